This design comes from an exercise in tuning for small area on the open sky130 flow, not from production work.
At most, simulation tests tie the RTL to the original design; equivalence was not proved.
The runs stand in the order in which they began. Some may have run side by side, so a run need not build on the results above it, and the first need not be the original design.
The series may have gaps, and a smaller design here may also do less where the tests do not look.
The RTL of runs 3 to 5 and 14 was laid out without a check of its function.
Power is estimated from default activity; no workload was simulated.

$ cat design.v
`timescale 1ns / 1ps
module mainClock(
    output reg Vsync,  
    output reg Hsync,  
    output reg [2:0] Rcolor,  
    output reg [2:0] Gcolor,  
    output reg [1:0] Bcolor,  
    output reg [3:0] lScore,  
    output reg [3:0] rScore,  
    output reg [1:0] winner,  
    output reg speakerOut,  
    input FPGAclk,  
    input reset,  
    input startGame,  
    input setColor,  
    input setSpeed,  
    input [2:0] Rinput,  
    input [2:0] Ginput,  
    input [1:0] Binput,  
    input encoderLA,  
    input encoderLB,  
    input encoderRA,  
    input encoderRB  
    );
    reg display;
    reg clockCount;
    reg [10:0] Hcount;
    reg [18:0] Vcount;
    reg [9:0] VpixelCount;
    reg [9:0] HpixelCount;
    reg [10:0] LpaddleTLH;
    reg [10:0] LpaddleHeight;
    reg [18:0] LpaddleTLV;
    reg [18:0] LpaddleWidth;
    reg [10:0] RpaddleTLH;
    reg [10:0] RpaddleHeight;
    reg [18:0] RpaddleTLV;
    reg [18:0] RpaddleWidth;
    reg [10:0] ballTLH;
    reg [10:0] ballHeight;
    reg [18:0] ballTLV;
    reg [18:0] ballWidth;
    reg [3:0] ballVspeed;
    reg [3:0] ballHspeed;
    reg ballMovingRight;
    reg ballMovingDown;
    reg [4:0] ballOffset;  
    reg [7:0] gameSpeed;
    reg [7:0] gameCount;
    reg [2:0] Rmem;
    reg [2:0] Gmem;
    reg [1:0] Bmem;
    reg [11:0] screenWidth;
    reg [11:0] screenHeight;
    reg [1:0] gameState;
    reg [26:0] pauseCount;
    reg prevRA;
    reg prevLA;
    reg playTone;
    reg [16:0] toneFrq;
    parameter toneFrqMax=31;  
    parameter toneLength=6200;  
    always@(posedge FPGAclk or posedge reset)
    begin
        if(reset) begin
            Vcount = 0;
            Hcount = 0;
            Vsync = 1;
            Hsync = 1;
            display = 0;
            VpixelCount = 0;
            HpixelCount = 0;
            clockCount = 0;
            ballOffset = 25;
            Rcolor = 0;
            Rmem = 0;
            Gcolor = 0;
            Gmem = 0;
            Bcolor = 0;
            Bmem = 0;
            LpaddleWidth = 20;
            LpaddleHeight = 100;
            LpaddleTLH = 20;
            LpaddleTLV = 190;
            RpaddleWidth = 20;
            RpaddleHeight = 100;
            RpaddleTLH = 600;
            RpaddleTLV = 190;
            ballTLH = 310;
            ballHeight = 20;
            ballTLV = 230;
            ballWidth = 20;
            playTone = 1;
            ballVspeed = 50;
            ballHspeed = 50;
            ballMovingRight = 0;
            ballMovingDown = 0;
            gameState = 0;
            gameSpeed = 128;
            gameCount = 0;
            screenWidth = 639;
            screenHeight = 479;
            lScore = 0;
            rScore = 0;
            pauseCount = 0;
            prevRA = 0;
            prevLA = 0;
            speakerOut = 0;
            toneFrq = 0;
            winner = 0;
        end else begin
            if(playTone == 1) begin
                if(pauseCount < toneLength) begin
                    if(toneFrq == toneFrqMax) begin
                        speakerOut = ~speakerOut;
                        toneFrq = 0;
                    end else begin
                        toneFrq = toneFrq + 1;
                    end
                    pauseCount = pauseCount + 1;   
                end else begin
                    pauseCount = 0;
                    playTone = 0;
                end
            end
            if(prevRA != encoderRA) begin
                if(gameState != 0 && prevRA == 0) begin
                    if(encoderRB == 1) begin
                        if(RpaddleTLV > (16 - gameSpeed/16)) begin
                            RpaddleTLV = RpaddleTLV - (16 - gameSpeed/16) - 1;
                        end
                    end else begin
                        if(RpaddleTLV + RpaddleHeight < screenHeight - ballOffset - (16 - gameSpeed/16)) begin
                            RpaddleTLV = RpaddleTLV + (16 - gameSpeed/16) + 1;
                        end
                    end
                end
                prevRA = encoderRA;
            end
            if(prevLA != encoderLA) begin
                if(gameState != 0 && prevLA == 0) begin
                    if(encoderLB == 1) begin
                        if(LpaddleTLV > (16 - gameSpeed/16)) begin
                            LpaddleTLV = LpaddleTLV - (16-gameSpeed/16) - 1;
                        end
                    end else begin
                        if(LpaddleTLV + LpaddleHeight < screenHeight - ballOffset - (16-gameSpeed/16)) begin
                            LpaddleTLV = LpaddleTLV + (16 - gameSpeed/16) + 1;
                        end
                    end
                end
                prevLA = encoderLA;
            end
            if(clockCount == 0) begin
                if(display == 1) begin
                if(setColor == 1) begin
                    Rmem=Rinput;
                    Gmem=Ginput;
                    Bmem=Binput;
                end
                if(setSpeed == 1) begin
                    gameSpeed[7:5] = Rinput;
                    gameSpeed[4:2] = Ginput;
                    gameSpeed[1:0] = Binput;
                end
                if (((HpixelCount > RpaddleTLH
                        && HpixelCount < (RpaddleTLH+RpaddleWidth)
                        && (((VpixelCount-15) > RpaddleTLV))
                        && (VpixelCount-15) < (RpaddleTLV+RpaddleHeight)))
                        || (((HpixelCount > LpaddleTLH)
                        && (HpixelCount < (LpaddleTLH+LpaddleWidth))))
                        && (((VpixelCount-15) > LpaddleTLV)
                        && ((VpixelCount-15) < (LpaddleTLV+LpaddleHeight)))
                        || (((HpixelCount > ballTLH)
                        && (HpixelCount < (ballTLH+ballWidth))))
                        && (((VpixelCount-15) > ballTLV)
                        && ((VpixelCount-15) < (ballTLV+ballHeight)))) begin
                    Rcolor = ~Rmem;
                    Gcolor = ~Gmem;
                    Bcolor = ~Bmem;
                end else begin
                    Rcolor = Rmem;
                    Gcolor = Gmem;
                    Bcolor = Bmem;
                end
                case(gameState)
                    0:  
                    begin  
                        if(startGame == 1) begin
                            gameState = 1;
                        end
                    end
                    1:  
                    begin
                        begin
                            if(gameCount == gameSpeed || gameCount > gameSpeed) begin
                                gameCount=0;
                                if(ballMovingRight==1) begin
                                    if((ballTLH + ballWidth) > screenWidth) begin
                                        if(lScore == 9) begin
                                            gameState = 3;
                                            winner = 1;
                                            pauseCount = 0;
                                        end else begin
                                            lScore = lScore + 1;
                                            gameState = 2;
                                            winner = 0;
                                        end
                                        ballMovingRight = 0;
                                        ballTLH = (screenWidth - ballWidth);
                                        ballTLH = 310;
                                        ballTLV = 230;
                                    end
                                    else if((ballTLH+ballWidth)>RpaddleTLH
                                            && (ballTLH+ballWidth)<(RpaddleTLH+RpaddleWidth)
                                            && ballTLV<(RpaddleTLV+RpaddleHeight)
                                            && (ballTLV+ballHeight)>RpaddleTLV) begin
                                        ballMovingRight = 0;
                                        playTone = 1;
                                    end else begin
                                        ballTLH = (ballTLH + ballHspeed);
                                    end
                                end else begin
                                    if(ballTLH < ballHspeed) begin
                                        if(rScore == 9)  begin
                                            gameState = 3;
                                            pauseCount = 0;
                                            winner = 2;
                                        end else begin
                                            rScore = rScore + 1;
                                            gameState = 2;
                                            winner = 0;
                                        end
                                        ballMovingRight = 1;
                                        ballTLH = 310;
                                        ballTLV = 230;
                                    end else if(ballTLH < (LpaddleTLH + LpaddleWidth)
                                                && ballTLH>LpaddleTLH
                                                && ballTLV<(LpaddleTLV+LpaddleHeight)
                                                && (ballTLV+ballHeight)>LpaddleTLV) begin
                                        ballMovingRight = 1;
                                        playTone = 1;
                                    end else begin
                                        ballTLH = (ballTLH - ballHspeed);
                                    end
                                end
                                if(ballMovingDown == 1) begin
                                    if((ballTLV + ballHeight + ballOffset) > screenHeight) begin
                                        ballMovingDown=0;
                                        ballTLV = (screenHeight - ballHeight - ballOffset);
                                    end else begin
                                        ballTLV = (ballTLV + ballVspeed);
                                    end
                                end else begin
                                    if(ballTLV < ballVspeed) begin
                                        ballMovingDown = 1;
                                        ballTLV = 0;
                                    end else begin
                                        ballTLV = (ballTLV - ballVspeed);
                                    end
                                end
                            end else begin
                                gameCount = gameCount + 1;
                            end
                        end
                    end
                    2:  
                    begin
                        if(pauseCount == 16383) begin
                            pauseCount = 0;
                            gameState = 1;
                        end else begin
                            pauseCount = pauseCount + 1;
                        end
                    end
                    3:  
                    begin
                        if(startGame == 1) begin
                            rScore = 0;
                            lScore = 0;
                            gameState = 1;
                            winner = 0;
                        end else begin
                            case(winner)
                                0:
                                begin
                                    winner=3;
                                end
                                1:
                                begin
                                    if(pauseCount < 625) begin
                                        lScore = 9;
                                    end else begin
                                        lScore = 15;
                                    end
                                end
                                2:
                                begin
                                    if(pauseCount < 625) begin
                                        rScore = 9;
                                    end else begin
                                        rScore = 15;
                                    end
                                end
                                3:
                                begin
                                end
                            endcase
                            if(pauseCount > 1250) begin
                                pauseCount = 0;
                            end else begin
                                pauseCount = pauseCount + 1;
                            end
                        end
                    end
                endcase
                if(HpixelCount == 639) begin
                    HpixelCount = 0;
                    if(VpixelCount == 479) begin
                        VpixelCount = 0;
                    end else begin
                        VpixelCount = VpixelCount + 1;
                    end
                end else begin
                    HpixelCount = HpixelCount + 1;
                end
            end else begin
                Rcolor = 0;
                Gcolor = 0;
                Bcolor = 0;
            end
                if(Hcount==0) begin
                    Hsync = 0;
                end else if(Hcount==95) begin
                    Hsync=1;
                end
                else if(Hcount==143) begin
                    display = 1;
                    HpixelCount = 0;
                end else if(Hcount == 783) begin
                    display = 0;
                end
                Hcount = Hcount + 1;
                if(Hcount == 800) begin
                    Hcount = 0;
                end
                if(Vcount == 0) begin
                    Vsync = 0;
                end else if(Vcount==1600) begin
                    Vsync = 1;
                    VpixelCount = 0;
                end
                Vcount = Vcount + 1;
                if(Vcount == 416800) begin
                    Vcount = 0;
                end
                clockCount = ~clockCount;
            end else begin
                clockCount = ~clockCount;
            end
        end
    end
endmodule
$ cat run.sh
#!/bin/bash
# synth_recipe.tcl (not shown) runs the flow's synth.tcl, then flattens the netlist and writes it again
# the make line also repeats each setting of config.mk as NAME=value (left out here)
make -C /OpenROAD-flow-scripts/flow DESIGN_CONFIG=/design/flow/config.mk WORK_HOME=/design/flow/orfs CLKGATE_MAP_FILE= SYNTH_SCRIPT=/design/flow/synth_recipe.tcl finish
$ cat config.mk
export PLATFORM = sky130hd
export DESIGN_NAME = mainClock
export DESIGN_NICKNAME = mainClock
export VERILOG_FILES = /design/flow/design.v
export SDC_FILE = /design/flow/constraint.sdc
export NUM_CORES = 4
export LEC_CHECK = 0
export CAP_MARGIN = 20
export CORE_MARGIN = 2
export CORE_UTILIZATION = 40
export SLEW_MARGIN = 20
$ cat constraint.sdc
create_clock -name core_clock -period 20.0 [get_ports {FPGAclk}]
set_input_delay 4.0000 -clock core_clock [delete_from_list [all_inputs] [get_ports {FPGAclk}]]
set_output_delay 4.0000 -clock core_clock [all_outputs]
set_load 0.01 [all_outputs]
==> summary.txt, run 1 <==
Run status
  • Outcome: timing/DRC/antenna clean

GRT
  • GRT Total Usage: 22.3%
  • Pin count of the biggest net entering global routing: 110
  • Gr ovfl total: 0
  • Vias in the first global route: 19349
  • Initial antenna violation count: 0
  • First-pass GRT wire length: 103000 um

Worst setup path
  • Crit. End Element: flop
  • Register-to-Register Path Depth: 32
  • CP required: 20.45 ns
  • Worst R2R Start: gameSpeed[4]$_DFFE_PP0P_
  • RR Endpoint: ballTLH[3]$_DFFE_PP0P_
  • Flop2flop setup slack: 11.32 ns
  • Crit path max fanout: 8
  • Critical path startpoint category: input port
  • Arr. time, crit path: 10.24 ns
  • Crit Path Class: input port to flop

Synthesis
  • Async SR Flop Fraction: 100%
  • Yosys cell types: 112
  • Register bit total from synthesis: 215
  • Register area share after synthesis: 25.0%
  • Cell with the most instances after synthesis: ha_1
  • Synthesized cell area: 0.0217 mm2
  • Most common library cells after synthesis: ha_1, nand2_1, nor2_1, dfrtp_1, o21ai_0
  • Yosys top cell by area: dfrtp_1
  • Yosys top cell area share: 21.8%
  • Ys flop type: dfrtp_1
  • Yosys warning total: 1
  • Mapped Cells: 2681
  • Mean post-synth cell area: 8.08 um2
  • Post-synth EDFFs: 0
  • Top post-synthesis cells by area: dfrtp_1, ha_1, xnor2_1, nand2_1, o21ai_0

Routing
  • DR DRC count: 0
  • Initial DRT Pass Iterations: 5
  • Routed WL: 63300 um
  • Antenna-violating nets left: 0
  • DR WL/cell: 18.8 um
  • Via/cell ratio: 5.95
  • Initial DRC count: 1470
  • Via Count: 19980

Final layout
  • Final Non-Filler Cells: 3360
  • Diode count: 0
  • Layout Area Growth over Synthesis: 8.52%
  • Final-stage net count: 2931
  • Design area: 0.0235 mm2
  • Layout cells sized above 1: 6.34%

Placement
  • Placed Cells: 3307
  • Post-DP Area: 0.0225 mm2
  • Placer Congestion: 0.915
  • Detailed Place HPWL: 48100 um
  • Port bufs: 37
  • Place WS: 9.77 ns

Clocking
  • Clock buffer count from CTS: 28
  • Max Root-Sink Buffers: 3
  • CTS Root Cell: clkbuf_16
  • Hold_buf cts: 0
  • # Post-CTS Setup Buffers: 0
  • Post-CTS sizing: 0
  • CTS tree: yes
  • CTS Sinks: 215
  • Clock transition at path regs: 0.06 ns
  • H-tree depth: 1
  • Clock Latency Late Sink: 0.57 ns

Floorplan
  • Die Height: 237 um
  • Num ports: 38
  • Num rows: 85
  • Core Footprint: 0.0537 mm2
  • Die area: 0.0560 mm2
  • Die W: 237 um
  • Starting Density: 40.3%

STA
  • Final Hold Vio Count: 0
  • Tcrit/Tclk final: 48.9%
  • Worst Tran Pin Value: 1.03 ns
  • Final worst slack: 10.21 ns
  • Final setup skew: 0.0118 ns
  • Max-slew headroom: 30.8%
  • Max Fclk: 102 MHz
  • Final setup vio count: 0
  • Setup TNS: 0 ns
  • Max-slew violation count: 0
  • Unrepaired setup endpoints after global routing: false
  • Minimum clock period: 9.79 ns

Worst hold path
  • Worst Hold Path EP: speakerOut$_DFFE_PP0P_
  • Hold/Removal Path Class: flop to flop
  • Min-delay src: speakerOut$_DFFE_PP0P_
  • Cells on Worst Hold Path: 1

Power and ir drop
  • Combinational share of power: 34.0%
  • Peak VDD IR: 0.0728 mV
  • Pwr Density: 67.9 mW/mm2
  • Int Pwr: 1000 uW
  • P_sw: 593 uW
  • Seq pwr share: 32.8%
  • Clock Power Share: 33.2%
  • Sw frac: 37.2%
  • Leakage: 0.00974 uW

Flow run
  • Max-Cap Viols: 0
per-stage QoR:
step | hold slack [ns] | utilization [%] | power [uW]
floorplan | 0.442 | - | 923
global placement | 0.456 | 41.9 | 1050
finish | 0.468 | 43.8 | 1600
detailed placement | 0.460 | 41.9 | 1060
CTS | 0.473 | 43.8 | 1610
global route | 0.506 | 43.8 | 1700
registers in the layout, indices dropped and copies added (netlist names), 2 cells and up:
register and flops:
Bcolor 2, Bmem 2, Gcolor 3, Gmem 3
Hcount 11, HpixelCount 10, LpaddleTLV 19, Rcolor 3
Rmem 3, RpaddleTLV 19, Vcount 19, VpixelCount 10
ballTLH 10, ballTLV 19, gameCount 8, gameSpeed 8
gameState 2, lScore 4, pauseCount 27, rScore 4
toneFrq 17, winner 2
worst max-delay path, cell delays in order:
cell	delay, ns
clkdlybuf4s50_1	0.49
nor3b_2	0.46
nand2_1	0.21
nor4b_1	0.27
o21ai_1	0.17
nor3_1	0.34
xor2_1	0.41
inv_2	0.16
nor2_1	0.21
and3_1	0.25
nand3_1	0.12
nor3_1	0.22
xnor2_1	0.19
ha_1	0.28
and4_1	0.22
a2111oi_0	0.41
nand4_1	0.14
a311oi_1	0.38
and2_1	0.20
o311ai_0	0.12
o211ai_1	0.25
a21o_1	0.29
a21o_2	0.21
o21ai_0	0.11
o31a_1	0.11
how the worst max path moves through the flow:
stage / from / endpoint / slack, ns / cells past startpoint
3_5_place_dp: encoderRA / ballTLH[3]$_DFFE_PP0P_ / 9.77 / 25
4_1_cts: encoderRA / ballTLH[3]$_DFFE_PP0P_ / 10.33 / 25
2_1_floorplan: reset / Bcolor[0]$_DFFE_PP0N_ / 10.16 / 1
6_report: encoderRA / ballTLH[3]$_DFFE_PP0P_ / 10.21 / 25
3_3_place_gp: encoderRA / ballTLH[3]$_DFFE_PP0P_ / 9.99 / 25
5_1_grt: encoderRA / ballTLH[3]$_DFFE_PP0P_ / 9.50 / 25
power groups by stage:
stage / sequential (uW) / clock [uW] / combinational, uW
2_1_floorplan: 486 / 0 / 437
3_3_place_gp: 531 / 0 / 519
3_5_place_dp: 532 / 0 / 532
4_1_cts: 524 / 545 / 537
5_1_grt: 530 / 565 / 607
6_report: 524 / 531 / 542
cell usage in the layout (no fill, tap or decap), drive strengths merged, types with 15 or more instances in the layout:
cell type      count
clkdlybuf4s50     37
mux2i             29
a21o              35
nor3              92
a211oi            19
a31oi             25
o21a              32
a21oi            170
o31ai             32
xor2              49
inv              137
o21ai            195
nor2b             51
and3              44
o211ai            16
and2              17
or3               19
nand2            245
ha               268
buf               18
xnor2            118
nand2b            44
nand4             63
nand3            115
o22ai             15
dfstp             26
dfrtp            189
clkbuf            42
nor2             222
nor4              46
logic make-up (layout without fill, tap and decap cells):
logic type,after synthesis,in the layout,synth area share [%]
AO/OA/AOI/OAI,688,688,21.1
multiplexers,38,38,1.81
adder cells (fa/ha/maj),274,274,15.9
AND/OR/NAND/NOR,1036,1036,24.5
buffers and inverters,263,246,4.81
XOR/XNOR,167,167,6.86
flip-flops,215,215,25.0
final cells by class:
class	instances	area (um2)
multi-input combinational	2203	15200
inverter	138	526
fill	5259	30200
sequential	215	5410
timing repair buffer	56	510
clock inverter	11	139
clock buffer	41	831
tap	696	871
per-layer routing:
metal  GRT usage, %  part of all wire [%]
met3           2.10                   4.7
met1           30.6                    46
met2           37.1                    46
met5              0                     0
met4           6.79                   2.6
==> run 2: changes to the inputs <==
==> design.v (replaced) <==
module mainClock(
    output reg Vsync,
    output reg Hsync,
    output [2:0] Rcolor,
    output [2:0] Gcolor,
    output [1:0] Bcolor,
    output reg [3:0] lScore,
    output reg [3:0] rScore,
    output reg [1:0] winner,
    output reg speakerOut,
    input FPGAclk,
    input reset,
    input startGame,
    input setColor,
    input setSpeed,
    input [2:0] Rinput,
    input [2:0] Ginput,
    input [1:0] Binput,
    input encoderLA,
    input encoderLB,
    input encoderRA,
    input encoderRB
    );
    function [15:0] add;
        input [15:0] a;
        input [15:0] b;
        input ci;
        integer i;
        reg c;
        begin
            c = ci;
            for (i = 0; i < 16; i = i + 1) begin
                add[i] = a[i] ^ b[i] ^ c;
                c = (a[i] & b[i]) | (c & (a[i] ^ b[i]));
            end
        end
    endfunction
    function [10:0] sub;
        input [10:0] a;
        input [10:0] b;
        reg [15:0] t;
        begin
            t = add({5'b0, a}, {5'b0, ~b}, 1'b1);
            sub = t[10:0];
        end
    endfunction
    function ltu;
        input [15:0] a;
        input [15:0] b;
        integer i;
        reg c;
        begin
            c = 0;
            for (i = 0; i < 16; i = i + 1)
                c = (~a[i] & b[i]) | (~a[i] & c) | (b[i] & c);
            ltu = c;
        end
    endfunction
    reg ph;              
    reg [9:0] X;         
    reg [9:0] Y;         
    reg cv;              
    reg inv;             
    reg [2:0] Rmem;
    reg [2:0] Gmem;
    reg [1:0] Bmem;
    reg [7:0] gameSpeed;
    reg [7:0] gameCount;
    reg [13:0] pauseCount;
    reg [4:0] toneFrq;
    reg playTone;
    reg [8:0] lp;        
    reg [8:0] rp;        
    reg [8:0] bh;        
    reg [7:0] bv;        
    reg mr, md;
    reg prevRA, prevLA;
    reg [1:0] gameState;
    assign Rcolor = cv ? (Rmem ^ {3{inv}}) : 3'd0;
    assign Gcolor = cv ? (Gmem ^ {3{inv}}) : 3'd0;
    assign Bcolor = cv ? (Bmem ^ {2{inv}}) : 2'd0;
    wire [4:0] step = 5'd17 - {1'b0, gameSpeed[7:4]};
    wire ge480 = Y[9] | (&Y[8:5]);
    wire [9:0] V = ge480 ? {4'b0, Y[9], Y[4:0]} : Y;
    wire ff = Y[9] & Y[8];   
    wire mvR = (gameState != 0) & encoderRA & ~prevRA;
    wire mvL = (gameState != 0) & encoderLA & ~prevLA;
    wire [10:0] rsum = add({2'b0, rp}, {6'b0, step} ^ {11{encoderRB}}, encoderRB);
    wire [10:0] lsum = add({2'b0, lp}, {6'b0, step} ^ {11{encoderLB}}, encoderLB);
    wire rok = encoderRB ? ~rsum[10] : ltu(rsum, 11'd355);
    wire lok = encoderLB ? ~lsum[10] : ltu(lsum, 11'd355);
    wire [8:0] rp_n = (mvR & rok) ? rsum[8:0] : rp;
    wire [8:0] lp_n = (mvL & lok) ? lsum[8:0] : lp;
    wire [8:0] pd = X[9] ? rp_n : lp_n;
    wire [10:0] dP = sub({1'b0, V}, {2'b0, pd});
    wire vP = ~dP[10] & ~ltu(dP, 11'd16) & ltu(dP, 11'd115);
    wire hP = (~ltu({1'b0, X}, 11'd601) & ltu({1'b0, X}, 11'd620))
            | (~ltu({1'b0, X}, 11'd21) & ltu({1'b0, X}, 11'd40));
    wire [10:0] dBH = sub({2'b0, X[9:1]}, {2'b0, bh});
    wire hB = ~dBH[10] & ltu(dBH, 11'd10) & ((dBH[3:0] != 0) | X[0]);
    wire [10:0] dBV = sub({2'b0, V[9:1]}, {3'b0, bv});
    wire vB = ~dBV[10] & ~ltu(dBV, 11'd8) & (ltu(dBV, 11'd17) | ((dBV[9:0] == 17) & ~V[0]));
    wire hit = ((hP & vP) | (hB & vB)) & ~ff;
    wire [8:0] pc_ = mr ? rp_n : lp_n;
    wire [10:0] dC = sub({2'b0, bv, 1'b0}, {2'b0, pc_});
    wire pHit = dC[10] ? ~ltu(dC[10:0], 11'd2029) : ltu(dC, 11'd100);
    always @(posedge FPGAclk or posedge reset) begin
        if (reset) begin
            ph = 0; X = 656; Y = 1021; Vsync = 1; Hsync = 1; cv = 0; inv = 0;
            Rmem = 0; Gmem = 0; Bmem = 0;
            gameSpeed = 128; gameCount = 0; pauseCount = 0; toneFrq = 0; playTone = 1;
            speakerOut = 0;
            lp = 190; rp = 190; bh = 155; bv = 115; mr = 0; md = 0;
            prevRA = 0; prevLA = 0; gameState = 0; lScore = 0; rScore = 0; winner = 0;
        end else begin
            if (playTone) begin
                if (ltu(pauseCount, 6200)) begin
                    if (&toneFrq) speakerOut = ~speakerOut;
                    toneFrq = add(toneFrq, 0, 1);
                    pauseCount = add(pauseCount, 0, 1);
                end else begin
                    pauseCount = 0;
                    playTone = 0;
                end
            end
            rp = rp_n;
            lp = lp_n;
            prevRA = encoderRA;
            prevLA = encoderLA;
            if (!ph) begin
                if (~X[9] | ~(X[8] | X[7])) begin
                    if (setColor) begin
                        Rmem = Rinput; Gmem = Ginput; Bmem = Binput;
                    end
                    if (setSpeed) gameSpeed = {Rinput, Ginput, Binput};
                    inv = hit;
                    cv = 1;
                    case (gameState)
                        0: if (startGame) gameState = 1;
                        1: begin
                            if (!ltu(gameCount, gameSpeed)) begin
                                gameCount = 0;
                                if (mr) begin
                                    if (bh[8] & bh[5] & bh[4] & bh[2] & bh[1]) begin  
                                        if (lScore == 9) begin
                                            gameState = 3; winner = 1; pauseCount = 0;
                                        end else begin
                                            lScore = add(lScore, 0, 1); gameState = 2; winner = 0;
                                        end
                                        mr = 0; bh = 155; bv = 115;
                                    end else if (~ltu(bh, 291) && ltu(bh, 300) && pHit) begin
                                        mr = 0; playTone = 1;
                                    end else begin
                                        bh = add(bh, 0, 1);
                                    end
                                end else begin
                                    if (bh == 0) begin
                                        if (rScore == 9) begin
                                            gameState = 3; pauseCount = 0; winner = 2;
                                        end else begin
                                            rScore = add(rScore, 0, 1); gameState = 2; winner = 0;
                                        end
                                        mr = 1; bh = 155; bv = 115;
                                    end else if (ltu(bh, 20) && ~ltu(bh, 11) && pHit) begin
                                        mr = 1; playTone = 1;
                                    end else begin
                                        bh = add(bh, 16'hffff, 0);
                                    end
                                end
                                if (md) begin
                                    if (bv[7] & bv[6] & bv[4] & bv[3] & bv[1]) begin  
                                        md = 0; bv = 217;
                                    end else begin
                                        bv = add(bv, 0, 1);
                                    end
                                end else begin
                                    if (bv == 0) begin
                                        md = 1;
                                    end else begin
                                        bv = add(bv, 16'hffff, 0);
                                    end
                                end
                            end else begin
                                gameCount = add(gameCount, 0, 1);
                            end
                        end
                        2: begin
                            if (&pauseCount) gameState = 1;
                            pauseCount = add(pauseCount, 0, 1);
                        end
                        3: begin
                            if (startGame) begin
                                rScore = 0; lScore = 0; gameState = 1; winner = 0;
                            end else begin
                                if (winner[0]) lScore = ltu(pauseCount, 625) ? 9 : 15;
                                if (winner[1]) rScore = ltu(pauseCount, 625) ? 9 : 15;
                                if (ltu(1250, pauseCount)) pauseCount = 0;
                                else pauseCount = add(pauseCount, 0, 1);
                            end
                        end
                    endcase
                end else begin
                    cv = 0;
                end
                if (X == 656) begin
                    Hsync = 0;
                    Y = (Y[9] & ~Y[8] & Y[3]) ? 10'd0 : add(Y, 0, 1);
                    Vsync = ~(Y[9] & ((~Y[8] & (Y[3] | (Y[2] & Y[1] & Y[0]))) | (Y[8] & Y[1])));
                end else if (X == 751) begin
                    Hsync = 1;
                end
                X = (X[9] & X[8] & (&X[4:0])) ? 10'd0 : add(X, 0, 1);
                ph = 1;
            end else begin
                ph = 0;
            end
        end
    end
endmodule
==> run 2 against run 1 <==
  * Flip-flop and latch count decreased by 94
  * Cell count decreased by 59%
  * Clock power shrank 36%
  * Combinational power rose by 1%
  * Critical path depth rose by 16
  * Via count is 63% lower
  * Synthesized area fell by 55%
  * Sequential power is 29% lower
  * Largest power group unchanged
  * Global-route usage down 4.1 points
  * Still clean
  * Non-clock buffer count decreased by 15
  * Final area decreased by 53%
  * Critical endpoint is now bh[0]$_DFFE_PP1P_
==> summary.txt, run 2 <==
Clocking
  • Clock transition at path regs: 0.06 ns
  • # Post-CTS Setup Buffers: 0
  • CTS tree: yes
  • Hold_buf cts: 0
  • CTS Root Cell: clkbuf_16
  • H-tree depth: 4
  • Clock Latency Late Sink: 0.42 ns
  • Post-CTS sizing: 0
  • Max Root-Sink Buffers: 2
  • Clock buffer count from CTS: 17
  • CTS Sinks: 121

Final layout
  • Largest register FFs: 14
  • Util after Layout: 45.9%
  • Final-stage net count: 1216
  • Layout cells sized above 1: 12.9%
  • Commonest non-fill, non-tap cells in the layout: nand2_1, inv_1, ha_1, dfrtp_1, o21ai_0
  • Diode count: 0
  • Layout Area Growth over Synthesis: 13.2%
  • Commonest non-fill, non-tap cell in the layout: nand2_1
  • Design area: 0.0111 mm2

Power and ir drop
  • Combinational share of power: 43.4%
  • P_sw: 489 uW
  • Peak VDD IR: 0.0461 mV
  • Pwr Density: 114 mW/mm2
  • Int Pwr: 774 uW
  • Seq pwr share: 29.6%
  • Leakage: 0.00518 uW
  • Overall power: 1260 uW
  • Sw frac: 38.8%
  • Clock Power Share: 27.0%

Worst setup path
  • Register-to-Register Path Depth: 40
  • Worst R2R Start: gameSpeed[4]$_DFFE_PP0P_
  • Crit path max fanout: 11
  • RR Endpoint: bh[0]$_DFFE_PP1P_
  • Crit Path Class: input port to flop
  • Largest stage delay on the critical path: 0.66 ns
  • CP required: 20.34 ns
  • Cell mode on critical path: fa_1
  • Arr. time, crit path: 14.10 ns
  • Crit. End Element: flop
  • Critical path startpoint category: input port
  • Critical path origin: encoderLB
  • Flop2flop setup slack: 9.89 ns
  • Slowest CP cell: clkdlybuf4s50_1
  • CP endpoint: bh[0]$_DFFE_PP1P_

Placement
  • Port bufs: 37
  • Placer Congestion: 0.873
  • Detailed Place HPWL: 16400 um
  • Post-DP Area: 0.0105 mm2

GRT
  • M1 GR Usage: 25.0%
  • GRT Total Usage: 18.2%
  • Gr ovfl total: 0
  • Initial antenna violation count: 0
  • First-pass GRT wire length: 38000 um
  • Met3 usage: 2.58%
  • Pin count of the biggest net entering global routing: 75
  • Vias in the first global route: 7543
  • Met2 usage: 29.6%
  • GRT Max-Usage Layer: met2

STA
  • Tcrit/Tclk final: 68.8%
  • Final setup vio count: 0
  • Max-slew headroom: 34.4%
  • Final setup skew: 0.0104 ns
  • Setup TNS: 0 ns
  • Max-slew violation count: 0
  • Minimum clock period: 13.76 ns
  • Max Fclk: 72.7 MHz
  • Fin Hold WS: 0.461 ns
  • Worst Tran Pin Value: 0.983 ns
  • Unrepaired setup endpoints after global routing: false
  • Final Hold Vio Count: 0

Worst hold path
  • Cells on Worst Hold Path: 2
  • Hold/Removal Path Class: flop to flop

Floorplan
  • Die Height: 161 um
  • Die area: 0.0258 mm2
  • Num ports: 38
  • Num rows: 57
  • Starting Density: 40.5%
  • Die W: 161 um
  • Core Footprint: 0.0242 mm2

Routing
  • Initial DRT Pass Iterations: 5
  • Via/cell ratio: 5.32
  • DR DRC count: 0
  • Antenna-violating nets left: 0
  • DR WL/cell: 15.8 um
  • Via Count: 7417
  • Routed WL: 22100 um
  • Initial DRC count: 284

Synthesis
  • Yosys warning total: 1
  • Mean post-synth cell area: 9.56 um2
  • Top post-synthesis cells by area: dfrtp_1, ha_1, dfstp_2, fa_1, nand2_1
  • Mapped Cells: 1028
  • Async SR Flop Fraction: 100%
  • Register bit total from synthesis: 121
  • Yosys cell types: 87
  • Yosys top cell by area: dfrtp_1
  • Most common library cells after synthesis: nand2_1, inv_1, ha_1, dfrtp_1, o21ai_0
  • Ys flop type: dfrtp_1
  • Synthesized cell area: 0.00982 mm2
  • Yosys top cell area share: 21.1%
  • Cell with the most instances after synthesis: nand2_1
  • Post-synth EDFFs: 0
  • Register area share after synthesis: 31.3%

Flow run
  • Max-Cap Viols: 0

Run status
  • Outcome: timing/DRC/antenna clean
[run 2: per-stage QoR]
stage | std cells | setup slack, ns
after floorplan | 1029 | 7.24
after global placement | 1362 | 6.01
after detailed placement | 1362 | 5.76
after CTS | 1394 | 6.20
after global routing | 1394 | 5.50
final | 1394 | 6.24
[run 2: power groups by stage]
| stage | clock, uW | sequential [uW] | combinational [uW] |
|---|---|---|---|
| after floorplan | 0 | 357 | 410 |
| after global placement | 0 | 376 | 536 |
| after detailed placement | 0 | 377 | 549 |
| after CTS | 348 | 374 | 553 |
| after global routing | 358 | 383 | 632 |
| final | 341 | 373 | 548 |
[run 2: critical path: cells and delay by family]
family / cells / cell delay [ns]
mux: 3 / 1.18
buf+inv: 11 / 1.28
compound gates: 5 / 1.16
fa+ha+maj: 16 / 4.59
simple gates: 6 / 1.88
[run 2: logic make-up after synthesis]
| logic type | share of synthesized area, % |
|---|---|
| DFF | 31.3 |
| AOI/OAI and AO/OA | 14.9 |
| buffers and inverters | 6.06 |
| muxes | 7.07 |
| other | 0.0382 |
| xor gates and xnor gates | 2.23 |
| and+or+nand+nor | 16.7 |
| adders and majority gates | 21.7 |
[run 2: worst min path at each step]
stage | startpoint | to | slack (ns)
6_report | Vsync$_DFFE_PP1P_ | Vsync$_DFFE_PP1P_ | 0.46
2_1_floorplan | toneFrq[1]$_DFFE_PP0P_ | toneFrq[1]$_DFFE_PP0P_ | 0.44
4_1_cts | Vsync$_DFFE_PP1P_ | Vsync$_DFFE_PP1P_ | 0.47
5_1_grt | Vsync$_DFFE_PP1P_ | Vsync$_DFFE_PP1P_ | 0.49
3_5_place_dp | Vsync$_DFFE_PP1P_ | Vsync$_DFFE_PP1P_ | 0.46
3_3_place_gp | Vsync$_DFFE_PP1P_ | Vsync$_DFFE_PP1P_ | 0.45
[run 2: layout make-up]
class                           count  area [um2]
Clock inverter                     12         185
Fill cell                        2325       13100
Sequential cell                   121        3080
Inverter                          115         434
Timing Repair Buffer               41         400
Tap cell                          324         405
Clock buffer                       20         467
Multi-Input combinational cell    761        6160
[run 2: per-layer routing]
| layer | up-vias | wire length (um) |
|---|---|---|
| met5 | - | 0 |
| met4 | 0 | 396 |
| met3 | 25 | 719 |
| met2 | 127 | 10400 |
| met1 | 3623 | 10600 |
| li1 | 3642 | - |
==> run 3: changes to the inputs <==
==> design.v (replaced) <==
module mainClock(
    output Vsync,
    output Hsync,
    output [2:0] Rcolor,
    output [2:0] Gcolor,
    output [1:0] Bcolor,
    output reg [3:0] lScore,
    output reg [3:0] rScore,
    output [1:0] winner,
    output reg speakerOut,
    input FPGAclk,
    input reset,
    input startGame,
    input setColor,
    input setSpeed,
    input [2:0] Rinput,
    input [2:0] Ginput,
    input [1:0] Binput,
    input encoderLA,
    input encoderLB,
    input encoderRA,
    input encoderRB
    );
    function [15:0] add;
        input [15:0] a;
        input [15:0] b;
        input ci;
        integer i;
        reg c;
        begin
            c = ci;
            for (i = 0; i < 16; i = i + 1) begin
                add[i] = a[i] ^ b[i] ^ c;
                c = (a[i] & b[i]) | (c & (a[i] ^ b[i]));
            end
        end
    endfunction
    function ltu;
        input [15:0] a;
        input [15:0] b;
        integer i;
        reg c;
        begin
            c = 0;
            for (i = 0; i < 16; i = i + 1)
                c = (~a[i] & b[i]) | (~a[i] & c) | (b[i] & c);
            ltu = c;
        end
    endfunction
    reg ph;              
    reg [9:0] X;         
    reg [9:0] Y;         
    reg inv;             
    reg [2:0] Rmem;
    reg [2:0] Gmem;
    reg [1:0] Bmem;
    reg [7:0] gameSpeed;
    reg [7:0] gameCount;
    reg [13:0] pauseCount;
    reg [4:0] toneFrq;
    reg playTone;
    reg [8:0] lp;        
    reg [8:0] rp;        
    reg [8:0] bh;        
    reg [7:0] bv;        
    reg mr, md;
    reg prevRA, prevLA;
    reg [1:0] gameState;
    reg wl;              
    wire disp = ~(X[9] & (X[8] | X[7]));            
    wire dp = ~ph & disp;                           
    wire cv = (X != 0) & ltu(X, 641);   
    assign Hsync = ~(~ltu(X, 657) & ltu(X, 752));
    wire yhigh = Y[9] & ((~Y[8] & (Y[3] | (Y[2] & Y[1] & Y[0]))) | (Y[8] & Y[1]));
    assign Vsync = ~yhigh;
    wire x656 = (X == 656);
    wire x799 = X[9] & X[8] & (&X[4:0]);
    wire y520 = Y[9] & ~Y[8] & Y[3];
    assign Rcolor = cv ? (Rmem ^ {3{inv}}) : 3'd0;
    assign Gcolor = cv ? (Gmem ^ {3{inv}}) : 3'd0;
    assign Bcolor = cv ? (Bmem ^ {2{inv}}) : 2'd0;
    wire g3 = gameState[1] & gameState[0];
    assign winner = {g3 & ~wl, g3 & wl};
    wire ge480 = Y[9] | (&Y[8:5]);
    wire [9:0] V = ge480 ? {4'b0, Y[9], Y[4:0]} : Y;
    wire ff = Y[9] & Y[8];   
    wire [4:0] step = 5'd17 - {1'b0, gameSpeed[7:4]};
    wire run = gameState[1] | gameState[0];
    wire mvR = run & encoderRA & ~prevRA;
    wire mvL = run & encoderLA & ~prevLA;
    wire [15:0] rsum = add({7'b0, rp}, {11'b0, step} ^ {16{encoderRB}}, encoderRB);
    wire [15:0] lsum = add({7'b0, lp}, {11'b0, step} ^ {16{encoderLB}}, encoderLB);
    wire rok = encoderRB ? ~rsum[15] : ltu(rsum, 355);
    wire lok = encoderLB ? ~lsum[15] : ltu(lsum, 355);
    wire [8:0] rp_n = (mvR & rok) ? rsum[8:0] : rp;
    wire [8:0] lp_n = (mvL & lok) ? lsum[8:0] : lp;
    wire [8:0] pd = X[9] ? rp_n : lp_n;
    wire [15:0] dP = add({6'b0, V}, ~{7'b0, pd}, 1'b1);
    wire vP = ~dP[15] & ~ltu(dP, 16) & ltu(dP, 115);
    wire hP = (~ltu(X, 601) & ltu(X, 620)) | (~ltu(X, 21) & ltu(X, 40));
    wire [15:0] dBH = add({7'b0, X[9:1]}, ~{7'b0, bh}, 1'b1);
    wire hB = ~dBH[15] & ltu(dBH, 10) & ((dBH[3:0] != 0) | X[0]);
    wire [15:0] dBV = add({7'b0, V[9:1]}, ~{8'b0, bv}, 1'b1);
    wire vB = ~dBV[15] & ~ltu(dBV, 8) & (ltu(dBV, 17) | ((dBV[9:0] == 17) & ~V[0]));
    wire hit = ((hP & vP) | (hB & vB)) & ~ff;
    wire [7:0] gs_n = setSpeed ? {Rinput, Ginput, Binput} : gameSpeed;
    wire stepNow = ~ltu(gameCount, gs_n);
    wire s1 = gameState == 1;
    wire s2 = gameState == 2;
    wire gstep = dp & s1 & stepNow;
    wire rw = mr & bh[8] & bh[5] & bh[4] & bh[2] & bh[1];    
    wire lw = ~mr & (bh == 0);
    wire wall = rw | lw;
    wire lwin = rw & lScore[3] & lScore[0];                  
    wire rwin = lw & rScore[3] & rScore[0];
    wire win = lwin | rwin;
    wire [8:0] pc_ = mr ? rp_n : lp_n;
    wire [15:0] dC = add({7'b0, bv, 1'b0}, ~{7'b0, pc_}, 1'b1);
    wire pHit = dC[15] ? ~ltu(dC, 16'hffed) : ltu(dC, 100);
    wire inCol = mr ? (~ltu(bh, 291) & ltu(bh, 300)) : (ltu(bh, 20) & ~ltu(bh, 11));
    wire phit = ~wall & inCol & pHit;
    wire lt6200 = ltu(pauseCount, 6200);
    wire tinc = playTone & lt6200;
    wire tz = playTone & ~lt6200;
    wire s3ns = dp & g3 & ~startGame;
    wire s23 = (dp & s2) | s3ns;
    wire [15:0] pcsum = add({2'b0, pauseCount}, {14'b0, tinc & s23, 1'b0}, tinc ^ s23);
    wire gt1250 = ~tz & (tinc ? ~ltu(pauseCount, 1250) : ~ltu(pauseCount, 1251));
    wire ge625 = ~tz & (tinc ? ~ltu(pauseCount, 624) : ~ltu(pauseCount, 625));
    wire pclr = (gstep & win) | (s3ns & gt1250) | tz;
    always @(posedge FPGAclk or posedge reset) begin
        if (reset) begin
            ph <= 0; X <= 656; Y <= 1021; inv <= 0;
            Rmem <= 0; Gmem <= 0; Bmem <= 0;
            gameSpeed <= 128; gameCount <= 0; pauseCount <= 0; toneFrq <= 0; playTone <= 1;
            speakerOut <= 0;
            lp <= 190; rp <= 190; bh <= 155; bv <= 115; mr <= 0; md <= 0;
            prevRA <= 0; prevLA <= 0; gameState <= 0; wl <= 0; lScore <= 0; rScore <= 0;
        end else begin
            ph <= ~ph;
            prevRA <= encoderRA;
            prevLA <= encoderLA;
            rp <= rp_n;
            lp <= lp_n;
            if (tinc) begin
                toneFrq <= add(toneFrq, 0, 1);
                if (&toneFrq) speakerOut <= ~speakerOut;
            end
            playTone <= (playTone & lt6200) | (gstep & phit);
            pauseCount <= pclr ? {13'b0, tz & s23} : pcsum[13:0];
            if (~ph) begin
                X <= x799 ? 10'd0 : add(X, 0, 1);
                if (x656) Y <= y520 ? 10'd0 : add(Y, 0, 1);
            end
            if (dp) begin
                inv <= hit;
                if (setColor) begin
                    Rmem <= Rinput; Gmem <= Ginput; Bmem <= Binput;
                end
                gameSpeed <= gs_n;
                case (gameState)
                    0: if (startGame) gameState <= 1;
                    1: begin
                        gameCount <= stepNow ? 8'd0 : add(gameCount, 0, 1);
                        if (stepNow) begin
                            if (wall) begin
                                mr <= lw;
                                bh <= 155;
                                bv <= md ? 116 : 114;
                                gameState <= win ? 2'd3 : 2'd2;
                                wl <= rw;
                                if (rw & ~win) lScore <= add(lScore, 0, 1);
                                if (lw & ~win) rScore <= add(rScore, 0, 1);
                            end else begin
                                if (phit) mr <= ~mr;
                                else bh <= add(bh, mr ? 0 : 16'hffff, mr);
                                if (md) begin
                                    bv <= add(bv, (bv == 218) ? 16'hffff : 0, bv != 218);
                                    if (bv == 218) md <= 0;
                                end else begin
                                    if (bv == 0) md <= 1;
                                    else bv <= add(bv, 16'hffff, 0);
                                end
                            end
                        end
                    end
                    2: if (~playTone & (&pauseCount)) gameState <= 1;
                    3: begin
                        if (startGame) begin
                            lScore <= 0; rScore <= 0; gameState <= 1;
                        end else if (wl) begin
                            lScore[2:1] <= {2{ge625}};
                        end else begin
                            rScore[2:1] <= {2{ge625}};
                        end
                    end
                endcase
            end
        end
    end
endmodule
==> run 3 against run 2 <==
  * Worst setup slack improved by 0.13 ns
  * Critical path depth decreased by 2
  * Highest routed layer unchanged
  * Clock-buffer cell count decreased by 1
  * Clock power decreased by 15%
  * Combinational power decreased by 7.7%
==> summary.txt, run 3 <==
Routing
  • Antenna-violating nets left: 0
  • Routed WL: 19100 um
  • Top layer in use: met4
  • Via/cell ratio: 5.16
  • Routed wl met3: 452 um
  • DR DRC count: 0
  • Initial DRC count: 327
  • M1 wire length: 9300 um
  • Via Count: 6156
  • DR WL/cell: 16.0 um
  • WL met2: 9040 um
  • Initial DRT Pass Iterations: 4

Synthesis
  • Ys flop type: dfrtp_1
  • Mapped Cells: 869
  • Async SR Flop Fraction: 100%
  • Register area share after synthesis: 34.5%
  • Cell with the most instances after synthesis: nand2_1
  • Yosys warning total: 1
  • Yosys top cell area share: 23.5%
  • Synthesized cell area: 0.00862 mm2
  • Most common library cells after synthesis: nand2_1, inv_1, dfrtp_1, o21ai_0, ha_1
  • Register bit total from synthesis: 117
  • Top post-synthesis cells by area: dfrtp_1, fa_1, dfstp_2, ha_1, nand2_1
  • Yosys top cell by area: dfrtp_1
  • Yosys cell types: 69
  • Post-synth EDFFs: 0
  • Mean post-synth cell area: 9.92 um2

Worst setup path
  • Crit path buf inv count: 8
  • Cell mode on critical path: fa_1
  • CP required: 20.36 ns
  • Crit Path Class: input port to flop
  • Crit path max fanout: 11
  • Crit. End Element: flop
  • Critical path startpoint category: input port
  • CP Depth: 39
  • Largest stage delay on the critical path: 0.71 ns
  • Arr. time, crit path: 13.99 ns
  • Critical path's top delay family: adder cells
  • Slowest CP cell: or4b_2
  • Register-to-Register Path Depth: 38

Clocking
  • Clock buffer count from CTS: 17
  • Clock transition at path regs: 0.05 ns
  • H-tree depth: 4
  • Hold_buf cts: 0
  • CTS tree: yes
  • # Post-CTS Setup Buffers: 0
  • CTS Sinks: 117
  • Post-CTS sizing: 0
  • CTS Root Cell: clkbuf_16
  • Max Root-Sink Buffers: 2
  • Clock Latency Late Sink: 0.43 ns

Power and ir drop
  • Pwr Density: 119 mW/mm2
  • Peak VDD IR: 0.0643 mV
  • Leakage: 0.00456 uW

Final layout
  • Final Non-Filler Cells: 1193
  • Layout Area Growth over Synthesis: 13.9%
  • Final-stage net count: 1046
  • Diode count: 0
  • Commonest non-fill, non-tap cells in the layout: nand2_1, inv_1, dfrtp_1, o21ai_0, ha_1
  • Commonest non-fill, non-tap cell in the layout: nand2_1
  • Layout cells sized above 1: 13.0%
  • Largest register FFs: 14

Placement
  • Placed Cells: 1161
  • Detailed Place HPWL: 14200 um
  • Port bufs: 37
  • Placer Congestion: 0.829

STA
  • Final setup skew: 0.00999 ns
  • Minimum clock period: 13.63 ns
  • Final setup vio count: 0
  • Setup TNS: 0 ns
  • Unrepaired setup endpoints after global routing: false
  • Worst Tran Pin Value: 0.879 ns
  • Max Fclk: 73.4 MHz
  • Max-slew violation count: 0
  • Tcrit/Tclk final: 68.1%
  • Final Hold Vio Count: 0
  • Max-slew headroom: 41.2%

GRT
  • Gr ovfl total: 0
  • GRT Total Usage: 18.3%
  • Initial antenna violation count: 0
  • First-pass GRT wire length: 32500 um
  • Pin count of the biggest net entering global routing: 67
  • Vias in the first global route: 6371

Floorplan
  • Core Footprint: 0.0211 mm2
  • Num ports: 38
  • Die area: 0.0227 mm2
  • Die Height: 151 um
  • Starting Density: 40.9%
  • Die W: 151 um
  • Num rows: 53

Flow run
  • Max-Cap Viols: 0

Run status
  • Outcome: timing/DRC/antenna clean

Worst hold path
  • Cells on Worst Hold Path: 1
  • Hold/Removal Path Class: flop to flop
## run 3: per-layer routing
metal / global-route usage [%] / up-vias
met5: 0 / -
met4: 5.56 / 0
met3: 3.67 / 28
met2: 29.6 / 62
met1: 24.9 / 3001
li1: - / 3065
## run 3: worst paths after layout
kind | start | endpoint | slack, ns
max in group asynchronous | reset | Gmem[1]$_DFFE_PP0P_ | 14.65
worst min-delay path | toneFrq[4]$_DFFE_PP0P_ | toneFrq[4]$_DFFE_PP0P_ | 0.48
min in group asynchronous | reset | gameSpeed[0]$_DFFE_PP0P_ | 4.03
worst max register to register | gameSpeed[4]$_DFFE_PP0P_ | bh[3]$_DFFE_PP1P_ | 10.01
worst min register to register | toneFrq[4]$_DFFE_PP0P_ | toneFrq[4]$_DFFE_PP0P_ | 0.48
worst max-delay path | encoderRB | bh[3]$_DFFE_PP1P_ | 6.37
## run 3: layout make-up
| type | count | area [um2] |
|---|---|---|
| Tap cell | 275 | 344 |
| Fill cell | 2030 | 11300 |
| Multi-Input combinational cell | 631 | 5180 |
| Inverter | 95 | 359 |
| Sequential cell | 117 | 2970 |
| Clock buffer | 19 | 453 |
| Timing Repair Buffer | 43 | 415 |
| Clock inverter | 13 | 101 |
## run 3: kinds of logic after synthesis
logic type,Yosys count,synth area share (%)
AND/OR/NAND/NOR,261,15.1
adder cells (fa/ha/maj),124,23.2
multiplexers,57,7.02
AO/OA/AOI/OAI,162,12.1
XOR/XNOR,25,2.54
buffers and inverters,122,5.53
other,1,0.0435
flip-flops,117,34.5
## run 3: report_power, final
group	leakage [uW]	switching, uW	total, uW	internal [uW]
combinational	0.00291	283	506	222
clock	0.000256	125	290	166
sequential	0.00140	64.1	369	305
## run 3: through the flow
stage               hold WS, ns  instance area (um2)  setup slack, ns  power [uW]  utilization [%]
finish                    0.476                 9820             6.37        1170             46.6
global route              0.484                 9820             5.72        1280             46.6
CTS                       0.474                 9820             6.34        1180             46.6
detailed placement        0.464                 9270             5.90         877             44.0
global placement          0.458                 9270             6.06         868             44.0
floorplan                 0.438                 8630             7.14         730                -
==> run 4: changes to the inputs <==
--- a/design.v
+++ b/design.v
@@ -84,3 +84,3 @@
     wire ge480 = Y[9] | (&Y[8:5]);
-    wire [9:0] V = ge480 ? {4'b0, Y[9], Y[4:0]} : Y;
+    wire [8:0] V = ge480 ? {3'b0, Y[9], Y[4:0]} : Y[8:0];
     wire ff = Y[9] & Y[8];   
@@ -90,6 +90,6 @@
     wire mvL = run & encoderLA & ~prevLA;
-    wire [15:0] rsum = add({7'b0, rp}, {11'b0, step} ^ {16{encoderRB}}, encoderRB);
-    wire [15:0] lsum = add({7'b0, lp}, {11'b0, step} ^ {16{encoderLB}}, encoderLB);
-    wire rok = encoderRB ? ~rsum[15] : ltu(rsum, 355);
-    wire lok = encoderLB ? ~lsum[15] : ltu(lsum, 355);
+    wire [15:0] rsum = add({7'b0, rp}, {6'b0, {5{encoderRB}}, step ^ {5{encoderRB}}}, encoderRB);
+    wire [15:0] lsum = add({7'b0, lp}, {6'b0, {5{encoderLB}}, step ^ {5{encoderLB}}}, encoderLB);
+    wire rok = encoderRB ? ~rsum[9] : ltu(rsum[8:0], 355);
+    wire lok = encoderLB ? ~lsum[9] : ltu(lsum[8:0], 355);
     wire [8:0] rp_n = (mvR & rok) ? rsum[8:0] : rp;
@@ -97,9 +97,9 @@
     wire [8:0] pd = X[9] ? rp_n : lp_n;
-    wire [15:0] dP = add({6'b0, V}, ~{7'b0, pd}, 1'b1);
-    wire vP = ~dP[15] & ~ltu(dP, 16) & ltu(dP, 115);
+    wire [15:0] dP = add({7'b0, V}, {6'b0, 1'b1, ~pd}, 1'b1);
+    wire vP = ~dP[9] & ~ltu(dP[8:0], 16) & ltu(dP[8:0], 115);
     wire hP = (~ltu(X, 601) & ltu(X, 620)) | (~ltu(X, 21) & ltu(X, 40));
-    wire [15:0] dBH = add({7'b0, X[9:1]}, ~{7'b0, bh}, 1'b1);
-    wire hB = ~dBH[15] & ltu(dBH, 10) & ((dBH[3:0] != 0) | X[0]);
-    wire [15:0] dBV = add({7'b0, V[9:1]}, ~{8'b0, bv}, 1'b1);
-    wire vB = ~dBV[15] & ~ltu(dBV, 8) & (ltu(dBV, 17) | ((dBV[9:0] == 17) & ~V[0]));
+    wire [15:0] dBH = add({7'b0, X[9:1]}, {6'b0, 1'b1, ~bh}, 1'b1);
+    wire hB = ~dBH[9] & ltu(dBH[8:0], 10) & ((dBH[3:0] != 0) | X[0]);
+    wire [15:0] dBV = add({8'b0, V[8:1]}, {7'b0, 1'b1, ~bv}, 1'b1);
+    wire vB = ~dBV[8] & ~ltu(dBV[7:0], 8) & (ltu(dBV[7:0], 17) | ((dBV[7:0] == 17) & ~V[0]));
     wire hit = ((hP & vP) | (hB & vB)) & ~ff;
@@ -117,4 +117,4 @@
     wire [8:0] pc_ = mr ? rp_n : lp_n;
-    wire [15:0] dC = add({7'b0, bv, 1'b0}, ~{7'b0, pc_}, 1'b1);
-    wire pHit = dC[15] ? ~ltu(dC, 16'hffed) : ltu(dC, 100);
+    wire [15:0] dC = add({7'b0, bv, 1'b0}, {6'b0, 1'b1, ~pc_}, 1'b1);
+    wire pHit = dC[9] ? ~ltu(dC[8:0], 9'h1ed) : ltu(dC[8:0], 100);
     wire inCol = mr ? (~ltu(bh, 291) & ltu(bh, 300)) : (ltu(bh, 20) & ~ltu(bh, 11));
--- a/config.mk
+++ b/config.mk
@@ -9,3 +9,4 @@
 export CORE_MARGIN = 2
-export CORE_UTILIZATION = 40
+export CORE_UTILIZATION = 65
+export CTS_BUF_LIST = sky130_fd_sc_hd__clkbuf_4
 export SLEW_MARGIN = 20
==> run 4 against run 3 <==
  * Register-to-register slack about the same
  * Maximum frequency increased by 1.5%
  * Synthesized area increased by 2.1%
  * Cell count decreased by 6.0%
  * Total power decreased by 4.0%
  * Clock skew increased by 0.0076 ns
  * Hold slack improved by 0.0071 ns
  * Sequential power increased by 2%
  * Combinational power increased by 6.7%
  * Die area decreased by 36%
  * Worst setup slack improved by 0.20 ns
  * Largest power group unchanged
==> summary.txt, run 4 <==
Run status
  • Outcome: timing/DRC/antenna clean

STA
  • Worst Tran Pin Value: 0.934 ns
  • Unrepaired setup endpoints after global routing: false
  • Final Hold Vio Count: 0
  • Max Fclk: 74.5 MHz
  • Final setup skew: 0.0176 ns
  • Minimum clock period: 13.43 ns
  • Max-slew headroom: 37.5%
  • Tcrit/Tclk final: 67.1%
  • Max-slew violation count: 0
  • Setup TNS: 0 ns
  • Final setup vio count: 0

Floorplan
  • Num ports: 38
  • Num rows: 42
  • Starting Density: 66.5%
  • Die W: 120 um
  • Die area: 0.0145 mm2
  • Core Footprint: 0.0132 mm2
  • Die Height: 120 um

Power and ir drop
  • Clock Power Share: 18.1%
  • Int Pwr: 658 uW
  • Overall power: 1120 uW
  • Pwr Density: 117 mW/mm2
  • Sw frac: 41.2%
  • Peak VDD IR: 0.0878 mV
  • Seq pwr share: 33.6%
  • P_sw: 460 uW
  • Leakage: 0.00434 uW
  • Combinational share of power: 48.3%

Clocking
  • CTS Sinks: 117
  • Clock Latency Late Sink: 0.56 ns
  • CTS Root Cell: clkbuf_4
  • Post-CTS sizing: 0
  • Clock transition at path regs: 0.10 ns
  • H-tree depth: 4
  • Clock buffer count from CTS: 17
  • CTS tree: yes
  • Max Root-Sink Buffers: 2
  • Hold_buf cts: 0
  • # Post-CTS Setup Buffers: 0

Final layout
  • Layout Area Growth over Synthesis: 9.01%
  • Commonest non-fill, non-tap cell in the layout: nand2_1
  • Diode count: 0
  • Design area: 0.00960 mm2
  • Layout cells sized above 1: 12.7%
  • Commonest non-fill, non-tap cells in the layout: nand2_1, dfrtp_1, inv_1, o21ai_0, ha_1
  • Final-stage net count: 1070
  • Largest register FFs: 14

Placement
  • Detailed Place HPWL: 14400 um
  • Placer Congestion: 0.895
  • Post-DP Area: 0.00927 mm2
  • Port bufs: 37

Worst setup path
  • Crit. End Element: flop
  • Crit path max fanout: 11
  • Largest stage delay on the critical path: 0.67 ns
  • Critical path startpoint category: input port
  • CP required: 20.44 ns
  • Crit Path Class: input port to flop
  • Cell mode on critical path: fa_1
  • Slowest CP cell: clkdlybuf4s50_1
  • Arr. time, crit path: 13.87 ns

Synthesis
  • Ys flop type: dfrtp_1
  • Top post-synthesis cells by area: dfrtp_1, fa_1, dfstp_2, ha_1, nand2_1
  • Yosys cell types: 71
  • Mapped Cells: 903
  • Mean post-synth cell area: 9.75 um2
  • Yosys top cell by area: dfrtp_1
  • Yosys warning total: 1
  • Async SR Flop Fraction: 100%
  • Synthesized cell area: 0.00880 mm2
  • Register area share after synthesis: 33.8%
  • Yosys top cell area share: 23.0%
  • Register bit total from synthesis: 117
  • Most common library cells after synthesis: nand2_1, inv_1, dfrtp_1, ha_1, o21ai_0
  • Cell with the most instances after synthesis: nand2_1
  • Post-synth EDFFs: 0

GRT
  • Initial antenna violation count: 0
  • Pin count of the biggest net entering global routing: 72
  • First-pass GRT wire length: 33100 um
  • Gr ovfl total: 0
  • Vias in the first global route: 6865
  • GRT Total Usage: 28.7%

Routing
  • Routed WL: 19100 um
  • DR WL/cell: 17.1 um
  • Initial DRT Pass Iterations: 9
  • Via Count: 6702
  • Via/cell ratio: 5.98
  • DR DRC count: 0
  • Antenna-violating nets left: 0
  • Initial DRC count: 465

Worst hold path
  • Hold/Removal Path Class: flop to flop

Flow run
  • Max-Cap Viols: 0
==> run 4: cell count changes in the layout (fill, tap and decap cells not counted), sizes merged, moves of 7 or more <==
cell   previous run  this run
nor2             40        57
nor3             16        24
o21ai            71        63
nand3            16        25
inv              97        82
nand2           104       116
a31oi             8        15
==> run 4: through the flow <==
stage / hold slack [ns] / util, % / cells / setup WS [ns]
final: 0.483 / 72.5 / 1121 / 6.57
after global routing: 0.498 / 72.5 / 1121 / 6.03
after CTS: 0.482 / 72.5 / 1121 / 6.63
after detailed placement: 0.465 / 70.0 / 1089 / 6.07
after global placement: 0.461 / 70.0 / 1089 / 6.52
after floorplan: 0.445 / - / 903 / 7.54
==> run 4: path summary, 6_finish.rpt <==
kind,start,to,slack (ns),cells after the start
worst max-delay path,encoderRB,bh[2]$_DFFE_PP0P_,6.57,39
worst min-delay path,toneFrq[4]$_DFFE_PP0P_,toneFrq[4]$_DFFE_PP0P_,0.48,1
worst max register to register,gameSpeed[4]$_DFFE_PP0P_,bh[2]$_DFFE_PP0P_,10.00,38
worst min register to register,toneFrq[4]$_DFFE_PP0P_,toneFrq[4]$_DFFE_PP0P_,0.48,1
max in group asynchronous,reset,bh[5]$_DFFE_PP0P_,14.89,3
min in group asynchronous,reset,rp[8]$_DFF_PP0_,3.98,2
==> run 4: logic make-up (layout without fill, tap and decap cells) <==
group / Yosys count / after routing / synth area share [%]
AND/OR/NAND/NOR: 316 / 316 / 17.9
buffers and inverters: 115 / 157 / 5.43
flip-flops: 117 / 117 / 33.8
AO/OA/AOI/OAI: 153 / 153 / 11.4
XOR/XNOR: 25 / 25 / 2.49
adder cells (fa/ha/maj): 121 / 121 / 22.3
multiplexers: 56 / 56 / 6.79
==> run 4: power groups by stage <==
stage               combinational (uW)  clock [uW]  sequential [uW]
finish                             540         202              376
global route                       614         217              387
CTS                                536         205              376
detailed placement                 530           0              380
global placement                   493           0              378
floorplan                          406           0              358
==> run 4: final cells by class <==
cell class / instances / area [um2]
Inverter: 83 / 314
Timing Repair Buffer: 42 / 408
Clock inverter: 13 / 186
Fill cell: 1005 / 3650
Tap cell: 176 / 220
Sequential cell: 117 / 2970
Multi-Input combinational cell: 671 / 5350
Clock buffer: 19 / 143
==> run 4: routing by layer <==
| metal | GRT usage, % | up-vias | share of wire [%] |
|---|---|---|---|
| met5 | 0 | - | 0 |
| met4 | 8.79 | 0 | 1.8 |
| met3 | 6.56 | 40 | 5.0 |
| met2 | 47.5 | 193 | 49 |
| met1 | 38.0 | 3301 | 44 |
| li1 | - | 3168 | - |
==> run 4: worst max-delay path, delay by kind of cell <==
family / cells / cell delay [ns]
mux: 3 / 1.16
simple gates: 9 / 1.81
compound gates: 3 / 0.55
fa+ha+maj: 16 / 5.18
buf+inv: 8 / 1.16
==> run 5: changes to the inputs <==
--- a/config.mk
+++ b/config.mk
@@ -9,4 +9,4 @@
 export CORE_MARGIN = 2
-export CORE_UTILIZATION = 65
-export CTS_BUF_LIST = sky130_fd_sc_hd__clkbuf_4
+export CORE_UTILIZATION = 40
+export CTS_BUF_LIST = sky130_fd_sc_hd__clkbuf_8
 export SLEW_MARGIN = 20
==> run 5 against run 4 <==
  * Still clean on timing, DRC and antenna
  * Sequential power hardly changed
  * Non-clock buffer count did not move
  * Register-to-register slack improved by 0.25 ns
  * Sequential share of layout area is 0.62 points lower
  * Flip-flop and latch count unchanged
  * Global-route usage decreased by 11 points
  * Clock power rose by 9%
  * Cell count up 9.3%
  * Final area up 2.0%
  * Critical path type unchanged
  * Critical endpoint is now bh[6]$_DFFE_PP0P_
  * Highest routed layer unchanged
==> summary.txt, run 5 <==
Run status
  • Outcome: timing/DRC/antenna clean

Floorplan
  • Starting Density: 40.6%
  • Num rows: 54
  • Core Footprint: 0.0217 mm2
  • Die Height: 152 um
  • Num ports: 38
  • Die area: 0.0232 mm2
  • Die W: 152 um

Worst hold path
  • Worst Hold Path EP: toneFrq[4]$_DFFE_PP0P_
  • Hold/Removal Path Class: flop to flop
  • Cells on Worst Hold Path: 1
  • Min-delay src: toneFrq[4]$_DFFE_PP0P_

Clocking
  • Max Root-Sink Buffers: 2
  • CTS Sinks: 117
  • Hold_buf cts: 0
  • H-tree depth: 4
  • # Post-CTS Setup Buffers: 0
  • CTS Root Cell: clkbuf_8
  • CTS tree: yes
  • Clock buffer count from CTS: 17
  • Post-CTS sizing: 0
  • Clock Latency Late Sink: 0.44 ns
  • Clock transition at path regs: 0.08 ns

Flow run
  • Max-Cap Viols: 0

STA
  • Worst Tran Pin Value: 1.04 ns
  • Max-slew violation count: 0
  • Max Fclk: 75.1 MHz
  • Setup TNS: 0 ns
  • Tcrit/Tclk final: 66.6%
  • Unrepaired setup endpoints after global routing: false
  • Final setup skew: 0.0124 ns
  • Minimum clock period: 13.31 ns
  • Max-slew headroom: 30.2%
  • Final Hold Vio Count: 0
  • Final setup vio count: 0

Final layout
  • Layout Area Growth over Synthesis: 11.2%
  • Layout cells sized above 1: 13.2%
  • # fillers: 2079
  • Diode count: 0
  • Largest register FFs: 14
  • Commonest non-fill, non-tap cell in the layout: nand2_1
  • Final-stage net count: 1070
  • Commonest non-fill, non-tap cells in the layout: nand2_1, inv_1, dfrtp_1, o21ai_0, ha_1

Synthesis
  • Mean post-synth cell area: 9.75 um2
  • Yosys cell types: 71
  • Synthesized cell area: 0.00880 mm2
  • Register area share after synthesis: 33.8%
  • Yosys top cell area share: 23.0%
  • Yosys warning total: 1
  • Most common library cells after synthesis: nand2_1, inv_1, dfrtp_1, ha_1, o21ai_0
  • Cell with the most instances after synthesis: nand2_1
  • Yosys top cell by area: dfrtp_1
  • Mapped Cells: 903
  • Async SR Flop Fraction: 100%
  • Ys flop type: dfrtp_1
  • Post-synth EDFFs: 0
  • Register bit total from synthesis: 117
  • Top post-synthesis cells by area: dfrtp_1, fa_1, dfstp_2, ha_1, nand2_1

GRT
  • GRT Total Usage: 17.6%
  • Initial antenna violation count: 0
  • Pin count of the biggest net entering global routing: 77
  • Vias in the first global route: 6480
  • Gr ovfl total: 0
  • First-pass GRT wire length: 33100 um

Routing
  • Via/cell ratio: 5.22
  • DR DRC count: 0
  • Antenna-violating nets left: 0
  • Initial DRC count: 318
  • Routed WL: 19300 um
  • Initial DRT Pass Iterations: 5
  • Via Count: 6396
  • DR WL/cell: 15.8 um

Power and ir drop
  • Leakage: 0.00436 uW
  • Overall power: 1120 uW
  • Pwr Density: 114 mW/mm2
  • Peak VDD IR: 0.0501 mV

Worst setup path
  • Worst R2R Start: gameSpeed[4]$_DFFE_PP0P_
  • Critical path startpoint category: input port
  • RR Endpoint: bh[6]$_DFFE_PP0P_
  • Flop2flop setup slack: 10.25 ns
  • Cell mode on critical path: fa_1
  • Register-to-Register Path Depth: 37
  • Largest stage delay on the critical path: 0.67 ns
  • Crit Path Class: input port to flop
  • Arr. time, crit path: 13.64 ns
  • Crit path max fanout: 11
  • Slowest CP cell: clkdlybuf4s50_1
  • CP required: 20.33 ns
  • Crit. End Element: flop

Placement
  • Port bufs: 37
  • Placer Congestion: 0.861
  • Detailed Place HPWL: 14400 um
run 5: kinds of logic after synthesis:
kind of cell / Yosys count / synth area share (%)
flops: 117 / 33.8
xor+xnor: 25 / 2.49
buf+inv: 115 / 5.43
simple gates: 316 / 17.9
fa+ha+maj: 121 / 22.3
compound gates: 153 / 11.4
mux: 56 / 6.79
run 5: worst max-delay path by stage:
stage | slack [ns] | startpoint | to | cells after the start
final | 6.69 | encoderLB | bh[6]$_DFFE_PP0P_ | 38
after global routing | 6.05 | encoderLB | bh[6]$_DFFE_PP0P_ | 38
after global placement | 6.43 | encoderLB | bh[6]$_DFFE_PP0P_ | 38
after detailed placement | 6.22 | encoderLB | bh[6]$_DFFE_PP0P_ | 38
after floorplan | 7.54 | encoderLB | bh[2]$_DFFE_PP0P_ | 38
after CTS | 6.72 | encoderLB | bh[6]$_DFFE_PP0P_ | 38
run 5: metal layers:
| layer | GRT usage [%] | up-vias | part of all wire (%) | wire [um] |
|---|---|---|---|---|
| met5 | 0 | - | 0 | 0 |
| met2 | 28.8 | 100 | 48 | 9190 |
| met4 | 4.98 | 0 | 1.5 | 295 |
| li1 | - | 3166 | - | - |
| met3 | 3.58 | 17 | 3.0 | 581 |
| met1 | 23.7 | 3113 | 48 | 9260 |
run 5: through the flow:
stage	hold WS (ns)	utilization, %	setup slack [ns]	instances	cell area (um2)
floorplan	0.445	-	7.54	903	8800
global placement	0.461	43.3	6.43	1193	9400
detailed placement	0.463	43.3	6.22	1193	9400
CTS	0.483	45.1	6.72	1225	9790
global route	0.498	45.2	6.05	1225	9790
finish	0.474	45.2	6.69	1225	9790
run 5: cell type report:
class / count / area (um2) / area share (%)
well taps: 280 / 350 / 3.58
clock inverters: 15 / 158 / 1.61
multi-input cells: 671 / 5350 / 54.7
flip-flops and latches: 117 / 2970 / 30.4
clock buffers: 17 / 234 / 2.39
repair buffers: 42 / 412 / 4.20
inverters: 83 / 314 / 3.21
run 5: power breakdown:
group          switching, uW  internal [uW]
Clock                    109            111
Combinational            286            234
Sequential              70.8            307
run 5: worst max-delay path, delay by kind of cell:
family | cells | cell delay [ns]
simple gates | 8 | 1.59
compound gates | 3 | 0.63
mux | 3 | 1.17
fa+ha+maj | 16 | 5.11
buf+inv | 8 | 1.11
==> run 6: changes to the inputs <==
--- a/design.v
+++ b/design.v
@@ -73,3 +73,3 @@
     assign Hsync = ~(~ltu(X, 657) & ltu(X, 752));
-    wire yhigh = Y[9] & ((~Y[8] & (Y[3] | (Y[2] & Y[1] & Y[0]))) | (Y[8] & Y[1]));
+    wire yhigh = Y[9] & ((~Y[8] & Y[5] & (Y[3] | (Y[2] & Y[1] & Y[0]))) | (Y[8] & Y[1]));
     assign Vsync = ~yhigh;
@@ -77,3 +77,4 @@
     wire x799 = X[9] & X[8] & (&X[4:0]);
-    wire y520 = Y[9] & ~Y[8] & Y[3];
+    wire y479 = ~Y[9] & Y[8] & Y[7] & Y[6] & (&Y[4:0]);
+    wire y552 = Y[9] & ~Y[8] & Y[5] & Y[3];
     assign Rcolor = cv ? (Rmem ^ {3{inv}}) : 3'd0;
@@ -83,5 +84,3 @@
     assign winner = {g3 & ~wl, g3 & wl};
-    wire ge480 = Y[9] | (&Y[8:5]);
-    wire [8:0] V = ge480 ? {3'b0, Y[9], Y[4:0]} : Y[8:0];
-    wire ff = Y[9] & Y[8];   
+    wire [8:0] V = Y[8:0];
     wire [4:0] step = 5'd17 - {1'b0, gameSpeed[7:4]};
@@ -104,3 +103,3 @@
     wire vB = ~dBV[8] & ~ltu(dBV[7:0], 8) & (ltu(dBV[7:0], 17) | ((dBV[7:0] == 17) & ~V[0]));
-    wire hit = ((hP & vP) | (hB & vB)) & ~ff;
+    wire hit = (hP & vP) | (hB & vB);
     wire [7:0] gs_n = setSpeed ? {Rinput, Ginput, Binput} : gameSpeed;
@@ -130,5 +129,11 @@
     wire pclr = (gstep & win) | (s3ns & gt1250) | tz;
+    always @(posedge FPGAclk) begin
+        prevRA <= encoderRA;
+        prevLA <= encoderLA;
+        if (dp) inv <= hit;
+        if (gstep & wall) wl <= rw;
+    end
     always @(posedge FPGAclk or posedge reset) begin
         if (reset) begin
-            ph <= 0; X <= 656; Y <= 1021; inv <= 0;
+            ph <= 0; X <= 656; Y <= 1021;
             Rmem <= 0; Gmem <= 0; Bmem <= 0;
@@ -137,7 +142,5 @@
             lp <= 190; rp <= 190; bh <= 155; bv <= 115; mr <= 0; md <= 0;
-            prevRA <= 0; prevLA <= 0; gameState <= 0; wl <= 0; lScore <= 0; rScore <= 0;
+            gameState <= 0; lScore <= 0; rScore <= 0;
         end else begin
             ph <= ~ph;
-            prevRA <= encoderRA;
-            prevLA <= encoderLA;
             rp <= rp_n;
@@ -152,6 +155,5 @@
                 X <= x799 ? 10'd0 : add(X, 0, 1);
-                if (x656) Y <= y520 ? 10'd0 : add(Y, 0, 1);
+                if (x656) Y <= y479 ? 10'd512 : y552 ? 10'd0 : add(Y, 0, 1);
             end
             if (dp) begin
-                inv <= hit;
                 if (setColor) begin
@@ -170,3 +172,2 @@
                                 gameState <= win ? 2'd3 : 2'd2;
-                                wl <= rw;
                                 if (rw & ~win) lScore <= add(lScore, 0, 1);
--- a/config.mk
+++ b/config.mk
@@ -7,2 +7,3 @@
 export LEC_CHECK = 0
+export ABC_AREA = 1
 export CAP_MARGIN = 20
==> run 6 against run 5 <==
  * Register-to-register slack gained 1.0 ns
  * Critical path depth increased by 2
  * Combinational power up 16%
  * Synthesized area down 3.2%
  * Sequential power increased by 3%
  * Clock-buffer cell count increased by 2
  * Via count shrank 0.16%
  * Largest power group unchanged
  * Total power rose by 7.9%
  * Flip-flop and latch count did not move
  * Maximum frequency rose by 5.4%
==> summary.txt, run 6 <==
Run status
  • Outcome: timing/DRC/antenna clean

Clocking
  • CTS tree: yes
  • Post-CTS sizing: 0
  • Clock transition at path regs: 0.07 ns
  • Hold_buf cts: 0
  • Max Root-Sink Buffers: 2
  • CTS Root Cell: clkbuf_8
  • H-tree depth: 4
  • # Post-CTS Setup Buffers: 0
  • Clock Latency Late Sink: 0.46 ns
  • CTS Sinks: 117
  • Clock buffer count from CTS: 17

STA
  • Tcrit/Tclk final: 63.2%
  • Worst Tran Pin Value: 0.938 ns
  • Final Hold Vio Count: 0
  • Final setup skew: 0.0152 ns
  • Final setup vio count: 0
  • Unrepaired setup endpoints after global routing: false
  • Setup TNS: 0 ns
  • Final worst slack: 7.36 ns
  • Max-slew violation count: 0
  • Max Fclk: 79.1 MHz
  • Max-slew headroom: 37.4%
  • Minimum clock period: 12.64 ns

GRT
  • Pin count of the biggest net entering global routing: 74
  • Initial antenna violation count: 0
  • Gr ovfl total: 0
  • GRT Total Usage: 17.8%
  • First-pass GRT wire length: 31500 um
  • Vias in the first global route: 6405

Routing
  • Routed WL: 18200 um
  • Via/cell ratio: 4.89
  • Initial DRT Pass Iterations: 5
  • DR DRC count: 0
  • Initial DRC count: 235
  • Antenna-violating nets left: 0
  • Via Count: 6386
  • DR WL/cell: 13.9 um

Synthesis
  • Yosys top cell by area: dfrtp_1
  • Yosys cell types: 49
  • Cell with the most instances after synthesis: nand2_1
  • Most common library cells after synthesis: nand2_1, inv_1, o21ai_0, dfrtp_1, nor2_1
  • Register area share after synthesis: 34.9%
  • Synthesized cell area: 0.00852 mm2
  • Register bit total from synthesis: 117
  • Post-synth EDFFs: 2
  • Ys flop type: dfrtp_1
  • Top post-synthesis cells by area: dfrtp_1, fa_1, dfstp_2, ha_1, nand2_1
  • Yosys warning total: 1
  • Yosys top cell area share: 22.6%
  • Async SR Flop Fraction: 96.6%
  • Mean post-synth cell area: 8.70 um2
  • Mapped Cells: 979

Placement
  • Place WS: 6.93 ns
  • Port bufs: 37
  • Placed Cells: 1274
  • Detailed Place HPWL: 13800 um
  • Placer Congestion: 0.848

Floorplan
  • Die area: 0.0225 mm2
  • Starting Density: 40.7%
  • Core Footprint: 0.0210 mm2
  • Num ports: 38
  • Die Height: 150 um
  • Die W: 150 um
  • Num rows: 53

Worst setup path
  • Worst R2R Start: gameSpeed[4]$_DFFE_PP0P_
  • Critical path startpoint category: input port
  • Arr. time, crit path: 13.02 ns
  • Crit path max fanout: 14
  • Crit. End Element: flop
  • Flop2flop setup slack: 11.25 ns
  • Critical path origin: encoderLB
  • CP required: 20.38 ns
  • Crit Path Class: input port to flop
  • Slowest CP cell: clkdlybuf4s50_1
  • Register-to-Register Path Depth: 40
  • RR Endpoint: bh[4]$_DFFE_PP1P_
  • Cell mode on critical path: fa_1
  • Largest stage delay on the critical path: 0.63 ns
  • CP endpoint: bh[4]$_DFFE_PP1P_

Final layout
  • Largest register FFs: 14
  • Util after Layout: 45.6%
  • Layout cells sized above 1: 11.6%
  • Commonest non-fill, non-tap cells in the layout: nand2_1, inv_1, o21ai_0, dfrtp_1, nor2_1
  • Footprint of the multi-input gates: 0.00481 mm2
  • Final-stage net count: 1156
  • Diode count: 0
  • Final Non-Filler Cells: 1306
  • Layout Area Growth over Synthesis: 12.1%
  • FF+latch area: 0.00297 mm2
  • # fillers: 2084
  • Commonest non-fill, non-tap cell in the layout: nand2_1

Worst hold path
  • Hold/Removal Path Class: flop to flop

Flow run
  • Max-Cap Viols: 0

Power and ir drop
  • Pwr Density: 126 mW/mm2
  • Peak VDD IR: 0.0583 mV
  • Leakage: 0.00453 uW
==> run 6: changes by cell type after synthesis, sizes merged, moves of 12 or more <==
cell and delta:
o21ai +43, nor2 +18, nand3 +28, and2 -19, mux2i -26, mux2 -19, inv +87, nand2 +80
nor3 -12
==> run 6: how the worst min path moves through the flow <==
stage	from	to	slack (ns)	cells past startpoint
floorplan	toneFrq[0]$_DFFE_PP0P_	toneFrq[0]$_DFFE_PP0P_	0.45	1
global placement	speakerOut$_DFFE_PP0P_	speakerOut$_DFFE_PP0P_	0.47	1
detailed placement	speakerOut$_DFFE_PP0P_	speakerOut$_DFFE_PP0P_	0.47	1
CTS	speakerOut$_DFFE_PP0P_	speakerOut$_DFFE_PP0P_	0.49	1
global route	toneFrq[0]$_DFFE_PP0P_	toneFrq[0]$_DFFE_PP0P_	0.51	1
finish	speakerOut$_DFFE_PP0P_	speakerOut$_DFFE_PP0P_	0.48	1
==> run 6: stage by stage <==
stage | total power [uW] | area, um2 | hold slack, ns
finish | 1210 | 9550 | 0.478
global route | 1350 | 9550 | 0.514
CTS | 1220 | 9540 | 0.486
detailed placement | 990 | 9160 | 0.470
global placement | 984 | 9160 | 0.467
floorplan | 827 | 8520 | 0.453
==> run 6: routing by layer <==
| metal | part of all wire [%] | global-route usage (%) |
|---|---|---|
| met1 | 49 | 24.6 |
| met2 | 46 | 27.9 |
| met3 | 3.2 | 4.33 |
| met4 | 1.8 | 4.81 |
| met5 | 0 | 0 |
==> run 6: power by group <==
group / total [uW] / internal [uW] / switching, uW
combinational: 601 / 250 / 350
sequential: 388 / 313 / 75.0
clock: 218 / 106 / 111
==> run 6: cell type report <==
cell class                      instances  share of cell area, %
Multi-Input combinational cell        672                   50.4
Sequential cell                       117                   31.1
Inverter                              170                   6.73
Timing Repair Buffer                   40                   4.11
Tap cell                              275                   3.60
Clock buffer                           19                   2.74
Clock inverter                         13                   1.28
==> run 6: critical path: cells and delay by family <==
kind | cells | cell delay [ns]
adders and majority gates | 16 | 5.28
and+or+nand+nor | 10 | 1.32
buffers and inverters | 9 | 1.37
AOI/OAI and AO/OA | 4 | 0.66
muxes | 1 | 0.38
==> run 6: logic make-up after synthesis <==
group	Yosys count	synth area share [%]
XOR/XNOR	27	2.78
multiplexers	11	1.45
adder cells (fa/ha/maj)	121	23.1
buffers and inverters	190	8.81
AO/OA/AOI/OAI	150	10.0
flip-flops	117	34.9
AND/OR/NAND/NOR	363	19.0
==> run 7: changes to the inputs <==
==> flow/run.sh (new file) <==
#!/bin/bash
# Own layout flow: the standard ORFS flow, with an area-oriented ABC
# script for the combinational mapping and a clock tree without dummy loads.
# Registers come from the standard synthesis unchanged (ABC does not touch
# flip-flops).  Each tool's output is in the ORFS logs under orfs/logs; the
# make output is in flow_make.log here.
set -euo pipefail
rm -rf scripts_area
cp -r "$FLOW_HOME/scripts" scripts_area
cp flow/abc_area.script scripts_area/abc_area.script
bash standard.sh "SCRIPTS_DIR=$PWD/scripts_area" ABC_AREA=1 \
    "CTS_ARGS=-sink_clustering_enable -repair_clock_nets -dont_use_dummy_load -buf_list sky130_fd_sc_hd__clkbuf_4" \
    finish > flow_make.log 2>&1
==> flow/abc_area.script (new file) <==
strash
dc2
balance
resub -K 8
rewrite -z
resub -K 10 -z
refactor -z
dc2
dch -f
amap
topo
==> standard.sh (new file) <==
#!/bin/bash
# synth_recipe.tcl (not shown) runs the flow's synth.tcl, then flattens the netlist and writes it again
# the make line also repeats each setting of config.mk as NAME=value (left out here)
make -C /OpenROAD-flow-scripts/flow DESIGN_CONFIG=/design/flow/config.mk WORK_HOME=/design/flow/orfs CLKGATE_MAP_FILE= SYNTH_SCRIPT=/design/flow/synth_recipe.tcl "${@:-finish}"
--- a/config.mk
+++ b/config.mk
@@ -7,7 +7,5 @@
 export LEC_CHECK = 0
-export ABC_AREA = 1
 export CAP_MARGIN = 20
 export CORE_MARGIN = 2
-export CORE_UTILIZATION = 40
-export CTS_BUF_LIST = sky130_fd_sc_hd__clkbuf_8
+export CORE_UTILIZATION = 55
 export SLEW_MARGIN = 20
removed: run.sh
==> run 7 against run 6 <==
  * Clock power fell by 49%
  * Combinational power fell by 57%
  * Maximum frequency fell by 10%
  * Largest cell class unchanged
  * Largest power group is now sequential cells
==> summary.txt, run 7 <==
Power and ir drop
  • Overall power: 667 uW
  • Leakage: 0.00347 uW
  • Peak VDD IR: 0.0385 mV
  • Pwr Density: 77.1 mW/mm2

Floorplan
  • Die W: 124 um
  • Die area: 0.0153 mm2
  • Die Height: 124 um
  • Num rows: 43
  • Num ports: 38
  • Starting Density: 56.5%
  • Core Footprint: 0.0139 mm2

Clocking
  • CTS tree: yes
  • Max Root-Sink Buffers: 2
  • Hold_buf cts: 0
  • CTS Sinks: 117
  • Clock transition at path regs: 0.07 ns
  • CTS Root Cell: clkbuf_4
  • Clock buffer count from CTS: 17
  • Post-CTS sizing: 0
  • H-tree depth: 4
  • # Post-CTS Setup Buffers: 0
  • Clock Latency Late Sink: 0.53 ns

STA
  • Setup TNS: 0 ns
  • Max-slew headroom: 38.8%
  • Final Hold Vio Count: 0
  • Max Fclk: 71.1 MHz
  • Worst Tran Pin Value: 0.918 ns
  • Tcrit/Tclk final: 70.3%
  • Minimum clock period: 14.07 ns
  • Final setup vio count: 0
  • Fin Hold WS: 0.470 ns
  • Final setup skew: 0.0473 ns
  • Unrepaired setup endpoints after global routing: false
  • Max-slew violation count: 0

Synthesis
  • Async SR Flop Fraction: 96.6%
  • Yosys warning total: 1
  • Yosys top cell area share: 24.5%
  • Mean post-synth cell area: 9.83 um2
  • Register bit total from synthesis: 117
  • Register area share after synthesis: 37.7%
  • Yosys top cell by area: dfrtp_1
  • Top post-synthesis cells by area: dfrtp_1, fa_1, dfstp_2, ha_1, clkinv_1
  • Synthesized cell area: 0.00788 mm2
  • Ys flop type: dfrtp_1
  • Mapped Cells: 801
  • Post-synth EDFFs: 2
  • Cell with the most instances after synthesis: clkinv_1
  • Yosys cell types: 44
  • Most common library cells after synthesis: clkinv_1, dfrtp_1, nor2_1, ha_1, fa_1

GRT
  • Gr ovfl total: 0
  • Initial antenna violation count: 0
  • GRT Total Usage: 25.9%
  • Vias in the first global route: 6237
  • Pin count of the biggest net entering global routing: 75
  • First-pass GRT wire length: 30500 um

Routing
  • Via Count: 6205
  • Antenna-violating nets left: 0
  • DR WL/cell: 17.3 um
  • Via/cell ratio: 5.97
  • Initial DRC count: 403
  • Routed WL: 18000 um
  • Initial DRT Pass Iterations: 6
  • DR DRC count: 0

Worst setup path
  • Crit path max fanout: 10
  • Largest stage delay on the critical path: 0.70 ns
  • Crit. End Element: flop
  • Critical path startpoint category: input port
  • Arr. time, crit path: 14.45 ns
  • Worst R2R Start: gameSpeed[5]$_DFFE_PP0P_
  • Slowest CP cell: clkdlybuf4s50_1
  • Critical path origin: encoderRB
  • Cell mode on critical path: fa_1
  • Crit Path Class: input port to flop
  • CP required: 20.39 ns

Worst hold path
  • Hold/Removal Path Class: flop to flop
  • Min-delay src: speakerOut$_DFFE_PP0P_

Final layout
  • Util after Layout: 62.1%
  • Layout cells sized above 1: 7.09%
  • Commonest non-fill, non-tap cell in the layout: clkinv_1
  • Commonest non-fill, non-tap cells in the layout: clkinv_1, dfrtp_1, nor2_1, ha_1, fa_1
  • Diode count: 0
  • Largest register FFs: 14
  • Final Non-Filler Cells: 1040
  • Final-stage net count: 1000
  • Layout Area Growth over Synthesis: 9.86%

Placement
  • Detailed Place HPWL: 14300 um
  • Placer Congestion: 0.935
  • Placed Cells: 1023
  • Port bufs: 37

Flow run
  • Max-Cap Viols: 0

Run status
  • Outcome: timing/DRC/antenna clean
run 7: changes by cell type in the layout (fill, tap and decap cells not counted), moves of 19 or more:
cell      previous run  this run
o21ai_0             90        37
inv_1              165         0
clkbuf_8            19         0
a21oi_1             11        39
clkinv_1             1       147
nand2_1            187        48
nand3_1             50        14
o22ai_1              8        53
run 7: path summary, 6_finish.rpt:
path                       depth (start not counted)                  endpoint  slack, ns
max                                               42         bh[8]$_DFFE_PP0P_       5.93
max in group asynchronous                          3  gameSpeed[6]$_DFFE_PP0P_      14.83
min reg2reg                                        1    speakerOut$_DFFE_PP0P_       0.47
min in group asynchronous                          2          X[0]$_DFFE_PP0N_       3.86
min                                                1    speakerOut$_DFFE_PP0P_       0.47
max reg2reg                                       42         bh[8]$_DFFE_PP0P_       9.71
run 7: worst max-delay path, delay by kind of cell:
| family | cells | cell delay (ns) |
|---|---|---|
| buffers and inverters | 11 | 2.26 |
| AOI/OAI and AO/OA | 9 | 2.35 |
| and+or+nand+nor | 6 | 0.99 |
| adders and majority gates | 16 | 4.84 |
run 7: report_power, final:
part           switching, uW  internal (uW)  total, uW  leakage [uW]
combinational            147            112        259       0.00207
sequential              21.9            275        296       0.00132
clock                   73.5           38.6        112     0.0000782
run 7: final cells by class:
| cell class | instances | area (um2) |
|---|---|---|
| clock buffers | 17 | 128 |
| fillers | 1184 | 5280 |
| inverters | 148 | 558 |
| multi-input cells | 536 | 4360 |
| flip-flops and latches | 117 | 2970 |
| well taps | 180 | 225 |
| repair buffers | 42 | 408 |
run 7: metrics by stage:
stage / area [um2] / setup slack, ns
after floorplan: 7880 / 7.49
after CTS: 8650 / 6.00
after global routing: 8650 / 5.21
final: 8650 / 5.93
after global placement: 8520 / 6.06
after detailed placement: 8520 / 5.49
run 7: cell families (layout without fill, tap and decap cells):
group	Yosys count	count (layout)	share of synthesized area (%)
buffers and inverters	148	207	7.05
AO/OA/AOI/OAI	219	219	18.8
flip-flops	117	117	37.7
AND/OR/NAND/NOR	196	196	11.5
adder cells (fa/ha/maj)	121	121	24.9
run 7: per-layer routing:
layer | track usage [%] | wire length (um)
met1 | 36.3 | 8090
met4 | 10.4 | 525
met2 | 39.8 | 8370
met3 | 5.08 | 975
met5 | 0 | 0
==> run 8: changes to the inputs <==
==> flow/run.sh (replaced) <==
#!/bin/bash
# Own layout flow: the standard ORFS flow (standard.sh) with
#  - an area-oriented ABC script (flow/abc_area.script) for the
#    combinational mapping, and no separate full/half-adder extraction,
#    so ABC maps the adders too;
#  - a clock tree built from clkbuf_4 without dummy loads.
# Registers come from the standard synthesis unchanged (dfflibmap runs before
# ABC, which does not touch flip-flops).  Each tool's full output is in the
# ORFS logs under orfs/logs; make's own output is in flow_make.log here.
set -euo pipefail
rm -rf scripts_area
cp -r "$FLOW_HOME/scripts" scripts_area
cp flow/abc_area.script scripts_area/abc_area.script
bash standard.sh "SCRIPTS_DIR=$PWD/scripts_area" ABC_AREA=1 ADDER_MAP_FILE= \
    "CTS_ARGS=-sink_clustering_enable -repair_clock_nets -dont_use_dummy_load -buf_list sky130_fd_sc_hd__clkbuf_4" \
    finish > flow_make.log 2>&1
==> flow/abc_area.script (replaced) <==
strash
&get -n
&deepsyn -T 60
&put
dch -f
amap
topo
==> run 8 against run 7 <==
  * Total power is 29% higher
  * Flip-flop and latch count did not move
  * Via count up 10%
  * Die area fell by 11%
  * Highest routed layer unchanged
==> summary.txt, run 8 <==
Routing
  • Initial DRC count: 492
  • Via Count: 6854
  • Initial DRT Pass Iterations: 5
  • DR DRC count: 0
  • DR WL/cell: 15.4 um
  • Via/cell ratio: 6.03
  • Routed WL: 17500 um
  • Antenna-violating nets left: 0

Final layout
  • Final-stage net count: 984
  • Diode count: 0
  • Final Non-Filler Cells: 1137
  • # fillers: 1211
  • Commonest non-fill, non-tap cells in the layout: nor2_1, clkinv_1, dfrtp_1, o21ai_0, o22ai_1
  • Layout cells sized above 1: 5.80%
  • Commonest non-fill, non-tap cell in the layout: nor2_1
  • Layout Area Growth over Synthesis: 10.5%
  • Largest register FFs: 14

Clocking
  • Clock transition at path regs: 0.08 ns
  • Max Root-Sink Buffers: 2
  • Clock buffer count from CTS: 17
  • Clock Latency Late Sink: 0.53 ns
  • CTS Sinks: 117
  • Post-CTS sizing: 0
  • H-tree depth: 4
  • # Post-CTS Setup Buffers: 0
  • CTS Root Cell: clkbuf_4
  • CTS tree: yes
  • Hold_buf cts: 0

Run status
  • Outcome: timing/DRC/antenna clean

Floorplan
  • Starting Density: 55.8%
  • Num ports: 38
  • Die W: 117 um
  • Num rows: 41
  • Die Height: 117 um
  • Core Footprint: 0.0125 mm2
  • Die area: 0.0136 mm2

Worst setup path
  • Register-to-Register Path Depth: 40
  • Crit path max fanout: 7
  • Flop2flop setup slack: 11.63 ns
  • Critical path's top delay family: compound AO/OA/AOI/OAI gates
  • Crit. End Element: flop
  • Largest stage delay on the critical path: 0.88 ns
  • Crit path buf inv count: 6
  • Slowest CP cell: o41ai_1
  • Cell mode on critical path: nor2_1
  • Worst R2R Start: gameSpeed[5]$_DFFE_PP0P_
  • CP required: 20.43 ns
  • Critical path startpoint category: input port
  • RR Endpoint: bh[2]$_DFFE_PP0P_
  • Arr. time, crit path: 12.36 ns
  • Crit Path Class: input port to flop

Synthesis
  • Mapped Cells: 909
  • Mean post-synth cell area: 7.69 um2
  • Yosys top cell area share: 27.6%
  • Register bit total from synthesis: 117
  • Yosys top cell by area: dfrtp_1
  • Post-synth EDFFs: 2
  • Most common library cells after synthesis: nor2_1, clkinv_1, dfrtp_1, o21ai_0, o22ai_1
  • Register area share after synthesis: 42.5%
  • Synthesized cell area: 0.00699 mm2
  • Async SR Flop Fraction: 96.6%
  • Yosys warning total: 1
  • Cell with the most instances after synthesis: nor2_1
  • Top post-synthesis cells by area: dfrtp_1, dfstp_2, nor2_1, clkinv_1, o22ai_1
  • Yosys cell types: 47
  • Ys flop type: dfrtp_1

STA
  • Unrepaired setup endpoints after global routing: false
  • Worst Tran Pin Value: 0.976 ns
  • Max Fclk: 83.8 MHz
  • Final setup vio count: 0
  • Setup TNS: 0 ns
  • Final setup skew: 0.0317 ns
  • Max-slew violation count: 0
  • Minimum clock period: 11.93 ns
  • Max-slew headroom: 34.1%
  • Tcrit/Tclk final: 59.6%
  • Final worst slack: 8.07 ns
  • Final Hold Vio Count: 0

GRT
  • First-pass GRT wire length: 28800 um
  • GRT Total Usage: 26.8%
  • Initial antenna violation count: 0
  • Gr ovfl total: 0
  • Pin count of the biggest net entering global routing: 70
  • Vias in the first global route: 6184

Placement
  • Port bufs: 37
  • Placed Cells: 1120
  • Placer Congestion: 0.928
  • Detailed Place HPWL: 13300 um
  • Place WS: 7.66 ns

Worst hold path
  • Min-delay src: ph$_DFF_PP0_
  • Hold/Removal Path Class: flop to flop
  • Worst Hold Path EP: X[0]$_DFFE_PP0N_
  • Cells on Worst Hold Path: 1

Power and ir drop
  • Peak VDD IR: 0.0694 mV
  • Leakage: 0.00285 uW
  • Pwr Density: 112 mW/mm2

Flow run
  • Max-Cap Viols: 0
run 8: cell type report:
class	count	area [um2]	share of cell area, %
Multi-Input combinational cell	658	3510	45.5
Inverter	134	505	6.55
Clock buffer	17	128	1.65
Timing Repair Buffer	39	385	4.99
Sequential cell	117	2970	38.5
Tap cell	172	215	2.79
run 8: worst register-to-register path: cells and delay by family, from the launching register on:
family                 cells  cell delay [ns]
AND/OR/NAND/NOR           15             1.86
flip-flops                 1             0.49
buffers and inverters      5             1.08
AO/OA/AOI/OAI             20             4.86
run 8: worst max path at each step:
stage / endpoint / cells past startpoint / slack, ns / start
final: bh[2]$_DFFE_PP0P_ / 41 / 8.07 / encoderLB
after global routing: bh[2]$_DFFE_PP0P_ / 41 / 7.06 / encoderLB
after CTS: bh[2]$_DFFE_PP0P_ / 41 / 8.19 / encoderLB
after detailed placement: bh[8]$_DFFE_PP0P_ / 40 / 7.66 / encoderLB
after global placement: bh[2]$_DFFE_PP0P_ / 41 / 8.06 / encoderLB
after floorplan: bh[7]$_DFFE_PP1P_ / 40 / 9.37 / encoderLB
run 8: per-layer routing:
metal  share of wire [%]  GRT usage [%]
met3                 4.5           5.97
met5                   0              0
met2                  46           42.2
met1                  47           36.5
met4                 2.5           9.96
run 8: report_power, final:
part	total (uW)	switching [uW]	internal, uW	leakage [uW]
Combinational	381	233	148	0.00141
Clock	113	74.3	38.7	0.0000782
Sequential	370	63.9	306	0.00137
Total	864	371	493	0.00285
run 8: per-stage QoR:
step | utilization [%] | hold WS [ns] | power [uW] | cell area, um2
2_1_floorplan | - | 0.451 | 643 | 6990
3_3_place_gp | 60.7 | 0.465 | 731 | 7590
3_5_place_dp | 60.7 | 0.478 | 746 | 7590
4_1_cts | 61.7 | 0.486 | 859 | 7720
5_1_grt | 61.7 | 0.496 | 932 | 7720
6_report | 61.7 | 0.482 | 864 | 7720
run 8: kinds of logic after synthesis:
family | Yosys count | synth area share [%]
buf+inv | 134 | 7.20
simple gates | 352 | 22.0
compound gates | 306 | 28.3
flops | 117 | 42.5
==> run 9: changes to the inputs <==
==> flow/run.sh (replaced) <==
#!/bin/bash
set -euo pipefail
rm -rf scripts_area
cp -r "$FLOW_HOME/scripts" scripts_area
cp flow/abc_area.script scripts_area/abc_area.script
bash standard.sh "SCRIPTS_DIR=$PWD/scripts_area" ABC_AREA=1 ADDER_MAP_FILE= \
    "CTS_ARGS=-sink_clustering_enable -repair_clock_nets -dont_use_dummy_load -buf_list sky130_fd_sc_hd__clkbuf_8 -sink_clustering_size 30 -sink_clustering_max_diameter 100" \
    finish > flow_make.log 2>&1
==> flow/abc_area.script (replaced) <==
strash
dc2
balance
resub -K 8
rewrite -z
resub -K 10 -z
refactor -z
dc2
dch -f
amap
topo
==> run 9 against run 8 <==
  * Global-route usage up 2.5 points
  * Hold slack improved by 0.012 ns
  * Clock-buffer cell count did not move
  * Clock skew shrank 0.014 ns
  * Wire length up 11%
  * Critical endpoint is now bh[4]$_DFFE_PP1P_
  * Still clean
  * Non-clock buffer count rose by 3
  * Die area up 3.9%
  * Sequential share of layout area is 2.0 points lower
==> summary.txt, run 9 <==
Worst setup path
  • Crit Path Class: input port to flop
  • Flop2flop setup slack: 11.86 ns
  • Crit path max fanout: 13
  • CP required: 20.35 ns
  • Crit. End Element: flop
  • Slowest CP cell: o22ai_1
  • Arr. time, crit path: 12.38 ns
  • Cell mode on critical path: nand2_1
  • Critical path startpoint category: input port
  • Largest stage delay on the critical path: 0.63 ns

Worst hold path
  • Hold/Removal Path Class: flop to flop

Floorplan
  • Die Height: 119 um
  • Die area: 0.0142 mm2
  • Core Footprint: 0.0131 mm2
  • Num rows: 42
  • Num ports: 38
  • Starting Density: 55.6%
  • Die W: 119 um

GRT
  • First-pass GRT wire length: 33300 um
  • GRT Total Usage: 29.3%
  • Vias in the first global route: 6745
  • Gr ovfl total: 0
  • Pin count of the biggest net entering global routing: 82
  • Initial antenna violation count: 0

Synthesis
  • Yosys warning total: 1
  • Async SR Flop Fraction: 96.6%
  • Mean post-synth cell area: 7.46 um2
  • Yosys cell types: 42
  • Cell with the most instances after synthesis: nor2_1
  • Mapped Cells: 975
  • Synthesized cell area: 0.00727 mm2
  • Ys flop type: dfrtp_1
  • Post-synth EDFFs: 2
  • Yosys top cell area share: 26.5%
  • Register bit total from synthesis: 117
  • Register area share after synthesis: 40.9%
  • Most common library cells after synthesis: nor2_1, clkinv_1, o21ai_0, nand2_1
  • Top post-synthesis cells by area: dfrtp_1, dfstp_2, nor2_1, o21ai_0, clkinv_1
  • Yosys top cell by area: dfrtp_1

Final layout
  • Util after Layout: 62.3%
  • Commonest non-fill, non-tap cell in the layout: nor2_1
  • Commonest non-fill, non-tap cells in the layout: nor2_1, clkinv_1, o21ai_0, nand2_1
  • Layout cells sized above 1: 5.80%
  • Final Non-Filler Cells: 1210
  • FF+latch area: 0.00297 mm2
  • Footprint of the multi-input gates: 0.00380 mm2
  • Final-stage net count: 1053
  • Layout Area Growth over Synthesis: 12.0%
  • Largest register FFs: 14
  • # fillers: 1180
  • Diode count: 0

Clocking
  • CTS tree: yes
  • Clock Latency Late Sink: 0.44 ns
  • H-tree depth: 4
  • # Post-CTS Setup Buffers: 0
  • Post-CTS sizing: 0
  • Clock buffer count from CTS: 17
  • CTS Root Cell: clkbuf_8
  • Clock transition at path regs: 0.06 ns
  • Hold_buf cts: 0
  • Max Root-Sink Buffers: 2
  • CTS Sinks: 117

Run status
  • Outcome: timing/DRC/antenna clean

STA
  • Final setup vio count: 0
  • Max-slew headroom: 32.5%
  • Setup TNS: 0 ns
  • Minimum clock period: 12.03 ns
  • Fin Hold WS: 0.494 ns
  • Tcrit/Tclk final: 60.2%
  • Final Hold Vio Count: 0
  • Max-slew violation count: 0
  • Final setup skew: 0.0181 ns
  • Worst Tran Pin Value: 1.01 ns
  • Unrepaired setup endpoints after global routing: false
  • Max Fclk: 83.1 MHz

Power and ir drop
  • P_sw: 451 uW
  • Combinational share of power: 50.2%
  • Clock Power Share: 15.2%
  • Seq pwr share: 34.6%
  • Sw frac: 44.1%
  • Peak VDD IR: 0.0603 mV
  • Pwr Density: 125 mW/mm2
  • Leakage: 0.00302 uW
  • Int Pwr: 571 uW

Placement
  • Placer Congestion: 0.901
  • Port bufs: 37
  • Detailed Place HPWL: 14800 um
  • Placed Cells: 1193

Routing
  • Via Count: 7222
  • Antenna-violating nets left: 0
  • DR WL/cell: 16.1 um
  • Initial DRT Pass Iterations: 5
  • Via/cell ratio: 5.97
  • Initial DRC count: 631
  • Routed WL: 19400 um
  • DR DRC count: 0

Flow run
  • Max-Cap Viols: 0
-- run 9: cell types whose count changed in the layout (fill, tap and decap cells not counted), moves of 10 or more --
cell	previous run	this run
o221ai_1	15	5
a22oi_1	9	24
clkbuf_4	17	0
o21ai_0	68	115
a211oi_1	23	10
nor2_1	183	160
nand2_1	65	103
a21oi_1	51	67
clkbuf_8	0	17
o22ai_1	66	77
-- run 9: area by class of cell --
class	count	share of cell area, %
clock buffer	17	2.87
inverter	134	6.23
multi-input combinational	724	46.7
sequential	117	36.5
tap	176	2.70
timing repair buffer	42	5.01
-- run 9: path summary, 6_finish.rpt --
check / startpoint / end / depth (start not counted)
worst min-delay path: gameSpeed[0]$_DFFE_PP0P_ / gameSpeed[0]$_DFFE_PP0P_ / 2
max in group asynchronous: reset / rp[5]$_DFF_PP1_ / 3
worst min register to register: gameSpeed[0]$_DFFE_PP0P_ / gameSpeed[0]$_DFFE_PP0P_ / 2
worst max-delay path: encoderRB / bh[4]$_DFFE_PP1P_ / 47
worst max register to register: gameSpeed[5]$_DFFE_PP0P_ / bh[4]$_DFFE_PP1P_ / 46
min in group asynchronous: reset / Gmem[1]$_DFFE_PP0P_ / 2
-- run 9: worst max-delay path, delay by kind of cell --
| kind | cells | cell delay [ns] |
|---|---|---|
| buffers and inverters | 6 | 1.95 |
| AOI/OAI and AO/OA | 19 | 3.54 |
| and+or+nand+nor | 22 | 2.91 |
-- run 9: layer usage --
metal  part of all wire [%]  global-route usage (%)  vias up  wire (um)
met5                      0                       0        -          0
met4                    2.2                    8.48        0        425
met3                    5.5                    5.94       41       1070
met2                     46                    46.9      208       8970
met1                     46                    40.4     3313       8970
li1                       -                       -     3660          -
-- run 9: power groups by stage --
stage | Combinational (uW) | Sequential, uW | Clock (uW)
floorplan | 377 | 347 | 0
global placement | 500 | 355 | 0
detailed placement | 504 | 356 | 0
CTS | 507 | 353 | 158
global route | 584 | 362 | 168
finish | 513 | 354 | 155
-- run 9: logic make-up (layout without fill, tap and decap cells) --
logic type | after synthesis | count (layout) | synth area share [%]
compound gates | 374 | 374 | 31.9
simple gates | 350 | 350 | 20.3
buf+inv | 134 | 193 | 6.92
flops | 117 | 117 | 40.9
-- run 9: through the flow --
stage	power (uW)	setup slack [ns]	area [um2]
finish	1020	7.97	8150
floorplan	724	9.65	7270
detailed placement	860	7.72	7910
global route	1110	6.58	8150
CTS	1020	8.16	8150
global placement	855	8.15	7910
==> run 10: changes to the inputs <==
==> flow/run.sh (replaced) <==
#!/bin/bash
set -euo pipefail
rm -rf scripts_area
cp -r "$FLOW_HOME/scripts" scripts_area
cp flow/abc_area.script scripts_area/abc_area.script
bash standard.sh "SCRIPTS_DIR=$PWD/scripts_area" ABC_AREA=1 ADDER_MAP_FILE= \
    "CTS_ARGS=-sink_clustering_enable -repair_clock_nets -dont_use_dummy_load -buf_list sky130_fd_sc_hd__clkbuf_4 -sink_clustering_size 15 -sink_clustering_max_diameter 80" \
    finish > flow_make.log 2>&1
==> run 10 against run 9 <==
  * Clock power down 26%
  * Sequential power about the same
  * Flip-flop and latch count unchanged
  * Sequential share of layout area up 0.48 points
  * Synthesized area unchanged
  * Worst setup slack better by 0.057 ns
  * Critical path type unchanged
  * Critical endpoint unchanged
==> summary.txt, run 10 <==
Final layout
  • Commonest non-fill, non-tap cell in the layout: nor2_1
  • Final-stage net count: 1053
  • Largest register FFs: 14
  • Layout cells sized above 1: 5.80%
  • Util after Layout: 61.5%
  • Commonest non-fill, non-tap cells in the layout: nor2_1, clkinv_1, o21ai_0, nand2_1
  • Layout Area Growth over Synthesis: 10.6%
  • Diode count: 0

Worst hold path
  • Min-delay src: speakerOut$_DFFE_PP0P_
  • Worst Hold Path EP: speakerOut$_DFFE_PP0P_
  • Hold/Removal Path Class: flop to flop
  • Cells on Worst Hold Path: 1

STA
  • Final setup vio count: 0
  • Tcrit/Tclk final: 59.9%
  • Final setup skew: 0.0298 ns
  • Minimum clock period: 11.97 ns
  • Setup TNS: 0 ns
  • Max Fclk: 83.5 MHz
  • Worst Tran Pin Value: 1.00 ns
  • Fin Hold WS: 0.499 ns
  • Unrepaired setup endpoints after global routing: false
  • Final Hold Vio Count: 0
  • Max-slew violation count: 0
  • Max-slew headroom: 33.1%

Worst setup path
  • Flop2flop setup slack: 11.83 ns
  • CP required: 20.44 ns
  • Largest stage delay on the critical path: 0.62 ns
  • Register-to-Register Path Depth: 45
  • Crit. End Element: flop
  • Worst R2R Start: gameSpeed[5]$_DFFE_PP0P_
  • Cell mode on critical path: nand2_1
  • RR Endpoint: bh[4]$_DFFE_PP1P_
  • Crit Path Class: input port to flop
  • Arr. time, crit path: 12.42 ns
  • Slowest CP cell: clkdlybuf4s50_1
  • Critical path startpoint category: input port
  • Crit path max fanout: 13

Synthesis
  • Yosys top cell area share: 26.5%
  • Top post-synthesis cells by area: dfrtp_1, dfstp_2, nor2_1, o21ai_0, clkinv_1
  • Cell with the most instances after synthesis: nor2_1
  • Mean post-synth cell area: 7.46 um2
  • Yosys top cell by area: dfrtp_1
  • Yosys cell types: 42
  • Ys flop type: dfrtp_1
  • Register area share after synthesis: 40.9%
  • Register bit total from synthesis: 117
  • Post-synth EDFFs: 2
  • Yosys warning total: 1
  • Mapped Cells: 975
  • Synthesized cell area: 0.00727 mm2
  • Async SR Flop Fraction: 96.6%
  • Most common library cells after synthesis: nor2_1, clkinv_1, o21ai_0, nand2_1

Power and ir drop
  • Combinational share of power: 52.3%
  • P_sw: 444 uW
  • Overall power: 979 uW
  • Seq pwr share: 36.1%
  • Peak VDD IR: 0.0556 mV
  • Sw frac: 45.4%
  • Clock Power Share: 11.6%
  • Pwr Density: 122 mW/mm2
  • Leakage: 0.00297 uW
  • Int Pwr: 535 uW

Floorplan
  • Die Height: 119 um
  • Starting Density: 55.6%
  • Num rows: 42
  • Die area: 0.0142 mm2
  • Core Footprint: 0.0131 mm2
  • Die W: 119 um
  • Num ports: 38

Clocking
  • CTS Sinks: 117
  • Max Root-Sink Buffers: 2
  • Clock Latency Late Sink: 0.53 ns
  • Clock transition at path regs: 0.10 ns
  • # Post-CTS Setup Buffers: 0
  • CTS tree: yes
  • Clock buffer count from CTS: 17
  • Post-CTS sizing: 0
  • CTS Root Cell: clkbuf_4
  • Hold_buf cts: 0
  • H-tree depth: 4

Routing
  • Routed WL: 19300 um
  • DR DRC count: 0
  • Initial DRT Pass Iterations: 6
  • Via Count: 7254
  • Via/cell ratio: 6.00
  • DR WL/cell: 16.0 um
  • Initial DRC count: 646
  • Antenna-violating nets left: 0

GRT
  • Pin count of the biggest net entering global routing: 82
  • Gr ovfl total: 0
  • Vias in the first global route: 6711
  • Initial antenna violation count: 0
  • GRT Total Usage: 29.0%
  • First-pass GRT wire length: 33000 um

Placement
  • Placer Congestion: 0.901
  • Detailed Place HPWL: 14800 um
  • Port bufs: 37

Flow run
  • Max-Cap Viols: 0

Run status
  • Outcome: timing/DRC/antenna clean
[run 10: power by group through the flow]
stage | Clock, uW | Combinational, uW | Sequential, uW
2_1_floorplan | 0 | 377 | 347
3_3_place_gp | 0 | 500 | 355
3_5_place_dp | 0 | 504 | 356
4_1_cts | 117 | 506 | 352
5_1_grt | 127 | 584 | 361
6_report | 114 | 512 | 353
[run 10: layer usage]
metal	up-vias	track usage [%]	routed length (um)
met1	3323	40.0	8980
met2	221	45.7	8840
li1	3663	-	-
met4	0	8.71	459
met3	47	6.66	1040
met5	-	0	0
[run 10: layout make-up]
cell class,instances,area [um2]
Sequential cell,117,2970
Inverter,134,508
Tap cell,176,220
Fill cell,1189,5040
Timing Repair Buffer,42,408
Clock buffer,17,128
Multi-Input combinational cell,724,3800
[run 10: worst max-delay path by stage]
stage,startpoint,end,depth (start not counted)
3_3_place_gp,encoderRB,bh[1]$_DFFE_PP1P_,47
2_1_floorplan,encoderLB,bh[1]$_DFFE_PP1P_,46
3_5_place_dp,encoderRB,bh[3]$_DFFE_PP1P_,46
4_1_cts,encoderRB,bh[7]$_DFFE_PP1P_,46
5_1_grt,encoderLB,bh[4]$_DFFE_PP1P_,46
6_report,encoderRB,bh[4]$_DFFE_PP1P_,46
[run 10: cell families after synthesis]
family,after synthesis,share of synthesized area [%]
AOI/OAI and AO/OA,374,31.9
DFF,117,40.9
buffers and inverters,134,6.92
and+or+nand+nor,350,20.3
[run 10: critical path: cells and delay by family]
kind	cells	cell delay (ns)
AO/OA/AOI/OAI	19	3.73
buffers and inverters	6	1.97
AND/OR/NAND/NOR	21	2.72
[run 10: per-stage QoR]
stage	setup WS [ns]	std cells	cell area, um2
global route	6.68	1210	8040
finish	8.03	1210	8040
global placement	8.15	1193	7910
CTS	8.26	1210	8040
detailed placement	7.72	1193	7910
floorplan	9.65	975	7270
==> run 11: changes to the inputs <==
==> flow/run.sh (replaced) <==
#!/bin/bash
# Own layout flow: the standard ORFS flow (standard.sh) with
#  - an area-oriented ABC script (flow/abc_area.script) for the
#    combinational mapping, and no separate full/half-adder extraction,
#    so ABC maps the adders too;
#  - a clock tree built from clkbuf_4 without dummy loads.
# Registers come from the standard synthesis unchanged (dfflibmap runs before
# ABC, which does not touch flip-flops).  Each tool's full output is in the
# ORFS logs under orfs/logs; make's own output is in flow_make.log here.
set -euo pipefail
rm -rf scripts_area
cp -r "$FLOW_HOME/scripts" scripts_area
cp flow/abc_area.script scripts_area/abc_area.script
bash standard.sh "SCRIPTS_DIR=$PWD/scripts_area" ABC_AREA=1 ADDER_MAP_FILE= \
    "CTS_ARGS=-sink_clustering_enable -repair_clock_nets -dont_use_dummy_load -buf_list sky130_fd_sc_hd__clkbuf_4" \
    finish > flow_make.log 2>&1
==> flow/abc_area.script (replaced) <==
strash
&get -n
&deepsyn -T 120
&put
dch -f
amap
topo
==> run 11 against run 10 <==
  * Maximum frequency down 5.6%
  * Clock power about the same
  * Utilization is 0.17 points higher
  * Highest routed layer unchanged
  * Cell count decreased by 5.3%
  * Flip-flop and latch count unchanged
  * Final area shrank 4.5%
  * Total power fell by 17%
  * Critical path type unchanged
  * Via count decreased by 5.5%
  * Sequential power up 1%
  * Critical path depth grew 3
  * Hold slack got worse by 0.0085 ns
==> summary.txt, run 11 <==
Synthesis
  • Register bit total from synthesis: 117
  • Most common library cells after synthesis: nor2_1, clkinv_1, dfrtp_1, o21ai_0, o22ai_1
  • Post-synth EDFFs: 2
  • Yosys warning total: 1
  • Cell with the most instances after synthesis: nor2_1
  • Mean post-synth cell area: 7.57 um2
  • Yosys cell types: 47
  • Async SR Flop Fraction: 96.6%
  • Mapped Cells: 918
  • Yosys top cell by area: dfrtp_1
  • Register area share after synthesis: 42.8%
  • Top post-synthesis cells by area: dfrtp_1, dfstp_2, nor2_1, clkinv_1, o22ai_1
  • Ys flop type: dfrtp_1
  • Yosys top cell area share: 27.7%
  • Synthesized cell area: 0.00695 mm2

Final layout
  • Commonest non-fill, non-tap cell in the layout: nor2_1
  • Layout Area Growth over Synthesis: 10.5%
  • Largest register FFs: 14
  • Diode count: 0
  • Commonest non-fill, non-tap cells in the layout: nor2_1, clkinv_1, dfrtp_1, o21ai_0, o22ai_1
  • Util after Layout: 61.6%
  • Final Non-Filler Cells: 1146
  • Design area: 0.00768 mm2
  • Final-stage net count: 993
  • # fillers: 1121
  • Layout cells sized above 1: 5.75%

GRT
  • Pin count of the biggest net entering global routing: 61
  • GRT Total Usage: 27.1%
  • Gr ovfl total: 0
  • First-pass GRT wire length: 28700 um
  • Vias in the first global route: 6199
  • Initial antenna violation count: 0

STA
  • Setup TNS: 0 ns
  • Unrepaired setup endpoints after global routing: false
  • Final setup skew: 0.0330 ns
  • Fin Hold WS: 0.490 ns
  • Minimum clock period: 12.69 ns
  • Max Fclk: 78.8 MHz
  • Worst Tran Pin Value: 1.07 ns
  • Tcrit/Tclk final: 63.4%
  • Max-slew violation count: 0
  • Final Hold Vio Count: 0
  • Final setup vio count: 0
  • Max-slew headroom: 28.1%

Placement
  • Detailed Place HPWL: 13400 um
  • Port bufs: 37
  • Placer Congestion: 0.910
  • Post-DP Area: 0.00755 mm2
  • Placed Cells: 1129

Routing
  • WL met2: 8240 um
  • Top layer in use: met4
  • M1 wire length: 7980 um
  • DR DRC count: 0
  • Via Count: 6854
  • Via/cell ratio: 5.98
  • Initial DRC count: 506
  • Antenna-violating nets left: 0
  • Routed wl met3: 1110 um
  • DR WL/cell: 15.4 um
  • Routed WL: 17700 um
  • Initial DRT Pass Iterations: 6

Worst setup path
  • Slowest CP cell: a311oi_1
  • Critical path startpoint category: input port
  • Crit path max fanout: 6
  • Register-to-Register Path Depth: 48
  • Crit. End Element: flop
  • Crit Path Class: input port to flop
  • Crit path buf inv count: 7
  • Cell mode on critical path: o21ai_0
  • CP Depth: 49
  • CP required: 20.41 ns
  • Critical path origin: encoderLB
  • Largest stage delay on the critical path: 0.73 ns
  • RR Endpoint: bh[8]$_DFFE_PP0P_
  • Arr. time, crit path: 13.09 ns
  • Critical path's top delay family: compound AO/OA/AOI/OAI gates
  • CP endpoint: bh[8]$_DFFE_PP0P_
  • Flop2flop setup slack: 10.88 ns
  • Worst R2R Start: gameSpeed[5]$_DFFE_PP0P_

Floorplan
  • Core Footprint: 0.0125 mm2
  • Num rows: 41
  • Die area: 0.0136 mm2
  • Num ports: 38
  • Starting Density: 55.8%
  • Die Height: 116 um
  • Die W: 116 um

Clocking
  • H-tree depth: 4
  • Clock buffer count from CTS: 17
  • Clock Latency Late Sink: 0.52 ns
  • CTS Sinks: 117
  • Hold_buf cts: 0
  • Max Root-Sink Buffers: 2
  • Post-CTS sizing: 0
  • # Post-CTS Setup Buffers: 0
  • CTS Root Cell: clkbuf_4
  • CTS tree: yes
  • Clock transition at path regs: 0.08 ns

Power and ir drop
  • Pwr Density: 105 mW/mm2
  • Leakage: 0.00287 uW
  • P_sw: 340 uW
  • Combinational share of power: 41.9%
  • Clock Power Share: 14.0%
  • Seq pwr share: 44.1%
  • Int Pwr: 470 uW
  • Sw frac: 42.0%
  • Peak VDD IR: 0.0437 mV

Flow run
  • Max-Cap Viols: 0

Worst hold path
  • Hold/Removal Path Class: flop to flop
  • Min-delay src: toneFrq[4]$_DFFE_PP0P_

Run status
  • Outcome: timing/DRC/antenna clean
==> run 11: cell count changes after synthesis, moves of 5 or more <==
cell and change:
o21ai_0 -42, nor2_1 +39, nand2_1 -38, a22oi_1 -17
nor3_1 -11, o21a_1 -11, a211oi_1 +9, o221a_1 -9
or3_1 +7, nor4_1 +6, nand3_1 -5, o22ai_1 -5
or2_0 +5
==> run 11: worst reg2reg max path: cells and delay by family, from the launching register on <==
family | cells | cell delay [ns]
flip-flops | 1 | 0.52
AO/OA/AOI/OAI | 25 | 5.31
buffers and inverters | 6 | 0.99
AND/OR/NAND/NOR | 17 | 2.19
==> run 11: cell families (layout without fill, tap and decap cells) <==
| logic type | count (synthesis) | in the layout | synth area share, % |
|---|---|---|---|
| buf+inv | 136 | 192 | 7.34 |
| flops | 117 | 117 | 42.8 |
| simple gates | 356 | 356 | 22.1 |
| compound gates | 309 | 309 | 27.8 |
==> run 11: per-layer routing <==
layer	vias to the layer above	track usage [%]
met2	218	44.4
met1	3187	35.5
met3	33	6.18
li1	3416	-
met5	-	0
met4	0	9.37
==> run 11: area by class of cell <==
class	instances	area [um2]	area share, %
inverters	136	513	6.68
clock buffers	17	128	1.66
repair buffers	39	385	5.02
multi-input cells	665	3470	45.1
well taps	172	215	2.80
flip-flops and latches	117	2970	38.7
==> run 11: per-stage QoR <==
stage / total power [uW] / setup slack (ns)
global placement: 681 / 7.26
CTS: 808 / 7.53
detailed placement: 694 / 7.00
floorplan: 606 / 9.25
global route: 877 / 6.21
finish: 810 / 7.31
==> run 11: power groups by stage <==
stage	Clock (uW)	Sequential [uW]	Combinational, uW
final	113	357	339
after global routing	127	366	384
after CTS	117	356	335
after detailed placement	0	360	334
after global placement	0	359	322
after floorplan	0	346	260
==> run 11: worst min-delay path by stage <==
stage               cells after the start  slack (ns)                  endpoint
global placement                        1        0.47    speakerOut$_DFFE_PP0P_
floorplan                               2        0.45  gameSpeed[2]$_DFFE_PP0P_
detailed placement                      1        0.48    speakerOut$_DFFE_PP0P_
global route                            1        0.51    toneFrq[4]$_DFFE_PP0P_
CTS                                     1        0.49    speakerOut$_DFFE_PP0P_
finish                                  1        0.49    toneFrq[4]$_DFFE_PP0P_
==> run 12: changes to the inputs <==
--- a/config.mk
+++ b/config.mk
@@ -9,3 +9,3 @@
 export CORE_MARGIN = 2
-export CORE_UTILIZATION = 55
+export CORE_UTILIZATION = 80
 export SLEW_MARGIN = 20
==> run 12 against run 11 <==
  * The flow now stops in global placement
  * Synthesized cell count unchanged
  * Synthesized area unchanged
==> summary.txt, run 12 <==
Run status
  • Outcome: stopped before the end
  • Last flow stage reached: global placement
  • Tool error: [ERROR GPL-0301] Utilization 100.190 % exceeds 100%.

Synthesis
  • Most common library cells after synthesis: nor2_1, clkinv_1, dfrtp_1, o21ai_0, o22ai_1
  • Yosys top cell by area: dfrtp_1
  • Cell with the most instances after synthesis: nor2_1
  • Mux cell area share after synthesis: 0%
  • Async SR Flop Fraction: 96.6%
  • Compound-gate portion of the synthesized area: 27.8%
  • Simple-Gate Fraction of Synth Area: 22.1%
  • Yosys cell types: 47
  • Post-synth EDFFs: 2
  • Register area share after synthesis: 42.8%
  • Mapped Cells: 918
  • Synthesized cell area: 0.00695 mm2
  • Xor-xnor portion of the synthesized cell area: 0%
  • Largest family of logic cells by synthesized area: compound AO/OA/AOI/OAI gates
  • Register bit total from synthesis: 117
  • Top post-synthesis cells by area: dfrtp_1, dfstp_2, nor2_1, clkinv_1, o22ai_1
  • Mean post-synth cell area: 7.57 um2
  • Yosys top cell area share: 27.7%
  • Adder-cell share of the synthesized area: 0%
  • Ys flop type: dfrtp_1
  • Yosys warning total: 1

Floorplan
  • Starting Density: 81.3%
  • Num ports: 38
  • Die W: 97.2 um
  • Die Height: 97.2 um
  • Num rows: 34

Placement
  • Port bufs: 37
==> run 12: kinds of logic after synthesis <==
| family | count (synthesis) |
|---|---|
| AND/OR/NAND/NOR | 356 |
| AO/OA/AOI/OAI | 309 |
| buffers and inverters | 136 |
| flip-flops | 117 |
==> run 13: changes to the inputs <==
--- a/config.mk
+++ b/config.mk
@@ -9,3 +9,3 @@
 export CORE_MARGIN = 2
-export CORE_UTILIZATION = 80
+export CORE_UTILIZATION = 70
 export SLEW_MARGIN = 20
==> run 13 against run 12 <==
  * Now clean on timing, DRC and antenna
  * Synthesized area unchanged
  * Synthesized cell count unchanged
==> summary.txt, run 13 <==
Run status
  • Outcome: timing/DRC/antenna clean

Placement
  • Placer Congestion: 0.969
  • Port bufs: 37
  • Detailed Place HPWL: 13800 um
  • Post-DP Area: 0.00751 mm2

Worst setup path
  • Crit path buf inv count: 7
  • Slowest CP cell: a311oi_1
  • Arr. time, crit path: 13.33 ns
  • Cell mode on critical path: o21ai_0
  • CP required: 20.43 ns
  • Largest stage delay on the critical path: 0.67 ns
  • Crit Path Class: input port to flop
  • Flop2flop setup slack: 10.69 ns
  • Critical path's top delay family: compound AO/OA/AOI/OAI gates
  • Critical path startpoint category: input port
  • Crit path max fanout: 6
  • Crit. End Element: flop

Synthesis
  • Yosys top cell by area: dfrtp_1
  • Register area share after synthesis: 42.8%
  • Yosys top cell area share: 27.7%
  • Top post-synthesis cells by area: dfrtp_1, dfstp_2, nor2_1, clkinv_1, o22ai_1
  • Register bit total from synthesis: 117
  • Post-synth EDFFs: 2
  • Largest family of logic cells by synthesized area: compound AO/OA/AOI/OAI gates
  • Most common library cells after synthesis: nor2_1, clkinv_1, dfrtp_1, o21ai_0, o22ai_1
  • Compound-gate portion of the synthesized area: 27.8%
  • Adder-cell share of the synthesized area: 0%
  • Mean post-synth cell area: 7.57 um2
  • Synthesized cell area: 0.00695 mm2
  • Yosys cell types: 47
  • Cell with the most instances after synthesis: nor2_1
  • Mux cell area share after synthesis: 0%
  • Mapped Cells: 918
  • Simple-Gate Fraction of Synth Area: 22.1%
  • Yosys warning total: 1
  • Async SR Flop Fraction: 96.6%
  • Xor-xnor portion of the synthesized cell area: 0%
  • Ys flop type: dfrtp_1

Clocking
  • CTS tree: yes
  • H-tree depth: 4
  • Hold_buf cts: 0
  • Clock transition at path regs: 0.08 ns
  • CTS Sinks: 117
  • CTS Root Cell: clkbuf_4
  • Clock Latency Late Sink: 0.54 ns
  • Max Root-Sink Buffers: 2
  • # Post-CTS Setup Buffers: 0
  • Clock buffer count from CTS: 17
  • Post-CTS sizing: 0

STA
  • Final setup vio count: 0
  • Worst Tran Pin Value: 0.893 ns
  • Final setup skew: 0.0203 ns
  • Max Fclk: 77.5 MHz
  • Max-slew violation count: 0
  • Minimum clock period: 12.90 ns
  • Unrepaired setup endpoints after global routing: false
  • Final Hold Vio Count: 0
  • Tcrit/Tclk final: 64.5%
  • Max-slew headroom: 39.7%
  • Setup TNS: 0 ns

Floorplan
  • Die W: 104 um
  • Num rows: 36
  • Core Footprint: 0.00968 mm2
  • Die Height: 104 um
  • Starting Density: 71.8%
  • Num ports: 38
  • Die area: 0.0107 mm2

Power and ir drop
  • Int Pwr: 470 uW
  • Pwr Density: 108 mW/mm2
  • P_sw: 356 uW
  • Leakage: 0.00287 uW
  • Peak VDD IR: 0.0567 mV
  • Combinational share of power: 42.4%
  • Seq pwr share: 43.7%
  • Sw frac: 43.1%
  • Clock Power Share: 13.9%

Routing
  • Initial DRT Pass Iterations: 7
  • Initial DRC count: 753
  • Via/cell ratio: 6.58
  • Via Count: 7287
  • DR WL/cell: 16.8 um
  • Routed WL: 18600 um
  • DR DRC count: 0
  • Antenna-violating nets left: 0

Final layout
  • Largest register FFs: 14
  • # fillers: 679
  • Design area: 0.00763 mm2
  • Diode count: 0
  • FF+latch area: 0.00297 mm2
  • Final-stage net count: 993
  • Commonest non-fill, non-tap cell in the layout: nor2_1
  • Layout Area Growth over Synthesis: 9.81%
  • Commonest non-fill, non-tap cells in the layout: nor2_1, clkinv_1, dfrtp_1, o21ai_0, o22ai_1
  • Footprint of the multi-input gates: 0.00347 mm2
  • Layout cells sized above 1: 5.75%

GRT
  • Initial antenna violation count: 0
  • Gr ovfl total: 0
  • Vias in the first global route: 6944
  • First-pass GRT wire length: 31000 um
  • GRT Total Usage: 34.9%
  • Pin count of the biggest net entering global routing: 72

Worst hold path
  • Hold/Removal Path Class: flop to flop

Flow run
  • Max-Cap Viols: 0
==> run 13: power by group through the flow <==
stage	Clock (uW)	Sequential (uW)	Combinational, uW
2_1_floorplan	0	346	260
4_1_cts	114	357	340
3_5_place_dp	0	361	339
6_report	115	361	351
3_3_place_gp	0	358	318
5_1_grt	124	367	388
==> run 13: path summary, 6_finish.rpt <==
check | endpoint | cells past startpoint | start
hold reg to reg | gameSpeed[2]$_DFFE_PP0P_ | 2 | gameSpeed[2]$_DFFE_PP0P_
setup reg to reg | bh[8]$_DFFE_PP0P_ | 50 | gameSpeed[5]$_DFFE_PP0P_
hold / removal | gameSpeed[2]$_DFFE_PP0P_ | 2 | gameSpeed[2]$_DFFE_PP0P_
max in group asynchronous | X[8]$_DFFE_PP0N_ | 3 | reset
min in group asynchronous | gameCount[2]$_DFFE_PP0P_ | 2 | reset
setup / recovery | bh[8]$_DFFE_PP0P_ | 51 | encoderLB
==> run 13: routing by layer <==
metal	wire length, um	global-route usage, %	up-vias
met5	0	0	-
met2	8980	59.9	391
li1	-	-	3408
met3	1500	8.12	89
met1	7420	42.6	3399
met4	651	14.3	0
==> run 13: area by class of cell <==
class	instances	area share, %
inverters	136	6.72
clock buffers	17	1.67
repair buffers	39	5.05
flip-flops and latches	117	38.9
well taps	133	2.18
multi-input cells	665	45.4
==> run 13: cells by family (layout without fill, tap and decap cells) <==
kind of cell / Yosys count / after routing
DFF: 117 / 117
AOI/OAI and AO/OA: 309 / 309
and+or+nand+nor: 356 / 356
buffers and inverters: 136 / 192
==> run 13: tightest hold or removal path, delay by kind of cell (launching register included) <==
family	cells	cell delay, ns
flip-flops	1	0.35
AND/OR/NAND/NOR	1	0.05
AO/OA/AOI/OAI	1	0.07
==> run 13: per-stage QoR <==
step / power (uW) / hold slack, ns / utilization, % / setup WS, ns / cells
2_1_floorplan: 606 / 0.451 / - / 9.25 / 918
3_3_place_gp: 676 / 0.472 / 77.5 / 7.12 / 1090
3_5_place_dp: 700 / 0.480 / 77.5 / 6.81 / 1090
4_1_cts: 812 / 0.499 / 78.8 / 7.32 / 1107
5_1_grt: 879 / 0.531 / 78.8 / 6.12 / 1107
6_report: 826 / 0.499 / 78.8 / 7.10 / 1107
==> run 14: changes to the inputs <==
--- a/design.v
+++ b/design.v
@@ -68,3 +68,2 @@
     reg [1:0] gameState;
-    reg wl;              
     wire disp = ~(X[9] & (X[8] | X[7]));            
@@ -83,3 +82,3 @@
     wire g3 = gameState[1] & gameState[0];
-    assign winner = {g3 & ~wl, g3 & wl};
+    assign winner = {g3 & mr, g3 & ~mr};
     wire [8:0] V = Y[8:0];
@@ -133,3 +132,2 @@
         if (dp) inv <= hit;
-        if (gstep & wall) wl <= rw;
     end
@@ -191,3 +189,3 @@
                             lScore <= 0; rScore <= 0; gameState <= 1;
-                        end else if (wl) begin
+                        end else if (~mr) begin
                             lScore[2:1] <= {2{ge625}};
--- a/config.mk
+++ b/config.mk
@@ -9,3 +9,3 @@
 export CORE_MARGIN = 2
-export CORE_UTILIZATION = 70
+export CORE_UTILIZATION = 55
 export SLEW_MARGIN = 20
==> run 14 against run 13 <==
  * Still clean on timing, DRC and antenna
  * Hold slack got worse by 0.012 ns
  * Critical path depth down 18
  * Synthesized cell count decreased by 0.76%
  * Sequential power is 11% lower
  * Maximum frequency rose by 15%
  * Wire length shrank 3.4%
  * Combinational power shrank 21%
  * Sequential share of layout area down 0.72 points
  * Clock-buffer cell count did not move
  * Global-route usage down 6.6 points
  * Largest cell class unchanged
==> summary.txt, run 14 <==
Run status
  • Outcome: timing/DRC/antenna clean

Synthesis
  • Top post-synthesis cells by area: dfrtp_1, dfstp_2, nor2_1, clkinv_1, o21ai_0
  • Synthesized cell area: 0.00696 mm2
  • Mean post-synth cell area: 7.64 um2
  • Ys flop type: dfrtp_1
  • Yosys top cell area share: 27.7%
  • Async SR Flop Fraction: 97.4%
  • Most common library cells after synthesis: nor2_1, clkinv_1, dfrtp_1, o21ai_0, nand2_1
  • Register area share after synthesis: 42.3%
  • Mapped Cells: 911
  • Cell with the most instances after synthesis: nor2_1
  • Yosys cell types: 51
  • Post-synth EDFFs: 1
  • Register bit total from synthesis: 116
  • Yosys warning total: 1
  • Yosys top cell by area: dfrtp_1

GRT
  • First-pass GRT wire length: 30200 um
  • Gr ovfl total: 0
  • Vias in the first global route: 6449
  • GRT Total Usage: 28.3%
  • Initial antenna violation count: 0
  • Pin count of the biggest net entering global routing: 75

Floorplan
  • Die W: 116 um
  • Num ports: 38
  • Die Height: 116 um
  • Starting Density: 55.8%
  • Die area: 0.0136 mm2
  • Core Footprint: 0.0125 mm2
  • Num rows: 41

STA
  • Unrepaired setup endpoints after global routing: false
  • Max-slew headroom: 23.6%
  • Tcrit/Tclk final: 56.2%
  • Max-slew violation count: 0
  • Worst Tran Pin Value: 1.13 ns
  • Final setup vio count: 0
  • Minimum clock period: 11.25 ns
  • Final setup skew: 0.0332 ns
  • Setup TNS: 0 ns
  • Final Hold Vio Count: 0
  • Max Fclk: 88.9 MHz

Flow run
  • Max-Cap Viols: 0

Clocking
  • # Post-CTS Setup Buffers: 0
  • CTS Sinks: 116
  • CTS tree: yes
  • Clock transition at path regs: 0.08 ns
  • Hold_buf cts: 0
  • H-tree depth: 4
  • Max Root-Sink Buffers: 2
  • Post-CTS sizing: 0
  • Clock Latency Late Sink: 0.55 ns
  • Clock buffer count from CTS: 17
  • CTS Root Cell: clkbuf_4

Worst setup path
  • Crit. End Element: flop
  • CP required: 20.43 ns
  • Cell mode on critical path: o21ai_0
  • Slowest CP cell: o41ai_1
  • Largest stage delay on the critical path: 0.98 ns
  • Critical path startpoint category: input port
  • Crit path max fanout: 9
  • Crit Path Class: input port to flop
  • Arr. time, crit path: 11.68 ns

Worst hold path
  • Hold/Removal Path Class: flop to flop

Power and ir drop
  • Pwr Density: 92.4 mW/mm2
  • Leakage: 0.00287 uW
  • Int Pwr: 424 uW
  • Clock Power Share: 16.0%
  • Sw frac: 40.3%
  • Combinational share of power: 39.0%
  • Peak VDD IR: 0.0565 mV
  • P_sw: 287 uW
  • Seq pwr share: 45.0%

Final layout
  • Commonest non-fill, non-tap cells in the layout: nor2_1, clkinv_1, dfrtp_1, o21ai_0, nand2_1
  • Util after Layout: 61.8%
  • Largest register FFs: 14
  • Layout Area Growth over Synthesis: 10.6%
  • Layout cells sized above 1: 5.89%
  • # fillers: 1164
  • Final-stage net count: 987
  • Commonest non-fill, non-tap cell in the layout: nor2_1

Routing
  • Via/cell ratio: 6.07
  • Initial DRT Pass Iterations: 5
  • DR DRC count: 0
  • Via Count: 6922
  • Antenna-violating nets left: 0
  • Initial DRC count: 456
  • Routed WL: 17900 um
  • DR WL/cell: 15.7 um

Placement
  • Port bufs: 37
  • Detailed Place HPWL: 13400 um
  • Placer Congestion: 0.918
run 14: changes by cell type after synthesis, sizes merged, moves of 5 or more:
| cell | before | now |
|---|---|---|
| nor3 | 24 | 30 |
| nor2 | 199 | 193 |
| o22a | 1 | 6 |
| a21oi | 65 | 53 |
| a31oi | 12 | 7 |
| a221oi | 3 | 10 |
| clkinv | 136 | 131 |
| o22ai | 72 | 55 |
| a211oi | 19 | 24 |
run 14: metal layers:
metal / up-vias / wire [um] / part of all wire, % / global-route usage [%]
li1: 3381 / - / - / -
met5: - / 0 / 0 / 0
met1: 3237 / 8010 / 45 / 37.7
met2: 261 / 8410 / 47 / 46.4
met3: 43 / 1060 / 5.9 / 5.40
met4: 0 / 437 / 2.4 / 10.6
run 14: cell type report:
cell class                      count  area [um2]  share of cell area [%]
Multi-Input combinational cell    664        3520                    45.8
Tap cell                          172         215                    2.80
Antenna cell                        1        2.50                  0.0325
Timing Repair Buffer               40         393                    5.10
Sequential cell                   116        2940                    38.2
Clock buffer                       17         128                    1.66
Inverter                          131         494                    6.42
run 14: critical path: cells and delay by family:
| family | cells | cell delay [ns] |
|---|---|---|
| compound gates | 21 | 5.10 |
| buf+inv | 4 | 1.32 |
| simple gates | 8 | 1.26 |
run 14: through the flow:
step / hold slack, ns / instance area (um2) / worst slack, ns / total power (uW) / instances
2_1_floorplan: 0.459 / 6960 / 10.39 / 520 / 911
5_1_grt: 0.519 / 7700 / 8.00 / 763 / 1140
4_1_cts: 0.492 / 7700 / 8.99 / 709 / 1140
3_5_place_dp: 0.478 / 7570 / 8.50 / 593 / 1123
3_3_place_gp: 0.472 / 7570 / 8.89 / 583 / 1123
6_report: 0.488 / 7700 / 8.75 / 711 / 1141
run 14: worst paths after layout:
check | startpoint | end | slack, ns | depth (start not counted)
min reg2reg | speakerOut$_DFFE_PP0P_ | speakerOut$_DFFE_PP0P_ | 0.49 | 1
min | speakerOut$_DFFE_PP0P_ | speakerOut$_DFFE_PP0P_ | 0.49 | 1
min in group asynchronous | reset | gameCount[2]$_DFFE_PP0P_ | 3.83 | 2
max in group asynchronous | reset | rp[6]$_DFF_PP0_ | 14.84 | 3
max | encoderLB | bh[6]$_DFFE_PP0P_ | 8.75 | 33
max reg2reg | gameSpeed[5]$_DFFE_PP0P_ | bh[6]$_DFFE_PP0P_ | 11.89 | 37
run 14: kinds of logic (layout without fill, tap and decap cells):
| logic type | Yosys count | count (layout) | synth area share, % |
|---|---|---|---|
| AOI/OAI and AO/OA | 302 | 302 | 28.2 |
| buffers and inverters | 131 | 188 | 7.07 |
| DFF | 116 | 116 | 42.3 |
| other | 0 | 1 | 0 |
| and+or+nand+nor | 362 | 362 | 22.4 |
run 14: power groups by stage:
stage,registers (uW),logic [uW],clock network (uW)
6_report,320,278,114
5_1_grt,326,310,127
4_1_cts,319,272,118
3_5_place_dp,323,271,0
3_3_place_gp,322,262,0
2_1_floorplan,313,207,0
==> run 15: changes to the inputs <==
--- a/design.v
+++ b/design.v
@@ -50,4 +50,4 @@
     reg ph;              
-    reg [9:0] X;         
-    reg [9:0] Y;         
+    reg [9:0] X_x;
+    reg [9:0] Y_x;
     reg inv;             
@@ -56,3 +56,3 @@
     reg [1:0] Bmem;
-    reg [7:0] gameSpeed;
+    reg [7:0] gameSpeed_x;
     reg [7:0] gameCount;
@@ -60,9 +60,17 @@
     reg [4:0] toneFrq;
-    reg playTone;
-    reg [8:0] lp;        
-    reg [8:0] rp;        
-    reg [8:0] bh;        
-    reg [7:0] bv;        
+    reg playTone_x;
+    reg [8:0] lp_x;
+    reg [8:0] rp_x;
+    reg [8:0] bh_x;
+    reg [7:0] bv_x;
     reg mr, md;
     reg prevRA, prevLA;
+    wire [9:0] X = X_x ^ 10'd656;
+    wire [9:0] Y = Y_x ^ 10'd1021;
+    wire [7:0] gameSpeed = gameSpeed_x ^ 8'd128;
+    wire [8:0] lp = lp_x ^ 9'd190;
+    wire [8:0] rp = rp_x ^ 9'd190;
+    wire [8:0] bh = bh_x ^ 9'd155;
+    wire [7:0] bv = bv_x ^ 8'd115;
+    wire playTone = playTone_x ^ 1'd1;
     reg [1:0] gameState;
@@ -135,7 +143,7 @@
         if (reset) begin
-            ph <= 0; X <= 656; Y <= 1021;
+            ph <= 0; X_x <= 0; Y_x <= 0;
             Rmem <= 0; Gmem <= 0; Bmem <= 0;
-            gameSpeed <= 128; gameCount <= 0; pauseCount <= 0; toneFrq <= 0; playTone <= 1;
+            gameSpeed_x <= 0; gameCount <= 0; pauseCount <= 0; toneFrq <= 0; playTone_x <= 0;
             speakerOut <= 0;
-            lp <= 190; rp <= 190; bh <= 155; bv <= 115; mr <= 0; md <= 0;
+            lp_x <= 0; rp_x <= 0; bh_x <= 0; bv_x <= 0; mr <= 0; md <= 0;
             gameState <= 0; lScore <= 0; rScore <= 0;
@@ -143,4 +151,4 @@
             ph <= ~ph;
-            rp <= rp_n;
-            lp <= lp_n;
+            rp_x <= (rp_n) ^ 9'd190;
+            lp_x <= (lp_n) ^ 9'd190;
             if (tinc) begin
@@ -149,7 +157,7 @@
             end
-            playTone <= (playTone & lt6200) | (gstep & phit);
+            playTone_x <= ((playTone & lt6200) | (gstep & phit)) ^ 1'd1;
             pauseCount <= pclr ? {13'b0, tz & s23} : pcsum[13:0];
             if (~ph) begin
-                X <= x799 ? 10'd0 : add(X, 0, 1);
-                if (x656) Y <= y479 ? 10'd512 : y552 ? 10'd0 : add(Y, 0, 1);
+                X_x <= (x799 ? 10'd0 : add(X, 0, 1)) ^ 10'd656;
+                if (x656) Y_x <= (y479 ? 10'd512 : y552 ? 10'd0 : add(Y, 0, 1)) ^ 10'd1021;
             end
@@ -159,3 +167,3 @@
                 end
-                gameSpeed <= gs_n;
+                gameSpeed_x <= (gs_n) ^ 8'd128;
                 case (gameState)
@@ -167,4 +175,4 @@
                                 mr <= lw;
-                                bh <= 155;
-                                bv <= md ? 116 : 114;
+                                bh_x <= (155) ^ 9'd155;
+                                bv_x <= (md ? 116 : 114) ^ 8'd115;
                                 gameState <= win ? 2'd3 : 2'd2;
@@ -174,5 +182,5 @@
                                 if (phit) mr <= ~mr;
-                                else bh <= add(bh, mr ? 0 : 16'hffff, mr);
+                                else bh_x <= (add(bh, mr ? 0 : 16'hffff, mr)) ^ 9'd155;
                                 if (md) begin
-                                    bv <= add(bv, (bv == 218) ? 16'hffff : 0, bv != 218);
+                                    bv_x <= (add(bv, (bv == 218) ? 16'hffff : 0, bv != 218)) ^ 8'd115;
                                     if (bv == 218) md <= 0;
@@ -180,3 +188,3 @@
                                     if (bv == 0) md <= 1;
-                                    else bv <= add(bv, 16'hffff, 0);
+                                    else bv_x <= (add(bv, 16'hffff, 0)) ^ 8'd115;
                                 end
==> run 15 against run 14 <==
  * Global-route usage down 0.41 points
  * First-iteration DRC count up 55%
  * Via count up 0.29%
  * Non-clock buffer count up 1
  * Clock skew up 0.0079 ns
  * Die area up 0.29%
  * Critical endpoint is now bh_x[4]$_DFFE_PP0P_
  * Utilization about the same
  * Critical path depth up 7
  * Combinational power down 12%
  * Hold slack better by 0.014 ns
  * Still clean on timing, DRC and antenna
  * Sequential share of layout area down 0.71 points
  * Largest power group unchanged
==> summary.txt, run 15 <==
Worst setup path
  • Flop2flop setup slack: 11.62 ns
  • Arr. time, crit path: 12.42 ns
  • Largest stage delay on the critical path: 0.75 ns
  • Slowest CP cell: a311oi_1
  • Crit. End Element: flop
  • Crit path max fanout: 8
  • CP required: 20.43 ns
  • Critical path startpoint category: input port
  • Crit Path Class: input port to flop

Final layout
  • Layout Area Growth over Synthesis: 10.7%
  • Final-stage net count: 1010
  • Commonest non-fill, non-tap cell in the layout: nor2_1
  • Diode count: 0
  • Layout cells sized above 1: 2.22%
  • Design area: 0.00772 mm2
  • Largest register FFs: 14
  • Util after Layout: 61.7%
  • Commonest non-fill, non-tap cells in the layout: nor2_1, clkinv_1, dfrtp_1, nand2_1, o22ai_1

Synthesis
  • Most common library cells after synthesis: nor2_1, clkinv_1, dfrtp_1, nand2_1, o22ai_1
  • Post-synth EDFFs: 1
  • Yosys warning total: 1
  • Yosys cell types: 49
  • Mapped Cells: 933
  • Async SR Flop Fraction: 97.4%
  • Mean post-synth cell area: 7.48 um2
  • Top post-synthesis cells by area: dfrtp_1, nor2_1, clkinv_1, o22ai_1, o21ai_0
  • Register bit total from synthesis: 116
  • Yosys top cell area share: 40.5%
  • Synthesized cell area: 0.00698 mm2
  • Cell with the most instances after synthesis: nor2_1
  • Register area share after synthesis: 41.5%
  • Ys flop type: dfrtp_1
  • Yosys top cell by area: dfrtp_1

STA
  • Setup TNS: 0 ns
  • Tcrit/Tclk final: 59.9%
  • Final Hold Vio Count: 0
  • Final setup skew: 0.0411 ns
  • Unrepaired setup endpoints after global routing: false
  • Max-slew violation count: 0
  • Max-slew headroom: 41.1%
  • Max Fclk: 83.4 MHz
  • Minimum clock period: 11.99 ns
  • Final setup vio count: 0
  • Worst Tran Pin Value: 0.877 ns

Clocking
  • Max Root-Sink Buffers: 2
  • Clock transition at path regs: 0.09 ns
  • Clock buffer count from CTS: 17
  • CTS Sinks: 116
  • H-tree depth: 4
  • Hold_buf cts: 0
  • Post-CTS sizing: 0
  • CTS tree: yes
  • Clock Latency Late Sink: 0.55 ns
  • CTS Root Cell: clkbuf_4
  • # Post-CTS Setup Buffers: 0

Routing
  • DR DRC count: 0
  • Via Count: 6942
  • Via/cell ratio: 5.97
  • Antenna-violating nets left: 0
  • DR WL/cell: 15.5 um
  • Initial DRC count: 705
  • Initial DRT Pass Iterations: 5
  • Routed WL: 18000 um

Floorplan
  • Die area: 0.0136 mm2
  • Die Height: 117 um
  • Num ports: 38
  • Starting Density: 55.8%
  • Die W: 117 um
  • Core Footprint: 0.0125 mm2
  • Num rows: 41

Power and ir drop
  • Leakage: 0.00290 uW
  • Clock Power Share: 17.5%
  • Peak VDD IR: 0.0618 mV
  • Sw frac: 40.1%
  • Seq pwr share: 45.0%
  • Pwr Density: 83.9 mW/mm2
  • P_sw: 260 uW
  • Combinational share of power: 37.6%
  • Int Pwr: 388 uW

Placement
  • Detailed Place HPWL: 13800 um
  • Post-DP Area: 0.00760 mm2
  • Placer Congestion: 0.902
  • Port bufs: 37

Worst hold path
  • Hold/Removal Path Class: flop to flop

Run status
  • Outcome: timing/DRC/antenna clean

Flow run
  • Max-Cap Viols: 0

GRT
  • Initial antenna violation count: 0
  • Pin count of the biggest net entering global routing: 60
  • Vias in the first global route: 6366
  • Gr ovfl total: 0
  • First-pass GRT wire length: 29800 um
  • GRT Total Usage: 27.9%
==> run 15: changes by cell type in the layout (fill, tap and decap cells not counted), moves of 11 or more <==
cell	previous run	this run
a21oi_1	53	42
a31oi_1	7	19
clkinv_1	130	150
dfrtp_1	77	113
dfstp_2	36	0
nand2_1	69	82
o22ai_1	55	74
==> run 15: final cells by class <==
cell class | instances | area (um2)
fillers | 1185 | 4790
multi-input cells | 666 | 3510
flip-flops and latches | 116 | 2900
inverters | 151 | 569
repair buffers | 41 | 400
well taps | 172 | 215
clock buffers | 17 | 128
==> run 15: final timing paths <==
| path | from | to | cells after the start |
|---|---|---|---|
| worst min-delay path | toneFrq[1]$_DFFE_PP0P_ | toneFrq[1]$_DFFE_PP0P_ | 2 |
| worst min register to register | toneFrq[1]$_DFFE_PP0P_ | toneFrq[1]$_DFFE_PP0P_ | 2 |
| max in group asynchronous | reset | bv_x[6]$_DFFE_PP0P_ | 3 |
| min in group asynchronous | reset | lp_x[8]$_DFF_PP0_ | 2 |
| worst max-delay path | encoderRB | bh_x[4]$_DFFE_PP0P_ | 40 |
| worst max register to register | gameSpeed_x[5]$_DFFE_PP0P_ | bh_x[4]$_DFFE_PP0P_ | 39 |
==> run 15: cell families after synthesis <==
| family | Yosys count | share of synthesized area (%) |
|---|---|---|
| buffers and inverters | 151 | 8.12 |
| DFF | 116 | 41.5 |
| and+or+nand+nor | 357 | 21.9 |
| AOI/OAI and AO/OA | 309 | 28.5 |
==> run 15: worst max-delay path, delay by kind of cell <==
kind                   cells  cell delay [ns]
and+or+nand+nor           16             2.80
AOI/OAI and AO/OA         19             4.40
buffers and inverters      5             1.19
==> run 15: metal layers <==
| metal | track usage [%] | vias to the layer above | share of wire, % |
|---|---|---|---|
| met5 | 0 | - | 0 |
| met4 | 12.5 | 0 | 3.1 |
| met3 | 5.71 | 43 | 5.2 |
| met2 | 43.1 | 199 | 45 |
| met1 | 38.2 | 3233 | 46 |
| li1 | - | 3467 | - |
==> run 15: power groups by stage <==
stage | clock [uW] | combinational [uW] | sequential (uW)
2_1_floorplan | 0 | 185 | 287
3_3_place_gp | 0 | 232 | 294
3_5_place_dp | 0 | 238 | 295
4_1_cts | 117 | 240 | 290
5_1_grt | 125 | 274 | 295
6_report | 113 | 244 | 291
==> run 15: stage by stage <==
step | power (uW) | cells | worst slack [ns] | hold WS (ns)
global placement | 526 | 1146 | 8.09 | 0.471
finish | 648 | 1163 | 8.01 | 0.501
CTS | 647 | 1163 | 8.28 | 0.501
detailed placement | 533 | 1146 | 7.75 | 0.475
global route | 695 | 1163 | 7.13 | 0.536
floorplan | 472 | 933 | 9.24 | 0.451
==> run 16: changes to the inputs <==
--- a/design.v
+++ b/design.v
@@ -50,4 +50,4 @@
     reg ph;              
-    reg [9:0] X_x;
-    reg [9:0] Y_x;
+    reg [9:0] X;         
+    reg [9:0] Y;         
     reg inv;             
@@ -56,3 +56,3 @@
     reg [1:0] Bmem;
-    reg [7:0] gameSpeed_x;
+    reg [7:0] gameSpeed;
     reg [7:0] gameCount;
@@ -60,18 +60,11 @@
     reg [4:0] toneFrq;
-    reg playTone_x;
-    reg [8:0] lp_x;
-    reg [8:0] rp_x;
-    reg [8:0] bh_x;
-    reg [7:0] bv_x;
+    reg playTone;
+    reg [8:0] lp;        
+    reg [8:0] rp;        
+    reg [8:0] bh;        
+    reg [7:0] bv;        
     reg mr, md;
     reg prevRA, prevLA;
-    wire [9:0] X = X_x ^ 10'd656;
-    wire [9:0] Y = Y_x ^ 10'd1021;
-    wire [7:0] gameSpeed = gameSpeed_x ^ 8'd128;
-    wire [8:0] lp = lp_x ^ 9'd190;
-    wire [8:0] rp = rp_x ^ 9'd190;
-    wire [8:0] bh = bh_x ^ 9'd155;
-    wire [7:0] bv = bv_x ^ 8'd115;
-    wire playTone = playTone_x ^ 1'd1;
     reg [1:0] gameState;
+    reg wl;              
     wire disp = ~(X[9] & (X[8] | X[7]));            
@@ -90,3 +83,3 @@
     wire g3 = gameState[1] & gameState[0];
-    assign winner = {g3 & mr, g3 & ~mr};
+    assign winner = {g3 & ~wl, g3 & wl};
     wire [8:0] V = Y[8:0];
@@ -132,3 +125,4 @@
     wire s23 = (dp & s2) | s3ns;
-    wire [15:0] pcsum = add({2'b0, pauseCount}, {14'b0, tinc & s23, 1'b0}, tinc ^ s23);
+    wire [15:0] pc1 = add({2'b0, pauseCount}, 0, tinc);
+    wire [15:0] pcsum = add(pc1, 0, s23);
     wire gt1250 = ~tz & (tinc ? ~ltu(pauseCount, 1250) : ~ltu(pauseCount, 1251));
@@ -140,2 +134,3 @@
         if (dp) inv <= hit;
+        if (gstep & wall) wl <= rw;
     end
@@ -143,7 +138,7 @@
         if (reset) begin
-            ph <= 0; X_x <= 0; Y_x <= 0;
+            ph <= 0; X <= 656; Y <= 1021;
             Rmem <= 0; Gmem <= 0; Bmem <= 0;
-            gameSpeed_x <= 0; gameCount <= 0; pauseCount <= 0; toneFrq <= 0; playTone_x <= 0;
+            gameSpeed <= 128; gameCount <= 0; pauseCount <= 0; toneFrq <= 0; playTone <= 1;
             speakerOut <= 0;
-            lp_x <= 0; rp_x <= 0; bh_x <= 0; bv_x <= 0; mr <= 0; md <= 0;
+            lp <= 190; rp <= 190; bh <= 155; bv <= 115; mr <= 0; md <= 0;
             gameState <= 0; lScore <= 0; rScore <= 0;
@@ -151,4 +146,4 @@
             ph <= ~ph;
-            rp_x <= (rp_n) ^ 9'd190;
-            lp_x <= (lp_n) ^ 9'd190;
+            rp <= rp_n;
+            lp <= lp_n;
             if (tinc) begin
@@ -157,7 +152,7 @@
             end
-            playTone_x <= ((playTone & lt6200) | (gstep & phit)) ^ 1'd1;
+            playTone <= (playTone & lt6200) | (gstep & phit);
             pauseCount <= pclr ? {13'b0, tz & s23} : pcsum[13:0];
             if (~ph) begin
-                X_x <= (x799 ? 10'd0 : add(X, 0, 1)) ^ 10'd656;
-                if (x656) Y_x <= (y479 ? 10'd512 : y552 ? 10'd0 : add(Y, 0, 1)) ^ 10'd1021;
+                X <= x799 ? 10'd0 : add(X, 0, 1);
+                if (x656) Y <= y479 ? 10'd512 : y552 ? 10'd0 : add(Y, 0, 1);
             end
@@ -167,3 +162,3 @@
                 end
-                gameSpeed_x <= (gs_n) ^ 8'd128;
+                gameSpeed <= gs_n;
                 case (gameState)
@@ -175,4 +170,4 @@
                                 mr <= lw;
-                                bh_x <= (155) ^ 9'd155;
-                                bv_x <= (md ? 116 : 114) ^ 8'd115;
+                                bh <= 155;
+                                bv <= md ? 116 : 114;
                                 gameState <= win ? 2'd3 : 2'd2;
@@ -182,5 +177,5 @@
                                 if (phit) mr <= ~mr;
-                                else bh_x <= (add(bh, mr ? 0 : 16'hffff, mr)) ^ 9'd155;
+                                else bh <= add(bh, mr ? 0 : 16'hffff, mr);
                                 if (md) begin
-                                    bv_x <= (add(bv, (bv == 218) ? 16'hffff : 0, bv != 218)) ^ 8'd115;
+                                    bv <= add(bv, (bv == 218) ? 16'hffff : 0, bv != 218);
                                     if (bv == 218) md <= 0;
@@ -188,3 +183,3 @@
                                     if (bv == 0) md <= 1;
-                                    else bv_x <= (add(bv, 16'hffff, 0)) ^ 8'd115;
+                                    else bv <= add(bv, 16'hffff, 0);
                                 end
@@ -197,3 +192,3 @@
                             lScore <= 0; rScore <= 0; gameState <= 1;
-                        end else if (~mr) begin
+                        end else if (wl) begin
                             lScore[2:1] <= {2{ge625}};
==> flow/abc_area.script (replaced) <==
strash
&get -n
&deepsyn -J 60 -T 600
&put
dch -f
amap
topo
==> run 16 against run 15 <==
  * Still clean on timing, DRC and antenna
  * Flip-flop and latch count increased by 1
  * Total power about the same
  * Hold slack got worse by 0.0063 ns
  * Synthesized area decreased by 0.81%
  * Wire length decreased by 3.9%
  * Global-route usage decreased by 0.78 points
  * Utilization increased by 1.4 points
  * Worst setup slack improved by 0.13 ns
  * Clock skew decreased by 0.0059 ns
  * Highest routed layer unchanged
==> summary.txt, run 16 <==
GRT
  • Pin count of the biggest net entering global routing: 70
  • First-pass GRT wire length: 29000 um
  • Initial antenna violation count: 0
  • Gr ovfl total: 0
  • Vias in the first global route: 6324
  • GRT Total Usage: 27.2%

Clocking
  • CTS tree: yes
  • CTS Root Cell: clkbuf_4
  • Max Root-Sink Buffers: 2
  • Clock Latency Late Sink: 0.55 ns
  • Post-CTS sizing: 0
  • CTS Sinks: 117
  • Clock buffer count from CTS: 17
  • Clock transition at path regs: 0.09 ns
  • # Post-CTS Setup Buffers: 0
  • H-tree depth: 4
  • Hold_buf cts: 0

Synthesis
  • Mean post-synth cell area: 7.71 um2
  • Yosys warning total: 1
  • Async SR Flop Fraction: 96.6%
  • Post-synth EDFFs: 2
  • Ys flop type: dfrtp_1
  • Top post-synthesis cells by area: dfrtp_1, dfstp_2, nor2_1, clkinv_1, o21ai_0
  • Yosys top cell area share: 27.8%
  • Yosys top cell by area: dfrtp_1
  • Yosys cell types: 49
  • Register area share after synthesis: 42.9%
  • Mapped Cells: 898
  • Register bit total from synthesis: 117
  • Most common library cells after synthesis: nor2_1, clkinv_1, dfrtp_1, o21ai_0, nand2_1
  • Cell with the most instances after synthesis: nor2_1
  • Synthesized cell area: 0.00692 mm2

Worst setup path
  • Crit path max fanout: 6
  • Crit Path Class: input port to flop
  • Register-to-Register Path Depth: 43
  • Flop2flop setup slack: 11.68 ns
  • Cell mode on critical path: o21ai_0
  • Arr. time, crit path: 12.32 ns
  • Crit. End Element: flop
  • Slowest CP cell: clkdlybuf4s50_1
  • RR Endpoint: bh[7]$_DFFE_PP1P_
  • Critical path origin: encoderLB
  • Worst R2R Start: gameSpeed[5]$_DFFE_PP0P_
  • Critical path startpoint category: input port
  • CP required: 20.46 ns
  • Largest stage delay on the critical path: 0.60 ns
  • CP endpoint: bh[7]$_DFFE_PP1P_

Placement
  • Detailed Place HPWL: 13000 um
  • Placer Congestion: 0.930
  • Port bufs: 37
  • Place WS: 7.79 ns
  • Placed Cells: 1107

Worst hold path
  • Cells on Worst Hold Path: 1
  • Hold/Removal Path Class: flop to flop

Final layout
  • Footprint of the multi-input gates: 0.00348 mm2
  • Largest register FFs: 14
  • Commonest non-fill, non-tap cell in the layout: nor2_1
  • Diode count: 0
  • Final Non-Filler Cells: 1124
  • Util after Layout: 63.1%
  • Layout Area Growth over Synthesis: 10.8%
  • Layout cells sized above 1: 6.17%
  • FF+latch area: 0.00297 mm2
  • Commonest non-fill, non-tap cells in the layout: nor2_1, clkinv_1, dfrtp_1, o21ai_0, nand2_1
  • Final-stage net count: 975
  • # fillers: 1104

STA
  • Worst Tran Pin Value: 0.874 ns
  • Final setup skew: 0.0352 ns
  • Final setup vio count: 0
  • Max-slew headroom: 41.1%
  • Unrepaired setup endpoints after global routing: false
  • Tcrit/Tclk final: 59.3%
  • Max Fclk: 84.3 MHz
  • Setup TNS: 0 ns
  • Fin Hold WS: 0.495 ns
  • Final worst slack: 8.14 ns
  • Final Hold Vio Count: 0
  • Max-slew violation count: 0
  • Minimum clock period: 11.86 ns

Flow run
  • Max-Cap Viols: 0

Routing
  • Antenna-violating nets left: 0
  • DR WL/cell: 15.4 um
  • Initial DRT Pass Iterations: 7
  • Via Count: 6793
  • Via/cell ratio: 6.04
  • DR DRC count: 0
  • Initial DRC count: 580
  • Routed WL: 17300 um

Floorplan
  • Num rows: 40
  • Num ports: 38
  • Starting Density: 56.9%
  • Core Footprint: 0.0122 mm2
  • Die area: 0.0135 mm2
  • Die Height: 116 um
  • Die W: 116 um

Power and ir drop
  • Leakage: 0.00286 uW
  • Peak VDD IR: 0.0365 mV
  • Pwr Density: 84.5 mW/mm2

Run status
  • Outcome: timing/DRC/antenna clean
[run 16: cells by family (layout without fill, tap and decap cells)]
family	Yosys count	in the layout	share of synthesized area [%]
AND/OR/NAND/NOR	339	339	20.9
AO/OA/AOI/OAI	315	315	29.3
buffers and inverters	127	185	6.89
flip-flops	117	117	42.9
[run 16: layout make-up]
cell class	count	area share [%]
multi-input combinational	654	45.4
sequential	117	38.8
inverter	127	6.25
timing repair buffer	41	5.22
tap	168	2.74
clock buffer	17	1.66
[run 16: how the worst min path moves through the flow]
| stage | endpoint | slack (ns) | startpoint |
|---|---|---|---|
| 6_report | toneFrq[4]$_DFFE_PP0P_ | 0.49 | toneFrq[4]$_DFFE_PP0P_ |
| 5_1_grt | Y[9]$_DFFE_PP1P_ | 0.54 | Y[9]$_DFFE_PP1P_ |
| 4_1_cts | Y[9]$_DFFE_PP1P_ | 0.50 | Y[9]$_DFFE_PP1P_ |
| 3_5_place_dp | toneFrq[4]$_DFFE_PP0P_ | 0.48 | toneFrq[4]$_DFFE_PP0P_ |
| 3_3_place_gp | toneFrq[3]$_DFFE_PP0P_ | 0.47 | toneFrq[3]$_DFFE_PP0P_ |
| 2_1_floorplan | gameSpeed[2]$_DFFE_PP0P_ | 0.45 | gameSpeed[2]$_DFFE_PP0P_ |
[run 16: metal layers]
layer / vias to the layer above / track usage (%) / part of all wire [%]
met4: 0 / 11.0 / 2.2
met2: 252 / 43.8 / 47
li1: 3374 / - / -
met3: 31 / 5.24 / 5.4
met5: - / 0 / 0
met1: 3136 / 36.3 / 46
[run 16: where the power goes]
group / internal, uW / switching [uW] / leakage [uW]
Clock: 38.6 / 73.4 / 0.0000782
Sequential: 270 / 21.0 / 0.00130
Combinational: 92.5 / 153 / 0.00149
[run 16: stage by stage]
| stage | power, uW | cell area [um2] |
|---|---|---|
| after floorplan | 472 | 6920 |
| after global placement | 527 | 7540 |
| after detailed placement | 535 | 7540 |
| after CTS | 650 | 7660 |
| after global routing | 696 | 7670 |
| final | 648 | 7670 |
[run 16: critical path, delay by kind of cell]
family          cells  cell delay [ns]
simple gates       15             2.21
compound gates     23             4.67
buf+inv             6             1.43

[what the ideal ports hide]
The flow's constraints put no driver on any port. The routed layouts listed below were extracted and timed again, unchanged, in two steps.
Step 1: set_driving_cell puts a clkbuf_16 on FPGAclk and a buf_2 on each other input, an assumption about the parent block.
Step 2 moves the port delays by t, midway between the first and last clock arrival at a register: inputs arrive t later, outputs are due t later. That takes back most of the time a late clock gives input paths.
Three values: no drivers, after step 1, after step 2; two values: the first two.
run	t (ns)	slack for setup (ns)	worst data-port slew with drivers (ns)
run 1	0.616	10.213 / 10.246 / 9.630	0.04
run 2	0.464	6.245 / 6.267 / 5.803	0.04
run 3	0.474	6.373 / 6.392 / 5.918	0.04
run 4	0.587	6.571 / 6.583 / 5.996	0.03
run 5	0.480	6.686 / 6.708 / 6.228	0.04
run 6	0.489	7.363 / 7.381 / 6.892	0.03
run 7	0.544	5.933 / 5.944 / 5.400	0.04
run 8	0.554	8.074 / 8.086 / 7.532	0.04
run 9	0.465	7.969 / 7.967 / 7.502	0.05
run 10	0.553	8.026 / 8.021 / 7.468	0.05
run 11	0.546	7.314 / 7.323 / 6.776	0.04
run 13	0.562	7.100 / 7.104 / 6.541	0.04
run 14	0.571	8.751 / 8.760 / 8.189	0.03
run 15	0.563	8.013 / 8.021 / 7.458	0.03
run 16	0.560	8.141 / 8.152 / 7.592	0.03
After both steps setup and hold are still met in every run listed. The setup slack of run 1, which loses most, moves by +0.033 ns with the drivers and by -0.583 ns with both steps.
